Context: an optimization exercise on an open-source flow, tuned for small area, a short achievable clock period and few clock cycles per item. The choices shown serve that exercise and are no tape-out recipe.
Only simulation tests tie the RTL to the original design; equivalence was not proved.
Order is by start time. A run may have started before the one above it ended, and the first run may already hold edits.
Not every run is shown, and edits may drop behaviour that the tests do not exercise.
Power and IR drop assume default switching activity.

$ cat flow/run.sh
#!/bin/bash
# synth_recipe.tcl (not shown) runs the flow's synth.tcl, then flattens the netlist and writes it again
# the make line also repeats each setting of config.mk as NAME=value (left out here)
make -C /OpenROAD-flow-scripts/flow DESIGN_CONFIG=/design/flow/config.mk WORK_HOME=/design/flow/orfs CLKGATE_MAP_FILE= SYNTH_SCRIPT=/design/flow/synth_recipe.tcl finish
$ cat flow/config.mk
export PLATFORM = sky130hd
export DESIGN_NAME = fft_engine
export DESIGN_NICKNAME = fft_engine
export VERILOG_FILES = /design/flow/design.v
export SDC_FILE = /design/flow/constraint.sdc
export NUM_CORES = 4
export LEC_CHECK = 0
export CAP_MARGIN = 20
export CORE_MARGIN = 2
export CORE_UTILIZATION = 40
export SLEW_MARGIN = 20
$ cat flow/constraint.sdc
create_clock -name core_clock -period 9.0 [get_ports {i_clk}]
set_input_delay 1.8000 -clock core_clock [delete_from_list [all_inputs] [get_ports {i_clk}]]
set_output_delay 1.8000 -clock core_clock [all_outputs]
set_load 0.01 [all_outputs]
$ cat flow/design.v
module cmul_k23170 (
    input  logic signed [15:0] i_a,
    output logic signed [15:0] o_r
);
wire signed [31:0] A = i_a;
wire signed [31:0] p = 32'sd16384 + (A <<< 1) + (A <<< 7) + (A <<< 9) - (A <<< 11) - (A <<< 13) + (A <<< 15);
assign o_r = p[30:15];
endmodule
module cmul_k30274 (
    input  logic signed [15:0] i_a,
    output logic signed [15:0] o_r
);
wire signed [31:0] A = i_a;
wire signed [31:0] p = 32'sd16384 + (A <<< 1) + (A <<< 6) - (A <<< 9) - (A <<< 11) + (A <<< 15);
assign o_r = p[30:15];
endmodule
module cmul_k12540 (
    input  logic signed [15:0] i_a,
    output logic signed [15:0] o_r
);
wire signed [31:0] A = i_a;
wire signed [31:0] p = 32'sd16384 - (A <<< 2) + (A <<< 8) - (A <<< 12) + (A <<< 14);
assign o_r = p[30:15];
endmodule
module twiddle_lut (
    input  logic [3:0] i_idx,
    output logic signed [15:0] o_c,
    output logic signed [15:0] o_d
);
always_comb begin
    case (i_idx)
        4'd0: begin o_c = 16'h7fff; o_d = 16'h0000; end
        4'd1: begin o_c = 16'h7d8a; o_d = 16'he707; end
        4'd2: begin o_c = 16'h7642; o_d = 16'hcf04; end
        4'd3: begin o_c = 16'h6a6e; o_d = 16'hb8e3; end
        4'd4: begin o_c = 16'h5a82; o_d = 16'ha57e; end
        4'd5: begin o_c = 16'h471d; o_d = 16'h9592; end
        4'd6: begin o_c = 16'h30fc; o_d = 16'h89be; end
        4'd7: begin o_c = 16'h18f9; o_d = 16'h8276; end
        4'd8: begin o_c = 16'h0000; o_d = 16'h8000; end
        4'd9: begin o_c = 16'he707; o_d = 16'h8276; end
        4'd10: begin o_c = 16'hcf04; o_d = 16'h89be; end
        4'd11: begin o_c = 16'hb8e3; o_d = 16'h9592; end
        4'd12: begin o_c = 16'ha57e; o_d = 16'ha57e; end
        4'd13: begin o_c = 16'h9592; o_d = 16'hb8e3; end
        4'd14: begin o_c = 16'h89be; o_d = 16'hcf04; end
        4'd15: begin o_c = 16'h8276; o_d = 16'he707; end
        default: begin o_c = 16'h0000; o_d = 16'h0000; end
    endcase
end
endmodule
module delay_line #(
    parameter N = 1
) (
    input  logic i_clk,
    input  logic i_en,
    input  logic [31:0] i_data,
    output logic [31:0] o_data
);
logic [31:0] r [0:N-1];
always_ff @(posedge i_clk) begin
    if (i_en) begin
        r[0] <= i_data;
        for (int i = 1; i < N; i++) r[i] <= r[i-1];
    end
end
assign o_data = r[N-1];
endmodule
module sdf_stage #(
    parameter D = 1
) (
    input  logic i_clk,
    input  logic i_en,
    input  logic i_second,
    input  logic [31:0] i_x,
    output logic [31:0] o_out
);
logic [31:0] head, top, btm, fin;
delay_line #(.N(D)) fifo (
    .i_clk(i_clk),
    .i_en(i_en),
    .i_data(fin),
    .o_data(head)
);
bfly bf (
    .i_e(head),
    .i_m(i_x),
    .o_top(top),
    .o_btm(btm)
);
assign fin = i_second ? btm : i_x;
always_ff @(posedge i_clk) begin
    if (i_en) o_out <= i_second ? top : head;
end
endmodule
module booth_rmul16 (
    input  logic signed [15:0] i_a,
    input  logic signed [15:0] i_c,
    output logic signed [15:0] o_r
);
localparam logic [31:0] CK = 32'd16384 - (32'h10000 * 32'h5555);
logic [31:0] acc;
logic [16:0] cc;
logic [31:0] negs;
always_comb begin
    cc = {i_c, 1'b0};
    acc = CK;
    negs = '0;
    for (int i = 0; i < 8; i++) begin
        logic [2:0] bb;
        logic [16:0] sel;
        logic [16:0] pp;
        logic neg, one, two;
        bb = cc[2*i +: 3];
        neg = bb[2];
        one = bb[1] ^ bb[0];
        two = (bb == 3'b011) || (bb == 3'b100);
        sel = one ? {i_a[15], i_a} : (two ? {i_a, 1'b0} : 17'd0);
        pp = neg ? ~sel : sel;
        acc = acc + ({15'd0, ~pp[16], pp[15:0]} << (2*i));
        negs[2*i] = neg;
    end
    acc = acc + negs;
end
assign o_r = acc[30:15];
endmodule
module bfly (
    input  logic [31:0] i_e,
    input  logic [31:0] i_m,
    output logic [31:0] o_top,
    output logic [31:0] o_btm
);
logic [15:0] sr, si, dr, di;
always_comb begin
    sr = i_e[31:16] + i_m[31:16] + 16'd1;
    si = i_e[15:0]  + i_m[15:0]  + 16'd1;
    dr = i_e[31:16] - i_m[31:16] + 16'd1;
    di = i_e[15:0]  - i_m[15:0]  + 16'd1;
    o_top = {sr[15], sr[15:1], si[15], si[15:1]};
    o_btm = {dr[15], dr[15:1], di[15], di[15:1]};
end
endmodule
module bitx #(
    parameter I = 1,
    parameter J = 0
) (
    input  logic i_clk,
    input  logic i_en,
    input  logic [4:0] i_pos,
    input  logic [31:0] i_x,
    output logic [31:0] o_y
);
localparam N = (1 << I) - (1 << J);
logic sel;
logic [31:0] dl_out, dl_in;
assign sel = i_pos[I] & ~i_pos[J];
assign dl_in = sel ? dl_out : i_x;
assign o_y = sel ? i_x : dl_out;
delay_line #(.N(N)) dl (
    .i_clk(i_clk),
    .i_en(i_en),
    .i_data(dl_in),
    .o_data(dl_out)
);
endmodule
module out_perm (
    input  logic i_clk,
    input  logic i_en,
    input  logic [4:0] i_pos,
    input  logic [31:0] i_x,
    output logic [31:0] o_y
);
logic [31:0] y1, y2, y3;
bitx #(.I(1), .J(0)) x1 (.i_clk(i_clk), .i_en(i_en), .i_pos(i_pos),         .i_x(i_x), .o_y(y1));
bitx #(.I(2), .J(1)) x2 (.i_clk(i_clk), .i_en(i_en), .i_pos(i_pos - 5'd1),  .i_x(y1),  .o_y(y2));
bitx #(.I(3), .J(2)) x3 (.i_clk(i_clk), .i_en(i_en), .i_pos(i_pos - 5'd3),  .i_x(y2),  .o_y(y3));
bitx #(.I(4), .J(3)) x4 (.i_clk(i_clk), .i_en(i_en), .i_pos(i_pos - 5'd7),  .i_x(y3),  .o_y(o_y));
endmodule
module control #(
    parameter LAT = 58
) (
    input  logic i_clk,
    input  logic i_rst,
    input  logic i_in_valid,
    output logic o_in_ready,
    output logic o_adv,
    output logic [4:0] o_cnt,
    output logic o_out_valid
);
logic v_r;        
logic bmode;      
logic f_cur;      
logic f_1, f_2;   
logic start;
assign start = (o_cnt == 5'd0) && !v_r && !bmode && (f_1 || f_2);
assign o_in_ready = !bmode && !start;
assign o_adv = v_r || bmode || start;
always_ff @(posedge i_clk) begin
    if (i_rst) begin
        v_r <= 1'b0;
        bmode <= 1'b0;
        o_cnt <= '0;
        f_cur <= 1'b0;
        f_1 <= 1'b0;
        f_2 <= 1'b0;
        o_out_valid <= 1'b0;
    end
    else begin
        v_r <= i_in_valid && o_in_ready;
        if (o_adv) begin
            o_cnt <= o_cnt + 5'd1;
            if (o_cnt == 5'd0) f_cur <= v_r;
            if (o_cnt == 5'd31) begin
                f_1 <= f_cur;
                f_2 <= f_1;
                bmode <= 1'b0;
            end
            else if (start) begin
                bmode <= 1'b1;
            end
        end
        o_out_valid <= o_adv && ((o_cnt >= 5'(LAT - 32)) ? f_1 : f_2);
    end
end
endmodule
module fft_engine (
    input i_clk,
    input i_rst,
    input i_in_valid,
    output o_in_ready,
    input signed [15:0] i_in_re,
    input signed [15:0] i_in_im,
    output o_out_valid,
    output signed [15:0] o_out_re,
    output signed [15:0] o_out_im
);
function automatic logic [15:0] fw0(input logic signed [15:0] a);
    fw0 = a - {15'd0, (a > 16'sd16384)} + {15'd0, (a <= -16'sd16384)};
endfunction
localparam LAT = 58;
logic adv;
logic [4:0] cnt;
control #(.LAT(LAT)) ctl (
    .i_clk(i_clk),
    .i_rst(i_rst),
    .i_in_valid(i_in_valid),
    .o_in_ready(o_in_ready),
    .o_adv(adv),
    .o_cnt(cnt),
    .o_out_valid(o_out_valid)
);
logic [31:0] data_r;
always_ff @(posedge i_clk) data_r <= {i_in_re, i_in_im};
logic s0_second;
logic [31:0] x0, out0;
assign s0_second = cnt[4];
assign x0 = s0_second ? {fw0(data_r[31:16]), fw0(data_r[15:0])} : data_r;
sdf_stage #(.D(16)) st0 (.i_clk(i_clk), .i_en(adv), .i_second(s0_second), .i_x(x0), .o_out(out0));
logic [4:0] l1;
logic s1_second;
logic [31:0] x1, out1;
assign l1 = cnt - 5'd17;
assign s1_second = l1[3];
always_comb begin
    if (!s1_second) x1 = out0;
    else if (!l1[4]) x1 = {fw0(out0[31:16]), fw0(out0[15:0])};
    else x1 = {out0[15:0], 16'd0 - out0[31:16]};
end
sdf_stage #(.D(8)) st1 (.i_clk(i_clk), .i_en(adv), .i_second(s1_second), .i_x(x1), .o_out(out1));
logic [4:0] l2a;
logic s2a_second;
logic [15:0] k2_ra, k2_rb;
logic [15:0] s2_x, s2_y;
logic s2_ea, s2_eb, s2_k, s2_w12;
assign l2a = cnt - 5'd26;
assign s2a_second = l2a[2];
cmul_k23170 m2a (.i_a(out1[31:16]), .o_r(k2_ra));
cmul_k23170 m2b (.i_a(out1[15:0]),  .o_r(k2_rb));
always_ff @(posedge i_clk) begin
    if (adv) begin
        s2_ea <= (out1[29:16] == 14'h2000);
        s2_eb <= (out1[13:0] == 14'h2000);
        s2_k <= s2a_second && l2a[4];
        s2_w12 <= l2a[3];
        if (!s2a_second) begin
            s2_x <= out1[31:16];
            s2_y <= out1[15:0];
        end
        else begin
            case (l2a[4:3])
                2'd0: begin s2_x <= fw0(out1[31:16]); s2_y <= fw0(out1[15:0]); end
                2'd1: begin s2_x <= out1[15:0]; s2_y <= 16'd0 - out1[31:16]; end
                default: begin s2_x <= k2_ra; s2_y <= k2_rb; end
            endcase
        end
    end
end
logic [31:0] x2, x2r, out2;
always_comb begin
    if (!s2_k) x2 = {s2_x, s2_y};
    else if (!s2_w12)  
        x2 = {s2_x + s2_y - {15'd0, s2_eb}, s2_y - s2_x + {15'd0, s2_ea}};
    else               
        x2 = {s2_y - s2_x + {15'd0, s2_ea} - {15'd0, s2_eb},
              16'd0 - s2_x - s2_y + {15'd0, s2_ea} + {15'd0, s2_eb}};
end
always_ff @(posedge i_clk) if (adv) x2r <= x2;
logic [4:0] l2;
assign l2 = cnt - 5'd28;
sdf_stage #(.D(4)) st2 (.i_clk(i_clk), .i_en(adv), .i_second(l2[2]), .i_x(x2r), .o_out(out2));
logic [4:0] l3a;
logic s3a_second;
logic [15:0] a3, b3;
logic [15:0] rA1, rA2, rAK, rB1, rB2, rBK;
logic eA1, eA2, eB1, eB2;
assign l3a = cnt - 5'd1;
assign s3a_second = l3a[1];
assign a3 = out2[31:16];
assign b3 = out2[15:0];
assign eA1 = (a3[13:0] == 14'h2000);
assign eB1 = (b3[13:0] == 14'h2000);
assign eA2 = (a3[12:0] == 13'h1000);
assign eB2 = (b3[12:0] == 13'h1000);
cmul_k30274 m3a1 (.i_a(a3), .o_r(rA1));
cmul_k12540 m3a2 (.i_a(a3), .o_r(rA2));
cmul_k23170 m3ak (.i_a(a3), .o_r(rAK));
cmul_k30274 m3b1 (.i_a(b3), .o_r(rB1));
cmul_k12540 m3b2 (.i_a(b3), .o_r(rB2));
cmul_k23170 m3bk (.i_a(b3), .o_r(rBK));
logic [15:0] r3_ac, r3_ad, r3_bc, r3_bd;
logic e3_ac, e3_ad, e3_bc, e3_bd, n3_c, n3_d;
always_ff @(posedge i_clk) begin
    if (adv) begin
        if (!s3a_second) begin
            r3_ac <= a3; r3_ad <= 16'd0; r3_bc <= b3; r3_bd <= 16'd0;
            e3_ac <= 1'b0; e3_ad <= 1'b0; e3_bc <= 1'b0; e3_bd <= 1'b0;
            n3_c <= 1'b0; n3_d <= 1'b0;
        end
        else begin
            case (l3a[4:2])
                3'd0: begin  
                    r3_ac <= fw0(a3); r3_ad <= 16'd0; r3_bc <= fw0(b3); r3_bd <= 16'd0;
                    e3_ac <= 1'b0; e3_ad <= 1'b0; e3_bc <= 1'b0; e3_bd <= 1'b0;
                    n3_c <= 1'b0; n3_d <= 1'b0;
                end
                3'd1: begin  
                    r3_ac <= 16'd0; r3_ad <= a3; r3_bc <= 16'd0; r3_bd <= b3;
                    e3_ac <= 1'b0; e3_ad <= 1'b0; e3_bc <= 1'b0; e3_bd <= 1'b0;
                    n3_c <= 1'b0; n3_d <= 1'b1;
                end
                3'd2, 3'd3: begin  
                    r3_ac <= rAK; r3_ad <= rAK; r3_bc <= rBK; r3_bd <= rBK;
                    e3_ac <= eA1; e3_ad <= eA1; e3_bc <= eB1; e3_bd <= eB1;
                    n3_c <= l3a[2]; n3_d <= 1'b1;
                end
                3'd4, 3'd7: begin  
                    r3_ac <= rA1; r3_ad <= rA2; r3_bc <= rB1; r3_bd <= rB2;
                    e3_ac <= eA1; e3_ad <= eA2; e3_bc <= eB1; e3_bd <= eB2;
                    n3_c <= l3a[2]; n3_d <= 1'b1;
                end
                default: begin  
                    r3_ac <= rA2; r3_ad <= rA1; r3_bc <= rB2; r3_bd <= rB1;
                    e3_ac <= eA2; e3_ad <= eA1; e3_bc <= eB2; e3_bd <= eB1;
                    n3_c <= l3a[2]; n3_d <= 1'b1;
                end
            endcase
        end
    end
end
logic [15:0] t1, t2, t3, t4;
assign t1 = n3_c ? (16'd0 - r3_ac + {15'd0, e3_ac}) : r3_ac;
assign t2 = n3_d ? (16'd0 - r3_ad + {15'd0, e3_ad}) : r3_ad;
assign t3 = n3_c ? (16'd0 - r3_bc + {15'd0, e3_bc}) : r3_bc;
assign t4 = n3_d ? (16'd0 - r3_bd + {15'd0, e3_bd}) : r3_bd;
logic [31:0] x3r, out3;
always_ff @(posedge i_clk) if (adv) x3r <= {t1 - t4, t2 + t3};
logic [4:0] l3;
assign l3 = cnt - 5'd35;
sdf_stage #(.D(2)) st3 (.i_clk(i_clk), .i_en(adv), .i_second(l3[1]), .i_x(x3r), .o_out(out3));
logic [4:0] l4, l4g;
logic par;
logic [15:0] tw_c, tw_d, coef, ma, mb, pa, pb;
logic [31:0] h4, e4, e4b, m4, b4, out4;
logic [15:0] T1, T2, T3, T4;
logic [31:0] top4, btm4;
assign l4 = cnt - 5'd38;
assign par = l4[0];
assign l4g = par ? l4 : (l4 - 5'd1);
twiddle_lut lut4 (.i_idx({l4g[1], l4g[2], l4g[3], l4g[4]}), .o_c(tw_c), .o_d(tw_d));
assign coef = par ? tw_c : tw_d;
assign ma = par ? out3[31:16] : h4[31:16];
assign mb = par ? out3[15:0] : h4[15:0];
booth_rmul16 mul4a (.i_a(ma), .i_c(coef), .o_r(pa));
booth_rmul16 mul4b (.i_a(mb), .i_c(coef), .o_r(pb));
bfly bf4 (.i_e(e4b), .i_m(m4), .o_top(top4), .o_btm(btm4));
always_ff @(posedge i_clk) begin
    if (adv) begin
        if (par) begin
            T1 <= pa;
            T3 <= pb;
            h4 <= out3;
            m4 <= {T1 - T4, T2 + T3};
            out4 <= b4;
        end
        else begin
            T2 <= pa;
            T4 <= pb;
            e4 <= out3;
            e4b <= e4;
            b4 <= btm4;
            out4 <= top4;
        end
    end
end
logic [31:0] y;
out_perm perm (.i_clk(i_clk), .i_en(adv), .i_pos(cnt - 5'd43), .i_x(out4), .o_y(y));
logic [31:0] out_r;
always_ff @(posedge i_clk) if (adv) out_r <= y;
assign o_out_re = out_r[31:16];
assign o_out_im = out_r[15:0];
endmodule
==> results of run 1 <==
-- layer usage --
layer  track usage, %  wire (µm)  vias to the layer above
li1                 -          -                    43300
met1             22.8     136000                    42200
met2             32.3     156000                     1770
met3             1.81      11800                      559
met4             6.82      12800                        0
met5                0          0                        -
-- Yosys cell counts, types with 23 or more instances --
library cell and number:
nand4_1 23, nor2b_1 101, a21boi_0 92, edfxtp_1 2020
nor3_1 188, or2_2 33, fa_1 481, xor2_1 259
buf_2 23, inv_1 1267, dfxtp_1 43, or3_1 77
and3_1 47, o31ai_1 80, o21ai_0 717, xnor2_1 741
nand2b_1 100, ha_1 1500, nor4_1 26, and2_1 31
nor2_1 830, mux2i_1 98, a22oi_1 234, a21oi_1 812
nand3_1 122, o211ai_1 45, a211oi_1 91, a31oi_1 67
buf_1 85, o41ai_1 31, clkbuf_1 233, mux2_2 76
o22ai_1 25, a221oi_1 45, nand2_1 712, o21a_1 84
o21bai_1 114, a21o_1 174
-- worst paths after layout --
check                                       from                to  slack [ps]  cells after the start
worst min-delay path            st1.fifo.r[5][4]  st1.fifo.r[6][4]         350                      0
worst min register to register  st1.fifo.r[5][4]  st1.fifo.r[6][4]         350                      0
worst max register to register      ctl.o_cnt[2]            T4[15]         430                     35
worst max-delay path                ctl.o_cnt[2]            T4[15]         430                     35
-- flip-flops by register name, indices dropped and copies added, names as in the netlist, 64 cells and up --
| register | cells |
|---|---|
| st0.fifo.r | 512 |
| perm.x4.dl.r | 256 |
| st1.fifo.r | 256 |
| perm.x3.dl.r | 128 |
| st2.fifo.r | 128 |
| perm.x2.dl.r | 64 |
| st3.fifo.r | 64 |
-- final cells by class --
cell class | count | area share [%]
clock buffers | 253 | 3.82
diodes | 2 | 0.00335
clock inverters | 152 | 1.08
multi-input cells | 8350 | 45.3
repair buffers | 294 | 1.66
well taps | 4515 | 3.78
inverters | 1274 | 3.21
flip-flops and latches | 2063 | 41.1
-- worst reg2reg max path: cells and delay by family (launching register included) --
kind | cells | cell delay, ps
fa+ha+maj | 9 | 3480
buf+inv | 4 | 290
compound gates | 13 | 2670
xor+xnor | 3 | 470
simple gates | 6 | 1070
flops | 1 | 360
-- per-stage QoR --
stage / setup WS [ps] / setup TNS [ps]
6_report: 435 / 0
5_1_grt: 2.81 / 0
2_1_floorplan: -998 / -34260
3_5_place_dp: 144 / 0
3_3_place_gp: 213 / 0
4_1_cts: 148 / 0
-- cells by family after synthesis --
group	share of synthesized area, %
compound gates	13.1
xor+xnor	6.51
fa+ha+maj	21.0
buf+inv	4.52
flops	45.5
mux	1.36
simple gates	7.92
-- repair_timing --
item,CTS,global route
setup buffers,0,3
hold buffers,0,0
gates resized for setup,0,14
setup endpoints to repair,0,44
==> flow_metrics.tcl, run 1 <==
set metrics [dict create \
    grt_max_degree 197 \
    gr-total-overflow 0 \
    period_share_pct 95.2 \
    syn_avg_cell_area_um2 11.2 \
    wl_per_cell_um 18.7 \
    placed_cells 16500 \
    die_y_um 585 \
    design_area_um2 150000 \
    critPathSlowestCell "fa_1" \
    slew_viol_final 0 \
    track_usage_pct 18.2 \
    final_cell_mix "edfxtp_1, ha_1, inv_1" \
    clock-sinks 2063 \
    dieArea_um2 342000 \
    seqCellArea_um2 61500 \
    finClkSkew_ps 89.7 \
    synth-async-reset-ratio_pct 0 \
    clock_path_buffers 4 \
    ys_warn_count 22 \
    required_ps 9630 \
    final_util_pct 44.5 \
    cap_violations 0 \
    synth_top_area_share_pct 44.9 \
    cp_num_buf_inv 4 \
    syn_nets 14000 \
    worst_slew_pin_slew_ps 1210 \
    fill_cells 31400 \
    layout_commonest_cell "edfxtp_1" \
    htreeDepth 4 \
    io_buffers 68 \
    fmax_ghz 0.117 \
    cts_buffers 220 \
    antenna_found_initial 2 \
    die_w_um 585 \
    row_count 213 \
    antenna_left 0 \
    synth-edff-count 2020 \
    wl_um 317000 \
    clkTransAtPathRegs_ps 70 \
    netlist_top_cells_area "edfxtp_1, ha_1, fa_1" \
    synth.distinct_cells 91 \
    crit_arrival_ps 9200 \
    dpl.hpwl_um 236000 \
    cts_tree "yes" \
    whs_ps 346 \
    status "complete, no violations" \
    relSlewSlack_pct 18.4 \
    drt_iter0_drc 6355 \
    vias 87800 \
    critical_path.startpoint_type "flip-flop" \
    fin_cells 16900 \
    path_class "reg2reg" \
    dpl_cell_area_um2 142000 \
    ios 69 \
    syn_area_um2 135000 \
    fin_crit_ps 8570 \
    drive_above_1_share_pct 6.22 \
    rsz0062_at_grt "no" \
    syn2layout_area_growth_pct 10.7 \
    grt_pass1_vias 87000 \
    start_util_pct 40.2 \
    max_stage_delay_ps 540 \
    clkLatencyLatePin_ps 930 \
    cp-end-kind "flip-flop" \
    gp_congestion 0.910 \
    holdCritPathClass "reg2reg" \
    synth_flop_cell "edfxtp_1" \
    drtPass1Iterations 6 \
    grt_pass1_wl_um 491000 \
    setup_violations 0 \
    crit_family "adder cells" \
    fin_nets 14200 \
    synth-seq-area-share_pct 45.5 \
    ys_ff_latch 2063 \
    remaining_drc_errors 0 \
    core_area_um2 336000 \
    hold_violations 0 \
    worstPathMaxFanout 5 \
    multi_input_area_um2 67800 \
    routed_via_density 5.19 \
    netlist_instances 12000 \
    cts_root_buffer "clkbuf_16" \
    synth_top_cell_by_area "edfxtp_1" \
]
Testbench counts, summed over its fixed seeds: cycles 6,624, frames 192.
Power of run 1 is not shown: the default activity estimate is doubtful for this run.
==> inputs of run 2 (changes only) <==
==> flow/design.v (replaced) <==
module csa #(
    parameter W = 16
) (
    input  logic [W-1:0] i_x,
    input  logic [W-1:0] i_y,
    input  logic [W-1:0] i_z,
    output logic [W-1:0] o_s,
    output logic [W-1:0] o_c
);
logic [W-1:0] maj;
assign o_s = i_x ^ i_y ^ i_z;
assign maj = (i_x & i_y) | (i_x & i_z) | (i_y & i_z);
assign o_c = {maj[W-2:0], 1'b0};
endmodule
module sum3 #(
    parameter W = 16
) (
    input  logic [W-1:0] i_x0,
    input  logic [W-1:0] i_x1,
    input  logic [W-1:0] i_x2,
    output logic [W-1:0] o_sum
);
logic [W-1:0] s0, c0;
csa #(.W(W)) u0 (.i_x(i_x0), .i_y(i_x1), .i_z(i_x2), .o_s(s0), .o_c(c0));
assign o_sum = s0 + c0;
endmodule
module sum4 #(
    parameter W = 16
) (
    input  logic [W-1:0] i_x0,
    input  logic [W-1:0] i_x1,
    input  logic [W-1:0] i_x2,
    input  logic [W-1:0] i_x3,
    output logic [W-1:0] o_sum
);
logic [W-1:0] s0, c0;
csa #(.W(W)) u0 (.i_x(i_x0), .i_y(i_x1), .i_z(i_x2), .o_s(s0), .o_c(c0));
logic [W-1:0] s1, c1;
csa #(.W(W)) u1 (.i_x(i_x3), .i_y(s0), .i_z(c0), .o_s(s1), .o_c(c1));
assign o_sum = s1 + c1;
endmodule
module sum5 #(
    parameter W = 16
) (
    input  logic [W-1:0] i_x0,
    input  logic [W-1:0] i_x1,
    input  logic [W-1:0] i_x2,
    input  logic [W-1:0] i_x3,
    input  logic [W-1:0] i_x4,
    output logic [W-1:0] o_sum
);
logic [W-1:0] s0, c0;
csa #(.W(W)) u0 (.i_x(i_x0), .i_y(i_x1), .i_z(i_x2), .o_s(s0), .o_c(c0));
logic [W-1:0] s1, c1;
csa #(.W(W)) u1 (.i_x(i_x3), .i_y(i_x4), .i_z(s0), .o_s(s1), .o_c(c1));
logic [W-1:0] s2, c2;
csa #(.W(W)) u2 (.i_x(c0), .i_y(s1), .i_z(c1), .o_s(s2), .o_c(c2));
assign o_sum = s2 + c2;
endmodule
module sum6 #(
    parameter W = 16
) (
    input  logic [W-1:0] i_x0,
    input  logic [W-1:0] i_x1,
    input  logic [W-1:0] i_x2,
    input  logic [W-1:0] i_x3,
    input  logic [W-1:0] i_x4,
    input  logic [W-1:0] i_x5,
    output logic [W-1:0] o_sum
);
logic [W-1:0] s0, c0;
csa #(.W(W)) u0 (.i_x(i_x0), .i_y(i_x1), .i_z(i_x2), .o_s(s0), .o_c(c0));
logic [W-1:0] s1, c1;
csa #(.W(W)) u1 (.i_x(i_x3), .i_y(i_x4), .i_z(i_x5), .o_s(s1), .o_c(c1));
logic [W-1:0] s2, c2;
csa #(.W(W)) u2 (.i_x(s0), .i_y(c0), .i_z(s1), .o_s(s2), .o_c(c2));
logic [W-1:0] s3, c3;
csa #(.W(W)) u3 (.i_x(c1), .i_y(s2), .i_z(c2), .o_s(s3), .o_c(c3));
assign o_sum = s3 + c3;
endmodule
module sum7 #(
    parameter W = 16
) (
    input  logic [W-1:0] i_x0,
    input  logic [W-1:0] i_x1,
    input  logic [W-1:0] i_x2,
    input  logic [W-1:0] i_x3,
    input  logic [W-1:0] i_x4,
    input  logic [W-1:0] i_x5,
    input  logic [W-1:0] i_x6,
    output logic [W-1:0] o_sum
);
logic [W-1:0] s0, c0;
csa #(.W(W)) u0 (.i_x(i_x0), .i_y(i_x1), .i_z(i_x2), .o_s(s0), .o_c(c0));
logic [W-1:0] s1, c1;
csa #(.W(W)) u1 (.i_x(i_x3), .i_y(i_x4), .i_z(i_x5), .o_s(s1), .o_c(c1));
logic [W-1:0] s2, c2;
csa #(.W(W)) u2 (.i_x(i_x6), .i_y(s0), .i_z(c0), .o_s(s2), .o_c(c2));
logic [W-1:0] s3, c3;
csa #(.W(W)) u3 (.i_x(s1), .i_y(c1), .i_z(s2), .o_s(s3), .o_c(c3));
logic [W-1:0] s4, c4;
csa #(.W(W)) u4 (.i_x(c2), .i_y(s3), .i_z(c3), .o_s(s4), .o_c(c4));
assign o_sum = s4 + c4;
endmodule
module cs5 #(
    parameter W = 16
) (
    input  logic [W-1:0] i_x0,
    input  logic [W-1:0] i_x1,
    input  logic [W-1:0] i_x2,
    input  logic [W-1:0] i_x3,
    input  logic [W-1:0] i_x4,
    output logic [W-1:0] o_s,
    output logic [W-1:0] o_c
);
logic [W-1:0] s0, c0;
csa #(.W(W)) u0 (.i_x(i_x0), .i_y(i_x1), .i_z(i_x2), .o_s(s0), .o_c(c0));
logic [W-1:0] s1, c1;
csa #(.W(W)) u1 (.i_x(i_x3), .i_y(i_x4), .i_z(s0), .o_s(s1), .o_c(c1));
logic [W-1:0] s2, c2;
csa #(.W(W)) u2 (.i_x(c0), .i_y(s1), .i_z(c1), .o_s(s2), .o_c(c2));
assign o_s = s2;
assign o_c = c2;
endmodule
module cs6 #(
    parameter W = 16
) (
    input  logic [W-1:0] i_x0,
    input  logic [W-1:0] i_x1,
    input  logic [W-1:0] i_x2,
    input  logic [W-1:0] i_x3,
    input  logic [W-1:0] i_x4,
    input  logic [W-1:0] i_x5,
    output logic [W-1:0] o_s,
    output logic [W-1:0] o_c
);
logic [W-1:0] s0, c0;
csa #(.W(W)) u0 (.i_x(i_x0), .i_y(i_x1), .i_z(i_x2), .o_s(s0), .o_c(c0));
logic [W-1:0] s1, c1;
csa #(.W(W)) u1 (.i_x(i_x3), .i_y(i_x4), .i_z(i_x5), .o_s(s1), .o_c(c1));
logic [W-1:0] s2, c2;
csa #(.W(W)) u2 (.i_x(s0), .i_y(c0), .i_z(s1), .o_s(s2), .o_c(c2));
logic [W-1:0] s3, c3;
csa #(.W(W)) u3 (.i_x(c1), .i_y(s2), .i_z(c2), .o_s(s3), .o_c(c3));
assign o_s = s3;
assign o_c = c3;
endmodule
module cs7 #(
    parameter W = 16
) (
    input  logic [W-1:0] i_x0,
    input  logic [W-1:0] i_x1,
    input  logic [W-1:0] i_x2,
    input  logic [W-1:0] i_x3,
    input  logic [W-1:0] i_x4,
    input  logic [W-1:0] i_x5,
    input  logic [W-1:0] i_x6,
    output logic [W-1:0] o_s,
    output logic [W-1:0] o_c
);
logic [W-1:0] s0, c0;
csa #(.W(W)) u0 (.i_x(i_x0), .i_y(i_x1), .i_z(i_x2), .o_s(s0), .o_c(c0));
logic [W-1:0] s1, c1;
csa #(.W(W)) u1 (.i_x(i_x3), .i_y(i_x4), .i_z(i_x5), .o_s(s1), .o_c(c1));
logic [W-1:0] s2, c2;
csa #(.W(W)) u2 (.i_x(i_x6), .i_y(s0), .i_z(c0), .o_s(s2), .o_c(c2));
logic [W-1:0] s3, c3;
csa #(.W(W)) u3 (.i_x(s1), .i_y(c1), .i_z(s2), .o_s(s3), .o_c(c3));
logic [W-1:0] s4, c4;
csa #(.W(W)) u4 (.i_x(c2), .i_y(s3), .i_z(c3), .o_s(s4), .o_c(c4));
assign o_s = s4;
assign o_c = c4;
endmodule
module cs9 #(
    parameter W = 16
) (
    input  logic [W-1:0] i_x0,
    input  logic [W-1:0] i_x1,
    input  logic [W-1:0] i_x2,
    input  logic [W-1:0] i_x3,
    input  logic [W-1:0] i_x4,
    input  logic [W-1:0] i_x5,
    input  logic [W-1:0] i_x6,
    input  logic [W-1:0] i_x7,
    input  logic [W-1:0] i_x8,
    output logic [W-1:0] o_s,
    output logic [W-1:0] o_c
);
logic [W-1:0] s0, c0;
csa #(.W(W)) u0 (.i_x(i_x0), .i_y(i_x1), .i_z(i_x2), .o_s(s0), .o_c(c0));
logic [W-1:0] s1, c1;
csa #(.W(W)) u1 (.i_x(i_x3), .i_y(i_x4), .i_z(i_x5), .o_s(s1), .o_c(c1));
logic [W-1:0] s2, c2;
csa #(.W(W)) u2 (.i_x(i_x6), .i_y(i_x7), .i_z(i_x8), .o_s(s2), .o_c(c2));
logic [W-1:0] s3, c3;
csa #(.W(W)) u3 (.i_x(s0), .i_y(c0), .i_z(s1), .o_s(s3), .o_c(c3));
logic [W-1:0] s4, c4;
csa #(.W(W)) u4 (.i_x(c1), .i_y(s2), .i_z(c2), .o_s(s4), .o_c(c4));
logic [W-1:0] s5, c5;
csa #(.W(W)) u5 (.i_x(s3), .i_y(c3), .i_z(s4), .o_s(s5), .o_c(c5));
logic [W-1:0] s6, c6;
csa #(.W(W)) u6 (.i_x(c4), .i_y(s5), .i_z(c5), .o_s(s6), .o_c(c6));
assign o_s = s6;
assign o_c = c6;
endmodule
module cmul_k23170 (
    input  logic signed [15:0] i_a,
    output logic [15:0] o_h1,
    output logic [15:0] o_h2,
    output logic o_cl
);
wire signed [31:0] A = i_a;
logic [31:0] ps, pc;
logic [15:0] lo;
cs7 #(.W(32)) t (.i_x0(32'(A) << 1), .i_x1(32'(A) << 7), .i_x2(32'(A) << 9), .i_x3(~(32'(A) << 11)), .i_x4(~(32'(A) << 13)), .i_x5(32'(A) << 15), .i_x6(32'd16386), .o_s(ps), .o_c(pc));
assign lo = {1'b0, ps[14:0]} + {1'b0, pc[14:0]};
assign o_h1 = ps[30:15];
assign o_h2 = pc[30:15];
assign o_cl = lo[15];
endmodule
module cmul_k30274 (
    input  logic signed [15:0] i_a,
    output logic [15:0] o_h1,
    output logic [15:0] o_h2,
    output logic o_cl
);
wire signed [31:0] A = i_a;
logic [31:0] ps, pc;
logic [15:0] lo;
cs6 #(.W(32)) t (.i_x0(32'(A) << 1), .i_x1(32'(A) << 6), .i_x2(~(32'(A) << 9)), .i_x3(~(32'(A) << 11)), .i_x4(32'(A) << 15), .i_x5(32'd16386), .o_s(ps), .o_c(pc));
assign lo = {1'b0, ps[14:0]} + {1'b0, pc[14:0]};
assign o_h1 = ps[30:15];
assign o_h2 = pc[30:15];
assign o_cl = lo[15];
endmodule
module cmul_k12540 (
    input  logic signed [15:0] i_a,
    output logic [15:0] o_h1,
    output logic [15:0] o_h2,
    output logic o_cl
);
wire signed [31:0] A = i_a;
logic [31:0] ps, pc;
logic [15:0] lo;
cs5 #(.W(32)) t (.i_x0(~(32'(A) << 2)), .i_x1(32'(A) << 8), .i_x2(~(32'(A) << 12)), .i_x3(32'(A) << 14), .i_x4(32'd16386), .o_s(ps), .o_c(pc));
assign lo = {1'b0, ps[14:0]} + {1'b0, pc[14:0]};
assign o_h1 = ps[30:15];
assign o_h2 = pc[30:15];
assign o_cl = lo[15];
endmodule
module twiddle_lut (
    input  logic [3:0] i_idx,
    output logic signed [15:0] o_c,
    output logic signed [15:0] o_d
);
always_comb begin
    case (i_idx)
        4'd0: begin o_c = 16'h7fff; o_d = 16'h0000; end
        4'd1: begin o_c = 16'h7d8a; o_d = 16'he707; end
        4'd2: begin o_c = 16'h7642; o_d = 16'hcf04; end
        4'd3: begin o_c = 16'h6a6e; o_d = 16'hb8e3; end
        4'd4: begin o_c = 16'h5a82; o_d = 16'ha57e; end
        4'd5: begin o_c = 16'h471d; o_d = 16'h9592; end
        4'd6: begin o_c = 16'h30fc; o_d = 16'h89be; end
        4'd7: begin o_c = 16'h18f9; o_d = 16'h8276; end
        4'd8: begin o_c = 16'h0000; o_d = 16'h8000; end
        4'd9: begin o_c = 16'he707; o_d = 16'h8276; end
        4'd10: begin o_c = 16'hcf04; o_d = 16'h89be; end
        4'd11: begin o_c = 16'hb8e3; o_d = 16'h9592; end
        4'd12: begin o_c = 16'ha57e; o_d = 16'ha57e; end
        4'd13: begin o_c = 16'h9592; o_d = 16'hb8e3; end
        4'd14: begin o_c = 16'h89be; o_d = 16'hcf04; end
        4'd15: begin o_c = 16'h8276; o_d = 16'he707; end
        default: begin o_c = 16'h0000; o_d = 16'h0000; end
    endcase
end
endmodule
module delay_line #(
    parameter N = 1
) (
    input  logic i_clk,
    input  logic i_en,
    input  logic [31:0] i_data,
    output logic [31:0] o_data
);
logic [31:0] r [0:N-1];
always_ff @(posedge i_clk) begin
    if (i_en) begin
        r[0] <= i_data;
        for (int i = 1; i < N; i++) r[i] <= r[i-1];
    end
end
assign o_data = r[N-1];
endmodule
module sdf_stage #(
    parameter D = 1
) (
    input  logic i_clk,
    input  logic i_en,
    input  logic i_second,
    input  logic [31:0] i_x,
    output logic [31:0] o_next,
    output logic [31:0] o_out
);
logic [31:0] head, top, btm, fin;
delay_line #(.N(D)) fifo (
    .i_clk(i_clk),
    .i_en(i_en),
    .i_data(fin),
    .o_data(head)
);
bfly bf (
    .i_e(head),
    .i_m(i_x),
    .o_top(top),
    .o_btm(btm)
);
assign fin = i_second ? btm : i_x;
assign o_next = i_second ? top : head;
always_ff @(posedge i_clk) begin
    if (i_en) o_out <= o_next;
end
endmodule
module booth_cs (
    input  logic i_clk,
    input  logic i_en,
    input  logic signed [15:0] i_a,
    input  logic signed [15:0] i_c,
    output logic [30:0] o_s,
    output logic [30:0] o_c
);
logic [16:0] cc;
logic [30:0] p [0:7];
logic [30:0] n;
logic [30:0] s, c;
always_comb begin
    cc = {i_c, 1'b0};
    n = '0;
    for (int i = 0; i < 8; i++) begin
        logic [2:0] bb;
        logic [16:0] sel;
        logic [16:0] pp;
        logic neg, one, two;
        bb = cc[2*i +: 3];
        neg = bb[2];
        one = bb[1] ^ bb[0];
        two = (bb == 3'b011) || (bb == 3'b100);
        sel = one ? {i_a[15], i_a} : (two ? {i_a, 1'b0} : 17'd0);
        pp = neg ? ~sel : sel;
        p[i] = 31'({~pp[16], pp[15:0]}) << (2*i);
        n[2*i] = neg;
    end
end
cs9 #(.W(31)) t (.i_x0(p[0]), .i_x1(p[1]), .i_x2(p[2]), .i_x3(p[3]), .i_x4(p[4]),
                 .i_x5(p[5]), .i_x6(p[6]), .i_x7(p[7]), .i_x8(n), .o_s(s), .o_c(c));
always_ff @(posedge i_clk) begin
    if (i_en) begin
        o_s <= s;
        o_c <= c;
    end
end
endmodule
module bfly (
    input  logic [31:0] i_e,
    input  logic [31:0] i_m,
    output logic [31:0] o_top,
    output logic [31:0] o_btm
);
logic [15:0] sr, si, dr, di;
always_comb begin
    sr = i_e[31:16] + i_m[31:16] + 16'd1;
    si = i_e[15:0]  + i_m[15:0]  + 16'd1;
    dr = i_e[31:16] - i_m[31:16] + 16'd1;
    di = i_e[15:0]  - i_m[15:0]  + 16'd1;
    o_top = {sr[15], sr[15:1], si[15], si[15:1]};
    o_btm = {dr[15], dr[15:1], di[15], di[15:1]};
end
endmodule
module bitx #(
    parameter I = 1,
    parameter J = 0
) (
    input  logic i_clk,
    input  logic i_en,
    input  logic i_sel,
    input  logic [31:0] i_x,
    output logic [31:0] o_y
);
localparam N = (1 << I) - (1 << J);
logic sel;
logic [31:0] dl_out, dl_in;
assign sel = i_sel;
assign dl_in = sel ? dl_out : i_x;
assign o_y = sel ? i_x : dl_out;
delay_line #(.N(N)) dl (
    .i_clk(i_clk),
    .i_en(i_en),
    .i_data(dl_in),
    .o_data(dl_out)
);
endmodule
module out_perm (
    input  logic i_clk,
    input  logic i_en,
    input  logic [3:0] i_sel,
    input  logic [31:0] i_x,
    output logic [31:0] o_y
);
logic [31:0] y1, y2, y3;
bitx #(.I(1), .J(0)) x1 (.i_clk(i_clk), .i_en(i_en), .i_sel(i_sel[0]), .i_x(i_x), .o_y(y1));
bitx #(.I(2), .J(1)) x2 (.i_clk(i_clk), .i_en(i_en), .i_sel(i_sel[1]), .i_x(y1),  .o_y(y2));
bitx #(.I(3), .J(2)) x3 (.i_clk(i_clk), .i_en(i_en), .i_sel(i_sel[2]), .i_x(y2),  .o_y(y3));
bitx #(.I(4), .J(3)) x4 (.i_clk(i_clk), .i_en(i_en), .i_sel(i_sel[3]), .i_x(y3),  .o_y(o_y));
endmodule
module control #(
    parameter LAT = 58
) (
    input  logic i_clk,
    input  logic i_rst,
    input  logic i_in_valid,
    output logic o_in_ready,
    output logic o_adv,
    output logic [4:0] o_cnt,
    output logic [4:0] o_cnt_next,
    output logic o_out_valid
);
logic v_r;        
logic bmode;      
logic f_cur;      
logic f_1, f_2;   
logic start;
logic v_n, bmode_n, f_cur_n, f_1_n, f_2_n, start_n, ready_n;
assign start = (o_cnt == 5'd0) && !v_r && !bmode && (f_1 || f_2);
assign o_cnt_next = o_cnt + {4'd0, o_adv};
always_comb begin
    v_n = i_in_valid && o_in_ready;
    bmode_n = bmode;
    f_cur_n = f_cur;
    f_1_n = f_1;
    f_2_n = f_2;
    if (o_adv) begin
        if (o_cnt == 5'd0) f_cur_n = v_r;
        if (o_cnt == 5'd31) begin
            f_1_n = f_cur;
            f_2_n = f_1;
            bmode_n = 1'b0;
        end
        else if (start) begin
            bmode_n = 1'b1;
        end
    end
    start_n = (o_cnt_next == 5'd0) && !v_n && !bmode_n && (f_1_n || f_2_n);
    ready_n = !bmode_n && !start_n;
end
always_ff @(posedge i_clk) begin
    if (i_rst) begin
        v_r <= 1'b0;
        bmode <= 1'b0;
        o_cnt <= '0;
        f_cur <= 1'b0;
        f_1 <= 1'b0;
        f_2 <= 1'b0;
        o_out_valid <= 1'b0;
        o_in_ready <= 1'b1;
        o_adv <= 1'b0;
    end
    else begin
        v_r <= v_n;
        bmode <= bmode_n;
        o_cnt <= o_cnt_next;
        f_cur <= f_cur_n;
        f_1 <= f_1_n;
        f_2 <= f_2_n;
        o_in_ready <= ready_n;
        o_adv <= v_n || bmode_n || start_n;
        o_out_valid <= o_adv && ((o_cnt >= 5'(LAT - 32)) ? f_1 : f_2);
    end
end
endmodule
module fft_engine (
    input i_clk,
    input i_rst,
    input i_in_valid,
    output o_in_ready,
    input signed [15:0] i_in_re,
    input signed [15:0] i_in_im,
    output o_out_valid,
    output signed [15:0] o_out_re,
    output signed [15:0] o_out_im
);
function automatic logic [15:0] fw0(input logic signed [15:0] a);
    fw0 = a - {15'd0, (a > 16'sd16384)} + {15'd0, (a <= -16'sd16384)};
endfunction
localparam LAT = 58;
logic adv;
logic [4:0] cnt, cnt_next;
control #(.LAT(LAT)) ctl (
    .i_clk(i_clk),
    .i_rst(i_rst),
    .i_in_valid(i_in_valid),
    .o_in_ready(o_in_ready),
    .o_adv(adv),
    .o_cnt(cnt),
    .o_cnt_next(cnt_next),
    .o_out_valid(o_out_valid)
);
logic [4:0] i1a, i1b, i2a, i2, i3a, i3, i4, ip1, ip2, ip3, ip4;
assign i1a = cnt_next - 5'd17;    
assign i1b = cnt_next - 5'd18;    
assign i2a = cnt_next - 5'd27;    
assign i2  = cnt_next - 5'd29;    
assign i3a = cnt_next - 5'd2;     
assign i3  = cnt_next - 5'd4;     
assign i4  = cnt_next - 5'd6;     
assign ip1 = cnt_next - 5'd11;    
assign ip2 = cnt_next - 5'd12;
assign ip3 = cnt_next - 5'd14;
assign ip4 = cnt_next - 5'd18;
logic d0_sec, d1_sec, d1_g, d1b_sec, d2_sec, d2b_sec, d3_sec, d3b_sec;
logic [1:0] d2_g;
logic [2:0] d3_g;
logic [4:0] j4;
logic [3:0] dp_sel;
always_ff @(posedge i_clk) begin
    d0_sec <= cnt_next[4];
    d1_sec <= i1a[3];
    d1_g <= i1a[4];
    d1b_sec <= i1b[3];
    d2_sec <= i2a[2];
    d2_g <= i2a[4:3];
    d2b_sec <= i2[2];
    d3_sec <= i3a[1];
    d3_g <= i3a[4:2];
    d3b_sec <= i3[1];
    j4 <= i4;
    dp_sel <= {ip4[4] & ~ip4[3], ip3[3] & ~ip3[2], ip2[2] & ~ip2[1], ip1[1] & ~ip1[0]};
end
logic [31:0] data_r, out0;
always_ff @(posedge i_clk)
    data_r <= cnt_next[4] ? {fw0(i_in_re), fw0(i_in_im)} : {i_in_re, i_in_im};
sdf_stage #(.D(16)) st0 (.i_clk(i_clk), .i_en(adv), .i_second(d0_sec), .i_x(data_r), .o_next(), .o_out(out0));
logic [31:0] x1, x1r, out1;
always_comb begin
    if (!d1_sec) x1 = out0;
    else if (!d1_g) x1 = {fw0(out0[31:16]), fw0(out0[15:0])};
    else x1 = {out0[15:0], 16'd0 - out0[31:16]};
end
always_ff @(posedge i_clk) if (adv) x1r <= x1;
sdf_stage #(.D(8)) st1 (.i_clk(i_clk), .i_en(adv), .i_second(d1b_sec), .i_x(x1r), .o_next(), .o_out(out1));
logic [15:0] a2, b2, ka1, ka2, kb1, kb2;
logic kacl, kbcl;
logic [15:0] s2_x1, s2_x2, s2_y1, s2_y2;
logic s2_xc, s2_yc, s2_ea, s2_eb, s2_k, s2_w12;
assign a2 = out1[31:16];
assign b2 = out1[15:0];
cmul_k23170 m2a (.i_a(a2), .o_h1(ka1), .o_h2(ka2), .o_cl(kacl));
cmul_k23170 m2b (.i_a(b2), .o_h1(kb1), .o_h2(kb2), .o_cl(kbcl));
always_ff @(posedge i_clk) begin
    if (adv) begin
        s2_ea <= (a2[13:0] == 14'h2000);
        s2_eb <= (b2[13:0] == 14'h2000);
        s2_k <= d2_sec && d2_g[1];
        s2_w12 <= d2_g[0];
        if (!d2_sec) begin
            s2_x1 <= a2; s2_x2 <= 16'd0; s2_xc <= 1'b0;
            s2_y1 <= b2; s2_y2 <= 16'd0; s2_yc <= 1'b0;
        end
        else begin
            case (d2_g)
                2'd0: begin
                    s2_x1 <= fw0(a2); s2_x2 <= 16'd0; s2_xc <= 1'b0;
                    s2_y1 <= fw0(b2); s2_y2 <= 16'd0; s2_yc <= 1'b0;
                end
                2'd1: begin
                    s2_x1 <= b2; s2_x2 <= 16'd0; s2_xc <= 1'b0;
                    s2_y1 <= 16'd0 - a2; s2_y2 <= 16'd0; s2_yc <= 1'b0;
                end
                default: begin
                    s2_x1 <= ka1; s2_x2 <= ka2; s2_xc <= kacl;
                    s2_y1 <= kb1; s2_y2 <= kb2; s2_yc <= kbcl;
                end
            endcase
        end
    end
end
logic [15:0] rx1p, rx2p, rx1n, rx2n, ry1p, ry2p, ry1n, ry2n;
logic [15:0] o2r1, o2r2, o2r3, o2r4, o2rk, o2i1, o2i2, o2i3, o2i4, o2ik, x2re, x2im;
assign rx1p = s2_x1; assign rx2p = s2_x2; assign rx1n = ~s2_x1; assign rx2n = ~s2_x2;
assign ry1p = s2_y1; assign ry2p = s2_y2; assign ry1n = ~s2_y1; assign ry2n = ~s2_y2;
always_comb begin
    if (!s2_k) begin
        o2r1 = rx1p; o2r2 = rx2p; o2r3 = 16'd0; o2r4 = 16'd0; o2rk = {15'd0, s2_xc};
        o2i1 = 16'd0; o2i2 = 16'd0; o2i3 = ry1p; o2i4 = ry2p; o2ik = {15'd0, s2_yc};
    end
    else if (!s2_w12) begin
        o2r1 = rx1p; o2r2 = rx2p; o2r3 = ry1p; o2r4 = ry2p;
        o2rk = {15'd0, s2_xc} + {15'd0, s2_yc} - {15'd0, s2_eb};
        o2i1 = rx1n; o2i2 = rx2n; o2i3 = ry1p; o2i4 = ry2p;
        o2ik = 16'd2 - {15'd0, s2_xc} + {15'd0, s2_yc} + {15'd0, s2_ea};
    end
    else begin
        o2r1 = rx1n; o2r2 = rx2n; o2r3 = ry1p; o2r4 = ry2p;
        o2rk = 16'd2 - {15'd0, s2_xc} + {15'd0, s2_yc} + {15'd0, s2_ea} - {15'd0, s2_eb};
        o2i1 = rx1n; o2i2 = rx2n; o2i3 = ry1n; o2i4 = ry2n;
        o2ik = 16'd4 - {15'd0, s2_xc} - {15'd0, s2_yc} + {15'd0, s2_ea} + {15'd0, s2_eb};
    end
end
sum5 #(.W(16)) a2re (.i_x0(o2r1), .i_x1(o2r2), .i_x2(o2r3), .i_x3(o2r4), .i_x4(o2rk), .o_sum(x2re));
sum5 #(.W(16)) a2im (.i_x0(o2i1), .i_x1(o2i2), .i_x2(o2i3), .i_x3(o2i4), .i_x4(o2ik), .o_sum(x2im));
logic [31:0] x2r, out2;
always_ff @(posedge i_clk) if (adv) x2r <= {x2re, x2im};
sdf_stage #(.D(4)) st2 (.i_clk(i_clk), .i_en(adv), .i_second(d2b_sec), .i_x(x2r), .o_next(), .o_out(out2));
logic [15:0] a3, b3;
logic [15:0] A1h1, A1h2, A2h1, A2h2, AKh1, AKh2, B1h1, B1h2, B2h1, B2h2, BKh1, BKh2;
logic A1c, A2c, AKc, B1c, B2c, BKc;
logic eA1, eA2, eB1, eB2;
assign a3 = out2[31:16];
assign b3 = out2[15:0];
assign eA1 = (a3[13:0] == 14'h2000);
assign eB1 = (b3[13:0] == 14'h2000);
assign eA2 = (a3[12:0] == 13'h1000);
assign eB2 = (b3[12:0] == 13'h1000);
cmul_k30274 m3a1 (.i_a(a3), .o_h1(A1h1), .o_h2(A1h2), .o_cl(A1c));
cmul_k12540 m3a2 (.i_a(a3), .o_h1(A2h1), .o_h2(A2h2), .o_cl(A2c));
cmul_k23170 m3ak (.i_a(a3), .o_h1(AKh1), .o_h2(AKh2), .o_cl(AKc));
cmul_k30274 m3b1 (.i_a(b3), .o_h1(B1h1), .o_h2(B1h2), .o_cl(B1c));
cmul_k12540 m3b2 (.i_a(b3), .o_h1(B2h1), .o_h2(B2h2), .o_cl(B2c));
cmul_k23170 m3bk (.i_a(b3), .o_h1(BKh1), .o_h2(BKh2), .o_cl(BKc));
logic [15:0] ac1, ac2, ad1, ad2, bc1, bc2, bd1, bd2;
logic acc_, adc, bcc, bdc;
logic e3_ac, e3_ad, e3_bc, e3_bd, n3_c, n3_d;
always_ff @(posedge i_clk) begin
    if (adv) begin
        if (!d3_sec) begin
            ac1 <= a3; ac2 <= 16'd0; acc_ <= 1'b0;
            ad1 <= 16'd0; ad2 <= 16'd0; adc <= 1'b0;
            bc1 <= b3; bc2 <= 16'd0; bcc <= 1'b0;
            bd1 <= 16'd0; bd2 <= 16'd0; bdc <= 1'b0;
            e3_ac <= 1'b0; e3_ad <= 1'b0; e3_bc <= 1'b0; e3_bd <= 1'b0;
            n3_c <= 1'b0; n3_d <= 1'b0;
        end
        else begin
            case (d3_g)
                3'd0: begin  
                    ac1 <= fw0(a3); ac2 <= 16'd0; acc_ <= 1'b0;
                    ad1 <= 16'd0; ad2 <= 16'd0; adc <= 1'b0;
                    bc1 <= fw0(b3); bc2 <= 16'd0; bcc <= 1'b0;
                    bd1 <= 16'd0; bd2 <= 16'd0; bdc <= 1'b0;
                    e3_ac <= 1'b0; e3_ad <= 1'b0; e3_bc <= 1'b0; e3_bd <= 1'b0;
                    n3_c <= 1'b0; n3_d <= 1'b0;
                end
                3'd1: begin  
                    ac1 <= 16'd0; ac2 <= 16'd0; acc_ <= 1'b0;
                    ad1 <= a3; ad2 <= 16'd0; adc <= 1'b0;
                    bc1 <= 16'd0; bc2 <= 16'd0; bcc <= 1'b0;
                    bd1 <= b3; bd2 <= 16'd0; bdc <= 1'b0;
                    e3_ac <= 1'b0; e3_ad <= 1'b0; e3_bc <= 1'b0; e3_bd <= 1'b0;
                    n3_c <= 1'b0; n3_d <= 1'b1;
                end
                3'd2, 3'd3: begin  
                    ac1 <= AKh1; ac2 <= AKh2; acc_ <= AKc;
                    ad1 <= AKh1; ad2 <= AKh2; adc <= AKc;
                    bc1 <= BKh1; bc2 <= BKh2; bcc <= BKc;
                    bd1 <= BKh1; bd2 <= BKh2; bdc <= BKc;
                    e3_ac <= eA1; e3_ad <= eA1; e3_bc <= eB1; e3_bd <= eB1;
                    n3_c <= d3_g[0]; n3_d <= 1'b1;
                end
                3'd4, 3'd7: begin  
                    ac1 <= A1h1; ac2 <= A1h2; acc_ <= A1c;
                    ad1 <= A2h1; ad2 <= A2h2; adc <= A2c;
                    bc1 <= B1h1; bc2 <= B1h2; bcc <= B1c;
                    bd1 <= B2h1; bd2 <= B2h2; bdc <= B2c;
                    e3_ac <= eA1; e3_ad <= eA2; e3_bc <= eB1; e3_bd <= eB2;
                    n3_c <= d3_g[0]; n3_d <= 1'b1;
                end
                default: begin  
                    ac1 <= A2h1; ac2 <= A2h2; acc_ <= A2c;
                    ad1 <= A1h1; ad2 <= A1h2; adc <= A1c;
                    bc1 <= B2h1; bc2 <= B2h2; bcc <= B2c;
                    bd1 <= B1h1; bd2 <= B1h2; bdc <= B1c;
                    e3_ac <= eA2; e3_ad <= eA1; e3_bc <= eB2; e3_bd <= eB1;
                    n3_c <= d3_g[0]; n3_d <= 1'b1;
                end
            endcase
        end
    end
end
logic [15:0] x3re, x3im, k3re, k3im;
always_comb begin
    k3re = (n3_c ? 16'd2 - {15'd0, acc_} + {15'd0, e3_ac} : {15'd0, acc_})
         + (n3_d ? {15'd0, bdc} - {15'd0, e3_bd} : 16'd2 - {15'd0, bdc});
    k3im = (n3_d ? 16'd2 - {15'd0, adc} + {15'd0, e3_ad} : {15'd0, adc})
         + (n3_c ? 16'd2 - {15'd0, bcc} + {15'd0, e3_bc} : {15'd0, bcc});
end
sum5 #(.W(16)) a3re (.i_x0(n3_c ? ~ac1 : ac1), .i_x1(n3_c ? ~ac2 : ac2),
                     .i_x2(n3_d ? bd1 : ~bd1), .i_x3(n3_d ? bd2 : ~bd2), .i_x4(k3re), .o_sum(x3re));
sum5 #(.W(16)) a3im (.i_x0(n3_d ? ~ad1 : ad1), .i_x1(n3_d ? ~ad2 : ad2),
                     .i_x2(n3_c ? ~bc1 : bc1), .i_x3(n3_c ? ~bc2 : bc2), .i_x4(k3im), .o_sum(x3im));
logic [31:0] x3r;
always_ff @(posedge i_clk) if (adv) x3r <= {x3re, x3im};
logic [31:0] n3;
sdf_stage #(.D(2)) st3 (.i_clk(i_clk), .i_en(adv), .i_second(d3b_sec), .i_x(x3r), .o_next(n3), .o_out());
localparam logic [30:0] CK = 31'(32'd16384 - (32'h10000 * 32'h5555));
localparam logic [30:0] CKN = 31'(32'h8001 - (32'd16384 - (32'h10000 * 32'h5555)));
logic [4:0] j4g;
logic [15:0] tw_c, tw_d;
logic [31:0] h4, e4, e4b, e4c, m4, b4;
logic [15:0] coef_r, T1, T3;
logic pA, pB;
logic [31:0] top4, btm4, x4;
logic [30:0] sa, ca, sb, cb, pa, pb, smr, smi;
assign j4g = j4[0] ? j4 : (j4 - 5'd1);
twiddle_lut lut4 (.i_idx({j4g[1], j4g[2], j4g[3], j4g[4]}), .o_c(tw_c), .o_d(tw_d));
booth_cs mul4a (.i_clk(i_clk), .i_en(adv), .i_a(h4[31:16]), .i_c(coef_r), .o_s(sa), .o_c(ca));
booth_cs mul4b (.i_clk(i_clk), .i_en(adv), .i_a(h4[15:0]),  .i_c(coef_r), .o_s(sb), .o_c(cb));
sum3 #(.W(31)) pta (.i_x0(sa), .i_x1(ca), .i_x2(CK), .o_sum(pa));
sum3 #(.W(31)) ptb (.i_x0(sb), .i_x1(cb), .i_x2(CK), .o_sum(pb));
sum4 #(.W(31)) pmr (.i_x0({T1, 15'd0}), .i_x1(~sb), .i_x2(~cb), .i_x3(CKN), .o_sum(smr));
sum4 #(.W(31)) pmi (.i_x0({T3, 15'd0}), .i_x1(sa), .i_x2(ca), .i_x3(CK), .o_sum(smi));
bfly bf4 (.i_e(e4c), .i_m(m4), .o_top(top4), .o_btm(btm4));
always_ff @(posedge i_clk) begin
    if (adv) begin
        coef_r <= j4[0] ? tw_c : tw_d;
        pA <= j4[0];
        pB <= pA;
        if (j4[0]) begin
            h4 <= n3;
            b4 <= btm4;
        end
        else begin
            e4 <= n3;
            e4b <= e4;
            e4c <= e4b;
        end
        if (pB) begin
            T1 <= pa[30:15];
            T3 <= pb[30:15];
        end
        else begin
            m4 <= {smr[30:15], smi[30:15]};
        end
    end
end
assign x4 = j4[0] ? top4 : b4;
logic [31:0] y;
out_perm perm (.i_clk(i_clk), .i_en(adv), .i_sel(dp_sel), .i_x(x4), .o_y(y));
logic [31:0] out_r;
always_ff @(posedge i_clk) out_r <= y;
assign o_out_re = out_r[31:16];
assign o_out_im = out_r[15:0];
endmodule
--- a/flow/config.mk
+++ b/flow/config.mk
@@ -8,4 +8,5 @@
 export CAP_MARGIN = 20
 export CORE_MARGIN = 2
 export CORE_UTILIZATION = 40
+export SETUP_SLACK_MARGIN = 4
 export SLEW_MARGIN = 20
==> flow_metrics.tcl, run 2 <==
set metrics [dict create \
    status "complete, no violations" \
    synth-edff-count 2192 \
    ios 69 \
    syn_nets 14400 \
    synth_common_cells "edfxtp_1, inv_1, ha_1" \
    drive_above_1_share_pct 8.94 \
    worstReg2RegEnd "x2r[30]" \
    clkTransAtPathRegs_ps 70 \
    synth.most_common_cell "edfxtp_1" \
    antenna_found_initial 11 \
    die_y_um 603 \
    cp-end-kind "flip-flop" \
    finClkSkew_ps 107 \
    crit_family "adder cells" \
    period_share_pct 56.2 \
    reg2reg_depth 23 \
    layout_commonest_cell "edfxtp_1" \
    ys_ff_latch 2289 \
    required_ps 9630 \
    ff2ff_setup_slack_ps 3950 \
    gr-total-overflow 0 \
    htreeDepth 4 \
    drtPass1Iterations 8 \
    cts_root_buffer "clkbuf_16" \
    synth_top_cell_by_area "edfxtp_1" \
    grt_pass1_vias 87500 \
    crit_arrival_ps 5680 \
    core_area_um2 358000 \
    hold_violations 0 \
    ys_warn_count 21 \
    fin_crit_ps 5050 \
    slew_viol_final 0 \
    reg2reg_from "s2_yc" \
    power_density_nw_per_um2 322 \
    postCtsHoldBufs 0 \
    hold_path.startpoint "perm.x2.dl.r[0][13]" \
    critPathSlowestCell "fa_1" \
    vias 88900 \
    drt_iter0_drc 6789 \
    setup_violations 0 \
    io_buffers 68 \
    clkLatencyLatePin_ps 960 \
    syn2layout_area_growth_pct 12.1 \
    synth-seq-area-share_pct 47.2 \
    critical_path.startpoint_type "flip-flop" \
    dpl.hpwl_um 248000 \
    cts_buffers 238 \
    crit_chain "inv_2 > buf_6 > fa_2 > ha_4 > ha_4 > ha_4 > o21ai_2 > nand2_2 > fa_1 > fa_1 > inv_2 > ha_4 > fa_2 > a21o_1 > a21oi_2 > o21bai_1 > a21oi_2 > o21ai_1 > and2_4 > nor3_4 > nor2_2 > o41ai_2 > xnor2_1" \
    top_register "st0.fifo.r" \
    cp_num_buf_inv 3 \
    synth.distinct_cells 87 \
    hold_depth 0 \
    syn_avg_cell_area_um2 11.8 \
    final_util_pct 44.9 \
    grt_max_degree 208 \
    die_w_um 603 \
    gp_congestion 0.899 \
    max_stage_delay_ps 510 \
    worst_slew_pin_slew_ps 1130 \
    cap_violations 0 \
    path_class "reg2reg" \
    track_usage_pct 18.6 \
    largest_reg_flops 512 \
    netlist_top_cells_area "edfxtp_1, ha_1, fa_1" \
    rsz0062_at_grt "yes" \
    p_leak_nw 65.4 \
    tns_ps 0 \
    antenna_left 0 \
    syn_area_um2 144000 \
    ir_worst_vdd_uv 552 \
    netlist_instances 12100 \
    reg_top3 "st0.fifo.r (512), perm.x4.dl.r (256), st1.fifo.r (256)" \
    grt_pass1_wl_um 524000 \
    clock-sinks 2289 \
    cts_tree "yes" \
    hold_end "perm.x2.dl.r[1][13]" \
    routed_via_density 5.12 \
    start_util_pct 40.1 \
    worstPathMaxFanout 2 \
    holdCritPathClass "reg2reg" \
    synth_flop_cell "edfxtp_1" \
    fmax_ghz 0.198 \
    synth_top_area_share_pct 45.8 \
    dieArea_um2 364000 \
    crit_top_cell "ha_4" \
    wl_um 345000 \
    final_cell_mix "edfxtp_1, inv_1, ha_1" \
    clock_path_buffers 4 \
    synth-async-reset-ratio_pct 0 \
    wl_per_cell_um 19.9 \
    remaining_drc_errors 0 \
    fin_nets 14700 \
    row_count 220 \
    relSlewSlack_pct 23.7 \
]
-- run 2: how the worst max path moves through the flow --
stage | start | endpoint | slack, ps | cells past startpoint
finish | s2_yc | x2r[30] | 3950 | 23
global route | s2_yc | x2r[14] | 3780 | 21
CTS | n3_d | x3r[14] | 3850 | 23
detailed placement | i_in_im[12] | data_r[14] | 2670 | 21
global placement | i_in_im[4] | data_r[14] | 2620 | 21
floorplan | ctl.o_adv | e4[0] | -8420 | 1
-- run 2: through the flow --
stage	worst slack, ps	instances	total power [mW]	hold slack, ps	area (µm²)
after floorplan	-8420	12100	33.4	400	144000
after global placement	2620	16700	40.5	400	150000
after detailed placement	2670	16700	40.8	405	150000
after CTS	3850	17200	51.8	339	159000
after global routing	3780	17400	56.2	357	161000
final	3950	17400	51.9	342	161000
-- run 2: routing by layer --
layer | up-vias | part of all wire, % | global-route usage (%)
met3 | 610 | 4.4 | 2.04
met2 | 2211 | 49 | 32.0
met5 | - | 0.0072 | 0
met4 | 4 | 4.3 | 7.50
met1 | 43500 | 43 | 23.9
li1 | 42600 | - | -
-- run 2: power breakdown --
group | total [mW] | internal (mW) | switching [mW]
clock network | 10.2 | 5.87 | 4.30
registers | 15.3 | 14.5 | 0.825
logic | 26.4 | 11.1 | 15.4
-- run 2: cells by family (layout without fill, tap and decap cells) --
group / Yosys count / count (layout) / share of synthesized area (%)
AO/OA/AOI/OAI: 2273 / 2273 / 9.87
XOR/XNOR: 927 / 927 / 5.65
adder cells (fa/ha/maj): 2263 / 2263 / 23.7
buffers and inverters: 2131 / 2591 / 5.57
flip-flops: 2289 / 2289 / 47.2
multiplexers: 186 / 186 / 1.38
other: 0 / 1 / 0
AND/OR/NAND/NOR: 2062 / 2065 / 6.62
-- run 2: area by class of cell --
type,count,area (µm²)
sequential,2289,67800
clock inverter,149,1840
clock buffer,293,6320
timing repair buffer,427,3740
fill,32800,197000
tap,4773,5970
multi-input combinational,7714,68800
antenna,1,2.50
inverter,1722,6570
-- run 2: timing repair --
item | in CTS | in global routing
endpoints found under the setup margin | 102 | 78
pin swaps | 46 | 90
setup buffers | 59 | 151
cloned | 4 | 6
gates resized for setup | 101 | 134
Testbench counts for the RTL of run 2, summed over its fixed seeds: cycles 6,624, frames 192.
==> inputs of run 3 (changes only) <==
--- a/flow/design.v
+++ b/flow/design.v
@@ -12,6 +12,38 @@
 assign maj = (i_x & i_y) | (i_x & i_z) | (i_y & i_z);
 assign o_c = {maj[W-2:0], 1'b0};
 endmodule
+module padd #(
+    parameter W = 16
+) (
+    input  logic [W-1:0] i_a,
+    input  logic [W-1:0] i_b,
+    input  logic i_ci,
+    output logic [W-1:0] o_s
+);
+localparam L = (W <= 2) ? 1 : (W <= 4) ? 2 : (W <= 8) ? 3 : (W <= 16) ? 4 : (W <= 32) ? 5 : 6;
+logic [L:0][W-1:0] g, p;
+logic [W-1:0] c;
+always_comb begin
+    g[0] = i_a & i_b;
+    p[0] = i_a ^ i_b;
+    g[0][0] = (i_a[0] & i_b[0]) | ((i_a[0] ^ i_b[0]) & i_ci);
+    for (int l = 0; l < L; l++) begin
+        for (int i = 0; i < W; i++) begin
+            if ((i >> l) & 1) begin
+                g[l+1][i] = g[l][i] | (p[l][i] & g[l][((i >> l) << l) - 1]);
+                p[l+1][i] = p[l][i] & p[l][((i >> l) << l) - 1];
+            end
+            else begin
+                g[l+1][i] = g[l][i];
+                p[l+1][i] = p[l][i];
+            end
+        end
+    end
+    c[0] = i_ci;
+    for (int i = 1; i < W; i++) c[i] = g[L][i-1];
+    o_s = p[0] ^ c;
+end
+endmodule
 module sum3 #(
     parameter W = 16
 ) (
@@ -22,7 +54,7 @@
 );
 logic [W-1:0] s0, c0;
 csa #(.W(W)) u0 (.i_x(i_x0), .i_y(i_x1), .i_z(i_x2), .o_s(s0), .o_c(c0));
-assign o_sum = s0 + c0;
+padd #(.W(W)) fin (.i_a(s0), .i_b(c0), .i_ci(1'b0), .o_s(o_sum));
 endmodule
 module sum4 #(
     parameter W = 16
@@ -37,7 +69,7 @@
 csa #(.W(W)) u0 (.i_x(i_x0), .i_y(i_x1), .i_z(i_x2), .o_s(s0), .o_c(c0));
 logic [W-1:0] s1, c1;
 csa #(.W(W)) u1 (.i_x(i_x3), .i_y(s0), .i_z(c0), .o_s(s1), .o_c(c1));
-assign o_sum = s1 + c1;
+padd #(.W(W)) fin (.i_a(s1), .i_b(c1), .i_ci(1'b0), .o_s(o_sum));
 endmodule
 module sum5 #(
     parameter W = 16
@@ -55,7 +87,7 @@
 csa #(.W(W)) u1 (.i_x(i_x3), .i_y(i_x4), .i_z(s0), .o_s(s1), .o_c(c1));
 logic [W-1:0] s2, c2;
 csa #(.W(W)) u2 (.i_x(c0), .i_y(s1), .i_z(c1), .o_s(s2), .o_c(c2));
-assign o_sum = s2 + c2;
+padd #(.W(W)) fin (.i_a(s2), .i_b(c2), .i_ci(1'b0), .o_s(o_sum));
 endmodule
 module sum6 #(
     parameter W = 16
@@ -76,7 +108,7 @@
 csa #(.W(W)) u2 (.i_x(s0), .i_y(c0), .i_z(s1), .o_s(s2), .o_c(c2));
 logic [W-1:0] s3, c3;
 csa #(.W(W)) u3 (.i_x(c1), .i_y(s2), .i_z(c2), .o_s(s3), .o_c(c3));
-assign o_sum = s3 + c3;
+padd #(.W(W)) fin (.i_a(s3), .i_b(c3), .i_ci(1'b0), .o_s(o_sum));
 endmodule
 module sum7 #(
     parameter W = 16
@@ -100,7 +132,7 @@
 csa #(.W(W)) u3 (.i_x(s1), .i_y(c1), .i_z(s2), .o_s(s3), .o_c(c3));
 logic [W-1:0] s4, c4;
 csa #(.W(W)) u4 (.i_x(c2), .i_y(s3), .i_z(c3), .o_s(s4), .o_c(c4));
-assign o_sum = s4 + c4;
+padd #(.W(W)) fin (.i_a(s4), .i_b(c4), .i_ci(1'b0), .o_s(o_sum));
 endmodule
 module cs5 #(
     parameter W = 16
@@ -213,7 +245,7 @@
 logic [31:0] ps, pc;
 logic [15:0] lo;
 cs7 #(.W(32)) t (.i_x0(32'(A) << 1), .i_x1(32'(A) << 7), .i_x2(32'(A) << 9), .i_x3(~(32'(A) << 11)), .i_x4(~(32'(A) << 13)), .i_x5(32'(A) << 15), .i_x6(32'd16386), .o_s(ps), .o_c(pc));
-assign lo = {1'b0, ps[14:0]} + {1'b0, pc[14:0]};
+padd #(.W(16)) low (.i_a({1'b0, ps[14:0]}), .i_b({1'b0, pc[14:0]}), .i_ci(1'b0), .o_s(lo));
 assign o_h1 = ps[30:15];
 assign o_h2 = pc[30:15];
 assign o_cl = lo[15];
@@ -228,7 +260,7 @@
 logic [31:0] ps, pc;
 logic [15:0] lo;
 cs6 #(.W(32)) t (.i_x0(32'(A) << 1), .i_x1(32'(A) << 6), .i_x2(~(32'(A) << 9)), .i_x3(~(32'(A) << 11)), .i_x4(32'(A) << 15), .i_x5(32'd16386), .o_s(ps), .o_c(pc));
-assign lo = {1'b0, ps[14:0]} + {1'b0, pc[14:0]};
+padd #(.W(16)) low (.i_a({1'b0, ps[14:0]}), .i_b({1'b0, pc[14:0]}), .i_ci(1'b0), .o_s(lo));
 assign o_h1 = ps[30:15];
 assign o_h2 = pc[30:15];
 assign o_cl = lo[15];
@@ -243,7 +275,7 @@
 logic [31:0] ps, pc;
 logic [15:0] lo;
 cs5 #(.W(32)) t (.i_x0(~(32'(A) << 2)), .i_x1(32'(A) << 8), .i_x2(~(32'(A) << 12)), .i_x3(32'(A) << 14), .i_x4(32'd16386), .o_s(ps), .o_c(pc));
-assign lo = {1'b0, ps[14:0]} + {1'b0, pc[14:0]};
+padd #(.W(16)) low (.i_a({1'b0, ps[14:0]}), .i_b({1'b0, pc[14:0]}), .i_ci(1'b0), .o_s(lo));
 assign o_h1 = ps[30:15];
 assign o_h2 = pc[30:15];
 assign o_cl = lo[15];
@@ -299,6 +331,8 @@
     input  logic i_en,
     input  logic i_second,
     input  logic [31:0] i_x,
+    input  logic [3:0] i_kt,
+    input  logic [3:0] i_kb,
     output logic [31:0] o_next,
     output logic [31:0] o_out
 );
@@ -312,6 +346,8 @@
 bfly bf (
     .i_e(head),
     .i_m(i_x),
+    .i_kt(i_kt),
+    .i_kb(i_kb),
     .o_top(top),
     .o_btm(btm)
 );
@@ -325,26 +361,20 @@
     input  logic i_clk,
     input  logic i_en,
     input  logic signed [15:0] i_a,
-    input  logic signed [15:0] i_c,
+    input  logic [23:0] i_enc,
     output logic [30:0] o_s,
     output logic [30:0] o_c
 );
-logic [16:0] cc;
 logic [30:0] p [0:7];
 logic [30:0] n;
 logic [30:0] s, c;
 always_comb begin
-    cc = {i_c, 1'b0};
     n = '0;
     for (int i = 0; i < 8; i++) begin
-        logic [2:0] bb;
         logic [16:0] sel;
         logic [16:0] pp;
         logic neg, one, two;
-        bb = cc[2*i +: 3];
-        neg = bb[2];
-        one = bb[1] ^ bb[0];
-        two = (bb == 3'b011) || (bb == 3'b100);
+        {neg, one, two} = i_enc[3*i +: 3];
         sel = one ? {i_a[15], i_a} : (two ? {i_a, 1'b0} : 17'd0);
         pp = neg ? ~sel : sel;
         p[i] = 31'({~pp[16], pp[15:0]}) << (2*i);
@@ -360,21 +390,70 @@
     end
 end
 endmodule
+module booth_enc (
+    input  logic [15:0] i_c,
+    output logic [23:0] o_enc
+);
+logic [16:0] cc;
+always_comb begin
+    cc = {i_c, 1'b0};
+    for (int i = 0; i < 8; i++) begin
+        logic [2:0] bb;
+        bb = cc[2*i +: 3];
+        o_enc[3*i +: 3] = {bb[2], bb[1] ^ bb[0], (bb == 3'b011) || (bb == 3'b100)};
+    end
+end
+endmodule
 module bfly (
     input  logic [31:0] i_e,
     input  logic [31:0] i_m,
+    input  logic [3:0] i_kt,
+    input  logic [3:0] i_kb,
     output logic [31:0] o_top,
     output logic [31:0] o_btm
 );
-logic [15:0] sr, si, dr, di;
-always_comb begin
-    sr = i_e[31:16] + i_m[31:16] + 16'd1;
-    si = i_e[15:0]  + i_m[15:0]  + 16'd1;
-    dr = i_e[31:16] - i_m[31:16] + 16'd1;
-    di = i_e[15:0]  - i_m[15:0]  + 16'd1;
-    o_top = {sr[15], sr[15:1], si[15], si[15:1]};
-    o_btm = {dr[15], dr[15:1], di[15], di[15:1]};
-end
+logic [15:0] sr, si, dr, di, srs, src, sis, sic, drs, drc, dis, dic;
+csa #(.W(16)) csr (.i_x(i_e[31:16]), .i_y(i_m[31:16]),  .i_z({14'd0, i_kt[3:2]}), .o_s(srs), .o_c(src));
+csa #(.W(16)) csi (.i_x(i_e[15:0]),  .i_y(i_m[15:0]),   .i_z({14'd0, i_kt[1:0]}), .o_s(sis), .o_c(sic));
+csa #(.W(16)) cdr (.i_x(i_e[31:16]), .i_y(~i_m[31:16]), .i_z({14'd0, i_kb[3:2]}), .o_s(drs), .o_c(drc));
+csa #(.W(16)) cdi (.i_x(i_e[15:0]),  .i_y(~i_m[15:0]),  .i_z({14'd0, i_kb[1:0]}), .o_s(dis), .o_c(dic));
+padd #(.W(16)) asr (.i_a(srs), .i_b(src), .i_ci(1'b0), .o_s(sr));
+padd #(.W(16)) asi (.i_a(sis), .i_b(sic), .i_ci(1'b0), .o_s(si));
+padd #(.W(16)) adr (.i_a(drs), .i_b(drc), .i_ci(1'b0), .o_s(dr));
+padd #(.W(16)) adi (.i_a(dis), .i_b(dic), .i_ci(1'b0), .o_s(di));
+assign o_top = {sr[15], sr[15:1], si[15], si[15:1]};
+assign o_btm = {dr[15], dr[15:1], di[15], di[15:1]};
+endmodule
+module fw0u (
+    input  logic [15:0] i_a,
+    output logic [15:0] o_y
+);
+logic dec, inc;
+assign dec = !i_a[15] && i_a[14] && (i_a[13:0] != 14'd0);
+assign inc = i_a[15] && (!i_a[14] || (i_a[13:0] == 14'd0));
+padd #(.W(16)) a (.i_a(i_a), .i_b({16{dec}}), .i_ci(inc), .o_s(o_y));
+endmodule
+module neg16 (
+    input  logic [15:0] i_a,
+    output logic [15:0] o_y
+);
+padd #(.W(16)) a (.i_a(~i_a), .i_b(16'd0), .i_ci(1'b1), .o_s(o_y));
+endmodule
+module sum4b (
+    input  logic [15:0] i_x0,
+    input  logic [15:0] i_x1,
+    input  logic [15:0] i_x2,
+    input  logic [15:0] i_x3,
+    input  logic [3:0] i_k,
+    input  logic i_b1,
+    input  logic i_b2,
+    output logic [15:0] o_sum
+);
+logic [15:0] s0, c0, s1, c1, s2, c2;
+csa #(.W(16)) u0 (.i_x(i_x0), .i_y(i_x1), .i_z(i_x2), .o_s(s0), .o_c(c0));
+csa #(.W(16)) u1 (.i_x(i_x3), .i_y({{12{i_k[3]}}, i_k}), .i_z(s0), .o_s(s1), .o_c(c1));
+csa #(.W(16)) u2 (.i_x({c0[15:1], i_b2}), .i_y(c1), .i_z(s1), .o_s(s2), .o_c(c2));
+padd #(.W(16)) fin (.i_a(s2), .i_b(c2), .i_ci(i_b1), .o_s(o_sum));
 endmodule
 module bitx #(
     parameter I = 1,
@@ -488,8 +567,11 @@
     output signed [15:0] o_out_re,
     output signed [15:0] o_out_im
 );
-function automatic logic [15:0] fw0(input logic signed [15:0] a);
-    fw0 = a - {15'd0, (a > 16'sd16384)} + {15'd0, (a <= -16'sd16384)};
+function automatic logic w0dec(input logic [15:0] a);
+    w0dec = !a[15] && a[14] && (a[13:0] != 14'd0);
+endfunction
+function automatic logic w0inc(input logic [15:0] a);
+    w0inc = a[15] && (!a[14] || (a[13:0] == 14'd0));
 endfunction
 localparam LAT = 58;
 logic adv;
@@ -536,31 +618,78 @@
     dp_sel <= {ip4[4] & ~ip4[3], ip3[3] & ~ip3[2], ip2[2] & ~ip2[1], ip1[1] & ~ip1[0]};
 end
 logic [31:0] data_r, out0;
-always_ff @(posedge i_clk)
-    data_r <= cnt_next[4] ? {fw0(i_in_re), fw0(i_in_im)} : {i_in_re, i_in_im};
-sdf_stage #(.D(16)) st0 (.i_clk(i_clk), .i_en(adv), .i_second(d0_sec), .i_x(data_r), .o_next(), .o_out(out0));
+logic [3:0] d0_kt, d0_kb;
+always_ff @(posedge i_clk) begin
+    data_r <= {i_in_re, i_in_im};
+    if (cnt_next[4]) begin
+        d0_kt <= {2'd1 + {1'b0, w0inc(i_in_re)} - {1'b0, w0dec(i_in_re)},
+                  2'd1 + {1'b0, w0inc(i_in_im)} - {1'b0, w0dec(i_in_im)}};
+        d0_kb <= {2'd2 - {1'b0, w0inc(i_in_re)} + {1'b0, w0dec(i_in_re)},
+                  2'd2 - {1'b0, w0inc(i_in_im)} + {1'b0, w0dec(i_in_im)}};
+    end
+    else begin
+        d0_kt <= 4'b0101;
+        d0_kb <= 4'b1010;
+    end
+end
+sdf_stage #(.D(16)) st0 (.i_clk(i_clk), .i_en(adv), .i_second(d0_sec), .i_x(data_r),
+                         .i_kt(d0_kt), .i_kb(d0_kb), .o_next(), .o_out(out0));
 logic [31:0] x1, x1r, out1;
+logic [3:0] x1_kt, x1_kb, x1_ktr, x1_kbr;
 always_comb begin
+    x1_kt = 4'b0101;
+    x1_kb = 4'b1010;
     if (!d1_sec) x1 = out0;
-    else if (!d1_g) x1 = {fw0(out0[31:16]), fw0(out0[15:0])};
-    else x1 = {out0[15:0], 16'd0 - out0[31:16]};
+    else if (!d1_g) begin
+        x1 = out0;
+        x1_kt = {2'd1 + {1'b0, w0inc(out0[31:16])} - {1'b0, w0dec(out0[31:16])},
+                 2'd1 + {1'b0, w0inc(out0[15:0])} - {1'b0, w0dec(out0[15:0])}};
+        x1_kb = {2'd2 - {1'b0, w0inc(out0[31:16])} + {1'b0, w0dec(out0[31:16])},
+                 2'd2 - {1'b0, w0inc(out0[15:0])} + {1'b0, w0dec(out0[15:0])}};
+    end
+    else begin
+        x1 = {out0[15:0], ~out0[31:16]};
+        x1_kt = 4'b0110;
+        x1_kb = 4'b1001;
+    end
+end
+always_ff @(posedge i_clk) begin
+    if (adv) begin
+        x1r <= x1;
+        x1_ktr <= x1_kt;
+        x1_kbr <= x1_kb;
+    end
 end
-always_ff @(posedge i_clk) if (adv) x1r <= x1;
-sdf_stage #(.D(8)) st1 (.i_clk(i_clk), .i_en(adv), .i_second(d1b_sec), .i_x(x1r), .o_next(), .o_out(out1));
+sdf_stage #(.D(8)) st1 (.i_clk(i_clk), .i_en(adv), .i_second(d1b_sec), .i_x(x1r),
+                        .i_kt(x1_ktr), .i_kb(x1_kbr), .o_next(), .o_out(out1));
 logic [15:0] a2, b2, ka1, ka2, kb1, kb2;
 logic kacl, kbcl;
 logic [15:0] s2_x1, s2_x2, s2_y1, s2_y2;
-logic s2_xc, s2_yc, s2_ea, s2_eb, s2_k, s2_w12;
+logic s2_xc, s2_yc, s2_k, s2_w12;
+logic [3:0] s2_cr, s2_ci;
+logic ea2, eb2;
 assign a2 = out1[31:16];
 assign b2 = out1[15:0];
+assign ea2 = (a2[13:0] == 14'h2000);
+assign eb2 = (b2[13:0] == 14'h2000);
 cmul_k23170 m2a (.i_a(a2), .o_h1(ka1), .o_h2(ka2), .o_cl(kacl));
 cmul_k23170 m2b (.i_a(b2), .o_h1(kb1), .o_h2(kb2), .o_cl(kbcl));
 always_ff @(posedge i_clk) begin
     if (adv) begin
-        s2_ea <= (a2[13:0] == 14'h2000);
-        s2_eb <= (b2[13:0] == 14'h2000);
         s2_k <= d2_sec && d2_g[1];
         s2_w12 <= d2_g[0];
+        if (!(d2_sec && d2_g[1])) begin
+            s2_cr <= 4'd0;
+            s2_ci <= 4'd0;
+        end
+        else if (!d2_g[0]) begin
+            s2_cr <= 4'd0 - {3'd0, eb2};
+            s2_ci <= 4'd1 + {3'd0, ea2};
+        end
+        else begin
+            s2_cr <= 4'd1 + {3'd0, ea2} - {3'd0, eb2};
+            s2_ci <= 4'd2 + {3'd0, ea2} + {3'd0, eb2};
+        end
         if (!d2_sec) begin
             s2_x1 <= a2; s2_x2 <= 16'd0; s2_xc <= 1'b0;
             s2_y1 <= b2; s2_y2 <= 16'd0; s2_yc <= 1'b0;
@@ -568,12 +697,12 @@
         else begin
             case (d2_g)
                 2'd0: begin
-                    s2_x1 <= fw0(a2); s2_x2 <= 16'd0; s2_xc <= 1'b0;
-                    s2_y1 <= fw0(b2); s2_y2 <= 16'd0; s2_yc <= 1'b0;
+                    s2_x1 <= a2; s2_x2 <= {16{w0dec(a2)}}; s2_xc <= w0inc(a2);
+                    s2_y1 <= b2; s2_y2 <= {16{w0dec(b2)}}; s2_yc <= w0inc(b2);
                 end
                 2'd1: begin
                     s2_x1 <= b2; s2_x2 <= 16'd0; s2_xc <= 1'b0;
-                    s2_y1 <= 16'd0 - a2; s2_y2 <= 16'd0; s2_yc <= 1'b0;
+                    s2_y1 <= ~a2; s2_y2 <= 16'd0; s2_yc <= 1'b1;
                 end
                 default: begin
                     s2_x1 <= ka1; s2_x2 <= ka2; s2_xc <= kacl;
@@ -583,33 +712,28 @@
         end
     end
 end
-logic [15:0] rx1p, rx2p, rx1n, rx2n, ry1p, ry2p, ry1n, ry2n;
-logic [15:0] o2r1, o2r2, o2r3, o2r4, o2rk, o2i1, o2i2, o2i3, o2i4, o2ik, x2re, x2im;
-assign rx1p = s2_x1; assign rx2p = s2_x2; assign rx1n = ~s2_x1; assign rx2n = ~s2_x2;
-assign ry1p = s2_y1; assign ry2p = s2_y2; assign ry1n = ~s2_y1; assign ry2n = ~s2_y2;
+logic [15:0] o2r1, o2r2, o2r3, o2r4, o2i1, o2i2, o2i3, o2i4, x2re, x2im;
+logic o2rb1, o2rb2, o2ib1, o2ib2;
 always_comb begin
     if (!s2_k) begin
-        o2r1 = rx1p; o2r2 = rx2p; o2r3 = 16'd0; o2r4 = 16'd0; o2rk = {15'd0, s2_xc};
-        o2i1 = 16'd0; o2i2 = 16'd0; o2i3 = ry1p; o2i4 = ry2p; o2ik = {15'd0, s2_yc};
+        o2r1 = s2_x1; o2r2 = s2_x2; o2r3 = 16'd0; o2r4 = 16'd0; o2rb1 = s2_xc; o2rb2 = 1'b0;
+        o2i1 = 16'd0; o2i2 = 16'd0; o2i3 = s2_y1; o2i4 = s2_y2; o2ib1 = s2_yc; o2ib2 = 1'b0;
     end
     else if (!s2_w12) begin
-        o2r1 = rx1p; o2r2 = rx2p; o2r3 = ry1p; o2r4 = ry2p;
-        o2rk = {15'd0, s2_xc} + {15'd0, s2_yc} - {15'd0, s2_eb};
-        o2i1 = rx1n; o2i2 = rx2n; o2i3 = ry1p; o2i4 = ry2p;
-        o2ik = 16'd2 - {15'd0, s2_xc} + {15'd0, s2_yc} + {15'd0, s2_ea};
+        o2r1 = s2_x1;  o2r2 = s2_x2;  o2r3 = s2_y1; o2r4 = s2_y2; o2rb1 = s2_xc;  o2rb2 = s2_yc;
+        o2i1 = ~s2_x1; o2i2 = ~s2_x2; o2i3 = s2_y1; o2i4 = s2_y2; o2ib1 = !s2_xc; o2ib2 = s2_yc;
     end
     else begin
-        o2r1 = rx1n; o2r2 = rx2n; o2r3 = ry1p; o2r4 = ry2p;
-        o2rk = 16'd2 - {15'd0, s2_xc} + {15'd0, s2_yc} + {15'd0, s2_ea} - {15'd0, s2_eb};
-        o2i1 = rx1n; o2i2 = rx2n; o2i3 = ry1n; o2i4 = ry2n;
-        o2ik = 16'd4 - {15'd0, s2_xc} - {15'd0, s2_yc} + {15'd0, s2_ea} + {15'd0, s2_eb};
+        o2r1 = ~s2_x1; o2r2 = ~s2_x2; o2r3 = s2_y1;  o2r4 = s2_y2;  o2rb1 = !s2_xc; o2rb2 = s2_yc;
+        o2i1 = ~s2_x1; o2i2 = ~s2_x2; o2i3 = ~s2_y1; o2i4 = ~s2_y2; o2ib1 = !s2_xc; o2ib2 = !s2_yc;
     end
 end
-sum5 #(.W(16)) a2re (.i_x0(o2r1), .i_x1(o2r2), .i_x2(o2r3), .i_x3(o2r4), .i_x4(o2rk), .o_sum(x2re));
-sum5 #(.W(16)) a2im (.i_x0(o2i1), .i_x1(o2i2), .i_x2(o2i3), .i_x3(o2i4), .i_x4(o2ik), .o_sum(x2im));
+sum4b a2re (.i_x0(o2r1), .i_x1(o2r2), .i_x2(o2r3), .i_x3(o2r4), .i_k(s2_cr), .i_b1(o2rb1), .i_b2(o2rb2), .o_sum(x2re));
+sum4b a2im (.i_x0(o2i1), .i_x1(o2i2), .i_x2(o2i3), .i_x3(o2i4), .i_k(s2_ci), .i_b1(o2ib1), .i_b2(o2ib2), .o_sum(x2im));
 logic [31:0] x2r, out2;
 always_ff @(posedge i_clk) if (adv) x2r <= {x2re, x2im};
-sdf_stage #(.D(4)) st2 (.i_clk(i_clk), .i_en(adv), .i_second(d2b_sec), .i_x(x2r), .o_next(), .o_out(out2));
+sdf_stage #(.D(4)) st2 (.i_clk(i_clk), .i_en(adv), .i_second(d2b_sec), .i_x(x2r),
+                        .i_kt(4'b0101), .i_kb(4'b1010), .o_next(), .o_out(out2));
 logic [15:0] a3, b3;
 logic [15:0] A1h1, A1h2, A2h1, A2h2, AKh1, AKh2, B1h1, B1h2, B2h1, B2h2, BKh1, BKh2;
 logic A1c, A2c, AKc, B1c, B2c, BKc;
@@ -629,6 +753,32 @@
 logic [15:0] ac1, ac2, ad1, ad2, bc1, bc2, bd1, bd2;
 logic acc_, adc, bcc, bdc;
 logic e3_ac, e3_ad, e3_bc, e3_bd, n3_c, n3_d;
+logic [3:0] k3r4, k3i4;
+logic e3n_ac, e3n_ad, e3n_bc, e3n_bd, n3n_c, n3n_d;
+always_comb begin
+    e3n_ac = 1'b0; e3n_ad = 1'b0; e3n_bc = 1'b0; e3n_bd = 1'b0; n3n_c = 1'b0; n3n_d = 1'b0;
+    if (d3_sec) begin
+        case (d3_g)
+            3'd0: ;
+            3'd1: n3n_d = 1'b1;
+            3'd2, 3'd3: begin
+                e3n_ac = eA1; e3n_ad = eA1; e3n_bc = eB1; e3n_bd = eB1; n3n_c = d3_g[0]; n3n_d = 1'b1;
+            end
+            3'd4, 3'd7: begin
+                e3n_ac = eA1; e3n_ad = eA2; e3n_bc = eB1; e3n_bd = eB2; n3n_c = d3_g[0]; n3n_d = 1'b1;
+            end
+            default: begin
+                e3n_ac = eA2; e3n_ad = eA1; e3n_bc = eB2; e3n_bd = eB1; n3n_c = d3_g[0]; n3n_d = 1'b1;
+            end
+        endcase
+    end
+end
+always_ff @(posedge i_clk) begin
+    if (adv) begin
+        k3r4 <= (n3n_c ? 4'd1 + {3'd0, e3n_ac} : 4'd0) + (n3n_d ? 4'd0 - {3'd0, e3n_bd} : 4'd1);
+        k3i4 <= (n3n_d ? 4'd1 + {3'd0, e3n_ad} : 4'd0) + (n3n_c ? 4'd1 + {3'd0, e3n_bc} : 4'd0);
+    end
+end
 always_ff @(posedge i_clk) begin
     if (adv) begin
         if (!d3_sec) begin
@@ -642,9 +792,9 @@
         else begin
             case (d3_g)
                 3'd0: begin  
-                    ac1 <= fw0(a3); ac2 <= 16'd0; acc_ <= 1'b0;
+                    ac1 <= a3; ac2 <= {16{w0dec(a3)}}; acc_ <= w0inc(a3);
                     ad1 <= 16'd0; ad2 <= 16'd0; adc <= 1'b0;
-                    bc1 <= fw0(b3); bc2 <= 16'd0; bcc <= 1'b0;
+                    bc1 <= b3; bc2 <= {16{w0dec(b3)}}; bcc <= w0inc(b3);
                     bd1 <= 16'd0; bd2 <= 16'd0; bdc <= 1'b0;
                     e3_ac <= 1'b0; e3_ad <= 1'b0; e3_bc <= 1'b0; e3_bd <= 1'b0;
                     n3_c <= 1'b0; n3_d <= 1'b0;
@@ -685,42 +835,42 @@
         end
     end
 end
-logic [15:0] x3re, x3im, k3re, k3im;
-always_comb begin
-    k3re = (n3_c ? 16'd2 - {15'd0, acc_} + {15'd0, e3_ac} : {15'd0, acc_})
-         + (n3_d ? {15'd0, bdc} - {15'd0, e3_bd} : 16'd2 - {15'd0, bdc});
-    k3im = (n3_d ? 16'd2 - {15'd0, adc} + {15'd0, e3_ad} : {15'd0, adc})
-         + (n3_c ? 16'd2 - {15'd0, bcc} + {15'd0, e3_bc} : {15'd0, bcc});
-end
-sum5 #(.W(16)) a3re (.i_x0(n3_c ? ~ac1 : ac1), .i_x1(n3_c ? ~ac2 : ac2),
-                     .i_x2(n3_d ? bd1 : ~bd1), .i_x3(n3_d ? bd2 : ~bd2), .i_x4(k3re), .o_sum(x3re));
-sum5 #(.W(16)) a3im (.i_x0(n3_d ? ~ad1 : ad1), .i_x1(n3_d ? ~ad2 : ad2),
-                     .i_x2(n3_c ? ~bc1 : bc1), .i_x3(n3_c ? ~bc2 : bc2), .i_x4(k3im), .o_sum(x3im));
+logic [15:0] x3re, x3im;
+sum4b a3re (.i_x0(n3_c ? ~ac1 : ac1), .i_x1(n3_c ? ~ac2 : ac2),
+            .i_x2(n3_d ? bd1 : ~bd1), .i_x3(n3_d ? bd2 : ~bd2),
+            .i_k(k3r4), .i_b1(acc_ ^ n3_c), .i_b2(bdc ^ !n3_d), .o_sum(x3re));
+sum4b a3im (.i_x0(n3_d ? ~ad1 : ad1), .i_x1(n3_d ? ~ad2 : ad2),
+            .i_x2(n3_c ? ~bc1 : bc1), .i_x3(n3_c ? ~bc2 : bc2),
+            .i_k(k3i4), .i_b1(adc ^ n3_d), .i_b2(bcc ^ n3_c), .o_sum(x3im));
 logic [31:0] x3r;
 always_ff @(posedge i_clk) if (adv) x3r <= {x3re, x3im};
 logic [31:0] n3;
-sdf_stage #(.D(2)) st3 (.i_clk(i_clk), .i_en(adv), .i_second(d3b_sec), .i_x(x3r), .o_next(n3), .o_out());
+sdf_stage #(.D(2)) st3 (.i_clk(i_clk), .i_en(adv), .i_second(d3b_sec), .i_x(x3r),
+                        .i_kt(4'b0101), .i_kb(4'b1010), .o_next(n3), .o_out());
 localparam logic [30:0] CK = 31'(32'd16384 - (32'h10000 * 32'h5555));
 localparam logic [30:0] CKN = 31'(32'h8001 - (32'd16384 - (32'h10000 * 32'h5555)));
 logic [4:0] j4g;
 logic [15:0] tw_c, tw_d;
 logic [31:0] h4, e4, e4b, e4c, m4, b4;
-logic [15:0] coef_r, T1, T3;
+logic [15:0] T1, T3;
+logic [23:0] coef_r, enc_c, enc_d;
 logic pA, pB;
 logic [31:0] top4, btm4, x4;
 logic [30:0] sa, ca, sb, cb, pa, pb, smr, smi;
 assign j4g = j4[0] ? j4 : (j4 - 5'd1);
 twiddle_lut lut4 (.i_idx({j4g[1], j4g[2], j4g[3], j4g[4]}), .o_c(tw_c), .o_d(tw_d));
-booth_cs mul4a (.i_clk(i_clk), .i_en(adv), .i_a(h4[31:16]), .i_c(coef_r), .o_s(sa), .o_c(ca));
-booth_cs mul4b (.i_clk(i_clk), .i_en(adv), .i_a(h4[15:0]),  .i_c(coef_r), .o_s(sb), .o_c(cb));
+booth_enc bec (.i_c(tw_c), .o_enc(enc_c));
+booth_enc bed (.i_c(tw_d), .o_enc(enc_d));
+booth_cs mul4a (.i_clk(i_clk), .i_en(adv), .i_a(h4[31:16]), .i_enc(coef_r), .o_s(sa), .o_c(ca));
+booth_cs mul4b (.i_clk(i_clk), .i_en(adv), .i_a(h4[15:0]),  .i_enc(coef_r), .o_s(sb), .o_c(cb));
 sum3 #(.W(31)) pta (.i_x0(sa), .i_x1(ca), .i_x2(CK), .o_sum(pa));
 sum3 #(.W(31)) ptb (.i_x0(sb), .i_x1(cb), .i_x2(CK), .o_sum(pb));
 sum4 #(.W(31)) pmr (.i_x0({T1, 15'd0}), .i_x1(~sb), .i_x2(~cb), .i_x3(CKN), .o_sum(smr));
 sum4 #(.W(31)) pmi (.i_x0({T3, 15'd0}), .i_x1(sa), .i_x2(ca), .i_x3(CK), .o_sum(smi));
-bfly bf4 (.i_e(e4c), .i_m(m4), .o_top(top4), .o_btm(btm4));
+bfly bf4 (.i_e(e4c), .i_m(m4), .i_kt(4'b0101), .i_kb(4'b1010), .o_top(top4), .o_btm(btm4));
 always_ff @(posedge i_clk) begin
     if (adv) begin
-        coef_r <= j4[0] ? tw_c : tw_d;
+        coef_r <= j4[0] ? enc_c : enc_d;
         pA <= j4[0];
         pB <= pA;
         if (j4[0]) begin
--- a/flow/config.mk
+++ b/flow/config.mk
@@ -8,5 +8,5 @@
 export CAP_MARGIN = 20
 export CORE_MARGIN = 2
 export CORE_UTILIZATION = 40
-export SETUP_SLACK_MARGIN = 4
+export SETUP_SLACK_MARGIN = 5
 export SLEW_MARGIN = 20
==> flow_metrics.tcl, run 3 <==
set metrics [dict create \
    critical_path.startpoint_type "flip-flop" \
    remaining_drc_errors 0 \
    grt_max_degree 220 \
    cts_buffers 240 \
    ys_ff_latch 2320 \
    ir_worst_vdd_uv 625 \
    wl_um 325000 \
    largest_reg_flops 512 \
    worst_slew_pin_slew_ps 1110 \
    drt_iter0_drc 5777 \
    vias 82400 \
    synth_flop_cell "edfxtp_1" \
    syn_nets 13400 \
    start_util_pct 40.2 \
    wl_per_cell_um 20.1 \
    setup_violations 0 \
    status "complete, no violations" \
    grt_pass1_vias 85100 \
    synth_common_cells "edfxtp_1, inv_1, ha_1" \
    htreeDepth 4 \
    synth.distinct_cells 79 \
    layout_commonest_cell "edfxtp_1" \
    holdCritPathClass "reg2reg" \
    syn_area_um2 139000 \
    antenna_left 0 \
    cap_violations 0 \
    synth-async-reset-ratio_pct 0 \
    required_ps 9650 \
    netlist_top_cells_area "edfxtp_1, ha_1, fa_1" \
    die_y_um 594 \
    fmax_ghz 0.216 \
    relSlewSlack_pct 25.9 \
    io_buffers 68 \
    top_register "st0.fifo.r" \
    track_usage_pct 18.2 \
    syn2layout_area_growth_pct 12.7 \
    row_count 216 \
    path_class "reg2reg" \
    cts_root_buffer "clkbuf_16" \
    crit_arrival_ps 5280 \
    antenna_found_initial 10 \
    netlist_instances 11200 \
    synth-edff-count 2215 \
    gp_congestion 0.872 \
    postCtsHoldBufs 0 \
    worstPathMaxFanout 5 \
    whs_ps 333 \
    reg_top3 "st0.fifo.r (512), perm.x4.dl.r (256), st1.fifo.r (256)" \
    slew_viol_final 0 \
    fin_crit_ps 4630 \
    cp-end-kind "flip-flop" \
    die_w_um 594 \
    cts_tree "yes" \
    period_share_pct 51.5 \
    ys_warn_count 23 \
    clkLatencyLatePin_ps 960 \
    gr-total-overflow 0 \
    clkTransAtPathRegs_ps 60 \
    clock-sinks 2320 \
    p_leak_nw 64.2 \
    core_area_um2 346000 \
    fin_nets 13600 \
    routed_via_density 5.10 \
    synth-seq-area-share_pct 49.3 \
    drtPass1Iterations 6 \
    tns_ps 0 \
    drive_above_1_share_pct 10.2 \
    clock_path_buffers 4 \
    rsz0062_at_grt "yes" \
    dpl.hpwl_um 230000 \
    syn_avg_cell_area_um2 12.5 \
    synth_top_area_share_pct 47.8 \
    hold_violations 0 \
    finClkSkew_ps 115 \
    ios 69 \
    synth.most_common_cell "edfxtp_1" \
    dieArea_um2 353000 \
    synth_top_cell_by_area "edfxtp_1" \
    power_density_nw_per_um2 336 \
    ff2ff_setup_slack_ps 4370 \
    final_cell_mix "edfxtp_1, inv_1, ha_1" \
    grt_pass1_wl_um 501000 \
]
==> run 3: cell types whose count changed after synthesis, moves of 43 or more <==
cell	previous run	this run
xnor2_1	755	504
xor2_1	172	325
nor2_1	733	447
nand2_1	552	708
nand3_1	133	62
o211ai_1	61	18
ha_1	1491	1422
a22oi_1	253	160
o21ai_0	577	482
a21oi_1	659	381
o21ai_1	5	77
mux2_2	93	181
==> run 3: layer usage <==
layer	part of all wire, %	up-vias	track usage, %
met1	43	41200	23.7
met4	4.0	4	6.85
met3	4.5	625	2.16
li1	-	38500	-
met5	0.0095	-	0
met2	49	2004	31.0
==> run 3: worst paths after layout <==
check             cells past startpoint              start                 to
setup / recovery                     19               s2_k            x2r[15]
hold / removal                        0  st1.fifo.r[3][30]  st1.fifo.r[4][30]
setup reg to reg                     19               s2_k            x2r[15]
hold reg to reg                       0  st1.fifo.r[3][30]  st1.fifo.r[4][30]
==> run 3: cell type report <==
| class | count | area (µm²) |
|---|---|---|
| diodes | 4 | 10.0 |
| clock buffers | 273 | 6230 |
| clock inverters | 179 | 1890 |
| fillers | 30900 | 189000 |
| inverters | 1742 | 6640 |
| multi-input cells | 6709 | 64200 |
| flip-flops and latches | 2320 | 68700 |
| well taps | 4578 | 5730 |
| repair buffers | 361 | 3550 |
==> run 3: kinds of logic (layout without fill, tap and decap cells) <==
logic type	after synthesis	count (layout)	share of synthesized area, %
flip-flops	2320	2320	49.3
adder cells (fa/ha/maj)	2236	2236	24.5
buffers and inverters	2149	2555	5.79
AO/OA/AOI/OAI	1685	1685	7.70
AND/OR/NAND/NOR	1670	1674	5.35
XOR/XNOR	829	829	5.21
multiplexers	285	285	2.21
other	0	4	0
==> run 3: stage by stage <==
step	cell area [µm²]	util (%)	setup WS [ps]	total power, mW	instances
floorplan	139000	-	-8590	33.1	11200
global placement	145000	42.0	3050	40.1	15500
detailed placement	145000	42.0	3030	40.9	15500
CTS	156000	45.0	4350	52.7	16100
global route	157000	45.3	4140	57.1	16200
finish	157000	45.3	4370	52.8	16200
==> run 3: where the power goes <==
| group | switching (mW) | total (mW) | internal, mW |
|---|---|---|---|
| clock | 4.34 | 10.2 | 5.88 |
| sequential | 0.849 | 15.5 | 14.6 |
| combinational | 15.6 | 27.1 | 11.4 |
==> run 3: critical path, stage by stage, from the launching register on <==
cell	delay (ps)
edfxtp_1	410
buf_6	150
buf_12	100
nand2_8	70
buf_12	130
xor2_2	140
fa_1	500
inv_2	50
fa_1	540
fa_1	450
fa_2	410
a21o_1	200
a21oi_2	160
o21bai_1	120
a21oi_2	160
o21a_1	220
o211ai_1	130
a31o_2	250
a21oi_2	130
xor2_1	70
==> run 3: what timing repair did <==
item	4_1_cts	5_1_grt
cloned	10	2
pin swaps	121	53
endpoints found under the setup margin	181	324
gates resized for setup	201	111
buffers inserted	117	44
Testbench counts for the RTL of run 3, summed over its fixed seeds: cycles 6,624, frames 192.
==> inputs of run 4 (changes only) <==
--- a/flow/design.v
+++ b/flow/design.v
@@ -664,9 +664,6 @@
                         .i_kt(x1_ktr), .i_kb(x1_kbr), .o_next(), .o_out(out1));
 logic [15:0] a2, b2, ka1, ka2, kb1, kb2;
 logic kacl, kbcl;
-logic [15:0] s2_x1, s2_x2, s2_y1, s2_y2;
-logic s2_xc, s2_yc, s2_k, s2_w12;
-logic [3:0] s2_cr, s2_ci;
 logic ea2, eb2;
 assign a2 = out1[31:16];
 assign b2 = out1[15:0];
@@ -674,62 +671,44 @@
 assign eb2 = (b2[13:0] == 14'h2000);
 cmul_k23170 m2a (.i_a(a2), .o_h1(ka1), .o_h2(ka2), .o_cl(kacl));
 cmul_k23170 m2b (.i_a(b2), .o_h1(kb1), .o_h2(kb2), .o_cl(kbcl));
+logic [15:0] r2o1, r2o2, r2o3, r2o4, i2o1, i2o2, i2o3, i2o4;
+logic [3:0] s2_cr, s2_ci;
+logic r2b1, r2b2, i2b1, i2b2;
 always_ff @(posedge i_clk) begin
     if (adv) begin
-        s2_k <= d2_sec && d2_g[1];
-        s2_w12 <= d2_g[0];
-        if (!(d2_sec && d2_g[1])) begin
-            s2_cr <= 4'd0;
-            s2_ci <= 4'd0;
-        end
-        else if (!d2_g[0]) begin
-            s2_cr <= 4'd0 - {3'd0, eb2};
-            s2_ci <= 4'd1 + {3'd0, ea2};
-        end
-        else begin
-            s2_cr <= 4'd1 + {3'd0, ea2} - {3'd0, eb2};
-            s2_ci <= 4'd2 + {3'd0, ea2} + {3'd0, eb2};
-        end
-        if (!d2_sec) begin
-            s2_x1 <= a2; s2_x2 <= 16'd0; s2_xc <= 1'b0;
-            s2_y1 <= b2; s2_y2 <= 16'd0; s2_yc <= 1'b0;
-        end
-        else begin
+        r2o2 <= 16'd0; r2o3 <= 16'd0; r2o4 <= 16'd0; r2b1 <= 1'b0; r2b2 <= 1'b0; s2_cr <= 4'd0;
+        i2o2 <= 16'd0; i2o3 <= 16'd0; i2o4 <= 16'd0; i2b1 <= 1'b0; i2b2 <= 1'b0; s2_ci <= 4'd0;
+        r2o1 <= a2;
+        i2o1 <= b2;
+        if (d2_sec) begin
             case (d2_g)
                 2'd0: begin
-                    s2_x1 <= a2; s2_x2 <= {16{w0dec(a2)}}; s2_xc <= w0inc(a2);
-                    s2_y1 <= b2; s2_y2 <= {16{w0dec(b2)}}; s2_yc <= w0inc(b2);
+                    r2o2 <= {16{w0dec(a2)}}; r2b1 <= w0inc(a2);
+                    i2o2 <= {16{w0dec(b2)}}; i2b1 <= w0inc(b2);
                 end
                 2'd1: begin
-                    s2_x1 <= b2; s2_x2 <= 16'd0; s2_xc <= 1'b0;
-                    s2_y1 <= ~a2; s2_y2 <= 16'd0; s2_yc <= 1'b1;
+                    r2o1 <= b2;
+                    i2o1 <= ~a2; i2b1 <= 1'b1;
+                end
+                2'd2: begin
+                    r2o1 <= ka1;  r2o2 <= ka2;  r2o3 <= kb1; r2o4 <= kb2;
+                    r2b1 <= kacl; r2b2 <= kbcl; s2_cr <= 4'd0 - {3'd0, eb2};
+                    i2o1 <= ~ka1; i2o2 <= ~ka2; i2o3 <= kb1; i2o4 <= kb2;
+                    i2b1 <= !kacl; i2b2 <= kbcl; s2_ci <= 4'd1 + {3'd0, ea2};
                 end
                 default: begin
-                    s2_x1 <= ka1; s2_x2 <= ka2; s2_xc <= kacl;
-                    s2_y1 <= kb1; s2_y2 <= kb2; s2_yc <= kbcl;
+                    r2o1 <= ~ka1; r2o2 <= ~ka2; r2o3 <= kb1; r2o4 <= kb2;
+                    r2b1 <= !kacl; r2b2 <= kbcl; s2_cr <= 4'd1 + {3'd0, ea2} - {3'd0, eb2};
+                    i2o1 <= ~ka1; i2o2 <= ~ka2; i2o3 <= ~kb1; i2o4 <= ~kb2;
+                    i2b1 <= !kacl; i2b2 <= !kbcl; s2_ci <= 4'd2 + {3'd0, ea2} + {3'd0, eb2};
                 end
             endcase
         end
     end
 end
-logic [15:0] o2r1, o2r2, o2r3, o2r4, o2i1, o2i2, o2i3, o2i4, x2re, x2im;
-logic o2rb1, o2rb2, o2ib1, o2ib2;
-always_comb begin
-    if (!s2_k) begin
-        o2r1 = s2_x1; o2r2 = s2_x2; o2r3 = 16'd0; o2r4 = 16'd0; o2rb1 = s2_xc; o2rb2 = 1'b0;
-        o2i1 = 16'd0; o2i2 = 16'd0; o2i3 = s2_y1; o2i4 = s2_y2; o2ib1 = s2_yc; o2ib2 = 1'b0;
-    end
-    else if (!s2_w12) begin
-        o2r1 = s2_x1;  o2r2 = s2_x2;  o2r3 = s2_y1; o2r4 = s2_y2; o2rb1 = s2_xc;  o2rb2 = s2_yc;
-        o2i1 = ~s2_x1; o2i2 = ~s2_x2; o2i3 = s2_y1; o2i4 = s2_y2; o2ib1 = !s2_xc; o2ib2 = s2_yc;
-    end
-    else begin
-        o2r1 = ~s2_x1; o2r2 = ~s2_x2; o2r3 = s2_y1;  o2r4 = s2_y2;  o2rb1 = !s2_xc; o2rb2 = s2_yc;
-        o2i1 = ~s2_x1; o2i2 = ~s2_x2; o2i3 = ~s2_y1; o2i4 = ~s2_y2; o2ib1 = !s2_xc; o2ib2 = !s2_yc;
-    end
-end
-sum4b a2re (.i_x0(o2r1), .i_x1(o2r2), .i_x2(o2r3), .i_x3(o2r4), .i_k(s2_cr), .i_b1(o2rb1), .i_b2(o2rb2), .o_sum(x2re));
-sum4b a2im (.i_x0(o2i1), .i_x1(o2i2), .i_x2(o2i3), .i_x3(o2i4), .i_k(s2_ci), .i_b1(o2ib1), .i_b2(o2ib2), .o_sum(x2im));
+logic [15:0] x2re, x2im;
+sum4b a2re (.i_x0(r2o1), .i_x1(r2o2), .i_x2(r2o3), .i_x3(r2o4), .i_k(s2_cr), .i_b1(r2b1), .i_b2(r2b2), .o_sum(x2re));
+sum4b a2im (.i_x0(i2o1), .i_x1(i2o2), .i_x2(i2o3), .i_x3(i2o4), .i_k(s2_ci), .i_b1(i2b1), .i_b2(i2b2), .o_sum(x2im));
 logic [31:0] x2r, out2;
 always_ff @(posedge i_clk) if (adv) x2r <= {x2re, x2im};
 sdf_stage #(.D(4)) st2 (.i_clk(i_clk), .i_en(adv), .i_second(d2b_sec), .i_x(x2r),
@@ -750,98 +729,76 @@
 cmul_k30274 m3b1 (.i_a(b3), .o_h1(B1h1), .o_h2(B1h2), .o_cl(B1c));
 cmul_k12540 m3b2 (.i_a(b3), .o_h1(B2h1), .o_h2(B2h2), .o_cl(B2c));
 cmul_k23170 m3bk (.i_a(b3), .o_h1(BKh1), .o_h2(BKh2), .o_cl(BKc));
-logic [15:0] ac1, ac2, ad1, ad2, bc1, bc2, bd1, bd2;
-logic acc_, adc, bcc, bdc;
-logic e3_ac, e3_ad, e3_bc, e3_bd, n3_c, n3_d;
-logic [3:0] k3r4, k3i4;
-logic e3n_ac, e3n_ad, e3n_bc, e3n_bd, n3n_c, n3n_d;
+logic [15:0] p_ac1, p_ac2, p_ad1, p_ad2, p_bc1, p_bc2, p_bd1, p_bd2;
+logic p_acc, p_adc, p_bcc, p_bdc, p_eac, p_ead, p_ebc, p_ebd, n3n_c, n3n_d;
 always_comb begin
-    e3n_ac = 1'b0; e3n_ad = 1'b0; e3n_bc = 1'b0; e3n_bd = 1'b0; n3n_c = 1'b0; n3n_d = 1'b0;
+    p_ac1 = a3; p_ac2 = 16'd0; p_acc = 1'b0;
+    p_ad1 = 16'd0; p_ad2 = 16'd0; p_adc = 1'b0;
+    p_bc1 = b3; p_bc2 = 16'd0; p_bcc = 1'b0;
+    p_bd1 = 16'd0; p_bd2 = 16'd0; p_bdc = 1'b0;
+    p_eac = 1'b0; p_ead = 1'b0; p_ebc = 1'b0; p_ebd = 1'b0;
+    n3n_c = 1'b0; n3n_d = 1'b0;
     if (d3_sec) begin
         case (d3_g)
-            3'd0: ;
-            3'd1: n3n_d = 1'b1;
-            3'd2, 3'd3: begin
-                e3n_ac = eA1; e3n_ad = eA1; e3n_bc = eB1; e3n_bd = eB1; n3n_c = d3_g[0]; n3n_d = 1'b1;
+            3'd0: begin  
+                p_ac2 = {16{w0dec(a3)}}; p_acc = w0inc(a3);
+                p_bc2 = {16{w0dec(b3)}}; p_bcc = w0inc(b3);
+            end
+            3'd1: begin  
+                p_ac1 = 16'd0; p_ad1 = a3; p_bc1 = 16'd0; p_bd1 = b3;
+                n3n_d = 1'b1;
             end
-            3'd4, 3'd7: begin
-                e3n_ac = eA1; e3n_ad = eA2; e3n_bc = eB1; e3n_bd = eB2; n3n_c = d3_g[0]; n3n_d = 1'b1;
+            3'd2, 3'd3: begin  
+                p_ac1 = AKh1; p_ac2 = AKh2; p_acc = AKc;
+                p_ad1 = AKh1; p_ad2 = AKh2; p_adc = AKc;
+                p_bc1 = BKh1; p_bc2 = BKh2; p_bcc = BKc;
+                p_bd1 = BKh1; p_bd2 = BKh2; p_bdc = BKc;
+                p_eac = eA1; p_ead = eA1; p_ebc = eB1; p_ebd = eB1;
+                n3n_c = d3_g[0]; n3n_d = 1'b1;
             end
-            default: begin
-                e3n_ac = eA2; e3n_ad = eA1; e3n_bc = eB2; e3n_bd = eB1; n3n_c = d3_g[0]; n3n_d = 1'b1;
+            3'd4, 3'd7: begin  
+                p_ac1 = A1h1; p_ac2 = A1h2; p_acc = A1c;
+                p_ad1 = A2h1; p_ad2 = A2h2; p_adc = A2c;
+                p_bc1 = B1h1; p_bc2 = B1h2; p_bcc = B1c;
+                p_bd1 = B2h1; p_bd2 = B2h2; p_bdc = B2c;
+                p_eac = eA1; p_ead = eA2; p_ebc = eB1; p_ebd = eB2;
+                n3n_c = d3_g[0]; n3n_d = 1'b1;
+            end
+            default: begin  
+                p_ac1 = A2h1; p_ac2 = A2h2; p_acc = A2c;
+                p_ad1 = A1h1; p_ad2 = A1h2; p_adc = A1c;
+                p_bc1 = B2h1; p_bc2 = B2h2; p_bcc = B2c;
+                p_bd1 = B1h1; p_bd2 = B1h2; p_bdc = B1c;
+                p_eac = eA2; p_ead = eA1; p_ebc = eB2; p_ebd = eB1;
+                n3n_c = d3_g[0]; n3n_d = 1'b1;
             end
         endcase
     end
 end
+logic [15:0] q_r1, q_r2, q_r3, q_r4, q_i1, q_i2, q_i3, q_i4;
+logic q_rb1, q_rb2, q_ib1, q_ib2;
+logic [3:0] k3r4, k3i4;
 always_ff @(posedge i_clk) begin
     if (adv) begin
-        k3r4 <= (n3n_c ? 4'd1 + {3'd0, e3n_ac} : 4'd0) + (n3n_d ? 4'd0 - {3'd0, e3n_bd} : 4'd1);
-        k3i4 <= (n3n_d ? 4'd1 + {3'd0, e3n_ad} : 4'd0) + (n3n_c ? 4'd1 + {3'd0, e3n_bc} : 4'd0);
-    end
-end
-always_ff @(posedge i_clk) begin
-    if (adv) begin
-        if (!d3_sec) begin
-            ac1 <= a3; ac2 <= 16'd0; acc_ <= 1'b0;
-            ad1 <= 16'd0; ad2 <= 16'd0; adc <= 1'b0;
-            bc1 <= b3; bc2 <= 16'd0; bcc <= 1'b0;
-            bd1 <= 16'd0; bd2 <= 16'd0; bdc <= 1'b0;
-            e3_ac <= 1'b0; e3_ad <= 1'b0; e3_bc <= 1'b0; e3_bd <= 1'b0;
-            n3_c <= 1'b0; n3_d <= 1'b0;
-        end
-        else begin
-            case (d3_g)
-                3'd0: begin  
-                    ac1 <= a3; ac2 <= {16{w0dec(a3)}}; acc_ <= w0inc(a3);
-                    ad1 <= 16'd0; ad2 <= 16'd0; adc <= 1'b0;
-                    bc1 <= b3; bc2 <= {16{w0dec(b3)}}; bcc <= w0inc(b3);
-                    bd1 <= 16'd0; bd2 <= 16'd0; bdc <= 1'b0;
-                    e3_ac <= 1'b0; e3_ad <= 1'b0; e3_bc <= 1'b0; e3_bd <= 1'b0;
-                    n3_c <= 1'b0; n3_d <= 1'b0;
-                end
-                3'd1: begin  
-                    ac1 <= 16'd0; ac2 <= 16'd0; acc_ <= 1'b0;
-                    ad1 <= a3; ad2 <= 16'd0; adc <= 1'b0;
-                    bc1 <= 16'd0; bc2 <= 16'd0; bcc <= 1'b0;
-                    bd1 <= b3; bd2 <= 16'd0; bdc <= 1'b0;
-                    e3_ac <= 1'b0; e3_ad <= 1'b0; e3_bc <= 1'b0; e3_bd <= 1'b0;
-                    n3_c <= 1'b0; n3_d <= 1'b1;
-                end
-                3'd2, 3'd3: begin  
-                    ac1 <= AKh1; ac2 <= AKh2; acc_ <= AKc;
-                    ad1 <= AKh1; ad2 <= AKh2; adc <= AKc;
-                    bc1 <= BKh1; bc2 <= BKh2; bcc <= BKc;
-                    bd1 <= BKh1; bd2 <= BKh2; bdc <= BKc;
-                    e3_ac <= eA1; e3_ad <= eA1; e3_bc <= eB1; e3_bd <= eB1;
-                    n3_c <= d3_g[0]; n3_d <= 1'b1;
-                end
-                3'd4, 3'd7: begin  
-                    ac1 <= A1h1; ac2 <= A1h2; acc_ <= A1c;
-                    ad1 <= A2h1; ad2 <= A2h2; adc <= A2c;
-                    bc1 <= B1h1; bc2 <= B1h2; bcc <= B1c;
-                    bd1 <= B2h1; bd2 <= B2h2; bdc <= B2c;
-                    e3_ac <= eA1; e3_ad <= eA2; e3_bc <= eB1; e3_bd <= eB2;
-                    n3_c <= d3_g[0]; n3_d <= 1'b1;
-                end
-                default: begin  
-                    ac1 <= A2h1; ac2 <= A2h2; acc_ <= A2c;
-                    ad1 <= A1h1; ad2 <= A1h2; adc <= A1c;
-                    bc1 <= B2h1; bc2 <= B2h2; bcc <= B2c;
-                    bd1 <= B1h1; bd2 <= B1h2; bdc <= B1c;
-                    e3_ac <= eA2; e3_ad <= eA1; e3_bc <= eB2; e3_bd <= eB1;
-                    n3_c <= d3_g[0]; n3_d <= 1'b1;
-                end
-            endcase
-        end
+        q_r1 <= n3n_c ? ~p_ac1 : p_ac1;
+        q_r2 <= n3n_c ? ~p_ac2 : p_ac2;
+        q_rb1 <= p_acc ^ n3n_c;
+        q_r3 <= n3n_d ? p_bd1 : ~p_bd1;
+        q_r4 <= n3n_d ? p_bd2 : ~p_bd2;
+        q_rb2 <= p_bdc ^ !n3n_d;
+        k3r4 <= (n3n_c ? 4'd1 + {3'd0, p_eac} : 4'd0) + (n3n_d ? 4'd0 - {3'd0, p_ebd} : 4'd1);
+        q_i1 <= n3n_d ? ~p_ad1 : p_ad1;
+        q_i2 <= n3n_d ? ~p_ad2 : p_ad2;
+        q_ib1 <= p_adc ^ n3n_d;
+        q_i3 <= n3n_c ? ~p_bc1 : p_bc1;
+        q_i4 <= n3n_c ? ~p_bc2 : p_bc2;
+        q_ib2 <= p_bcc ^ n3n_c;
+        k3i4 <= (n3n_d ? 4'd1 + {3'd0, p_ead} : 4'd0) + (n3n_c ? 4'd1 + {3'd0, p_ebc} : 4'd0);
     end
 end
 logic [15:0] x3re, x3im;
-sum4b a3re (.i_x0(n3_c ? ~ac1 : ac1), .i_x1(n3_c ? ~ac2 : ac2),
-            .i_x2(n3_d ? bd1 : ~bd1), .i_x3(n3_d ? bd2 : ~bd2),
-            .i_k(k3r4), .i_b1(acc_ ^ n3_c), .i_b2(bdc ^ !n3_d), .o_sum(x3re));
-sum4b a3im (.i_x0(n3_d ? ~ad1 : ad1), .i_x1(n3_d ? ~ad2 : ad2),
-            .i_x2(n3_c ? ~bc1 : bc1), .i_x3(n3_c ? ~bc2 : bc2),
-            .i_k(k3i4), .i_b1(adc ^ n3_d), .i_b2(bcc ^ n3_c), .o_sum(x3im));
+sum4b a3re (.i_x0(q_r1), .i_x1(q_r2), .i_x2(q_r3), .i_x3(q_r4), .i_k(k3r4), .i_b1(q_rb1), .i_b2(q_rb2), .o_sum(x3re));
+sum4b a3im (.i_x0(q_i1), .i_x1(q_i2), .i_x2(q_i3), .i_x3(q_i4), .i_k(k3i4), .i_b1(q_ib1), .i_b2(q_ib2), .o_sum(x3im));
 logic [31:0] x3r;
 always_ff @(posedge i_clk) if (adv) x3r <= {x3re, x3im};
 logic [31:0] n3;
==> flow_metrics.tcl, run 4 <==
set metrics [dict create \
    gr-total-overflow 0 \
    synth.most_common_cell "edfxtp_1" \
    die_y_um 595 \
    crit_family "adder cells" \
    synth_flop_cell "edfxtp_1" \
    rsz0062_at_grt "yes" \
    dpl.hpwl_um 232000 \
    fmax_ghz 0.220 \
    period_share_pct 50.5 \
    fill_cells 30800 \
    core_area_um2 347000 \
    worstPathMaxFanout 2 \
    ys_ff_latch 2382 \
    ios 69 \
    synth.distinct_cells 91 \
    clock_path_buffers 4 \
    status "complete, no violations" \
    start_util_pct 40.2 \
    synth_top_area_share_pct 49.0 \
    cap_violations 0 \
    wl_um 329000 \
    final_util_pct 45.3 \
    power_density_nw_per_um2 332 \
    syn2layout_area_growth_pct 12.6 \
    top_register "st0.fifo.r" \
    switchingPower_mw 19.9 \
    max_stage_delay_ps 550 \
    path_class "reg2reg" \
    comb_power_share_pct 49.0 \
    switching_share_pct 38.2 \
    holdCritPathClass "reg2reg" \
    setup_slack_ps 4460 \
    synth_top_cell_by_area "edfxtp_1" \
    placed_cells 15400 \
    critical_path.startpoint_type "flip-flop" \
    clkLatencyLatePin_ps 890 \
    required_ps 9600 \
    hold_path.startpoint "perm.x3.dl.r[2][28]" \
    final_cell_mix "edfxtp_1, inv_1, ha_1" \
    slew_viol_final 0 \
    remaining_drc_errors 0 \
    antenna_left 0 \
    netlist_instances 11100 \
    finClkSkew_ps 113 \
    fin_crit_ps 4540 \
    grt_pass1_wl_um 505000 \
    reg_top3 "st0.fifo.r (512), perm.x4.dl.r (256), st1.fifo.r (256)" \
    reg2reg_depth 16 \
    netlist_top_cells_area "edfxtp_1, ha_1, fa_1" \
    fin_nets 13600 \
    syn_area_um2 140000 \
    cts_tree "yes" \
    fin_cells 16100 \
    crit_chain "fa_1 > inv_1 > fa_1 > fa_1 > inv_1 > ha_1 > nor2b_4 > o21a_1 > o21a_1 > o21a_1 > o41ai_4 > o21ai_2 > or4_4 > a31oi_4 > o21bai_1 > xnor2_1" \
    synth-async-reset-ratio_pct 0 \
    gp_congestion 0.889 \
    ff2ff_setup_slack_ps 4460 \
    synth-edff-count 2277 \
    setup_violations 0 \
    reg2reg_from "q_r3[2]" \
    htreeDepth 5 \
    die_w_um 595 \
    relSlewSlack_pct 23.3 \
    cp_num_buf_inv 2 \
    synth_common_cells "edfxtp_1, inv_1, ha_1" \
    internal-power_mw 32.2 \
    worst_slew_pin_slew_ps 1150 \
    routed_via_density 5.10 \
    drtPass1Iterations 6 \
    whs_ps 380 \
    crit_arrival_ps 5140 \
    dp_slack_ps 3750 \
    drt_iter0_drc 5670 \
    cp-end-kind "flip-flop" \
    p_leak_nw 64.1 \
    largest_reg_flops 512 \
    io_buffers 68 \
    layout_commonest_cell "edfxtp_1" \
    pwr-share-seq_pct 29.9 \
    cts_root_buffer "clkbuf_16" \
    dieArea_um2 354000 \
    grt_max_degree 214 \
    clock-sinks 2382 \
    clockPowerShare_pct 21.1 \
    hold_end "perm.x3.dl.r[3][28]" \
    grt_pass1_vias 85500 \
    drive_above_1_share_pct 10.2 \
    syn_nets 13300 \
    synth-seq-area-share_pct 50.5 \
    ir_worst_vdd_uv 331 \
    antenna_found_initial 4 \
    hold_depth 0 \
    worstReg2RegEnd "x3r[31]" \
    hold_violations 0 \
    wl_per_cell_um 20.4 \
    critPathSlowestCell "fa_1" \
    ys_warn_count 23 \
    track_usage_pct 18.3 \
    clkTransAtPathRegs_ps 60 \
    cts_buffers 267 \
    row_count 216 \
    tns_ps 0 \
    vias 82000 \
    syn_avg_cell_area_um2 12.6 \
]
run 4: cell type report:
type,instances,area [µm²],share of cell area (%)
Timing Repair Buffer,382,3390,2.16
Antenna cell,5,12.5,0.00797
Inverter,1609,6160,3.92
Multi-Input combinational cell,6662,62500,39.8
Sequential cell,2382,70500,44.9
Clock inverter,156,1780,1.13
Tap cell,4578,5730,3.65
Clock buffer,312,7010,4.46
run 4: repair_timing:
action                     in CTS  in global routing
pin swaps                      41                 80
gates resized for setup       102                144
buffers inserted              133                 63
hold buffers                    0                  0
setup endpoints to repair     215                127
cloned                          1                  1
run 4: per-layer routing:
layer  up-vias  track usage, %  routed length [µm]
met4         0            7.12               13300
met1     41000            22.9              135000
met3       614            2.06               14200
li1      38400               -                   -
met5         -               0                   0
met2      1988            32.4              166000
run 4: logic make-up (layout without fill, tap and decap cells):
family          after synthesis  in the layout  synth area share (%)
compound gates             1612           1612                  7.25
flops                      2382           2382                  50.5
xor+xnor                    746            746                  4.69
buf+inv                    2007           2459                  5.40
fa+ha+maj                  2234           2234                  24.4
simple gates               1801           1801                  5.68
mux                         269            269                  2.10
other cells                   0              5                     0
run 4: stage by stage:
stage | instance area [µm²] | power, mW
2_1_floorplan | 140000 | 32.5
3_3_place_gp | 146000 | 39.4
3_5_place_dp | 146000 | 40.0
4_1_cts | 156000 | 52.0
5_1_grt | 157000 | 56.1
6_report | 157000 | 52.1
run 4: worst max path at each step:
| stage | start | end | cells after the start |
|---|---|---|---|
| after detailed placement | st2.o_out[28] | q_rb1 | 16 |
| final | q_r3[2] | x3r[31] | 16 |
| after floorplan | ctl.o_adv | e4[0] | 1 |
| after CTS | q_r3[2] | x3r[31] | 16 |
| after global routing | q_r3[2] | x3r[31] | 16 |
| after global placement | st2.o_out[28] | q_rb1 | 16 |
run 4: power groups by stage:
stage | sequential [mW] | combinational [mW] | clock, mW
2_1_floorplan | 15.9 | 16.6 | 0
3_3_place_gp | 15.9 | 23.5 | 0
3_5_place_dp | 15.9 | 24.1 | 0
4_1_cts | 15.6 | 25.1 | 11.3
5_1_grt | 15.7 | 28.7 | 11.7
6_report | 15.6 | 25.5 | 11.0
Testbench counts for the RTL of run 4, summed over its fixed seeds: cycles 6,624, frames 192.
==> inputs of run 5 (changes only) <==
--- a/flow/design.v
+++ b/flow/design.v
@@ -455,6 +455,19 @@
 csa #(.W(16)) u2 (.i_x({c0[15:1], i_b2}), .i_y(c1), .i_z(s1), .o_s(s2), .o_c(c2));
 padd #(.W(16)) fin (.i_a(s2), .i_b(c2), .i_ci(i_b1), .o_s(o_sum));
 endmodule
+module sum3b (
+    input  logic [15:0] i_x0,
+    input  logic [15:0] i_x1,
+    input  logic [15:0] i_x2,
+    input  logic [3:0] i_k,
+    input  logic i_b1,
+    output logic [15:0] o_sum
+);
+logic [15:0] s0, c0, s1, c1;
+csa #(.W(16)) u0 (.i_x(i_x0), .i_y(i_x1), .i_z(i_x2), .o_s(s0), .o_c(c0));
+csa #(.W(16)) u1 (.i_x({{12{i_k[3]}}, i_k}), .i_y(c0), .i_z(s0), .o_s(s1), .o_c(c1));
+padd #(.W(16)) fin (.i_a(s1), .i_b(c1), .i_ci(i_b1), .o_s(o_sum));
+endmodule
 module bitx #(
     parameter I = 1,
     parameter J = 0
@@ -672,43 +685,53 @@
 cmul_k23170 m2a (.i_a(a2), .o_h1(ka1), .o_h2(ka2), .o_cl(kacl));
 cmul_k23170 m2b (.i_a(b2), .o_h1(kb1), .o_h2(kb2), .o_cl(kbcl));
 logic [15:0] r2o1, r2o2, r2o3, r2o4, i2o1, i2o2, i2o3, i2o4;
-logic [3:0] s2_cr, s2_ci;
+logic [3:0] c2r, c2i;
 logic r2b1, r2b2, i2b1, i2b2;
+always_comb begin
+    r2o2 = 16'd0; r2o3 = 16'd0; r2o4 = 16'd0; r2b1 = 1'b0; r2b2 = 1'b0; c2r = 4'd0;
+    i2o2 = 16'd0; i2o3 = 16'd0; i2o4 = 16'd0; i2b1 = 1'b0; i2b2 = 1'b0; c2i = 4'd0;
+    r2o1 = a2;
+    i2o1 = b2;
+    if (d2_sec) begin
+        case (d2_g)
+            2'd0: begin
+                r2o2 = {16{w0dec(a2)}}; r2b1 = w0inc(a2);
+                i2o2 = {16{w0dec(b2)}}; i2b1 = w0inc(b2);
+            end
+            2'd1: begin
+                r2o1 = b2;
+                i2o1 = ~a2; i2b1 = 1'b1;
+            end
+            2'd2: begin
+                r2o1 = ka1;  r2o2 = ka2;  r2o3 = kb1; r2o4 = kb2;
+                r2b1 = kacl; r2b2 = kbcl; c2r = 4'd0 - {3'd0, eb2};
+                i2o1 = ~ka1; i2o2 = ~ka2; i2o3 = kb1; i2o4 = kb2;
+                i2b1 = !kacl; i2b2 = kbcl; c2i = 4'd1 + {3'd0, ea2};
+            end
+            default: begin
+                r2o1 = ~ka1; r2o2 = ~ka2; r2o3 = kb1; r2o4 = kb2;
+                r2b1 = !kacl; r2b2 = kbcl; c2r = 4'd1 + {3'd0, ea2} - {3'd0, eb2};
+                i2o1 = ~ka1; i2o2 = ~ka2; i2o3 = ~kb1; i2o4 = ~kb2;
+                i2b1 = !kacl; i2b2 = !kbcl; c2i = 4'd2 + {3'd0, ea2} + {3'd0, eb2};
+            end
+        endcase
+    end
+end
+logic [15:0] r2s, r2c, i2s, i2c;
+logic [15:0] z2rs, z2rc, z2r4, z2is, z2ic, z2i4;
+logic [3:0] s2_cr, s2_ci;
+logic z2rb, z2ib;
+csa #(.W(16)) c2ra (.i_x(r2o1), .i_y(r2o2), .i_z(r2o3), .o_s(r2s), .o_c(r2c));
+csa #(.W(16)) c2ia (.i_x(i2o1), .i_y(i2o2), .i_z(i2o3), .o_s(i2s), .o_c(i2c));
 always_ff @(posedge i_clk) begin
     if (adv) begin
-        r2o2 <= 16'd0; r2o3 <= 16'd0; r2o4 <= 16'd0; r2b1 <= 1'b0; r2b2 <= 1'b0; s2_cr <= 4'd0;
-        i2o2 <= 16'd0; i2o3 <= 16'd0; i2o4 <= 16'd0; i2b1 <= 1'b0; i2b2 <= 1'b0; s2_ci <= 4'd0;
-        r2o1 <= a2;
-        i2o1 <= b2;
-        if (d2_sec) begin
-            case (d2_g)
-                2'd0: begin
-                    r2o2 <= {16{w0dec(a2)}}; r2b1 <= w0inc(a2);
-                    i2o2 <= {16{w0dec(b2)}}; i2b1 <= w0inc(b2);
-                end
-                2'd1: begin
-                    r2o1 <= b2;
-                    i2o1 <= ~a2; i2b1 <= 1'b1;
-                end
-                2'd2: begin
-                    r2o1 <= ka1;  r2o2 <= ka2;  r2o3 <= kb1; r2o4 <= kb2;
-                    r2b1 <= kacl; r2b2 <= kbcl; s2_cr <= 4'd0 - {3'd0, eb2};
-                    i2o1 <= ~ka1; i2o2 <= ~ka2; i2o3 <= kb1; i2o4 <= kb2;
-                    i2b1 <= !kacl; i2b2 <= kbcl; s2_ci <= 4'd1 + {3'd0, ea2};
-                end
-                default: begin
-                    r2o1 <= ~ka1; r2o2 <= ~ka2; r2o3 <= kb1; r2o4 <= kb2;
-                    r2b1 <= !kacl; r2b2 <= kbcl; s2_cr <= 4'd1 + {3'd0, ea2} - {3'd0, eb2};
-                    i2o1 <= ~ka1; i2o2 <= ~ka2; i2o3 <= ~kb1; i2o4 <= ~kb2;
-                    i2b1 <= !kacl; i2b2 <= !kbcl; s2_ci <= 4'd2 + {3'd0, ea2} + {3'd0, eb2};
-                end
-            endcase
-        end
+        z2rs <= r2s; z2rc <= {r2c[15:1], r2b2}; z2r4 <= r2o4; z2rb <= r2b1; s2_cr <= c2r;
+        z2is <= i2s; z2ic <= {i2c[15:1], i2b2}; z2i4 <= i2o4; z2ib <= i2b1; s2_ci <= c2i;
     end
 end
 logic [15:0] x2re, x2im;
-sum4b a2re (.i_x0(r2o1), .i_x1(r2o2), .i_x2(r2o3), .i_x3(r2o4), .i_k(s2_cr), .i_b1(r2b1), .i_b2(r2b2), .o_sum(x2re));
-sum4b a2im (.i_x0(i2o1), .i_x1(i2o2), .i_x2(i2o3), .i_x3(i2o4), .i_k(s2_ci), .i_b1(i2b1), .i_b2(i2b2), .o_sum(x2im));
+sum3b a2re (.i_x0(z2rs), .i_x1(z2rc), .i_x2(z2r4), .i_k(s2_cr), .i_b1(z2rb), .o_sum(x2re));
+sum3b a2im (.i_x0(z2is), .i_x1(z2ic), .i_x2(z2i4), .i_k(s2_ci), .i_b1(z2ib), .o_sum(x2im));
 logic [31:0] x2r, out2;
 always_ff @(posedge i_clk) if (adv) x2r <= {x2re, x2im};
 sdf_stage #(.D(4)) st2 (.i_clk(i_clk), .i_en(adv), .i_second(d2b_sec), .i_x(x2r),
@@ -775,30 +798,39 @@
         endcase
     end
 end
-logic [15:0] q_r1, q_r2, q_r3, q_r4, q_i1, q_i2, q_i3, q_i4;
-logic q_rb1, q_rb2, q_ib1, q_ib2;
+logic [15:0] u_r1, u_r2, u_r3, u_r4, u_i1, u_i2, u_i3, u_i4;
+logic u_rb1, u_rb2, u_ib1, u_ib2;
+logic [15:0] u_rs, u_rc, u_is, u_ic;
+always_comb begin
+    u_r1 = n3n_c ? ~p_ac1 : p_ac1;
+    u_r2 = n3n_c ? ~p_ac2 : p_ac2;
+    u_rb1 = p_acc ^ n3n_c;
+    u_r3 = n3n_d ? p_bd1 : ~p_bd1;
+    u_r4 = n3n_d ? p_bd2 : ~p_bd2;
+    u_rb2 = p_bdc ^ !n3n_d;
+    u_i1 = n3n_d ? ~p_ad1 : p_ad1;
+    u_i2 = n3n_d ? ~p_ad2 : p_ad2;
+    u_ib1 = p_adc ^ n3n_d;
+    u_i3 = n3n_c ? ~p_bc1 : p_bc1;
+    u_i4 = n3n_c ? ~p_bc2 : p_bc2;
+    u_ib2 = p_bcc ^ n3n_c;
+end
+csa #(.W(16)) c3ra (.i_x(u_r1), .i_y(u_r2), .i_z(u_r3), .o_s(u_rs), .o_c(u_rc));
+csa #(.W(16)) c3ia (.i_x(u_i1), .i_y(u_i2), .i_z(u_i3), .o_s(u_is), .o_c(u_ic));
+logic [15:0] q_rs, q_rc, q_r4, q_is, q_ic, q_i4;
+logic q_rb1, q_ib1;
 logic [3:0] k3r4, k3i4;
 always_ff @(posedge i_clk) begin
     if (adv) begin
-        q_r1 <= n3n_c ? ~p_ac1 : p_ac1;
-        q_r2 <= n3n_c ? ~p_ac2 : p_ac2;
-        q_rb1 <= p_acc ^ n3n_c;
-        q_r3 <= n3n_d ? p_bd1 : ~p_bd1;
-        q_r4 <= n3n_d ? p_bd2 : ~p_bd2;
-        q_rb2 <= p_bdc ^ !n3n_d;
+        q_rs <= u_rs; q_rc <= {u_rc[15:1], u_rb2}; q_r4 <= u_r4; q_rb1 <= u_rb1;
+        q_is <= u_is; q_ic <= {u_ic[15:1], u_ib2}; q_i4 <= u_i4; q_ib1 <= u_ib1;
         k3r4 <= (n3n_c ? 4'd1 + {3'd0, p_eac} : 4'd0) + (n3n_d ? 4'd0 - {3'd0, p_ebd} : 4'd1);
-        q_i1 <= n3n_d ? ~p_ad1 : p_ad1;
-        q_i2 <= n3n_d ? ~p_ad2 : p_ad2;
-        q_ib1 <= p_adc ^ n3n_d;
-        q_i3 <= n3n_c ? ~p_bc1 : p_bc1;
-        q_i4 <= n3n_c ? ~p_bc2 : p_bc2;
-        q_ib2 <= p_bcc ^ n3n_c;
         k3i4 <= (n3n_d ? 4'd1 + {3'd0, p_ead} : 4'd0) + (n3n_c ? 4'd1 + {3'd0, p_ebc} : 4'd0);
     end
 end
 logic [15:0] x3re, x3im;
-sum4b a3re (.i_x0(q_r1), .i_x1(q_r2), .i_x2(q_r3), .i_x3(q_r4), .i_k(k3r4), .i_b1(q_rb1), .i_b2(q_rb2), .o_sum(x3re));
-sum4b a3im (.i_x0(q_i1), .i_x1(q_i2), .i_x2(q_i3), .i_x3(q_i4), .i_k(k3i4), .i_b1(q_ib1), .i_b2(q_ib2), .o_sum(x3im));
+sum3b a3re (.i_x0(q_rs), .i_x1(q_rc), .i_x2(q_r4), .i_k(k3r4), .i_b1(q_rb1), .o_sum(x3re));
+sum3b a3im (.i_x0(q_is), .i_x1(q_ic), .i_x2(q_i4), .i_k(k3i4), .i_b1(q_ib1), .o_sum(x3im));
 logic [31:0] x3r;
 always_ff @(posedge i_clk) if (adv) x3r <= {x3re, x3im};
 logic [31:0] n3;
--- a/flow/config.mk
+++ b/flow/config.mk
@@ -7,6 +7,7 @@
 export LEC_CHECK = 0
 export CAP_MARGIN = 20
 export CORE_MARGIN = 2
-export CORE_UTILIZATION = 40
+export CORE_UTILIZATION = 58
 export SETUP_SLACK_MARGIN = 5
 export SLEW_MARGIN = 20
+export TNS_END_PERCENT = 10
==> flow_metrics.tcl, run 5 <==
set metrics [dict create \
    path_class "reg2reg" \
    hold_violations 0 \
    worstReg2RegEnd "q_ic[0]" \
    wl_um 324000 \
    syn_area_um2 138000 \
    syn2layout_area_growth_pct 10.8 \
    htreeDepth 4 \
    top_register "st0.fifo.r" \
    cp-end-kind "flip-flop" \
    hold_path.startpoint "perm.x3.dl.r[2][24]" \
    worst_slew_pin_slew_ps 1230 \
    synth_flop_cell "edfxtp_1" \
    critPathSlowestCell "fa_1" \
    drive_above_1_share_pct 10.0 \
    ys_warn_count 23 \
    fin_crit_ps 4390 \
    ys_ff_latch 2314 \
    die_w_um 491 \
    largest_reg_flops 512 \
    cts_tree "yes" \
    hold_depth 0 \
    finClkSkew_ps 113 \
    vias 81000 \
    gp_congestion 0.912 \
    ir_worst_vdd_uv 554 \
    antenna_found_initial 6 \
    netlist_instances 10800 \
    clkTransAtPathRegs_ps 70 \
    drt_iter0_drc 5840 \
    syn_avg_cell_area_um2 12.7 \
    start_util_pct 58.4 \
    netlist_top_cells_area "edfxtp_1, ha_1, fa_1" \
    worstPathMaxFanout 4 \
    reg2reg_from "st2.o_out[5]" \
    final_util_pct 64.7 \
    fin_nets 13300 \
    gr-total-overflow 0 \
    die_y_um 491 \
    synth.most_common_cell "edfxtp_1" \
    crit_chain "clkinvlp_4 > fa_1 > inv_1 > ha_1 > inv_1 > fa_2 > inv_2 > fa_2 > ha_2 > a2111o_1 > o21ai_1 > o31ai_4 > a31oi_1 > o21ai_1 > o211ai_1 > xor2_1" \
    io_buffers 68 \
    cap_violations 0 \
    required_ps 9550 \
    max_stage_delay_ps 550 \
    synth.distinct_cells 81 \
    drtPass1Iterations 8 \
    row_count 178 \
    clkLatencyLatePin_ps 930 \
    dpl.hpwl_um 228000 \
    fill_cells 17900 \
    syn_nets 13100 \
    final_cell_mix "edfxtp_1, inv_1, ha_1" \
    power.total_mw 49.7 \
    cts_buffers 234 \
    power_density_nw_per_um2 326 \
    grt_max_degree 172 \
    crit_arrival_ps 4940 \
    holdCritPathClass "reg2reg" \
    wl_per_cell_um 22.5 \
    p_leak_nw 62.6 \
    ff2ff_setup_slack_ps 4610 \
    critical_path.startpoint_type "flip-flop" \
    remaining_drc_errors 0 \
    synth-edff-count 2209 \
    cts_root_buffer "clkbuf_16" \
    slew_viol_final 0 \
    clock-sinks 2314 \
    synth-async-reset-ratio_pct 0 \
    fmax_ghz 0.228 \
    synth_common_cells "edfxtp_1, inv_1, ha_1" \
    antenna_left 0 \
    grt_pass1_vias 83300 \
    clock_path_buffers 3 \
    ios 69 \
    period_share_pct 48.8 \
    reg2reg_depth 16 \
    core_area_um2 236000 \
    rsz0062_at_grt "yes" \
    status "complete, no violations" \
    layout_commonest_cell "edfxtp_1" \
    synth-seq-area-share_pct 49.7 \
    reg_top3 "st0.fifo.r (512), perm.x4.dl.r (256), st1.fifo.r (256)" \
    postCtsHoldBufs 0 \
    tns_ps 0 \
    synth_top_cell_by_area "edfxtp_1" \
    setup_violations 0 \
    track_usage_pct 26.8 \
    synth_top_area_share_pct 48.2 \
    hold_end "perm.x3.dl.r[3][24]" \
    routed_via_density 5.62 \
    relSlewSlack_pct 16.8 \
    dieArea_um2 241000 \
    grt_pass1_wl_um 496000 \
]
[run 5: area by class of cell]
| class | instances | area, µm² | share of cell area (%) |
|---|---|---|---|
| clock buffer | 283 | 6170 | 4.05 |
| sequential | 2314 | 68500 | 44.9 |
| timing repair buffer | 362 | 3300 | 2.16 |
| antenna | 6 | 15.0 | 0.00985 |
| inverter | 1551 | 5930 | 3.89 |
| multi-input combinational | 6577 | 62800 | 41.2 |
| tap | 3150 | 3940 | 2.59 |
| clock inverter | 164 | 1840 | 1.20 |
[run 5: logic make-up after synthesis]
logic type / Yosys count / synth area share, %
flops: 2314 / 49.7
mux: 271 / 2.12
xor+xnor: 738 / 4.70
fa+ha+maj: 2239 / 24.8
simple gates: 1542 / 4.99
buf+inv: 1945 / 5.31
compound gates: 1787 / 8.36
[run 5: stage by stage]
stage / cells / hold slack, ps / setup WS (ps) / cell area, µm²
2_1_floorplan: 10800 / 400 / -8550 / 138000
4_1_cts: 14400 / 318 / 4550 / 152000
6_report: 14400 / 322 / 4610 / 152000
3_3_place_gp: 13800 / 400 / 3420 / 142000
3_5_place_dp: 13800 / 405 / 3420 / 142000
5_1_grt: 14400 / 339 / 4410 / 152000
[run 5: power by group]
| group | switching, mW | total (mW) | internal [mW] |
|---|---|---|---|
| sequential | 0.848 | 15.3 | 14.5 |
| clock | 4.31 | 9.96 | 5.65 |
| combinational | 14.2 | 24.4 | 10.2 |
[run 5: what timing repair did]
item	CTS	global route
setup buffers	112	47
cloned	1	2
resized for setup	188	86
pin swaps	85	38
setup endpoints to repair	265	379
[run 5: worst max-delay path by stage]
stage | start | endpoint | depth (start not counted)
after global routing | st2.o_out[5] | q_ic[0] | 17
after detailed placement | st2.o_out[15] | q_is[4] | 16
after global placement | st2.o_out[15] | q_is[4] | 16
final | st2.o_out[5] | q_ic[0] | 16
after floorplan | ctl.o_adv | e4[0] | 1
after CTS | st2.o_out[5] | q_ic[0] | 17
[run 5: worst max-delay path: cells and delay by family, from the launching register on]
family,cells,cell delay [ps]
AO/OA/AOI/OAI,6,1250
XOR/XNOR,1,100
adder cells (fa/ha/maj),5,1930
buffers and inverters,4,320
flip-flops,1,430
[run 5: metal layers]
metal / track usage [%] / up-vias / wire length [µm]
li1: - / 37900 / -
met1: 36.0 / 40400 / 139000
met2: 44.4 / 2118 / 156000
met3: 3.54 / 627 / 15300
met4: 10.7 / 2 / 14900
met5: 0 / - / 13
Testbench counts for the RTL of run 5, summed over its fixed seeds: cycles 6,624, frames 192.
==> inputs of run 6 (changes only) <==
--- a/flow/design.v
+++ b/flow/design.v
@@ -586,7 +586,7 @@
 function automatic logic w0inc(input logic [15:0] a);
     w0inc = a[15] && (!a[14] || (a[13:0] == 14'd0));
 endfunction
-localparam LAT = 58;
+localparam LAT = 57;
 logic adv;
 logic [4:0] cnt, cnt_next;
 control #(.LAT(LAT)) ctl (
@@ -599,19 +599,18 @@
     .o_cnt_next(cnt_next),
     .o_out_valid(o_out_valid)
 );
-logic [4:0] i1a, i1b, i2a, i2, i3a, i3, i4, ip1, ip2, ip3, ip4;
+logic [4:0] i1a, i2a, i2, i3a, i3, i4, ip1, ip2, ip3, ip4;
 assign i1a = cnt_next - 5'd17;    
-assign i1b = cnt_next - 5'd18;    
-assign i2a = cnt_next - 5'd27;    
-assign i2  = cnt_next - 5'd29;    
-assign i3a = cnt_next - 5'd2;     
-assign i3  = cnt_next - 5'd4;     
-assign i4  = cnt_next - 5'd6;     
-assign ip1 = cnt_next - 5'd11;    
-assign ip2 = cnt_next - 5'd12;
-assign ip3 = cnt_next - 5'd14;
-assign ip4 = cnt_next - 5'd18;
-logic d0_sec, d1_sec, d1_g, d1b_sec, d2_sec, d2b_sec, d3_sec, d3b_sec;
+assign i2a = cnt_next - 5'd26;    
+assign i2  = cnt_next - 5'd28;    
+assign i3a = cnt_next - 5'd1;     
+assign i3  = cnt_next - 5'd3;     
+assign i4  = cnt_next - 5'd5;     
+assign ip1 = cnt_next - 5'd10;    
+assign ip2 = cnt_next - 5'd11;
+assign ip3 = cnt_next - 5'd13;
+assign ip4 = cnt_next - 5'd17;
+logic d0_sec, d1_sec, d1_g, d2_sec, d2b_sec, d3_sec, d3b_sec;
 logic [1:0] d2_g;
 logic [2:0] d3_g;
 logic [4:0] j4;
@@ -620,7 +619,6 @@
     d0_sec <= cnt_next[4];
     d1_sec <= i1a[3];
     d1_g <= i1a[4];
-    d1b_sec <= i1b[3];
     d2_sec <= i2a[2];
     d2_g <= i2a[4:3];
     d2b_sec <= i2[2];
@@ -647,8 +645,8 @@
 end
 sdf_stage #(.D(16)) st0 (.i_clk(i_clk), .i_en(adv), .i_second(d0_sec), .i_x(data_r),
                          .i_kt(d0_kt), .i_kb(d0_kb), .o_next(), .o_out(out0));
-logic [31:0] x1, x1r, out1;
-logic [3:0] x1_kt, x1_kb, x1_ktr, x1_kbr;
+logic [31:0] x1, out1;
+logic [3:0] x1_kt, x1_kb;
 always_comb begin
     x1_kt = 4'b0101;
     x1_kb = 4'b1010;
@@ -666,15 +664,8 @@
         x1_kb = 4'b1001;
     end
 end
-always_ff @(posedge i_clk) begin
-    if (adv) begin
-        x1r <= x1;
-        x1_ktr <= x1_kt;
-        x1_kbr <= x1_kb;
-    end
-end
-sdf_stage #(.D(8)) st1 (.i_clk(i_clk), .i_en(adv), .i_second(d1b_sec), .i_x(x1r),
-                        .i_kt(x1_ktr), .i_kb(x1_kbr), .o_next(), .o_out(out1));
+sdf_stage #(.D(8)) st1 (.i_clk(i_clk), .i_en(adv), .i_second(d1_sec), .i_x(x1),
+                        .i_kt(x1_kt), .i_kb(x1_kb), .o_next(), .o_out(out1));
 logic [15:0] a2, b2, ka1, ka2, kb1, kb2;
 logic kacl, kbcl;
 logic ea2, eb2;
==> flow_metrics.tcl, run 6 <==
set metrics [dict create \
    wl_per_cell_um 22.5 \
    syn_nets 12900 \
    holdCritPathClass "reg2reg" \
    syn2layout_area_growth_pct 10.9 \
    track_usage_pct 26.8 \
    drt_iter0_drc 6166 \
    fin_nets 13100 \
    crit_arrival_ps 4930 \
    clock_path_buffers 3 \
    netlist_instances 10600 \
    cap_violations 0 \
    start_util_pct 58.3 \
    dpl_cell_area_um2 140000 \
    slew_viol_final 0 \
    critical_path.startpoint_type "flip-flop" \
    grt_pass1_vias 82600 \
    netlist_top_cells_area "edfxtp_1, ha_1, fa_1" \
    synth.distinct_cells 83 \
    dieArea_um2 238000 \
    dpl.hpwl_um 225000 \
    syn_area_um2 135000 \
    seqCellArea_um2 67300 \
    fmax_ghz 0.230 \
    routed_via_density 5.71 \
    wl_met1_um 139000 \
    cp-end-kind "flip-flop" \
    layout_commonest_cell "edfxtp_1" \
    fin_crit_ps 4350 \
    status "complete, no violations" \
    gr-total-overflow 0 \
    remaining_drc_errors 0 \
    final_cell_mix "edfxtp_1, ha_1, inv_1" \
    clock-sinks 2273 \
    reg2reg_from "st0.o_out[22]" \
    antenna_found_initial 12 \
    gp_congestion 0.924 \
    path_class "reg2reg" \
    synth_flop_cell "edfxtp_1" \
    wl_um 316000 \
    clkTransAtPathRegs_ps 60 \
    largest_reg_flops 512 \
    synth_common_cells "edfxtp_1, inv_1, ha_1" \
    cts_buffers 231 \
    synth_top_area_share_pct 48.1 \
    antenna_left 0 \
    synth-edff-count 2169 \
    hold_path.startpoint "st1.fifo.r[4][21]" \
    synth-seq-area-share_pct 49.6 \
    finClkSkew_ps 122 \
    tns_ps 0 \
    htreeDepth 4 \
    die_w_um 487 \
    worstPathMaxFanout 4 \
    wl_met2_um 152000 \
    fill_cells 17500 \
    die_y_um 487 \
    critPathSlowestCell "edfxtp_1" \
    core_area_um2 233000 \
    multi_input_area_um2 62200 \
    vias 80400 \
    relSlewSlack_pct 3.66 \
    cp-startpoint "st0.o_out[22]" \
    drive_above_1_share_pct 9.83 \
    synth.most_common_cell "edfxtp_1" \
    top_register "st0.fifo.r" \
    cts_root_buffer "clkbuf_16" \
    ios 69 \
    clkLatencyLatePin_ps 920 \
    synth_top_cell_by_area "edfxtp_1" \
    required_ps 9580 \
    max_stage_delay_ps 470 \
    grt_pass1_wl_um 488000 \
    setup_violations 0 \
    io_buffers 68 \
    hold_violations 0 \
    worst_slew_pin_slew_ps 1430 \
    ys_ff_latch 2273 \
    dr_wl_met3_um 15700 \
    design_area_um2 150000 \
    crit_top_cell "a21o_1" \
    ys_warn_count 23 \
    cts_tree "yes" \
    syn_avg_cell_area_um2 12.7 \
    reg_top3 "st0.fifo.r (512), perm.x4.dl.r (256), st1.fifo.r (256)" \
    grt_max_degree 208 \
    rsz0062_at_grt "yes" \
    drtPass1Iterations 7 \
    synth-async-reset-ratio_pct 0 \
    highest_layer "met5" \
    crit_chain "nor4_2 > a41oi_2 > nor2b_1 > ha_2 > nand3b_1 > fa_2 > ha_4 > a21o_1 > a21o_1 > a2111oi_4 > nor2_1 > or3_1 > a31o_1 > a21o_1 > xor2_1 > mux2_4" \
    row_count 177 \
    period_share_pct 48.4 \
]
==> run 6: cell count changes after synthesis, moves of 26 or more <==
cell,before,now
edfxtp_1,2209,2169
inv_1,1546,1441
mux2_2,165,199
nor2_1,467,511
o21ai_0,549,458
xnor2_1,507,481
xor2_1,231,262
==> run 6: worst paths after layout <==
check	slack (ps)	depth (start not counted)	endpoint
setup / recovery	4650	16	st1.fifo.r[0][29]
hold / removal	360	0	st1.fifo.r[5][21]
setup reg to reg	4650	16	st1.fifo.r[0][29]
hold reg to reg	360	0	st1.fifo.r[5][21]
==> run 6: cell type report <==
class                      count  share of cell area, %
antenna                        3                0.00499
timing repair buffer         362                   2.18
sequential                  2273                   44.7
clock inverter               152                   1.38
clock buffer                 286                   4.11
inverter                    1445                   3.68
tap                         3043                   2.53
multi-input combinational   6520                   41.4
==> run 6: critical path: cells and delay by family, from the launching register on <==
kind | cells | cell delay [ps]
compound gates | 6 | 1260
xor+xnor | 1 | 180
fa+ha+maj | 3 | 850
flops | 1 | 470
simple gates | 5 | 1030
mux | 1 | 260
==> run 6: repair_timing <==
action | in CTS | in global routing
setup buffers | 125 | 44
endpoints found under the setup margin | 268 | 287
pin swaps | 79 | 34
cloned | 1 | 0
resized for setup | 125 | 57
hold buffers | 0 | 0
==> run 6: cells by family after synthesis <==
logic type | count (synthesis) | synth area share [%]
multiplexers | 289 | 2.32
AO/OA/AOI/OAI | 1662 | 7.81
XOR/XNOR | 743 | 4.80
adder cells (fa/ha/maj) | 2236 | 25.1
buffers and inverters | 1837 | 5.09
flip-flops | 2273 | 49.6
AND/OR/NAND/NOR | 1590 | 5.23
==> run 6: metrics by stage <==
step	worst slack (ps)	utilization, %	std cells	hold slack (ps)
floorplan	-8260	-	10600	400
global placement	4080	60.1	13500	400
detailed placement	4040	60.1	13500	405
CTS	4630	64.3	14000	345
global route	4430	64.6	14100	362
finish	4650	64.6	14100	355
==> run 6: layer usage <==
metal / GRT usage (%) / vias up
met5: 0 / -
met4: 8.20 / 8
met3: 3.43 / 551
met2: 44.1 / 2175
met1: 37.3 / 40500
li1: - / 37200
Testbench counts for the RTL of run 6, summed over its fixed seeds: cycles 6,616, frames 192.
Power of run 6 is not shown: the default activity estimate is doubtful for this run.

[re-timing with driven ports]
Ports are ideal in the flow. The routed layouts listed here were re-timed in OpenROAD. Step 1: set_driving_cell puts a clkbuf_16 on i_clk and a buf_2 on each other input, an assumption about the parent block. Step 2 moves the port delays by t, midway between the first and last clock arrival at a register: inputs arrive t later, outputs are due t later. That takes back most of the time a late clock gives input paths. Three values: ideal, step 1, step 2; two values: the first two.
run	t (ns)	slack for setup (ns)	worst setup path after step 2	worst slew at a driven data input, ns
run 1	0.969	0.435 / 0.435 / 0.435	register to register	0.06
run 2	1.014	3.945 / 3.945 / 3.203	input to register	0.24
run 3	1.000	4.367 / 4.367 / 4.367	register to register	0.12
run 4	0.942	4.459 / 4.459 / 4.459	register to register	0.10
run 5	0.970	4.608 / 4.608 / 4.608	register to register	0.08
run 6	0.954	4.648 / 4.648 / 4.648	register to register	0.11
After both steps setup and hold are still met in every run listed. The setup slack of run 2, which loses most, moves by 0.000 ns with the drivers and by -0.742 ns with both steps.
